This is an optimization exercise on Yosys and OpenROAD, whose aim is small area, a short achievable clock period and few clock cycles, not a production implementation.
Where RTL was checked, it was by simulation tests only, not by an equivalence proof against the original.
The runs stand in the order in which they began. Some may have run side by side, so a run need not build on the results above it, and the first need not be the original design.
Not every run is shown, and edits may drop behaviour that the tests do not exercise.
Function not checked in run 1: the RTL went through the layout flow alone.

File: run.sh
#!/bin/bash
# synth_recipe.tcl (not shown) runs the flow's synth.tcl, then flattens the netlist and writes it again
# the make line also repeats each setting of config.mk as NAME=value (left out here)
make -C /OpenROAD-flow-scripts/flow DESIGN_CONFIG=/design/flow/config.mk WORK_HOME=/design/flow/orfs CLKGATE_MAP_FILE= SYNTH_SCRIPT=/design/flow/synth_recipe.tcl finish
File: config.mk
export PLATFORM = sky130hd
export DESIGN_NAME = arm
export DESIGN_NICKNAME = arm
export VERILOG_FILES = /design/flow/design.v
export SDC_FILE = /design/flow/constraint.sdc
export NUM_CORES = 4
export LEC_CHECK = 0
export CAP_MARGIN = 20
export CORE_MARGIN = 2
export CORE_UTILIZATION = 40
export SLEW_MARGIN = 20
File: constraint.sdc
create_clock -name core_clock -period 14.0 [get_ports {clk}]
set_input_delay 2.8000 -clock core_clock [delete_from_list [all_inputs] [get_ports {clk}]]
set_output_delay 2.8000 -clock core_clock [all_outputs]
set_load 0.01 [all_outputs]
File: design.v
`timescale 1ns / 1ps
module flopenr (
	clk,
	reset,
	en,
	d,
	q
);
	parameter WIDTH = 8;
	input wire clk;
	input wire reset;
	input wire en;
	input wire [WIDTH - 1:0] d;
	output reg [WIDTH - 1:0] q;
	always @(posedge clk or posedge reset)
		if (reset)
			q <= 0;
		else if (en)
			q <= d;
endmodule
`timescale 1ns / 1ps
module flopr (
	clk,
	reset,
	d,
	q
);
	parameter WIDTH = 8;
	input wire clk;
	input wire reset;
	input wire [WIDTH - 1:0] d;
	output reg [WIDTH - 1:0] q;
	always @(posedge clk or posedge reset)
		if (reset)
			q <= 0;
		else
			q <= d;
endmodule
`timescale 1ns / 1ps
module flopr2 (
	clk,
	reset,
	d1,
    d2,
	q1,
    q2
);
	parameter WIDTH = 8;
	input wire clk;
	input wire reset;
  input wire [WIDTH - 1:0] d1;
  input wire [WIDTH - 1:0] d2;
  output reg [WIDTH - 1:0] q1;
  output reg [WIDTH - 1:0] q2;
	always @(posedge clk or posedge reset)
      if (reset) begin
			q1 <= 0;
  			q2 <=0;
      end
		else begin
			q1 <= d1;
  			q2 <=d2;
        end
endmodule
`timescale 1ns / 1ps
module mux2 (
	d0,
	d1,
	s,
	y
);
	parameter WIDTH = 8;
	input wire [WIDTH - 1:0] d0;
	input wire [WIDTH - 1:0] d1;
	input wire s;
	output wire [WIDTH - 1:0] y;
	assign y = (s ? d1 : d0);
endmodule
`timescale 1ns / 1ps
module mux3 (
	d0,
	d1,
	d2,
	s,
	y
);
	parameter WIDTH = 8;
	input wire [WIDTH - 1:0] d0;
	input wire [WIDTH - 1:0] d1;
	input wire [WIDTH - 1:0] d2;
	input wire [1:0] s;
	output wire [WIDTH - 1:0] y;
	assign y = (s[1] ? d2 : (s[0] ? d1 : d0));
endmodule
`timescale 1ns / 1ps
module extend (
	Instr,
	ImmSrc,
	ExtImm
);
	input wire [23:0] Instr;
	input wire [1:0] ImmSrc;
	output reg [31:0] ExtImm;
	always @(*)
		case (ImmSrc)
			2'b00: ExtImm = {24'b000000000000000000000000, Instr[7:0]};
			2'b01: ExtImm = {20'b00000000000000000000, Instr[11:0]};
			2'b10: ExtImm = {{6 {Instr[23]}}, Instr[23:0], 2'b00};
			default: ExtImm = 32'b00000000000000000000000000000000;
		endcase
endmodule
`timescale 1ns / 1ps
module regfile (
	clk,
	we3,
	ra1,
	ra2,
	wa3,
	wd3,
	r15,
	rd1,
	rd2
);
	input wire clk;
	input wire we3;
	input wire [3:0] ra1;
	input wire [3:0] ra2;
	input wire [3:0] wa3;
	input wire [31:0] wd3;
	input wire [31:0] r15;
	output wire [31:0] rd1;
	output wire [31:0] rd2;
	reg [31:0] rf [14:0];
	always @(posedge clk)
		if (we3)
			rf[wa3] <= wd3;
	assign rd1 = (ra1 == 4'b1111 ? r15 : rf[ra1]);
	assign rd2 = (ra2 == 4'b1111 ? r15 : rf[ra2]);
endmodule
`timescale 1ns / 1ps
module alu(
input [31:0] a, b,
input [2:0] ALUControl,
output reg [31:0] Result,
output wire [3:0] ALUFlags
 );
wire neg, zero, carry, overflow;
wire [31:0] condinvb;
  wire [32:0] sum;
    assign condinvb = ALUControl[0] ? ~b : b;
    assign sum = a + condinvb + ALUControl[0];
    always @(*) begin
        casex (ALUControl)
          3'b00?: Result = sum[31:0];
            3'b010: Result = a & b;
            3'b011: Result = a | b;
            3'b100: Result = a ^ b;
          	3'b101: Result = b;
          	3'b110: Result = a*b;
            default: Result = 32'b0;
        endcase
    end
assign neg = Result[31];
assign zero = (Result == 32'b0);
  assign carry = (ALUControl[1] == 1'b0) & sum[32];
    assign overflow = (ALUControl[1] == 1'b0) &
      ~(a[31] ^ b[31] ^ ALUControl[0]) &
        (a[31] ^ sum[31]);
assign ALUFlags = {neg, zero, carry, overflow};
endmodule
`timescale 1ns / 1ps
module condcheck (
	input wire [3:0] Cond,
	input wire [3:0] Flags,
	output reg CondEx
);
	wire neg, zero, carry, overflow;
	wire ge;
	assign {neg, zero, carry, overflow} = Flags;
	assign ge = (neg == overflow);
	always @(*) begin
		case (Cond)
			4'b0000: CondEx = zero;
			4'b0001: CondEx = ~zero;
			4'b0010: CondEx = carry;
			4'b0011: CondEx = ~carry;
			4'b0100: CondEx = neg;
			4'b0101: CondEx = ~neg;
			4'b0110: CondEx = overflow;
			4'b0111: CondEx = ~overflow;
			4'b1000: CondEx = carry & ~zero;
			4'b1001: CondEx = ~(carry & ~zero);
			4'b1010: CondEx = ge;
			4'b1011: CondEx = ~ge;
			4'b1100: CondEx = ~zero & ge;
			4'b1101: CondEx = ~(~zero & ge);
			4'b1110: CondEx = 1'b1;
			default: CondEx = 1'b0;
		endcase
	end
endmodule
`timescale 1ns / 1ps
module condlogic (
clk,
reset,
Cond,
ALUFlags,
FlagW,
PCS,
NextPC,
RegW,
MemW,
PCWrite,
RegWrite,
MemWrite
);
input wire clk;
input wire reset;
input wire [3:0] Cond;
input wire [3:0] ALUFlags;
input wire [1:0] FlagW;
input wire PCS;
input wire NextPC;
input wire RegW;
input wire MemW;
output wire PCWrite;
output wire RegWrite;
output wire MemWrite;
wire [1:0] FlagWrite;
wire [3:0] Flags;
wire CondEx;
wire CondEx_reg;
flopenr #(2) flagreg1(
.clk(clk),
.reset(reset),
.en(FlagWrite[1]),
.d(ALUFlags[3:2]),
.q(Flags[3:2])
);
flopenr #(2) flagreg0(
.clk(clk),
.reset(reset),
.en(FlagWrite[0]),
.d(ALUFlags[1:0]),
.q(Flags[1:0])
);
condcheck cc(
.Cond(Cond),
.Flags(Flags),
.CondEx(CondEx)
);
flopr #(1) condExReg(
        .clk(clk),
        .reset(reset),
  		.d(CondEx),
  		.q(CondEx_reg)
        );
assign FlagWrite=FlagW &{2{CondEx}};  
assign RegWrite  = RegW  & CondEx_reg;
assign MemWrite  = MemW  & CondEx_reg;
  assign PCWrite   = NextPC | (PCS & CondEx_reg);
endmodule
`timescale 1ns / 1ps
module mainfsm (
	clk,
	reset,
	Op,
	Funct,
	MulFunct,
	IRWrite,
	AdrSrc,
	ALUSrcA,
	ALUSrcB,
	ResultSrc,
	NextPC,
	RegW,
	MemW,
	Branch,
	ALUOp
);
	input wire clk;
	input wire reset;
	input wire [1:0] Op;
	input wire [5:0] Funct;
	input wire [3:0] MulFunct;
	output wire IRWrite;
	output wire AdrSrc;
	output wire [1:0] ALUSrcA;
	output wire [1:0] ALUSrcB;
	output wire [1:0] ResultSrc;
	output wire NextPC;
	output wire RegW;
	output wire MemW;
	output wire Branch;
	output wire ALUOp;
	reg [3:0] state;
	reg [3:0] nextstate;
	reg [12:0] controls;
	localparam [3:0] FETCH = 0;
	localparam [3:0] BRANCH = 9;
	localparam [3:0] DECODE = 1;
	localparam [3:0] EXECUTEI = 7;
	localparam [3:0] EXECUTER = 6;
	localparam [3:0] MEMADR = 2;
	localparam [3:0] UNKNOWN = 10;
	localparam [3:0] ALUWB=8;
	localparam [3:0] MEMWR=5;
	localparam [3:0] MEMWB=4;
	localparam [3:0] MEMRD=3;
	localparam [3:0] EXECUTEMUL = 11;   
	always @(posedge clk or posedge reset)
		if (reset)
			state <= FETCH;
		else
			state <= nextstate;
	always @(*)
		casex (state)
			FETCH: nextstate = DECODE;
			DECODE:
				case (Op)
					2'b00:
						if (Funct[5:4] == 2'b00 && MulFunct == 4'b1001)   
							nextstate = EXECUTEMUL;
						else if (Funct[5] == 1'b1)
							nextstate = EXECUTEI;
						else
							nextstate = EXECUTER;
					2'b01: nextstate = MEMADR;
					2'b10: nextstate = BRANCH;
					default: nextstate = UNKNOWN;
				endcase
			EXECUTER: nextstate = ALUWB;
			EXECUTEI: nextstate = ALUWB;
			EXECUTEMUL: nextstate = ALUWB;   
			MEMADR:
				if (Funct[0])
					nextstate = MEMRD;
				else 
					nextstate = MEMWR;
			MEMRD: nextstate = MEMWB;
			default: nextstate = FETCH;
		endcase
	always @(*)
		case (state)
			FETCH: controls =  13'b1000101001100;
			DECODE: controls = 13'b0000001001100;
			EXECUTER: controls = 13'b0000000000001;
			EXECUTEI: controls = 13'b0000000000011; 
			EXECUTEMUL: controls = 13'b0001000000001;   
			ALUWB: controls = 13'b0001000000000;
			MEMADR: controls = 13'b0000000000010;
			MEMWR: controls = 13'b0010010000000;
			MEMRD: controls = 13'b0000010000000;
			MEMWB: controls = 13'b0001000100000;
			BRANCH: controls = 13'b0100001000010;
			default: controls = 13'b0000000000000;
		endcase
	assign {NextPC, Branch, MemW, RegW, IRWrite, AdrSrc, ResultSrc, ALUSrcA, ALUSrcB, ALUOp} = controls;
endmodule
`timescale 1ns / 1ps
module decode (
    clk,
    reset,
    Op,
    Funct,
    MulFunct,
    Rd,
    FlagW,
    PCS,
    NextPC,
    RegW,
    MemW,
    IRWrite,
    AdrSrc,
    ResultSrc,
    ALUSrcA,
    ALUSrcB,
    ImmSrc,
    RegSrc,
    ALUControl
);
    input wire clk;
    input wire reset;
    input wire [1:0] Op;
    input wire [5:0] Funct;
    input wire [3:0] MulFunct;
    input wire [3:0] Rd;
    output reg [1:0] FlagW;
    output wire PCS;
    output wire NextPC;
    output wire RegW;
    output wire MemW;
    output wire IRWrite;
    output wire AdrSrc;
    output wire [1:0] ResultSrc;
    output wire [1:0] ALUSrcA;
    output wire [1:0] ALUSrcB;
    output wire [1:0] ImmSrc;
    output wire [1:0] RegSrc;
    output reg [2:0] ALUControl;
    wire Branch;
    wire ALUOp;
    mainfsm fsm (
        .clk(clk),
        .reset(reset),
        .Op(Op),
        .Funct(Funct),
        .MulFunct(MulFunct),
        .IRWrite(IRWrite),
        .AdrSrc(AdrSrc),
        .ALUSrcA(ALUSrcA),
        .ALUSrcB(ALUSrcB),
        .ResultSrc(ResultSrc),
        .NextPC(NextPC),
        .RegW(RegW),
        .MemW(MemW),
        .Branch(Branch),
        .ALUOp(ALUOp)
    );
    always @(*) begin
        if (ALUOp) begin
            if (Funct[5:4] == 2'b00 && MulFunct[3:0] == 4'b1001) begin
                ALUControl = 3'b110;
                FlagW[1] = Funct[0];  
                FlagW[0] = 1'b0;      
            end else begin
                case (Funct[4:1])
                    4'b0000: ALUControl = 3'b010;  
                    4'b0001: ALUControl = 3'b100;  
                    4'b0010: ALUControl = 3'b001;  
                    4'b0100: ALUControl = 3'b000;  
                    4'b0101: ALUControl = 3'b000;  
                    4'b1000: ALUControl = 3'b010;  
                    4'b1011: ALUControl = 3'b000;  
                    4'b1100: ALUControl = 3'b011;  
                    default: ALUControl = 3'b000;
                endcase
                FlagW[1] = Funct[0];  
                case (Funct[4:1])
                    4'b0100, 4'b0010, 4'b1010, 4'b1011:
                        FlagW[0] = Funct[0];  
                    default:
                        FlagW[0] = 1'b0;
                endcase
            end
        end else begin
            ALUControl = 3'b000;
            FlagW = 2'b00;
        end
    end
    assign PCS = ((Rd == 4'b1111) & RegW) | Branch;
    assign ImmSrc = Op;
    assign RegSrc[0] = (Op == 2'b10);
    assign RegSrc[1] = (Op == 2'b01); 
endmodule
`timescale 1ns / 1ps
module controller (
	clk,
	reset,
	Instr,
	InstrMul,
	ALUFlags,
	PCWrite,
	MemWrite,
	RegWrite,
	IRWrite,
	AdrSrc,
	RegSrc,
	ALUSrcA,
	ALUSrcB,
	ResultSrc,
	ImmSrc,
	ALUControl
);
	input wire clk;
	input wire reset;
	input wire [31:12] Instr;
	input wire [3:0] InstrMul;
	input wire [3:0] ALUFlags;
	output wire PCWrite;
	output wire MemWrite;
	output wire RegWrite;
	output wire IRWrite;
	output wire AdrSrc;
	output wire [1:0] RegSrc;
	output wire [1:0] ALUSrcA;
	output wire [1:0] ALUSrcB;
	output wire [1:0] ResultSrc;
	output wire [1:0] ImmSrc;
  output wire [2:0] ALUControl;
	wire [1:0] FlagW;
	wire PCS;
	wire NextPC;
	wire RegW;
	wire MemW;
	decode dec(
		.clk(clk),
		.reset(reset),
		.Op(Instr[27:26]),
		.Funct(Instr[25:20]),
		.MulFunct(InstrMul),
		.Rd(Instr[15:12]),
		.FlagW(FlagW),
		.PCS(PCS),
		.NextPC(NextPC),
		.RegW(RegW),
		.MemW(MemW),
		.IRWrite(IRWrite),
		.AdrSrc(AdrSrc),
		.ResultSrc(ResultSrc),
		.ALUSrcA(ALUSrcA),
		.ALUSrcB(ALUSrcB),
		.ImmSrc(ImmSrc),
		.RegSrc(RegSrc),
		.ALUControl(ALUControl)
	);
	condlogic cl(
		.clk(clk),
		.reset(reset),
		.Cond(Instr[31:28]),
		.ALUFlags(ALUFlags),
		.FlagW(FlagW),
		.PCS(PCS),
		.NextPC(NextPC),
		.RegW(RegW),
		.MemW(MemW),
		.PCWrite(PCWrite),
		.RegWrite(RegWrite),
		.MemWrite(MemWrite)
	);
endmodule
`timescale 1ns / 1ps
module datapath (
	clk,
	reset,
	Adr,
	WriteData,
	ReadData,
	Instr,
	ALUFlags,
	PCWrite,
	RegWrite,
	IRWrite,
	AdrSrc,
	RegSrc,
	ALUSrcA,
	ALUSrcB,
	ResultSrc,
	ImmSrc,
	ALUControl
);
	input wire clk;
	input wire reset;
	output wire [31:0] Adr;
	output wire [31:0] WriteData;
	input wire [31:0] ReadData;
	output wire [31:0] Instr;
	output wire [3:0] ALUFlags;
	input wire PCWrite;
	input wire RegWrite;
	input wire IRWrite;
	input wire AdrSrc;
	input wire [1:0] RegSrc;
	input wire [1:0] ALUSrcA;
	input wire [1:0] ALUSrcB;
	input wire [1:0] ResultSrc;
	input wire [1:0] ImmSrc;
	input wire [2:0] ALUControl;
	wire [31:0] PCNext;
	wire [31:0] PC;
	wire [31:0] ExtImm;
	wire [31:0] SrcA;
	wire [31:0] SrcB;
	wire [31:0] Result;
	wire [31:0] Data;
	wire [31:0] RD1;
	wire [31:0] RD2;
	wire [31:0] A;
	wire [31:0] ALUResult;
	wire [31:0] ALUOut;
	wire [3:0] RA1;
	wire [3:0] RA2;
	wire [3:0] WA3;
	wire [3:0] RA1_sel;
	wire [3:0] RA2_sel;
	wire is_mul;
    assign is_mul = (Instr[27:22] == 6'b000000) && (Instr[7:4] == 4'b1001);
	flopenr #(32) pcreg(.clk(clk),.reset(reset),.en(PCWrite),.d(PCNext),.q(PC));
	mux2 #(32) pcmux(.d0(PC), .d1(Result), .s(AdrSrc),.y(Adr));
	flopenr #(32) rdreg(.clk(clk),.reset(reset),.en(IRWrite),.d(ReadData),.q(Instr));
	flopr #(32) datareg(
		.clk(clk),
		.reset(reset),
		.d(ReadData),
		.q(Data)
	);
    mux2 #(4) ra1mux(
        .d0(is_mul ? Instr[3:0] : Instr[19:16]),   
        .d1(4'b1111),
        .s(RegSrc[0]),
        .y(RA1)
    );
    mux2 #(4) ra2mux(
        .d0(is_mul ? Instr[11:8] : Instr[3:0]),    
        .d1(Instr[15:12]),
        .s(RegSrc[1]),
        .y(RA2)
    );
    regfile rf(
        .clk(clk),
        .we3(RegWrite),
        .ra1(RA1),
        .ra2(RA2),
        .wa3(is_mul ? Instr[19:16] : Instr[15:12]),
        .wd3(Result),
        .r15(Result),
        .rd1(RD1),
        .rd2(RD2)
    );
	extend ext(
		.Instr(Instr[23:0]),
		.ImmSrc(ImmSrc),
		.ExtImm(ExtImm)
	);
	flopr2 #(32) datareg2(
		.clk(clk),
		.reset(reset),
		.d1(RD1),
		.d2(RD2),
		.q1(A),
		.q2(WriteData)
	);
	mux2 #(32) Srcmux(
		.d0(A),
		.d1(PC),
		.s(ALUSrcA[0]),
		.y(SrcA)
	);
	mux3 #(32) Srcbmux (
		.d0(WriteData),
		.d1(ExtImm),
		.d2(32'b100),
		.s(ALUSrcB),
		.y(SrcB));
	alu alu(
		SrcA,
		SrcB,
		ALUControl,
		ALUResult,
		ALUFlags
	);
	flopr #(32) aluR(
		.clk(clk),
		.reset(reset),
		.d(ALUResult),
		.q(ALUOut)
	);
	mux3 #(32) AluOutMux (
		.d0(ALUOut),
		.d1(Data),
		.d2(ALUResult),
		.s(ResultSrc),
		.y(Result));
	assign PCNext = Result;
endmodule
`timescale 1ns / 1ps
module arm (
	clk,
	reset,
	MemWrite,
	Adr,
	WriteData,
	ReadData
);
	input wire clk;
	input wire reset;
	output wire MemWrite;
	output wire [31:0] Adr;
	output wire [31:0] WriteData;
	input wire [31:0] ReadData;
	wire [31:0] Instr;
	wire [3:0] ALUFlags;
	wire PCWrite;
	wire RegWrite;
	wire IRWrite;
	wire AdrSrc;
	wire [1:0] RegSrc;
	wire [1:0] ALUSrcA;
	wire [1:0] ALUSrcB;
	wire [1:0] ImmSrc;
  wire [2:0] ALUControl;
	wire [1:0] ResultSrc;
	controller c(
		.clk(clk),
		.reset(reset),
		.Instr(Instr[31:12]),
		.InstrMul(Instr[7:4]),
		.ALUFlags(ALUFlags),
		.PCWrite(PCWrite),
		.MemWrite(MemWrite),
		.RegWrite(RegWrite),
		.IRWrite(IRWrite),
		.AdrSrc(AdrSrc),
		.RegSrc(RegSrc),
		.ALUSrcA(ALUSrcA),
		.ALUSrcB(ALUSrcB),
		.ResultSrc(ResultSrc),
		.ImmSrc(ImmSrc),
		.ALUControl(ALUControl)
	);
	datapath dp(
		.clk(clk),
		.reset(reset),
		.Adr(Adr),
		.WriteData(WriteData),
		.ReadData(ReadData),
		.Instr(Instr),
		.ALUFlags(ALUFlags),
		.PCWrite(PCWrite),
		.RegWrite(RegWrite),
		.IRWrite(IRWrite),
		.AdrSrc(AdrSrc),
		.RegSrc(RegSrc),
		.ALUSrcA(ALUSrcA),
		.ALUSrcB(ALUSrcB),
		.ResultSrc(ResultSrc),
		.ImmSrc(ImmSrc),
		.ALUControl(ALUControl)
	);
endmodule
==> reports/results.tsv, run 1 <==
stage	metric	value	unit
timing	slew_headroom	17.65	%
setup_path	start_kind	register	
setup_path	arrival	10.94	ns
place	port_buffers	98	
setup_path	crit_fanout	12	
final_layout	syn2layout_area_growth	12.67	%
route	avgViaCountPerCell	6.060	
synth	synth-edff-count	480	
route	wl_per_cell	31.00	um
route	drt-total-wl	214300	um
setup_path	reg2reg_to	c.cl.flagreg1.q[0]	
min_path	hold_path_end	dp.rdreg.q[28]	
floorplan	dieHeight	362.8	um
final_layout	layout_common_cells	991 x nand2_1, 480 x edfxtp_1, 457 x inv_1	
setup_path	slowest_stage	clkdlybuf4s50_1	
route	dr_total_vias	41903	
synth	synth-seq-cells	681	
cts	insertion_delay	0.62	ns
setup_path	cpMostUsedCell	fa_1	
timing	fmax	72.79	MHz
cts	cts.htree.levels	3	
timing	setup_viol	0	
timing	setup_tns	0	ns
floorplan	coreArea	0.1277	mm^2
setup_path	reg2reg_from	c.dec.fsm.state[1]	
global_routing	antenna_found_initial	21	
synth	syn_inst	5096	
route	dr.first_iter.drc_count	4928	
global_routing	grt_usage	32.31	%
timing	rsz0062_at_grt	false	
cts	cts_buffer_depth	3	
floorplan	ios	99	
final_layout	final_layout_size_suffix_gt1_share	11.72	%
timing	fin_crit	13.74	ns
cts	clk_transition_reported_paths	0.06	ns
global_routing	grt_pass1_vias	41540	
floorplan	rows	131	
setup_path	cp_slowest_stage_delay	0.58	ns
place	gp_congestion	1.048	
final_layout	mostFrequentLayoutCell	nand2_1	
place	dp.cells	6769	
synth	async_flop_share	29.52	%
floorplan	start_util	40.32	%
route	dr.pass1.iters	8	
global_routing	grt_first_pass_wirelength	302600	um
synth	syn_nets	5761	
synth	synth_ff_type	edfxtp_1	
min_path	min-delay-start	dp.rdreg.q[28]	
synth	synthesis.area	0.05148	mm^2
min_path	holdPathStages	1	
timing	period_share	98.13	%
cts	cts_tree	built	
flow_run	maxCapViolations	0	
timing	hold_viol_final	0	
cts	numCtsBuffers	68	
floorplan	fp.dieW	362.8	um
cts	cts_hold_buf	0	
synth	ys_seq_area_share	37.77	%
timing	tightestPinTransition	1.235	ns
final_layout	stdcell_count	6915	
setup_path	r2r_slack	2.78	ns
setup_path	worst-setup-path-type	reg2out	
final_layout	fill_cells	12077	
cts	clockRootBuffer	clkbuf_16	
timing	slew_viol_final	0	
synth	syn_area_per_cell	10.10	um^2
setup_path	rr_worst_depth	33	
min_path	hold_class	reg2reg	
timing	fin_skew	0.01676	ns
setup_path	end_kind	output pin	
synth	yosysWarnings	11	
run_status	outcome	no timing/DRC/antenna violations	
floorplan	dieArea	0.1316	mm^2
final_layout	fin_nets	5862	
global_routing	grt_max_degree	160	
route	route.detailed.drc	0	
global_routing	grt-ovfl-total	0	
synth	synth_cell_types	82	
route	ant_nets	0	
cts	cts.sinks	681	
setup_path	worst_ep_required_time	11.20	ns
place	dpl.hpwl	156100	um
how the worst max path moves through the flow:
stage,startpoint,endpoint,slack (ns),cells past startpoint
detailed placement,c.dec.fsm.state[1],Adr[31],0.21,31
global route,c.dec.fsm.state[1],Adr[31],0.01,35
global placement,c.dec.fsm.state[1],Adr[31],0.30,34
floorplan,c.dec.fsm.state[1],Adr[31],1.27,33
CTS,c.dec.fsm.state[1],Adr[31],0.0005,32
finish,c.dec.fsm.state[1],Adr[21],0.26,36
cell families after synthesis:
| kind of cell | count (synthesis) | synth area share [%] |
|---|---|---|
| AOI/OAI and AO/OA | 729 | 9.955 |
| xor gates and xnor gates | 126 | 2.304 |
| adders and majority gates | 631 | 21.30 |
| buffers and inverters | 789 | 5.770 |
| DFF | 681 | 37.77 |
| muxes | 254 | 7.318 |
| and+or+nand+nor | 1886 | 15.59 |
flip-flops by register name, indices dropped and copies added, names as in the netlist:
register	count
dp.rf.rf	480
dp.aluR.q	32
dp.datareg.q	32
dp.datareg2.q1	32
dp.datareg2.q2	32
dp.pcreg.q	32
dp.rdreg.q	32
c.dec.fsm.state	4
c.cl.flagreg0.q	2
c.cl.flagreg1.q	2
c.cl.condExReg.q	1
per-layer routing:
metal / wire length [um] / track usage (%)
met5: 85 / 0
met4: 14820 / 18.62
met3: 20830 / 6.220
met2: 97010 / 51.12
met1: 81590 / 41.46
cell usage after synthesis, types with 20 or more instances:
cell type | count | share of area [%]
nand3_1 | 133 | 1.3
edfxtp_1 | 480 | 28
nor2b_1 | 23 | 0.28
xnor2_1 | 90 | 1.5
and3_1 | 82 | 1.0
o21ai_0 | 117 | 1.1
nor2_1 | 472 | 3.4
a221oi_1 | 21 | 0.36
clkbuf_1 | 264 | 1.9
a21oi_1 | 125 | 1.2
mux2_2 | 69 | 1.5
dfrtp_1 | 201 | 9.8
fa_1 | 409 | 16
xor2_1 | 30 | 0.51
mux4_2 | 91 | 4.0
nor3_1 | 33 | 0.32
o31ai_1 | 29 | 0.42
and2_1 | 49 | 0.60
a21o_1 | 40 | 0.58
buf_1 | 44 | 0.32
mux2i_1 | 94 | 1.8
a31oi_1 | 49 | 0.60
nand2b_1 | 20 | 0.24
a311oi_1 | 120 | 2.0
nand2_1 | 996 | 7.3
a211oi_1 | 76 | 1.1
inv_1 | 465 | 3.4
ha_1 | 222 | 5.4
worst max-delay path: cells and delay by family (launching register included):
family	cells	cell delay, ns
AO/OA/AOI/OAI	6	1.57
adder cells (fa/ha/maj)	11	4.64
buffers and inverters	11	1.90
flip-flops	1	0.48
multiplexers	1	0.51
AND/OR/NAND/NOR	7	1.19
metrics by stage:
step	utilization (%)	cell area [um^2]	hold slack [ns]	worst slack, ns
after detailed placement	43.44	55460	0.5252	0.2069
after CTS	45.21	57720	0.5358	0.0004983
final	45.43	58010	0.5377	0.2613
after floorplan	-	51480	0.4710	1.269
after global routing	45.42	58000	0.5548	0.01300
after global placement	43.42	55440	0.4992	0.2979
area by class of cell:
type                            count  area [um^2]  share of cell area (%)
Clock buffer                       88         1871                   3.225
Timing Repair Buffer              343         2930                   5.052
Clock inverter                     33        302.8                  0.5220
Inverter                          476         1821                   3.138
Timing Repair inverter              1        5.005                0.008628
Sequential cell                   681        19440                   33.52
Multi-Input combinational cell   3626        29540                   50.93
Tap cell                         1662         2079                   3.585
Antenna cell                        5        12.51                 0.02157
timing repair:
item | CTS | global route
gates cloned | 0 | 1
setup buffers | 5 | 14
pin swaps | 1 | 1
endpoints found under the setup margin | 8 | 13
gates resized for setup | 10 | 36
Power of run 1 is left out: the tool's default activity adds up to more than one toggle a clock period on the data nets, which glitch-free logic cannot reach.
==> run 2, diff against run 1 <==
==> design.v (replaced) <==
`timescale 1ns / 1ps
module regfile (
	input  wire        clk,
	input  wire        we3,
	input  wire [3:0]  ra1,
	input  wire [3:0]  ra2,
	input  wire [3:0]  wa3,
	input  wire [31:0] wd3,
	input  wire [31:0] r15,
	output wire [31:0] rd1,
	output wire [31:0] rd2
);
	reg [31:0] rf [14:0];
	always @(posedge clk)
		if (we3)
			rf[wa3] <= wd3;
	assign rd1 = (ra1 == 4'b1111) ? r15 : rf[ra1];
	assign rd2 = (ra2 == 4'b1111) ? r15 : rf[ra2];
endmodule
`timescale 1ns / 1ps
module alu (
	input  wire [31:0] a,
	input  wire [31:0] b,
	input  wire [3:0]  cmd,
	input  wire        sub,
	input  wire        lop,
	output reg  [31:0] Result,
	output wire [31:0] Sum,
	output wire [3:0]  ALUFlags
);
	wire [31:0] bb = sub ? ~b : b;
	wire [32:0] sum = {1'b0, a} + {1'b0, bb} + {32'b0, sub};
	assign Sum = sum[31:0];
	always @(*)
		if (~lop)
			Result = sum[31:0];
		else
			case (cmd)
				4'b0000, 4'b1000: Result = a & b;
				4'b0001:          Result = a ^ b;
				4'b1100:          Result = a | b;
				default:          Result = sum[31:0];
			endcase
	wire v = (a[31] ^ sum[31]) & ~(a[31] ^ bb[31]);
	assign ALUFlags = {Result[31], Result == 32'b0, sum[32], v};
endmodule
module mulstep (input wire [31:0] a, input wire [8:0] ch, input wire [23:0] as,
                input wire [23:0] ac, output wire [31:0] s, output wire [31:0] c);
  wire one0, two0, neg0;
  wire pp0_0;
  wire pp0_1;
  wire pp0_2;
  wire pp0_3;
  wire pp0_4;
  wire pp0_5;
  wire pp0_6;
  wire pp0_7;
  wire pp0_8;
  wire pp0_9;
  wire pp0_10;
  wire pp0_11;
  wire pp0_12;
  wire pp0_13;
  wire pp0_14;
  wire pp0_15;
  wire pp0_16;
  wire pp0_17;
  wire pp0_18;
  wire pp0_19;
  wire pp0_20;
  wire pp0_21;
  wire pp0_22;
  wire pp0_23;
  wire pp0_24;
  wire pp0_25;
  wire pp0_26;
  wire pp0_27;
  wire pp0_28;
  wire pp0_29;
  wire pp0_30;
  wire pp0_31;
  wire one1, two1, neg1;
  wire pp1_0;
  wire pp1_1;
  wire pp1_2;
  wire pp1_3;
  wire pp1_4;
  wire pp1_5;
  wire pp1_6;
  wire pp1_7;
  wire pp1_8;
  wire pp1_9;
  wire pp1_10;
  wire pp1_11;
  wire pp1_12;
  wire pp1_13;
  wire pp1_14;
  wire pp1_15;
  wire pp1_16;
  wire pp1_17;
  wire pp1_18;
  wire pp1_19;
  wire pp1_20;
  wire pp1_21;
  wire pp1_22;
  wire pp1_23;
  wire pp1_24;
  wire pp1_25;
  wire pp1_26;
  wire pp1_27;
  wire pp1_28;
  wire pp1_29;
  wire one2, two2, neg2;
  wire pp2_0;
  wire pp2_1;
  wire pp2_2;
  wire pp2_3;
  wire pp2_4;
  wire pp2_5;
  wire pp2_6;
  wire pp2_7;
  wire pp2_8;
  wire pp2_9;
  wire pp2_10;
  wire pp2_11;
  wire pp2_12;
  wire pp2_13;
  wire pp2_14;
  wire pp2_15;
  wire pp2_16;
  wire pp2_17;
  wire pp2_18;
  wire pp2_19;
  wire pp2_20;
  wire pp2_21;
  wire pp2_22;
  wire pp2_23;
  wire pp2_24;
  wire pp2_25;
  wire pp2_26;
  wire pp2_27;
  wire one3, two3, neg3;
  wire pp3_0;
  wire pp3_1;
  wire pp3_2;
  wire pp3_3;
  wire pp3_4;
  wire pp3_5;
  wire pp3_6;
  wire pp3_7;
  wire pp3_8;
  wire pp3_9;
  wire pp3_10;
  wire pp3_11;
  wire pp3_12;
  wire pp3_13;
  wire pp3_14;
  wire pp3_15;
  wire pp3_16;
  wire pp3_17;
  wire pp3_18;
  wire pp3_19;
  wire pp3_20;
  wire pp3_21;
  wire pp3_22;
  wire pp3_23;
  wire pp3_24;
  wire pp3_25;
  wire s1, c2;
  wire s3, c4;
  wire s5, c6;
  wire s7, c8;
  wire s9, c10;
  wire s11, c12;
  wire s13, c14;
  wire s15, c16;
  wire s17, c18;
  wire s19, c20;
  wire s21, c22;
  wire s23, c24;
  wire s25, c26;
  wire s27, c28;
  wire s29, c30;
  wire s31, c32;
  wire s33, c34;
  wire s35, c36;
  wire s37, c38;
  wire s39, c40;
  wire s41, c42;
  wire s43, c44;
  wire s45, c46;
  wire s47, c48;
  wire s49, c50;
  wire s51, c52;
  wire s53, c54;
  wire s55, c56;
  wire s57, c58;
  wire s59, c60;
  wire s61, c62;
  wire s63, c64;
  wire s65, c66;
  wire s67, c68;
  wire s69, c70;
  wire s71, c72;
  wire s73, c74;
  wire s75, c76;
  wire s77, c78;
  wire s79, c80;
  wire s81, c82;
  wire s83, c84;
  wire s85, c86;
  wire s87, c88;
  wire s89, c90;
  wire s91, c92;
  wire s93, c94;
  wire s95, c96;
  wire s97, c98;
  wire s99, c100;
  wire s101, c102;
  wire s103, c104;
  wire s105, c106;
  wire s107, c108;
  wire s109, c110;
  wire s111, c112;
  wire s113, c114;
  wire s115, c116;
  wire s117, c118;
  wire s119, c120;
  wire s121, c122;
  wire s123, c124;
  wire s125, c126;
  wire s127, c128;
  wire s129, c130;
  wire s131, c132;
  wire s133, c134;
  wire s135, c136;
  wire s137, c138;
  wire s139, c140;
  wire s141, c142;
  wire s143, c144;
  wire s145, c146;
  wire s147, c148;
  wire s149, c150;
  wire s151, c152;
  wire s153, c154;
  wire s155, c156;
  wire s157, c158;
  wire s159, c160;
  wire s161, c162;
  wire s163, c164;
  wire s165, c166;
  wire s167, c168;
  wire s169, c170;
  wire s171, c172;
  wire s173, c174;
  wire s175, c176;
  wire s177, c178;
  wire s179, c180;
  wire s181, c182;
  wire s183, c184;
  wire s185, c186;
  wire s187, c188;
  wire s189, c190;
  wire s191, c192;
  wire s193, c194;
  wire s195, c196;
  wire s197, c198;
  wire s199, c200;
  wire s201, c202;
  wire s203, c204;
  wire s205, c206;
  wire s207, c208;
  wire s209, c210;
  wire s211, c212;
  wire s213, c214;
  wire s215, c216;
  assign one0 = ch[1] ^ ch[0];
  assign two0 = (ch[2] & ~ch[1] & ~ch[0]) | (~ch[2] & ch[1] & ch[0]);
  assign neg0 = ch[2];
  assign pp0_0 = ((one0 & a[0]) | (two0 & 1'b0)) ^ neg0;
  assign pp0_1 = ((one0 & a[1]) | (two0 & a[0])) ^ neg0;
  assign pp0_2 = ((one0 & a[2]) | (two0 & a[1])) ^ neg0;
  assign pp0_3 = ((one0 & a[3]) | (two0 & a[2])) ^ neg0;
  assign pp0_4 = ((one0 & a[4]) | (two0 & a[3])) ^ neg0;
  assign pp0_5 = ((one0 & a[5]) | (two0 & a[4])) ^ neg0;
  assign pp0_6 = ((one0 & a[6]) | (two0 & a[5])) ^ neg0;
  assign pp0_7 = ((one0 & a[7]) | (two0 & a[6])) ^ neg0;
  assign pp0_8 = ((one0 & a[8]) | (two0 & a[7])) ^ neg0;
  assign pp0_9 = ((one0 & a[9]) | (two0 & a[8])) ^ neg0;
  assign pp0_10 = ((one0 & a[10]) | (two0 & a[9])) ^ neg0;
  assign pp0_11 = ((one0 & a[11]) | (two0 & a[10])) ^ neg0;
  assign pp0_12 = ((one0 & a[12]) | (two0 & a[11])) ^ neg0;
  assign pp0_13 = ((one0 & a[13]) | (two0 & a[12])) ^ neg0;
  assign pp0_14 = ((one0 & a[14]) | (two0 & a[13])) ^ neg0;
  assign pp0_15 = ((one0 & a[15]) | (two0 & a[14])) ^ neg0;
  assign pp0_16 = ((one0 & a[16]) | (two0 & a[15])) ^ neg0;
  assign pp0_17 = ((one0 & a[17]) | (two0 & a[16])) ^ neg0;
  assign pp0_18 = ((one0 & a[18]) | (two0 & a[17])) ^ neg0;
  assign pp0_19 = ((one0 & a[19]) | (two0 & a[18])) ^ neg0;
  assign pp0_20 = ((one0 & a[20]) | (two0 & a[19])) ^ neg0;
  assign pp0_21 = ((one0 & a[21]) | (two0 & a[20])) ^ neg0;
  assign pp0_22 = ((one0 & a[22]) | (two0 & a[21])) ^ neg0;
  assign pp0_23 = ((one0 & a[23]) | (two0 & a[22])) ^ neg0;
  assign pp0_24 = ((one0 & a[24]) | (two0 & a[23])) ^ neg0;
  assign pp0_25 = ((one0 & a[25]) | (two0 & a[24])) ^ neg0;
  assign pp0_26 = ((one0 & a[26]) | (two0 & a[25])) ^ neg0;
  assign pp0_27 = ((one0 & a[27]) | (two0 & a[26])) ^ neg0;
  assign pp0_28 = ((one0 & a[28]) | (two0 & a[27])) ^ neg0;
  assign pp0_29 = ((one0 & a[29]) | (two0 & a[28])) ^ neg0;
  assign pp0_30 = ((one0 & a[30]) | (two0 & a[29])) ^ neg0;
  assign pp0_31 = ((one0 & a[31]) | (two0 & a[30])) ^ neg0;
  assign one1 = ch[3] ^ ch[2];
  assign two1 = (ch[4] & ~ch[3] & ~ch[2]) | (~ch[4] & ch[3] & ch[2]);
  assign neg1 = ch[4];
  assign pp1_0 = ((one1 & a[0]) | (two1 & 1'b0)) ^ neg1;
  assign pp1_1 = ((one1 & a[1]) | (two1 & a[0])) ^ neg1;
  assign pp1_2 = ((one1 & a[2]) | (two1 & a[1])) ^ neg1;
  assign pp1_3 = ((one1 & a[3]) | (two1 & a[2])) ^ neg1;
  assign pp1_4 = ((one1 & a[4]) | (two1 & a[3])) ^ neg1;
  assign pp1_5 = ((one1 & a[5]) | (two1 & a[4])) ^ neg1;
  assign pp1_6 = ((one1 & a[6]) | (two1 & a[5])) ^ neg1;
  assign pp1_7 = ((one1 & a[7]) | (two1 & a[6])) ^ neg1;
  assign pp1_8 = ((one1 & a[8]) | (two1 & a[7])) ^ neg1;
  assign pp1_9 = ((one1 & a[9]) | (two1 & a[8])) ^ neg1;
  assign pp1_10 = ((one1 & a[10]) | (two1 & a[9])) ^ neg1;
  assign pp1_11 = ((one1 & a[11]) | (two1 & a[10])) ^ neg1;
  assign pp1_12 = ((one1 & a[12]) | (two1 & a[11])) ^ neg1;
  assign pp1_13 = ((one1 & a[13]) | (two1 & a[12])) ^ neg1;
  assign pp1_14 = ((one1 & a[14]) | (two1 & a[13])) ^ neg1;
  assign pp1_15 = ((one1 & a[15]) | (two1 & a[14])) ^ neg1;
  assign pp1_16 = ((one1 & a[16]) | (two1 & a[15])) ^ neg1;
  assign pp1_17 = ((one1 & a[17]) | (two1 & a[16])) ^ neg1;
  assign pp1_18 = ((one1 & a[18]) | (two1 & a[17])) ^ neg1;
  assign pp1_19 = ((one1 & a[19]) | (two1 & a[18])) ^ neg1;
  assign pp1_20 = ((one1 & a[20]) | (two1 & a[19])) ^ neg1;
  assign pp1_21 = ((one1 & a[21]) | (two1 & a[20])) ^ neg1;
  assign pp1_22 = ((one1 & a[22]) | (two1 & a[21])) ^ neg1;
  assign pp1_23 = ((one1 & a[23]) | (two1 & a[22])) ^ neg1;
  assign pp1_24 = ((one1 & a[24]) | (two1 & a[23])) ^ neg1;
  assign pp1_25 = ((one1 & a[25]) | (two1 & a[24])) ^ neg1;
  assign pp1_26 = ((one1 & a[26]) | (two1 & a[25])) ^ neg1;
  assign pp1_27 = ((one1 & a[27]) | (two1 & a[26])) ^ neg1;
  assign pp1_28 = ((one1 & a[28]) | (two1 & a[27])) ^ neg1;
  assign pp1_29 = ((one1 & a[29]) | (two1 & a[28])) ^ neg1;
  assign one2 = ch[5] ^ ch[4];
  assign two2 = (ch[6] & ~ch[5] & ~ch[4]) | (~ch[6] & ch[5] & ch[4]);
  assign neg2 = ch[6];
  assign pp2_0 = ((one2 & a[0]) | (two2 & 1'b0)) ^ neg2;
  assign pp2_1 = ((one2 & a[1]) | (two2 & a[0])) ^ neg2;
  assign pp2_2 = ((one2 & a[2]) | (two2 & a[1])) ^ neg2;
  assign pp2_3 = ((one2 & a[3]) | (two2 & a[2])) ^ neg2;
  assign pp2_4 = ((one2 & a[4]) | (two2 & a[3])) ^ neg2;
  assign pp2_5 = ((one2 & a[5]) | (two2 & a[4])) ^ neg2;
  assign pp2_6 = ((one2 & a[6]) | (two2 & a[5])) ^ neg2;
  assign pp2_7 = ((one2 & a[7]) | (two2 & a[6])) ^ neg2;
  assign pp2_8 = ((one2 & a[8]) | (two2 & a[7])) ^ neg2;
  assign pp2_9 = ((one2 & a[9]) | (two2 & a[8])) ^ neg2;
  assign pp2_10 = ((one2 & a[10]) | (two2 & a[9])) ^ neg2;
  assign pp2_11 = ((one2 & a[11]) | (two2 & a[10])) ^ neg2;
  assign pp2_12 = ((one2 & a[12]) | (two2 & a[11])) ^ neg2;
  assign pp2_13 = ((one2 & a[13]) | (two2 & a[12])) ^ neg2;
  assign pp2_14 = ((one2 & a[14]) | (two2 & a[13])) ^ neg2;
  assign pp2_15 = ((one2 & a[15]) | (two2 & a[14])) ^ neg2;
  assign pp2_16 = ((one2 & a[16]) | (two2 & a[15])) ^ neg2;
  assign pp2_17 = ((one2 & a[17]) | (two2 & a[16])) ^ neg2;
  assign pp2_18 = ((one2 & a[18]) | (two2 & a[17])) ^ neg2;
  assign pp2_19 = ((one2 & a[19]) | (two2 & a[18])) ^ neg2;
  assign pp2_20 = ((one2 & a[20]) | (two2 & a[19])) ^ neg2;
  assign pp2_21 = ((one2 & a[21]) | (two2 & a[20])) ^ neg2;
  assign pp2_22 = ((one2 & a[22]) | (two2 & a[21])) ^ neg2;
  assign pp2_23 = ((one2 & a[23]) | (two2 & a[22])) ^ neg2;
  assign pp2_24 = ((one2 & a[24]) | (two2 & a[23])) ^ neg2;
  assign pp2_25 = ((one2 & a[25]) | (two2 & a[24])) ^ neg2;
  assign pp2_26 = ((one2 & a[26]) | (two2 & a[25])) ^ neg2;
  assign pp2_27 = ((one2 & a[27]) | (two2 & a[26])) ^ neg2;
  assign one3 = ch[7] ^ ch[6];
  assign two3 = (ch[8] & ~ch[7] & ~ch[6]) | (~ch[8] & ch[7] & ch[6]);
  assign neg3 = ch[8];
  assign pp3_0 = ((one3 & a[0]) | (two3 & 1'b0)) ^ neg3;
  assign pp3_1 = ((one3 & a[1]) | (two3 & a[0])) ^ neg3;
  assign pp3_2 = ((one3 & a[2]) | (two3 & a[1])) ^ neg3;
  assign pp3_3 = ((one3 & a[3]) | (two3 & a[2])) ^ neg3;
  assign pp3_4 = ((one3 & a[4]) | (two3 & a[3])) ^ neg3;
  assign pp3_5 = ((one3 & a[5]) | (two3 & a[4])) ^ neg3;
  assign pp3_6 = ((one3 & a[6]) | (two3 & a[5])) ^ neg3;
  assign pp3_7 = ((one3 & a[7]) | (two3 & a[6])) ^ neg3;
  assign pp3_8 = ((one3 & a[8]) | (two3 & a[7])) ^ neg3;
  assign pp3_9 = ((one3 & a[9]) | (two3 & a[8])) ^ neg3;
  assign pp3_10 = ((one3 & a[10]) | (two3 & a[9])) ^ neg3;
  assign pp3_11 = ((one3 & a[11]) | (two3 & a[10])) ^ neg3;
  assign pp3_12 = ((one3 & a[12]) | (two3 & a[11])) ^ neg3;
  assign pp3_13 = ((one3 & a[13]) | (two3 & a[12])) ^ neg3;
  assign pp3_14 = ((one3 & a[14]) | (two3 & a[13])) ^ neg3;
  assign pp3_15 = ((one3 & a[15]) | (two3 & a[14])) ^ neg3;
  assign pp3_16 = ((one3 & a[16]) | (two3 & a[15])) ^ neg3;
  assign pp3_17 = ((one3 & a[17]) | (two3 & a[16])) ^ neg3;
  assign pp3_18 = ((one3 & a[18]) | (two3 & a[17])) ^ neg3;
  assign pp3_19 = ((one3 & a[19]) | (two3 & a[18])) ^ neg3;
  assign pp3_20 = ((one3 & a[20]) | (two3 & a[19])) ^ neg3;
  assign pp3_21 = ((one3 & a[21]) | (two3 & a[20])) ^ neg3;
  assign pp3_22 = ((one3 & a[22]) | (two3 & a[21])) ^ neg3;
  assign pp3_23 = ((one3 & a[23]) | (two3 & a[22])) ^ neg3;
  assign pp3_24 = ((one3 & a[24]) | (two3 & a[23])) ^ neg3;
  assign pp3_25 = ((one3 & a[25]) | (two3 & a[24])) ^ neg3;
  assign s1 = pp0_6 ^ pp1_4;
  assign c2 = pp0_6 & pp1_4;
  assign s3 = pp0_7 ^ pp1_5;
  assign c4 = pp0_7 & pp1_5;
  assign s5 = pp0_8 ^ pp1_6 ^ pp2_4;
  assign c6 = (pp0_8 & pp1_6) | (pp0_8 & pp2_4) | (pp1_6 & pp2_4);
  assign s7 = pp3_2 ^ as[0];
  assign c8 = pp3_2 & as[0];
  assign s9 = pp0_9 ^ pp1_7 ^ pp2_5;
  assign c10 = (pp0_9 & pp1_7) | (pp0_9 & pp2_5) | (pp1_7 & pp2_5);
  assign s11 = pp3_3 ^ as[1] ^ ac[1];
  assign c12 = (pp3_3 & as[1]) | (pp3_3 & ac[1]) | (as[1] & ac[1]);
  assign s13 = pp0_10 ^ pp1_8 ^ pp2_6;
  assign c14 = (pp0_10 & pp1_8) | (pp0_10 & pp2_6) | (pp1_8 & pp2_6);
  assign s15 = pp3_4 ^ as[2] ^ ac[2];
  assign c16 = (pp3_4 & as[2]) | (pp3_4 & ac[2]) | (as[2] & ac[2]);
  assign s17 = pp0_11 ^ pp1_9 ^ pp2_7;
  assign c18 = (pp0_11 & pp1_9) | (pp0_11 & pp2_7) | (pp1_9 & pp2_7);
  assign s19 = pp3_5 ^ as[3] ^ ac[3];
  assign c20 = (pp3_5 & as[3]) | (pp3_5 & ac[3]) | (as[3] & ac[3]);
  assign s21 = pp0_12 ^ pp1_10 ^ pp2_8;
  assign c22 = (pp0_12 & pp1_10) | (pp0_12 & pp2_8) | (pp1_10 & pp2_8);
  assign s23 = pp3_6 ^ as[4] ^ ac[4];
  assign c24 = (pp3_6 & as[4]) | (pp3_6 & ac[4]) | (as[4] & ac[4]);
  assign s25 = pp0_13 ^ pp1_11 ^ pp2_9;
  assign c26 = (pp0_13 & pp1_11) | (pp0_13 & pp2_9) | (pp1_11 & pp2_9);
  assign s27 = pp3_7 ^ as[5] ^ ac[5];
  assign c28 = (pp3_7 & as[5]) | (pp3_7 & ac[5]) | (as[5] & ac[5]);
  assign s29 = pp0_14 ^ pp1_12 ^ pp2_10;
  assign c30 = (pp0_14 & pp1_12) | (pp0_14 & pp2_10) | (pp1_12 & pp2_10);
  assign s31 = pp3_8 ^ as[6] ^ ac[6];
  assign c32 = (pp3_8 & as[6]) | (pp3_8 & ac[6]) | (as[6] & ac[6]);
  assign s33 = pp0_15 ^ pp1_13 ^ pp2_11;
  assign c34 = (pp0_15 & pp1_13) | (pp0_15 & pp2_11) | (pp1_13 & pp2_11);
  assign s35 = pp3_9 ^ as[7] ^ ac[7];
  assign c36 = (pp3_9 & as[7]) | (pp3_9 & ac[7]) | (as[7] & ac[7]);
  assign s37 = pp0_16 ^ pp1_14 ^ pp2_12;
  assign c38 = (pp0_16 & pp1_14) | (pp0_16 & pp2_12) | (pp1_14 & pp2_12);
  assign s39 = pp3_10 ^ as[8] ^ ac[8];
  assign c40 = (pp3_10 & as[8]) | (pp3_10 & ac[8]) | (as[8] & ac[8]);
  assign s41 = pp0_17 ^ pp1_15 ^ pp2_13;
  assign c42 = (pp0_17 & pp1_15) | (pp0_17 & pp2_13) | (pp1_15 & pp2_13);
  assign s43 = pp3_11 ^ as[9] ^ ac[9];
  assign c44 = (pp3_11 & as[9]) | (pp3_11 & ac[9]) | (as[9] & ac[9]);
  assign s45 = pp0_18 ^ pp1_16 ^ pp2_14;
  assign c46 = (pp0_18 & pp1_16) | (pp0_18 & pp2_14) | (pp1_16 & pp2_14);
  assign s47 = pp3_12 ^ as[10] ^ ac[10];
  assign c48 = (pp3_12 & as[10]) | (pp3_12 & ac[10]) | (as[10] & ac[10]);
  assign s49 = pp0_19 ^ pp1_17 ^ pp2_15;
  assign c50 = (pp0_19 & pp1_17) | (pp0_19 & pp2_15) | (pp1_17 & pp2_15);
  assign s51 = pp3_13 ^ as[11] ^ ac[11];
  assign c52 = (pp3_13 & as[11]) | (pp3_13 & ac[11]) | (as[11] & ac[11]);
  assign s53 = pp0_20 ^ pp1_18 ^ pp2_16;
  assign c54 = (pp0_20 & pp1_18) | (pp0_20 & pp2_16) | (pp1_18 & pp2_16);
  assign s55 = pp3_14 ^ as[12] ^ ac[12];
  assign c56 = (pp3_14 & as[12]) | (pp3_14 & ac[12]) | (as[12] & ac[12]);
  assign s57 = pp0_21 ^ pp1_19 ^ pp2_17;
  assign c58 = (pp0_21 & pp1_19) | (pp0_21 & pp2_17) | (pp1_19 & pp2_17);
  assign s59 = pp3_15 ^ as[13] ^ ac[13];
  assign c60 = (pp3_15 & as[13]) | (pp3_15 & ac[13]) | (as[13] & ac[13]);
  assign s61 = pp0_22 ^ pp1_20 ^ pp2_18;
  assign c62 = (pp0_22 & pp1_20) | (pp0_22 & pp2_18) | (pp1_20 & pp2_18);
  assign s63 = pp3_16 ^ as[14] ^ ac[14];
  assign c64 = (pp3_16 & as[14]) | (pp3_16 & ac[14]) | (as[14] & ac[14]);
  assign s65 = pp0_23 ^ pp1_21 ^ pp2_19;
  assign c66 = (pp0_23 & pp1_21) | (pp0_23 & pp2_19) | (pp1_21 & pp2_19);
  assign s67 = pp3_17 ^ as[15] ^ ac[15];
  assign c68 = (pp3_17 & as[15]) | (pp3_17 & ac[15]) | (as[15] & ac[15]);
  assign s69 = pp0_24 ^ pp1_22 ^ pp2_20;
  assign c70 = (pp0_24 & pp1_22) | (pp0_24 & pp2_20) | (pp1_22 & pp2_20);
  assign s71 = pp3_18 ^ as[16] ^ ac[16];
  assign c72 = (pp3_18 & as[16]) | (pp3_18 & ac[16]) | (as[16] & ac[16]);
  assign s73 = pp0_25 ^ pp1_23 ^ pp2_21;
  assign c74 = (pp0_25 & pp1_23) | (pp0_25 & pp2_21) | (pp1_23 & pp2_21);
  assign s75 = pp3_19 ^ as[17] ^ ac[17];
  assign c76 = (pp3_19 & as[17]) | (pp3_19 & ac[17]) | (as[17] & ac[17]);
  assign s77 = pp0_26 ^ pp1_24 ^ pp2_22;
  assign c78 = (pp0_26 & pp1_24) | (pp0_26 & pp2_22) | (pp1_24 & pp2_22);
  assign s79 = pp3_20 ^ as[18] ^ ac[18];
  assign c80 = (pp3_20 & as[18]) | (pp3_20 & ac[18]) | (as[18] & ac[18]);
  assign s81 = pp0_27 ^ pp1_25 ^ pp2_23;
  assign c82 = (pp0_27 & pp1_25) | (pp0_27 & pp2_23) | (pp1_25 & pp2_23);
  assign s83 = pp3_21 ^ as[19] ^ ac[19];
  assign c84 = (pp3_21 & as[19]) | (pp3_21 & ac[19]) | (as[19] & ac[19]);
  assign s85 = pp0_28 ^ pp1_26 ^ pp2_24;
  assign c86 = (pp0_28 & pp1_26) | (pp0_28 & pp2_24) | (pp1_26 & pp2_24);
  assign s87 = pp3_22 ^ as[20] ^ ac[20];
  assign c88 = (pp3_22 & as[20]) | (pp3_22 & ac[20]) | (as[20] & ac[20]);
  assign s89 = pp0_29 ^ pp1_27 ^ pp2_25;
  assign c90 = (pp0_29 & pp1_27) | (pp0_29 & pp2_25) | (pp1_27 & pp2_25);
  assign s91 = pp3_23 ^ as[21] ^ ac[21];
  assign c92 = (pp3_23 & as[21]) | (pp3_23 & ac[21]) | (as[21] & ac[21]);
  assign s93 = pp0_30 ^ pp1_28 ^ pp2_26;
  assign c94 = (pp0_30 & pp1_28) | (pp0_30 & pp2_26) | (pp1_28 & pp2_26);
  assign s95 = pp3_24 ^ as[22] ^ ac[22];
  assign c96 = (pp3_24 & as[22]) | (pp3_24 & ac[22]) | (as[22] & ac[22]);
  assign s97 = pp0_31 ^ pp1_29 ^ pp2_27;
  assign c98 = (pp0_31 & pp1_29) | (pp0_31 & pp2_27) | (pp1_29 & pp2_27);
  assign s99 = pp3_25 ^ as[23] ^ ac[23];
  assign c100 = (pp3_25 & as[23]) | (pp3_25 & ac[23]) | (as[23] & ac[23]);
  assign s101 = pp0_4 ^ pp1_2;
  assign c102 = pp0_4 & pp1_2;
  assign s103 = pp0_5 ^ pp1_3;
  assign c104 = pp0_5 & pp1_3;
  assign s105 = s1 ^ pp2_2 ^ pp3_0;
  assign c106 = (s1 & pp2_2) | (s1 & pp3_0) | (pp2_2 & pp3_0);
  assign s107 = s3 ^ pp2_3 ^ pp3_1;
  assign c108 = (s3 & pp2_3) | (s3 & pp3_1) | (pp2_3 & pp3_1);
  assign s109 = s5 ^ s7 ^ ac[0];
  assign c110 = (s5 & s7) | (s5 & ac[0]) | (s7 & ac[0]);
  assign s111 = s9 ^ s11 ^ c6;
  assign c112 = (s9 & s11) | (s9 & c6) | (s11 & c6);
  assign s113 = s13 ^ s15 ^ c10;
  assign c114 = (s13 & s15) | (s13 & c10) | (s15 & c10);
  assign s115 = s17 ^ s19 ^ c14;
  assign c116 = (s17 & s19) | (s17 & c14) | (s19 & c14);
  assign s117 = s21 ^ s23 ^ c18;
  assign c118 = (s21 & s23) | (s21 & c18) | (s23 & c18);
  assign s119 = s25 ^ s27 ^ c22;
  assign c120 = (s25 & s27) | (s25 & c22) | (s27 & c22);
  assign s121 = s29 ^ s31 ^ c26;
  assign c122 = (s29 & s31) | (s29 & c26) | (s31 & c26);
  assign s123 = s33 ^ s35 ^ c30;
  assign c124 = (s33 & s35) | (s33 & c30) | (s35 & c30);
  assign s125 = s37 ^ s39 ^ c34;
  assign c126 = (s37 & s39) | (s37 & c34) | (s39 & c34);
  assign s127 = s41 ^ s43 ^ c38;
  assign c128 = (s41 & s43) | (s41 & c38) | (s43 & c38);
  assign s129 = s45 ^ s47 ^ c42;
  assign c130 = (s45 & s47) | (s45 & c42) | (s47 & c42);
  assign s131 = s49 ^ s51 ^ c46;
  assign c132 = (s49 & s51) | (s49 & c46) | (s51 & c46);
  assign s133 = s53 ^ s55 ^ c50;
  assign c134 = (s53 & s55) | (s53 & c50) | (s55 & c50);
  assign s135 = s57 ^ s59 ^ c54;
  assign c136 = (s57 & s59) | (s57 & c54) | (s59 & c54);
  assign s137 = s61 ^ s63 ^ c58;
  assign c138 = (s61 & s63) | (s61 & c58) | (s63 & c58);
  assign s139 = s65 ^ s67 ^ c62;
  assign c140 = (s65 & s67) | (s65 & c62) | (s67 & c62);
  assign s141 = s69 ^ s71 ^ c66;
  assign c142 = (s69 & s71) | (s69 & c66) | (s71 & c66);
  assign s143 = s73 ^ s75 ^ c70;
  assign c144 = (s73 & s75) | (s73 & c70) | (s75 & c70);
  assign s145 = s77 ^ s79 ^ c74;
  assign c146 = (s77 & s79) | (s77 & c74) | (s79 & c74);
  assign s147 = s81 ^ s83 ^ c78;
  assign c148 = (s81 & s83) | (s81 & c78) | (s83 & c78);
  assign s149 = s85 ^ s87 ^ c82;
  assign c150 = (s85 & s87) | (s85 & c82) | (s87 & c82);
  assign s151 = s89 ^ s91 ^ c86;
  assign c152 = (s89 & s91) | (s89 & c86) | (s91 & c86);
  assign s153 = s93 ^ s95 ^ c90;
  assign c154 = (s93 & s95) | (s93 & c90) | (s95 & c90);
  assign s155 = s97 ^ s99 ^ c94;
  assign c156 = (s97 & s99) | (s97 & c94) | (s99 & c94);
  assign s157 = pp0_2 ^ pp1_0;
  assign c158 = pp0_2 & pp1_0;
  assign s159 = pp0_3 ^ pp1_1;
  assign c160 = pp0_3 & pp1_1;
  assign s161 = s101 ^ pp2_0 ^ neg2;
  assign c162 = (s101 & pp2_0) | (s101 & neg2) | (pp2_0 & neg2);
  assign s163 = s103 ^ pp2_1 ^ c102;
  assign c164 = (s103 & pp2_1) | (s103 & c102) | (pp2_1 & c102);
  assign s165 = s105 ^ neg3 ^ c104;
  assign c166 = (s105 & neg3) | (s105 & c104) | (neg3 & c104);
  assign s167 = s107 ^ c2 ^ c106;
  assign c168 = (s107 & c2) | (s107 & c106) | (c2 & c106);
  assign s169 = s109 ^ c4 ^ c108;
  assign c170 = (s109 & c4) | (s109 & c108) | (c4 & c108);
  assign s171 = s111 ^ c8 ^ c110;
  assign c172 = (s111 & c8) | (s111 & c110) | (c8 & c110);
  assign s173 = s113 ^ c12 ^ c112;
  assign c174 = (s113 & c12) | (s113 & c112) | (c12 & c112);
  assign s175 = s115 ^ c16 ^ c114;
  assign c176 = (s115 & c16) | (s115 & c114) | (c16 & c114);
  assign s177 = s117 ^ c20 ^ c116;
  assign c178 = (s117 & c20) | (s117 & c116) | (c20 & c116);
  assign s179 = s119 ^ c24 ^ c118;
  assign c180 = (s119 & c24) | (s119 & c118) | (c24 & c118);
  assign s181 = s121 ^ c28 ^ c120;
  assign c182 = (s121 & c28) | (s121 & c120) | (c28 & c120);
  assign s183 = s123 ^ c32 ^ c122;
  assign c184 = (s123 & c32) | (s123 & c122) | (c32 & c122);
  assign s185 = s125 ^ c36 ^ c124;
  assign c186 = (s125 & c36) | (s125 & c124) | (c36 & c124);
  assign s187 = s127 ^ c40 ^ c126;
  assign c188 = (s127 & c40) | (s127 & c126) | (c40 & c126);
  assign s189 = s129 ^ c44 ^ c128;
  assign c190 = (s129 & c44) | (s129 & c128) | (c44 & c128);
  assign s191 = s131 ^ c48 ^ c130;
  assign c192 = (s131 & c48) | (s131 & c130) | (c48 & c130);
  assign s193 = s133 ^ c52 ^ c132;
  assign c194 = (s133 & c52) | (s133 & c132) | (c52 & c132);
  assign s195 = s135 ^ c56 ^ c134;
  assign c196 = (s135 & c56) | (s135 & c134) | (c56 & c134);
  assign s197 = s137 ^ c60 ^ c136;
  assign c198 = (s137 & c60) | (s137 & c136) | (c60 & c136);
  assign s199 = s139 ^ c64 ^ c138;
  assign c200 = (s139 & c64) | (s139 & c138) | (c64 & c138);
  assign s201 = s141 ^ c68 ^ c140;
  assign c202 = (s141 & c68) | (s141 & c140) | (c68 & c140);
  assign s203 = s143 ^ c72 ^ c142;
  assign c204 = (s143 & c72) | (s143 & c142) | (c72 & c142);
  assign s205 = s145 ^ c76 ^ c144;
  assign c206 = (s145 & c76) | (s145 & c144) | (c76 & c144);
  assign s207 = s147 ^ c80 ^ c146;
  assign c208 = (s147 & c80) | (s147 & c146) | (c80 & c146);
  assign s209 = s149 ^ c84 ^ c148;
  assign c210 = (s149 & c84) | (s149 & c148) | (c84 & c148);
  assign s211 = s151 ^ c88 ^ c150;
  assign c212 = (s151 & c88) | (s151 & c150) | (c88 & c150);
  assign s213 = s153 ^ c92 ^ c152;
  assign c214 = (s153 & c92) | (s153 & c152) | (c92 & c152);
  assign s215 = s155 ^ c96 ^ c154;
  assign c216 = (s155 & c96) | (s155 & c154) | (c96 & c154);
  assign s = {s215, s213, s211, s209, s207, s205, s203, s201, s199, s197, s195, s193, s191, s189, s187, s185, s183, s181, s179, s177, s175, s173, s171, s169, s167, s165, s163, s161, s159, s157, pp0_1, pp0_0};
  assign c = {c214, c212, c210, c208, c206, c204, c202, c200, c198, c196, c194, c192, c190, c188, c186, c184, c182, c180, c178, c176, c174, c172, c170, c168, c166, c164, c162, c160, c158, neg1, 1'b0, neg0};
endmodule
`timescale 1ns / 1ps
module condcheck (
	input wire [3:0] Cond,
	input wire [3:0] Flags,
	output reg CondEx
);
	wire neg, zero, carry, overflow;
	wire ge;
	assign {neg, zero, carry, overflow} = Flags;
	assign ge = (neg == overflow);
	always @(*) begin
		case (Cond)
			4'b0000: CondEx = zero;
			4'b0001: CondEx = ~zero;
			4'b0010: CondEx = carry;
			4'b0011: CondEx = ~carry;
			4'b0100: CondEx = neg;
			4'b0101: CondEx = ~neg;
			4'b0110: CondEx = overflow;
			4'b0111: CondEx = ~overflow;
			4'b1000: CondEx = carry & ~zero;
			4'b1001: CondEx = ~(carry & ~zero);
			4'b1010: CondEx = ge;
			4'b1011: CondEx = ~ge;
			4'b1100: CondEx = ~zero & ge;
			4'b1101: CondEx = ~(~zero & ge);
			4'b1110: CondEx = 1'b1;
			default: CondEx = 1'b0;
		endcase
	end
endmodule
`timescale 1ns / 1ps
module arm (
	input  wire        clk,
	input  wire        reset,
	output wire        MemWrite,
	output wire [31:0] Adr,
	output wire [31:0] WriteData,
	input  wire [31:0] ReadData
);
	reg  [31:2] fpc;     
	reg  [31:0] ir;      
	reg  [31:28] tgthi;  
	reg         iv;      
	reg  [3:0]  flags;   
	reg         ml, mw;  
	reg  [3:0]  mrd;     
	reg  [2:0]  mcnt;    
	reg  [31:0] xr, yr;  
	wire [31:2] fpc4 = fpc + 30'd1;
	wire [31:0] r15 = {fpc4, 2'b00};
	wire [31:2] tgt = {tgthi, ir[25:0]};
	wire mcyc = ml | mw;
	wire [3:0] cmd    = ir[24:21];
	wire       sbit   = ir[20];
	wire       is_b   = ir[27];
	wire       is_mem = ~ir[27] & ir[26];
	wire       is_mul = ~ir[27] & ~ir[26] & ~ir[25] & ir[7];
	wire       is_dp  = ~ir[27] & ~ir[26] & ~is_mul;
	wire pass;
	condcheck cc (.Cond(ir[31:28]), .Flags(flags), .CondEx(pass));
	wire ex = iv & pass & ~mcyc;
	wire mulfin = mcnt == 3'd4;
	wire mulbusy = ex & is_mul & ~mulfin;
	wire btaken = ex & is_b;
	wire fetch = ~mcyc & ~mulbusy;
	wire [3:0] ra1 = is_mul ? ir[11:8] : ir[19:16];
	wire [3:0] ra2 = is_mem ? ir[15:12] : ir[3:0];
	wire [3:0] wa  = mcyc ? mrd : (is_mul ? ir[19:16] : ir[15:12]);
	wire [31:0] rd1, rd2, res;
	wire [31:0] mulres = xr + yr;
	wire [31:0] exres = mulfin ? mulres : res;
	wire [31:0] wd = mcyc ? ReadData : exres;
	wire we = ml | (ex & (is_dp | mulfin));
	regfile rf (.clk(clk), .we3(we), .ra1(ra1), .ra2(ra2), .wa3(wa), .wd3(wd),
	            .r15(r15), .rd1(rd1), .rd2(rd2));
	reg [31:0] op2;
	always @(*)
		if (is_mem)
			op2 = {20'b0, ir[11:0]};
		else if (ir[25])
			op2 = {24'b0, ir[7:0]};
		else
			op2 = rd2;
	wire sub = ~is_mem & (cmd == 4'b0010);
	wire [31:0] sum;
	wire [3:0] aflags;
	alu alu (.a(rd1), .b(op2), .cmd(cmd), .sub(sub), .lop(is_dp),
	         .Result(res), .Sum(sum), .ALUFlags(aflags));
	reg [8:0] ch;
	always @(*)
		case (mcnt[1:0])
			2'd0: ch = rd1[31:23];
			2'd1: ch = rd1[23:15];
			2'd2: ch = rd1[15:7];
			default: ch = {rd1[7:0], 1'b0};
		endcase
	wire first = mcnt == 3'd0;
	wire [31:0] ps, pc;
	mulstep ms (.a(rd2), .ch(ch), .as(first ? 24'b0 : xr[23:0]), .ac(first ? 24'b0 : yr[23:0]),
	            .s(ps), .c(pc));
	wire setnz = ex & sbit & (is_dp | mulfin);
	wire setcv = ex & sbit & is_dp &
	             ((cmd == 4'b0100) | (cmd == 4'b0010) | (cmd == 4'b1010) | (cmd == 4'b1011));
	always @(posedge clk or posedge reset)
		if (reset)
			flags <= 4'b0;
		else begin
			if (setnz) flags[3:2] <= {exres[31], exres == 32'b0};
			if (setcv) flags[1:0] <= aflags[1:0];
		end
	assign Adr = mcyc ? xr : {(btaken ? tgt : fpc), 2'b00};
	assign MemWrite = mw;
	assign WriteData = yr;
	wire [31:2] ftgt = Adr[31:2] + 30'd2 + {{6{ReadData[23]}}, ReadData[23:0]};
	always @(posedge clk or posedge reset)
		if (reset) begin
			fpc <= 30'b0;
			iv <= 1'b0;
			ml <= 1'b0;
			mw <= 1'b0;
			mcnt <= 3'd0;
		end else begin
			if (fetch) begin
				iv <= 1'b1;
				fpc <= btaken ? tgt + 30'd1 : fpc4;
			end
			ml <= ex & is_mem & ir[20];
			mw <= ex & is_mem & ~ir[20];
			mcnt <= mulbusy ? mcnt + 3'd1 : 3'd0;
		end
	always @(posedge clk) begin
		if (fetch) begin
			if (ReadData[27])
				{tgthi, ir} <= {ftgt[31:28], ReadData[31:26], ftgt[27:2]};
			else
				{tgthi, ir} <= {4'b0, ReadData};
		end
		mrd <= ir[15:12];
		if (mulbusy) begin
			xr <= ps;
			yr <= pc;
		end else begin
			xr <= sum;
			yr <= rd2;
		end
	end
endmodule
==> reports/results.tsv, run 2 <==
stage	metric	value	unit
run_status	outcome	no timing/DRC/antenna violations	
timing	hold_viol_final	0	
cts	cts_hold_buf	0	
timing	slew_viol_final	0	
synth	synth.area.top_cells	edfxtp_1 35%, mux4_2 8.9%, ha_1 5.6%, nand2_1 5.3%, fa_1 4.5%	
cts	cts.sinks	624	
place	dpl.hpwl	116200	um
synth	syn_area_per_cell	10.28	um^2
place	pre_cts_ws	4.753	ns
synth	synth_cell_types	104	
setup_path	worst-setup-path-type	reg2reg	
final_layout	mostFrequentLayoutCell	nand2_1	
global_routing	grt_pass1_vias	34520	
synth	syn_inst	4258	
synth	syn_nets	4585	
synth	synth_top_cell_area_share	35.41	%
final_layout	stdcell_count	5714	
global_routing	antenna_found_initial	5	
timing	rsz0062_at_grt	false	
setup_path	reg2reg_from	ir[25]	
place	gp_congestion	1.045	
min_path	min-delay-start	iv	
setup_path	critPathLaunch	ir[25]	
global_routing	grt_max_degree	99	
route	ant_nets	0	
final_layout	fin_nets	4566	
final_layout	seq_area	0.01786	mm^2
setup_path	cp_slowest_stage_delay	0.70	ns
cts	cts.htree.levels	3	
setup_path	start_kind	register	
synth	synth-seq-cells	624	
global_routing	grt_first_pass_wirelength	244300	um
synth	synthesis.area	0.04376	mm^2
setup_path	crit_fanout	44	
timing	fin_crit	9.471	ns
floorplan	coreArea	0.1087	mm^2
route	route.detailed.drc	0	
cts	cts_setup_buffers	0	
min_path	hold_class	reg2reg	
final_layout	fill_cells	10084	
synth	ys_seq_area_share	40.81	%
min_path	hold_path_end	iv	
setup_path	cpMostUsedCell	xnor2_1	
place	port_buffers	98	
synth	synth_ff_type	edfxtp_1	
route	dr_total_vias	36739	
final_layout	largest_reg_flops	480	
timing	setup_viol	0	
final_layout	syn2layout_area_growth	11.98	%
final_layout	largest-register	rf.rf	
flow_run	maxCapViolations	0	
route	avgViaCountPerCell	6.430	
setup_path	worst_ep_required_time	14.48	ns
place	dp.cells	5578	
cts	cts_tree	built	
min_path	holdPathStages	1	
cts	cts_buffer_depth	3	
setup_path	end_kind	register	
timing	slew_headroom	18.97	%
cts	insertion_delay	0.68	ns
timing	tightestPinTransition	1.214	ns
floorplan	rows	121	
final_layout	final_layout_size_suffix_gt1_share	12.89	%
setup_path	r2r_slack	4.53	ns
final_layout	layout_common_cells	617 x nand2_1, 516 x edfxtp_1, 345 x nor2_1	
floorplan	ios	99	
timing	fmax	105.6	MHz
final_layout	multi_input_area	0.02442	mm^2
setup_path	reg2reg_to	xr[31]	
timing	fin_ws	4.529	ns
setup_path	arrival	9.95	ns
timing	period_share	67.65	%
synth	synth_common_cells	619 x nand2_1, 516 x edfxtp_1, 364 x nor2_1	
floorplan	start_util	40.26	%
cts	clk_transition_reported_paths	0.06	ns
synth	yosys.area.top_type	edfxtp_1	
floorplan	dieArea	0.1121	mm^2
cts	cts_resized	0	
global_routing	grt-ovfl-total	0	
synth	async_flop_share	6.410	%
setup_path	rr_worst_depth	29	
cts	numCtsBuffers	73	
timing	setup_tns	0	ns
synth	synth-edff-count	516	
synth	yosysMostFrequentCell	nand2_1	
floorplan	fp.dieW	334.8	um
synth	yosysWarnings	4	
global_routing	grt_usage	29.95	%
route	dr.pass1.iters	6	
timing	fin_skew	0.05825	ns
route	wl_per_cell	30.02	um
route	drt-total-wl	171500	um
route	dr.first_iter.drc_count	4859	
cts	clockRootBuffer	clkbuf_16	
setup_path	slowest_stage	buf_4	
floorplan	dieHeight	334.8	um
-- run 2: cell count changes after synthesis, moves of 98 or more --
cell / before / now
o22ai_1: 13 / 157
fa_1: 409 / 98
inv_1: 465 / 137
dfrtp_1: 201 / 40
o21ai_0: 117 / 215
nand2_1: 996 / 619
nor2_1: 472 / 364
-- run 2: cell type report --
type / count / area share [%]
multi-input combinational: 3172 / 49.83
sequential: 624 / 36.44
timing repair buffer: 225 / 3.952
clock buffer: 80 / 3.822
tap: 1414 / 3.610
clock inverter: 54 / 1.233
inverter: 143 / 1.100
antenna: 2 / 0.01021
-- run 2: logic make-up after synthesis --
| family | count (synthesis) | synth area share (%) |
|---|---|---|
| flops | 624 | 40.81 |
| mux | 307 | 12.08 |
| xor+xnor | 215 | 4.303 |
| simple gates | 1310 | 13.02 |
| fa+ha+maj | 293 | 10.06 |
| compound gates | 1047 | 15.46 |
| buf+inv | 462 | 4.274 |
-- run 2: metrics by stage --
step	hold WS, ns	utilization, %	cell area, um^2
after global placement	0.4460	42.78	46500
after floorplan	0.3462	-	43760
after CTS	0.4647	45.07	48990
after detailed placement	0.4476	42.79	46510
final	0.4688	45.08	49010
after global routing	0.4692	45.08	49000
-- run 2: worst max-delay path, delay by kind of cell (launching register included) --
family	cells	cell delay, ns
buf+inv	5	2.37
compound gates	7	1.98
xor+xnor	9	1.51
mux	2	1.15
fa+ha+maj	2	0.90
simple gates	4	0.66
flops	1	0.58
-- run 2: worst max-delay path by stage --
stage	to	cells after the start
after CTS	xr[31]	28
after detailed placement	xr[31]	28
after global placement	xr[31]	28
final	xr[31]	29
after global routing	xr[31]	29
after floorplan	rf.rf[0][27]	27
-- run 2: layer usage --
| metal | global-route usage (%) | up-vias | wire length [um] | part of all wire, % |
|---|---|---|---|---|
| met4 | 18.48 | 6 | 12110 | 7.1 |
| li1 | - | 15766 | - | - |
| met1 | 38.72 | 18224 | 64720 | 38 |
| met3 | 5.563 | 486 | 17680 | 10 |
| met5 | 0 | - | 33 | 0.019 |
| met2 | 46.62 | 2257 | 77000 | 45 |
Testbench counts for the RTL of run 2, summed over its fixed seeds: cycles 35,928.
Power of run 2 is left out for the same reason.
==> run 3, diff against run 2 <==
--- a/design.v
+++ b/design.v
@@ -3,11 +3,13 @@
 	input  wire        clk,
 	input  wire        we3,
-	input  wire [3:0]  ra1,
-	input  wire [3:0]  ra2,
+	input  wire [16:0] s1,
+	input  wire [16:0] s2,
 	input  wire [3:0]  wa3,
 	input  wire [31:0] wd3,
 	input  wire [31:0] r15,
-	output wire [31:0] rd1,
-	output wire [31:0] rd2
+	input  wire [31:0] x1,
+	input  wire [31:0] x2,
+	output reg  [31:0] rd1,
+	output reg  [31:0] rd2
 );
 	reg [31:0] rf [14:0];
@@ -15,6 +17,13 @@
 		if (we3)
 			rf[wa3] <= wd3;
-	assign rd1 = (ra1 == 4'b1111) ? r15 : rf[ra1];
-	assign rd2 = (ra2 == 4'b1111) ? r15 : rf[ra2];
+	integer i;
+	always @(*) begin
+		rd1 = ({32{s1[15]}} & r15) | ({32{s1[16]}} & x1);
+		rd2 = ({32{s2[15]}} & r15) | ({32{s2[16]}} & x2);
+		for (i = 0; i < 15; i = i + 1) begin
+			rd1 = rd1 | ({32{s1[i]}} & rf[i]);
+			rd2 = rd2 | ({32{s2[i]}} & rf[i]);
+		end
+	end
 endmodule
 `timescale 1ns / 1ps
@@ -671,6 +680,4 @@
 	reg  [2:0]  mcnt;    
 	reg  [31:0] xr, yr;  
-	wire [31:2] fpc4 = fpc + 30'd1;
-	wire [31:0] r15 = {fpc4, 2'b00};
 	wire [31:2] tgt = {tgthi, ir[25:0]};
 	wire mcyc = ml | mw;
@@ -687,15 +694,16 @@
 	wire mulbusy = ex & is_mul & ~mulfin;
 	wire btaken = ex & is_b;
+	wire [31:2] fpc4 = fpc + 30'd1;
+	wire [31:0] r15 = {fpc4, 2'b00};
 	wire fetch = ~mcyc & ~mulbusy;
-	wire [3:0] ra1 = is_mul ? ir[11:8] : ir[19:16];
-	wire [3:0] ra2 = is_mem ? ir[15:12] : ir[3:0];
-	wire [3:0] wa  = mcyc ? mrd : (is_mul ? ir[19:16] : ir[15:12]);
+	reg  [16:0] s1, s2;         
+	reg  [3:0]  wax;            
+	wire [3:0] wa = mcyc ? mrd : wax;
 	wire [31:0] rd1, rd2, res;
-	wire [31:0] mulres = xr + yr;
-	wire [31:0] exres = mulfin ? mulres : res;
+	wire [31:0] exres = res;
 	wire [31:0] wd = mcyc ? ReadData : exres;
 	wire we = ml | (ex & (is_dp | mulfin));
-	regfile rf (.clk(clk), .we3(we), .ra1(ra1), .ra2(ra2), .wa3(wa), .wd3(wd),
-	            .r15(r15), .rd1(rd1), .rd2(rd2));
+	regfile rf (.clk(clk), .we3(we), .s1(s1), .s2(s2), .wa3(wa), .wd3(wd),
+	            .r15(r15), .x1(xr), .x2(yr), .rd1(rd1), .rd2(rd2));
 	reg [31:0] op2;
 	always @(*)
@@ -760,5 +768,14 @@
 				{tgthi, ir} <= {4'b0, ReadData};
 		end
-		mrd <= ir[15:12];
+		if (fetch) begin
+			s1 <= 17'b1 << ((ReadData[27:25] == 3'b000 && ReadData[7]) ? ReadData[11:8] : ReadData[19:16]);
+			s2 <= 17'b1 << ((ReadData[27:26] == 2'b01) ? ReadData[15:12] : ReadData[3:0]);
+			wax <= (ReadData[27:25] == 3'b000 && ReadData[7]) ? ReadData[19:16] : ReadData[15:12];
+		end
+		if (mulbusy && mcnt == 3'd3) begin
+			s1 <= 17'h10000;
+			s2 <= 17'h10000;
+		end
+		mrd <= wax;
 		if (mulbusy) begin
 			xr <= ps;
==> flow/run.sh (new file) <==
#!/bin/bash
set -euo pipefail
bash standard.sh SETUP_SLACK_MARGIN=8 finish > standard.log 2>&1
==> standard.sh (new file) <==
#!/bin/bash
# synth_recipe.tcl (not shown) runs the flow's synth.tcl, then flattens the netlist and writes it again
# the make line also repeats each setting of config.mk as NAME=value (left out here)
make -C /OpenROAD-flow-scripts/flow DESIGN_CONFIG=/design/flow/config.mk WORK_HOME=/design/flow/orfs CLKGATE_MAP_FILE= SYNTH_SCRIPT=/design/flow/synth_recipe.tcl "${@:-finish}"
removed: run.sh
==> reports/results.tsv, run 3 <==
stage	metric	value	unit
final_layout	syn2layout_area_growth	21.56	%
floorplan	dieHeight	324.5	um
synth	synth_cell_types	92	
timing	setup_viol	0	
synth	syn_inst	4050	
setup_path	worst-setup-path-type	reg2reg	
synth	synth-seq-cells	661	
floorplan	start_util	40.32	%
min_path	holdPathStages	0	
setup_path	reg2reg_to	rf.rf[2][28]	
cts	clk_transition_reported_paths	0.06	ns
synth	syn_nets	4348	
floorplan	coreArea	0.1019	mm^2
global_routing	grt_max_degree	78	
setup_path	start_kind	register	
cts	numCtsBuffers	75	
floorplan	rows	117	
global_routing	grt_pass1_vias	36319	
synth	yosys.area.top_type	edfxtp_1	
floorplan	fp.dieW	324.5	um
route	wl_per_cell	37.04	um
synth	synth_top_cell_area_share	38.01	%
synth	synth-edff-count	520	
route	route.detailed.drc	0	
timing	period_share	43.40	%
floorplan	ios	99	
timing	slew_viol_final	0	
setup_path	worst_ep_required_time	14.39	ns
final_layout	largest_reg_flops	480	
final_layout	mostFrequentLayoutCell	edfxtp_1	
cts	cts_tree	built	
setup_path	reg2reg_from	s2[10]	
route	ant_nets	0	
timing	hold_viol_final	0	
synth	ys_seq_area_share	45.37	%
cts	insertion_delay	0.68	ns
synth	syn_area_per_cell	10.14	um^2
synth	async_flop_share	6.051	%
synth	synth.area.top_cells	edfxtp_1 38%, a22oi_1 7.2%, ha_1 5.1%, dfxtp_1 4.9%, fa_1 4.8%	
cts	cts.htree.levels	3	
final_layout	largest-register	rf.rf	
route	avgViaCountPerCell	7.020	
place	dpl.hpwl	135300	um
timing	setup_tns	0	ns
floorplan	dieArea	0.1053	mm^2
setup_path	path_cells	buf_8 > nand2_1 > o21ai_0 > a221oi_1 > and3_1 > and3_2 > o21ai_1 > xnor2_1 > ha_1 > a21o_1 > a221o_1 > a211oi_4 > o211ai_1 > a41o_1 > a2111o_1 > a31o_2 > a21o_1 > a21oi_1 > xor2_1 > mux2_2 > o21ai_4 > buf_12	
route	drt-total-wl	210200	um
setup_path	end_kind	register	
global_routing	antenna_found_initial	16	
setup_path	r2r_slack	7.92	ns
place	port_buffers	98	
timing	tightestPinTransition	1.219	ns
synth	synth_common_cells	520 x edfxtp_1, 393 x a22oi_1, 352 x nand2_1	
cts	clockRootBuffer	clkbuf_16	
final_layout	multi_input_area	0.02252	mm^2
place	gp_congestion	1.045	
route	dr_total_vias	39843	
synth	synth_ff_type	edfxtp_1	
setup_path	slowest_stage	and3_2	
timing	rsz0062_at_grt	true	
global_routing	grt_first_pass_wirelength	283800	um
final_layout	fin_nets	4527	
timing	fin_skew	0.04097	ns
global_routing	grt_usage	37.98	%
synth	yosysWarnings	4	
setup_path	rr_worst_depth	22	
cts	cts.sinks	661	
route	dr.pass1.iters	8	
timing	fin_crit	6.076	ns
final_layout	seq_area	0.01872	mm^2
setup_path	crit_fanout	32	
run_status	outcome	no timing/DRC/antenna violations	
synth	yosysMostFrequentCell	edfxtp_1	
min_path	hold_class	reg2reg	
setup_path	cp_slowest_stage_delay	0.45	ns
final_layout	layout_common_cells	520 x edfxtp_1, 389 x a22oi_1, 329 x nand2_1	
route	dr.first_iter.drc_count	7455	
synth	synthesis.area	0.04108	mm^2
global_routing	grt-ovfl-total	0	
final_layout	fill_cells	9349	
flow_run	maxCapViolations	0	
setup_path	cpMostUsedCell	a21o_1	
timing	fmax	164.6	MHz
min_path	min-delay-start	wax[1]	
setup_path	arrival	6.47	ns
cts	cts_buffer_depth	3	
timing	slew_headroom	17.84	%
min_path	hold_path_end	mrd[1]	
final_layout	final_layout_size_suffix_gt1_share	18.46	%
==> run 3: logic make-up (layout without fill, tap and decap cells) <==
logic type | Yosys count | count (layout) | share of synthesized area, %
buffers and inverters | 439 | 672 | 4.130
multiplexers | 40 | 40 | 1.069
other | 0 | 18 | 0
flip-flops | 661 | 661 | 45.37
adder cells (fa/ha/maj) | 264 | 264 | 9.832
XOR/XNOR | 194 | 194 | 4.154
AND/OR/NAND/NOR | 1090 | 1096 | 12.61
AO/OA/AOI/OAI | 1362 | 1363 | 22.83
==> run 3: area by class of cell <==
type	count	share of cell area [%]
multi-input cells	2957	45.10
flip-flops and latches	661	37.49
repair buffers	403	7.927
clock buffers	104	4.202
well taps	1368	3.428
inverters	131	1.037
clock inverters	34	0.7241
diodes	18	0.09020
==> run 3: stage by stage <==
stage / instances / hold WS [ns] / util (%) / area [um^2] / worst slack [ns]
floorplan: 4050 / 0.3695 / - / 41100 / 8.033
global placement: 5347 / 0.3757 / 43.06 / 43870 / 6.754
detailed placement: 5347 / 0.3841 / 43.07 / 43880 / 6.665
CTS: 5569 / 0.4014 / 47.42 / 48310 / 7.919
global route: 5661 / 0.4158 / 48.98 / 49900 / 7.839
finish: 5676 / 0.4023 / 49.01 / 49940 / 7.924
==> run 3: how the worst max path moves through the flow <==
stage,cells past startpoint,endpoint,slack (ns),startpoint
2_1_floorplan,19,tgthi[31],8.03,ReadData[1]
3_3_place_gp,23,xr[31],6.75,fpc[2]
3_5_place_dp,24,xr[31],6.66,fpc[4]
4_1_cts,13,Adr[3],7.92,ir[29]
5_1_grt,26,xr[31],7.84,fpc[19]
6_report,22,rf.rf[2][28],7.92,s2[10]
==> run 3: layer usage <==
metal  global-route usage (%)  vias to the layer above  routed length [um]
met5                   0.6793                        -                 185
met4                    25.94                       16               18900
met3                    16.47                      993               34600
met2                    52.96                     3711               83600
met1                    47.12                    19278               72950
li1                         -                    15845                   -
==> run 3: timing repair <==
item / 4_1_cts / 5_1_grt
hold buffers: 0 / 0
pin swaps: 60 / 92
cloned: 13 / 8
gates resized for setup: 367 / 209
buffers inserted: 71 / 80
endpoints found under the setup margin: 284 / 200
hold endpoints to repair: 0 / 0
==> run 3: worst max-delay path: cells and delay by family (launching register included) <==
family	cells	cell delay (ns)
AO/OA/AOI/OAI	13	3.22
AND/OR/NAND/NOR	3	0.76
XOR/XNOR	2	0.43
buffers and inverters	2	0.42
adder cells (fa/ha/maj)	1	0.36
flip-flops	1	0.33
multiplexers	1	0.25
Testbench counts for the RTL of run 3, summed over its fixed seeds: cycles 35,928.
Power of run 3 is left out for the same reason.
==> run 4, diff against run 3 <==
--- a/design.v
+++ b/design.v
@@ -3,11 +3,9 @@
 	input  wire        clk,
 	input  wire        we3,
-	input  wire [16:0] s1,
-	input  wire [16:0] s2,
+	input  wire [15:0] s1,
+	input  wire [15:0] s2,
 	input  wire [3:0]  wa3,
 	input  wire [31:0] wd3,
 	input  wire [31:0] r15,
-	input  wire [31:0] x1,
-	input  wire [31:0] x2,
 	output reg  [31:0] rd1,
 	output reg  [31:0] rd2
@@ -19,6 +17,6 @@
 	integer i;
 	always @(*) begin
-		rd1 = ({32{s1[15]}} & r15) | ({32{s1[16]}} & x1);
-		rd2 = ({32{s2[15]}} & r15) | ({32{s2[16]}} & x2);
+		rd1 = {32{s1[15]}} & r15;
+		rd2 = {32{s2[15]}} & r15;
 		for (i = 0; i < 15; i = i + 1) begin
 			rd1 = rd1 | ({32{s1[i]}} & rf[i]);
@@ -671,14 +669,19 @@
 	input  wire [31:0] ReadData
 );
-	reg  [31:2] fpc;     
-	reg  [31:0] ir;      
-	reg  [31:28] tgthi;  
-	reg         iv;      
-	reg  [3:0]  flags;   
-	reg         ml, mw;  
-	reg  [3:0]  mrd;     
-	reg  [2:0]  mcnt;    
-	reg  [31:0] xr, yr;  
-	wire [31:2] tgt = {tgthi, ir[25:0]};
+	reg  [31:0] areg;     
+	reg  [31:0] yr;       
+	reg  [31:2] fpc;      
+	reg         ev;       
+	reg  [31:0] ir;       
+	reg  [31:28] althi;   
+	reg         ptk;      
+	reg  [31:0] A, B;     
+	reg  [3:0]  src1, src2;  
+	reg         bimm;     
+	reg  [3:0]  wa;       
+	reg         ml, mw;   
+	reg  [3:0]  mrd;      
+	reg  [2:0]  mcnt;     
+	reg  [3:0]  flags;    
 	wire mcyc = ml | mw;
 	wire [3:0] cmd    = ir[24:21];
@@ -690,45 +693,23 @@
 	wire pass;
 	condcheck cc (.Cond(ir[31:28]), .Flags(flags), .CondEx(pass));
-	wire ex = iv & pass & ~mcyc;
+	wire ev_now = ev & ~mcyc;
+	wire ex = ev_now & pass;
 	wire mulfin = mcnt == 3'd4;
 	wire mulbusy = ex & is_mul & ~mulfin;
-	wire btaken = ex & is_b;
-	wire [31:2] fpc4 = fpc + 30'd1;
-	wire [31:0] r15 = {fpc4, 2'b00};
+	wire ldst = ex & is_mem;
+	wire mispred = ev_now & is_b & (pass ^ ptk);
+	wire [31:2] alt = {althi, ir[25:0]};
 	wire fetch = ~mcyc & ~mulbusy;
-	reg  [16:0] s1, s2;         
-	reg  [3:0]  wax;            
-	wire [3:0] wa = mcyc ? mrd : wax;
-	wire [31:0] rd1, rd2, res;
-	wire [31:0] exres = res;
-	wire [31:0] wd = mcyc ? ReadData : exres;
-	wire we = ml | (ex & (is_dp | mulfin));
-	regfile rf (.clk(clk), .we3(we), .s1(s1), .s2(s2), .wa3(wa), .wd3(wd),
-	            .r15(r15), .x1(xr), .x2(yr), .rd1(rd1), .rd2(rd2));
-	reg [31:0] op2;
-	always @(*)
-		if (is_mem)
-			op2 = {20'b0, ir[11:0]};
-		else if (ir[25])
-			op2 = {24'b0, ir[7:0]};
-		else
-			op2 = rd2;
+	wire [31:0] op2 = is_mem ? {20'b0, ir[11:0]} : B;
 	wire sub = ~is_mem & (cmd == 4'b0010);
-	wire [31:0] sum;
+	wire [31:0] res, sum;
 	wire [3:0] aflags;
-	alu alu (.a(rd1), .b(op2), .cmd(cmd), .sub(sub), .lop(is_dp),
+	alu alu (.a(A), .b(op2), .cmd(cmd), .sub(sub), .lop(is_dp),
 	         .Result(res), .Sum(sum), .ALUFlags(aflags));
-	reg [8:0] ch;
-	always @(*)
-		case (mcnt[1:0])
-			2'd0: ch = rd1[31:23];
-			2'd1: ch = rd1[23:15];
-			2'd2: ch = rd1[15:7];
-			default: ch = {rd1[7:0], 1'b0};
-		endcase
+	wire ewe = ex & (is_dp | mulfin);    
 	wire first = mcnt == 3'd0;
 	wire [31:0] ps, pc;
-	mulstep ms (.a(rd2), .ch(ch), .as(first ? 24'b0 : xr[23:0]), .ac(first ? 24'b0 : yr[23:0]),
-	            .s(ps), .c(pc));
+	mulstep ms (.a(B), .ch(A[31:23]), .as(first ? 24'b0 : areg[23:0]),
+	            .ac(first ? 24'b0 : yr[23:0]), .s(ps), .c(pc));
 	wire setnz = ex & sbit & (is_dp | mulfin);
 	wire setcv = ex & sbit & is_dp &
@@ -738,51 +719,80 @@
 			flags <= 4'b0;
 		else begin
-			if (setnz) flags[3:2] <= {exres[31], exres == 32'b0};
+			if (setnz) flags[3:2] <= {res[31], res == 32'b0};
 			if (setcv) flags[1:0] <= aflags[1:0];
 		end
-	assign Adr = mcyc ? xr : {(btaken ? tgt : fpc), 2'b00};
-	assign MemWrite = mw;
-	assign WriteData = yr;
-	wire [31:2] ftgt = Adr[31:2] + 30'd2 + {{6{ReadData[23]}}, ReadData[23:0]};
+	wire [31:0] RD = ReadData;
+	wire f_mem  = ~RD[27] & RD[26];
+	wire f_mul  = ~RD[27] & ~RD[26] & ~RD[25] & RD[7];
+	wire f_imm8 = ~RD[27] & ~RD[26] & RD[25];
+	wire [3:0] rs1 = f_mul ? RD[11:8] : RD[19:16];
+	wire [3:0] rs2 = f_mem ? RD[15:12] : RD[3:0];
+	wire [3:0] rdst = f_mul ? RD[19:16] : RD[15:12];
+	wire [31:2] fa4 = areg[31:2] + 30'd1;
+	wire [31:0] r15 = {areg[31:2] + 30'd2, 2'b00};
+	wire [31:2] ftgt = areg[31:2] + 30'd2 + {{6{RD[23]}}, RD[23:0]};
+	wire pred = RD[27] & ((RD[31:28] == 4'b1110) | RD[23]);
+	wire [31:2] pnext = pred ? ftgt : fa4;
+	wire [31:2] palt = pred ? fa4 : ftgt;
+	wire [31:0] rd1, rd2;
+	wire we = ml | ewe;
+	regfile rf (.clk(clk), .we3(we), .s1(16'b1 << rs1), .s2(16'b1 << rs2),
+	            .wa3(ml ? mrd : wa), .wd3(ml ? ReadData : res),
+	            .r15(r15), .rd1(rd1), .rd2(rd2));
+	wire byp1 = ewe & (wa == rs1);
+	wire byp2 = ewe & (wa == rs2);
 	always @(posedge clk or posedge reset)
 		if (reset) begin
-			fpc <= 30'b0;
-			iv <= 1'b0;
+			areg <= 32'b0;
+			ev <= 1'b0;
 			ml <= 1'b0;
 			mw <= 1'b0;
 			mcnt <= 3'd0;
 		end else begin
-			if (fetch) begin
-				iv <= 1'b1;
-				fpc <= btaken ? tgt + 30'd1 : fpc4;
-			end
-			ml <= ex & is_mem & ir[20];
-			mw <= ex & is_mem & ~ir[20];
+			if (ldst)
+				areg <= sum;
+			else if (mispred)
+				areg <= {alt, 2'b00};
+			else if (mcyc)
+				areg <= {fpc, 2'b00};
+			else if (mulbusy)
+				areg <= (mcnt == 3'd3) ? {fpc, 2'b00} : ps;
+			else
+				areg <= {pnext, 2'b00};
+			if (fetch)
+				ev <= ~mispred;
+			ml <= ldst & ir[20];
+			mw <= ldst & ~ir[20];
 			mcnt <= mulbusy ? mcnt + 3'd1 : 3'd0;
 		end
 	always @(posedge clk) begin
 		if (fetch) begin
-			if (ReadData[27])
-				{tgthi, ir} <= {ftgt[31:28], ReadData[31:26], ftgt[27:2]};
+			fpc <= pnext;
+			if (RD[27])
+				{althi, ir} <= {palt[31:28], RD[31:26], palt[27:2]};
 			else
-				{tgthi, ir} <= {4'b0, ReadData};
-		end
-		if (fetch) begin
-			s1 <= 17'b1 << ((ReadData[27:25] == 3'b000 && ReadData[7]) ? ReadData[11:8] : ReadData[19:16]);
-			s2 <= 17'b1 << ((ReadData[27:26] == 2'b01) ? ReadData[15:12] : ReadData[3:0]);
-			wax <= (ReadData[27:25] == 3'b000 && ReadData[7]) ? ReadData[19:16] : ReadData[15:12];
-		end
-		if (mulbusy && mcnt == 3'd3) begin
-			s1 <= 17'h10000;
-			s2 <= 17'h10000;
-		end
-		mrd <= wax;
-		if (mulbusy) begin
-			xr <= ps;
-			yr <= pc;
-		end else begin
-			xr <= sum;
-			yr <= rd2;
+				{althi, ir} <= {4'b0, RD};
+			ptk <= pred;
+			A <= byp1 ? res : rd1;
+			B <= f_imm8 ? {24'b0, RD[7:0]} : (byp2 ? res : rd2);
+			src1 <= rs1;
+			src2 <= rs2;
+			bimm <= f_imm8;
+			wa <= rdst;
+		end else if (ml) begin
+			if (src1 == mrd) A <= ReadData;
+			if (src2 == mrd && !bimm) B <= ReadData;
+		end else if (mulbusy) begin
+			if (mcnt == 3'd3) begin
+				A <= ps;
+				B <= pc;
+			end else
+				A <= {A[23:0], 8'b0};
 		end
+		mrd <= wa;
+		yr <= mulbusy ? pc : B;
 	end
+	assign Adr = areg;
+	assign MemWrite = mw;
+	assign WriteData = yr;
 endmodule
==> flow/run.sh (replaced) <==
#!/bin/bash
set -euo pipefail
bash standard.sh SETUP_SLACK_MARGIN=9 TNS_END_PERCENT=10 finish > standard.log 2>&1
==> reports/results.tsv, run 4 <==
stage	metric	value	unit
synth	yosysWarnings	4	
timing	period_share	38.25	%
route	dr_total_vias	45729	
final_layout	largest-register	rf.rf	
final_layout	layout_common_cells	624 x edfxtp_1, 542 x nand2_1, 289 x a21oi_1, 289 x buf_4, 285 x nor2_1	
synth	yosysMostFrequentCell	edfxtp_1	
floorplan	rows	124	
setup_path	worst-setup-path-type	in2reg	
place	port_buffers	98	
floorplan	dieHeight	343.4	um
global_routing	antenna_found_initial	21	
timing	setup_tns	0	ns
timing	hold_viol_final	0	
final_layout	fin_nets	5142	
min_path	hold_class	reg2reg	
global_routing	grt_first_pass_wirelength	326700	um
cts	cts.htree.levels	3	
synth	synthesis.area	0.04607	mm^2
cts	clk_transition_reported_paths	0.07	ns
final_layout	final_layout_size_suffix_gt1_share	17.89	%
synth	synth_top_cell_area_share	40.68	%
final_layout	largest_reg_flops	480	
final_layout	mostFrequentLayoutCell	edfxtp_1	
cts	numCtsBuffers	80	
floorplan	coreArea	0.1143	mm^2
setup_path	crit_fanout	9	
synth	synth_cell_types	81	
setup_path	arrival	5.75	ns
global_routing	grt_usage	39.45	%
timing	tightestPinTransition	1.355	ns
setup_path	worst_ep_required_time	14.40	ns
global_routing	grt-ovfl-total	0	
synth	synth-seq-cells	702	
place	dpl.hpwl	155100	um
synth	synth_common_cells	624 x edfxtp_1, 557 x nand2_1, 336 x nor2_1	
min_path	holdPathStages	1	
cts	insertion_delay	0.71	ns
synth	syn_inst	4704	
setup_path	end_kind	register	
timing	fmax	186.8	MHz
floorplan	dieArea	0.1179	mm^2
floorplan	start_util	40.29	%
setup_path	start_kind	primary input	
cts	cts_buffer_depth	3	
synth	syn_area_per_cell	9.793	um^2
route	avgViaCountPerCell	7.069	
route	dr.pass1.iters	15	
route	ant_nets	0	
synth	yosys.area.top_type	edfxtp_1	
timing	setup_viol	0	
floorplan	ios	99	
route	dr.first_iter.drc_count	8490	
timing	fin_crit	5.355	ns
floorplan	fp.dieW	343.4	um
cts	clockRootBuffer	clkbuf_16	
synth	synth.area.top_cells	edfxtp_1 41%, nand2_1 4.5%, fa_1 4.3%, a22oi_1 3.8%, ha_1 3.7%	
timing	fin_skew	0.06085	ns
global_routing	grt_max_degree	82	
route	route.detailed.drc	0	
global_routing	grt_pass1_vias	41476	
route	drt-total-wl	240600	um
setup_path	rr_worst_depth	18	
synth	async_flop_share	5.983	%
timing	slew_headroom	9.355	%
final_layout	syn2layout_area_growth	21.89	%
route	wl_per_cell	37.19	um
cts	cts.sinks	702	
timing	rsz0062_at_grt	true	
timing	slew_viol_final	0	
timing	fin_ws	8.645	ns
synth	synth_ff_type	edfxtp_1	
synth	syn_nets	4972	
flow_run	maxCapViolations	0	
place	pre_cts_ws	5.838	ns
run_status	outcome	no timing/DRC/antenna violations	
synth	ys_seq_area_share	44.52	%
place	gp_congestion	1.064	
synth	synth-edff-count	624	
cts	cts_tree	built	
[run 4: kinds of logic after synthesis]
| group | share of synthesized area, % |
|---|---|
| AO/OA/AOI/OAI | 22.53 |
| AND/OR/NAND/NOR | 11.99 |
| flip-flops | 44.52 |
| adder cells (fa/ha/maj) | 9.496 |
| buffers and inverters | 5.215 |
| XOR/XNOR | 3.441 |
| multiplexers | 2.806 |
[run 4: repair_timing]
| item | CTS | global route |
|---|---|---|
| setup buffers | 151 | 36 |
| hold buffers | 0 | 0 |
| setup endpoints to repair | 469 | 325 |
| gates resized for setup | 366 | 118 |
| pin swaps | 88 | 46 |
| gates cloned | 15 | 2 |
[run 4: final timing paths]
path | to | slack (ns) | startpoint
worst max-delay path | A[14] | 8.65 | ReadData[7]
worst min-delay path | mcnt[0] | 0.46 | mcnt[0]
worst max register to register | areg[24] | 8.78 | areg[3]
worst min register to register | mcnt[0] | 0.46 | mcnt[0]
max in group asynchronous | areg[1] | 10.84 | reset
min in group asynchronous | areg[14] | 2.62 | reset
[run 4: critical path, cell delays in order]
cell       delay, ns
buf_6           0.09
buf_6           0.12
nor4b_4         0.13
buf_4           0.15
buf_6           0.13
buf_6           0.12
mux2i_4         0.18
buf_12          0.17
buf_12          0.13
nand2_8         0.11
nor2_4          0.06
buf_6           0.15
a22o_1          0.27
a221oi_4        0.23
o2111ai_2       0.25
a211o_1         0.36
o211ai_1        0.14
o211ai_1        0.12
[run 4: through the flow]
stage | cell area, um^2 | std cells | util (%) | hold WS (ns)
final | 56150 | 6469 | 49.11 | 0.4635
after global routing | 56120 | 6455 | 49.08 | 0.4771
after CTS | 55310 | 6415 | 48.37 | 0.4671
after detailed placement | 49370 | 6100 | 43.18 | 0.4575
after global placement | 49330 | 6098 | 43.14 | 0.4497
after floorplan | 46430 | 4704 | - | 0.3462
[run 4: layer usage]
metal | vias up | GRT usage (%) | routed length [um]
met1 | 21914 | 47.15 | 81350
met4 | 12 | 32.98 | 26100
met2 | 4370 | 55.41 | 96080
met3 | 1344 | 15.87 | 36840
met5 | - | 0 | 193
li1 | 18089 | - | -
[run 4: layout make-up]
type | count | area (um^2)
Inverter | 224 | 879.6
Fill cell | 10188 | 58190
Antenna cell | 16 | 40.04
Sequential cell | 702 | 20520
Multi-Input combinational cell | 3380 | 25080
Tap cell | 1512 | 1892
Clock inverter | 54 | 670.6
Timing Repair Buffer | 486 | 4975
Clock buffer | 95 | 2098
Testbench counts for the RTL of run 4, summed over its fixed seeds: cycles 36,909.
Power of run 4 is left out for the same reason.
==> run 5, diff against run 4 <==
==> design.v: back to that of run 3 <==
==> flow/run.sh (replaced) <==
#!/bin/bash
set -euo pipefail
bash standard.sh SETUP_SLACK_MARGIN=8.3 TNS_END_PERCENT=30 finish > standard.log 2>&1
--- a/config.mk
+++ b/config.mk
@@ -8,4 +8,5 @@
 export CAP_MARGIN = 20
 export CORE_MARGIN = 2
-export CORE_UTILIZATION = 40
+export CORE_UTILIZATION = 55
+export PLACE_DENSITY = 0.72
 export SLEW_MARGIN = 20
==> reports/results.tsv, run 5 <==
stage	metric	value	unit
final_layout	fill_cells	5597	
synth	synth_simple_gate_area_share	12.61	%
route	drt-total-wl	204900	um
timing	slew_headroom	13.57	%
setup_path	reg2reg_from	xr[22]	
setup_path	reg2reg_to	xr[25]	
global_routing	grtUsageMet1	60.36	%
route	route.detailed.drc	0	
min_path	min-delay-start	wax[0]	
cts	clockRootBuffer	clkbuf_16	
final_layout	largest-register	rf.rf	
cts	cts_hold_buf	0	
setup_path	arrival	6.50	ns
synth	synth.area.top_cells	edfxtp_1 38%, a22oi_1 7.2%, ha_1 5.1%, dfxtp_1 4.9%, fa_1 4.8%	
synth	synth_common_cells	520 x edfxtp_1, 393 x a22oi_1, 352 x nand2_1	
floorplan	start_util	55.37	%
setup_path	start_kind	register	
synth	yosys.area.top_type	edfxtp_1	
synth	async_flop_share	6.051	%
global_routing	busiest_layer	met2	
synth	synth_fa_ha_area_share	9.832	%
timing	hold_viol_final	0	
synth	synth_top_cell_area_share	38.01	%
min_path	hold_class	reg2reg	
global_routing	grt_usage	50.26	%
route	avgViaCountPerCell	7.769	
cts	cts_buffer_depth	3	
synth	synth-edff-count	520	
floorplan	fp.dieW	277.3	um
global_routing	grt_first_pass_wirelength	272600	um
min_path	holdPathStages	0	
setup_path	end_kind	register	
flow_run	maxCapViolations	0	
timing	tightestPinTransition	1.283	ns
synth	synthesis.area	0.04108	mm^2
synth	syn_inst	4050	
global_routing	grt_use_met2	68.04	%
synth	synthMuxAreaShare	1.069	%
synth	yosysMostFrequentCell	edfxtp_1	
synth	syn_area_per_cell	10.14	um^2
timing	fmax	164.2	MHz
timing	period_share	43.50	%
route	dr.first_iter.drc_count	9113	
final_layout	largest_reg_flops	480	
synth	synth_cell_types	92	
place	pre_cts_ws	6.628	ns
floorplan	dieHeight	277.3	um
synth	ys_seq_area_share	45.37	%
floorplan	coreArea	0.07420	mm^2
synth	synth_compound_area_share	22.83	%
floorplan	rows	100	
place	dpl.hpwl	128100	um
final_layout	fin_nets	4581	
synth	synthXorXnorAreaFrac	4.154	%
cts	cts.htree.levels	3	
cts	insertion_delay	0.68	ns
route	dr.pass1.iters	12	
final_layout	post-route-util	67.68	%
timing	rsz0062_at_grt	true	
synth	yosysWarnings	4	
route	ant_nets	0	
global_routing	grt-ovfl-total	0	
timing	setup_viol	0	
setup_path	worst-setup-path-type	reg2reg	
final_layout	syn2layout_area_growth	22.24	%
final_layout	final_layout_size_suffix_gt1_share	20.72	%
run_status	outcome	no timing/DRC/antenna violations	
timing	slew_viol_final	0	
cts	numCtsBuffers	74	
global_routing	gr-usage-met3	25.41	%
synth	syn_nets	4348	
cts	cts_tree	built	
synth	synth-seq-cells	661	
route	wl_per_cell	38.48	um
min_path	hold_path_end	mrd[0]	
setup_path	rr_worst_depth	16	
final_layout	mostFrequentLayoutCell	edfxtp_1	
cts	clk_transition_reported_paths	0.06	ns
timing	fin_crit	6.090	ns
route	dr_total_vias	41376	
synth	synth_ff_type	edfxtp_1	
setup_path	r2r_slack	7.91	ns
timing	fin_ws	7.910	ns
floorplan	ios	99	
place	gp_congestion	1.090	
place	placed_area	0.04346	mm^2
timing	setup_tns	0	ns
global_routing	grt_pass1_vias	36715	
final_layout	final_area	0.05021	mm^2
place	port_buffers	98	
final_layout	layout_common_cells	520 x edfxtp_1, 384 x a22oi_1, 327 x nand2_1	
global_routing	antenna_found_initial	22	
synth	synth_top_family_by_area	compound AO/OA/AOI/OAI gates	
floorplan	dieArea	0.07689	mm^2
setup_path	worst_ep_required_time	14.41	ns
cts	cts.sinks	661	
setup_path	crit_fanout	9	
global_routing	grt_max_degree	84	
timing	fin_skew	0.04283	ns
[run 5: cell types whose count changed in the layout (fill, tap and decap cells not counted), sizes merged, moves of 67 or more]
cell | before | now
inv | 226 | 132
maj3 | 71 | 0
a22oi | 233 | 396
or3 | 79 | 12
o211ai | 94 | 4
nand2 | 557 | 352
o21ai | 327 | 213
edfxtp | 624 | 520
[run 5: worst max-delay path by stage]
stage | endpoint | startpoint | cells after the start | slack, ns
2_1_floorplan | tgthi[29] | ReadData[1] | 19 | 8.27
3_3_place_gp | xr[31] | fpc[12] | 22 | 6.51
3_5_place_dp | xr[31] | fpc[12] | 22 | 6.63
4_1_cts | xr[31] | s1[5] | 25 | 8.04
5_1_grt | xr[31] | fpc[2] | 26 | 7.82
6_report | xr[25] | xr[22] | 16 | 7.91
[run 5: final cells by class]
class                   instances  area [um^2]  share of cell area [%]
multi-input cells            2956        22780                   45.36
diodes                         18        45.04                 0.08970
flip-flops and latches        661        18760                   37.35
inverters                     131        518.0                   1.032
repair buffers                459         4488                   8.938
clock buffers                  94         1979                   3.942
well taps                     969         1212                   2.414
clock inverters                38        436.7                  0.8696
[run 5: critical path, stage by stage (launching register included)]
cell and delay (ns):
dfxtp_1 0.64, a221oi_2 0.39, nand4_1 0.65, a21o_4 0.45
a222oi_1 0.40, mux2i_4 0.22, and2_4 0.21, buf_12 0.13
buf_4 0.17, o21ai_0 0.21, a21oi_1 0.10, a221oi_1 0.34
fa_1 0.51, fa_1 0.43, fa_1 0.56, nand2_1 0.10
o21ai_0 0.29
[run 5: timing repair]
action	4_1_cts	5_1_grt
pin swaps	65	81
endpoints found under the setup margin	377	328
gates cloned	13	13
buffers inserted	78	121
resized for setup	420	230
[run 5: cells by family after synthesis]
family,count (synthesis)
XOR/XNOR,194
multiplexers,40
adder cells (fa/ha/maj),264
AO/OA/AOI/OAI,1362
flip-flops,661
AND/OR/NAND/NOR,1090
buffers and inverters,439
[run 5: routing by layer]
| metal | vias up | part of all wire, % |
|---|---|---|
| met5 | - | 0.33 |
| met4 | 18 | 10 |
| met3 | 1445 | 19 |
| met2 | 4572 | 39 |
| met1 | 19389 | 32 |
| li1 | 15952 | - |
[run 5: through the flow]
stage	std cells	hold slack (ns)
finish	5326	0.3961
global route	5310	0.4083
CTS	5174	0.3975
detailed placement	4951	0.3839
global placement	4951	0.3749
floorplan	4050	0.3695
Testbench counts for the RTL of run 5, summed over its fixed seeds: cycles 35,928.
Power of run 5 is left out for the same reason.
==> run 6, diff against run 5 <==
--- a/design.v
+++ b/design.v
@@ -3,11 +3,9 @@
 	input  wire        clk,
 	input  wire        we3,
-	input  wire [16:0] s1,
-	input  wire [16:0] s2,
+	input  wire [15:0] s1,
+	input  wire [15:0] s2,
 	input  wire [3:0]  wa3,
 	input  wire [31:0] wd3,
 	input  wire [31:0] r15,
-	input  wire [31:0] x1,
-	input  wire [31:0] x2,
 	output reg  [31:0] rd1,
 	output reg  [31:0] rd2
@@ -19,6 +17,6 @@
 	integer i;
 	always @(*) begin
-		rd1 = ({32{s1[15]}} & r15) | ({32{s1[16]}} & x1);
-		rd2 = ({32{s2[15]}} & r15) | ({32{s2[16]}} & x2);
+		rd1 = {32{s1[15]}} & r15;
+		rd2 = {32{s2[15]}} & r15;
 		for (i = 0; i < 15; i = i + 1) begin
 			rd1 = rd1 | ({32{s1[i]}} & rf[i]);
@@ -671,14 +669,26 @@
 	input  wire [31:0] ReadData
 );
-	reg  [31:2] fpc;     
-	reg  [31:0] ir;      
-	reg  [31:28] tgthi;  
-	reg         iv;      
-	reg  [3:0]  flags;   
-	reg         ml, mw;  
-	reg  [3:0]  mrd;     
-	reg  [2:0]  mcnt;    
-	reg  [31:0] xr, yr;  
-	wire [31:2] tgt = {tgthi, ir[25:0]};
+	reg  [31:0] areg;     
+	reg  [31:0] yr;       
+	reg  [31:2] fpc;      
+	reg         ml, mw;   
+	reg  [3:0]  mrd;      
+	reg  [2:0]  mcnt;     
+	reg  [3:0]  flags;    
+	reg         dv;
+	reg  [31:0] dir;      
+	reg  [31:28] dalthi;  
+	reg         dptk;     
+	reg  [3:0]  drs1, drs2;  
+	reg         dimm8;    
+	reg  [3:0]  dwa;      
+	reg         ev;
+	reg  [31:0] ir;
+	reg  [31:28] althi;
+	reg         ptk;
+	reg  [31:0] A, B;
+	reg  [3:0]  src1, src2;
+	reg         bimm;
+	reg  [3:0]  wa;
 	wire mcyc = ml | mw;
 	wire [3:0] cmd    = ir[24:21];
@@ -690,45 +700,23 @@
 	wire pass;
 	condcheck cc (.Cond(ir[31:28]), .Flags(flags), .CondEx(pass));
-	wire ex = iv & pass & ~mcyc;
+	wire ev_now = ev & ~mcyc;
+	wire ex = ev_now & pass;
 	wire mulfin = mcnt == 3'd4;
 	wire mulbusy = ex & is_mul & ~mulfin;
-	wire btaken = ex & is_b;
-	wire [31:2] fpc4 = fpc + 30'd1;
-	wire [31:0] r15 = {fpc4, 2'b00};
-	wire fetch = ~mcyc & ~mulbusy;
-	reg  [16:0] s1, s2;         
-	reg  [3:0]  wax;            
-	wire [3:0] wa = mcyc ? mrd : wax;
-	wire [31:0] rd1, rd2, res;
-	wire [31:0] exres = res;
-	wire [31:0] wd = mcyc ? ReadData : exres;
-	wire we = ml | (ex & (is_dp | mulfin));
-	regfile rf (.clk(clk), .we3(we), .s1(s1), .s2(s2), .wa3(wa), .wd3(wd),
-	            .r15(r15), .x1(xr), .x2(yr), .rd1(rd1), .rd2(rd2));
-	reg [31:0] op2;
-	always @(*)
-		if (is_mem)
-			op2 = {20'b0, ir[11:0]};
-		else if (ir[25])
-			op2 = {24'b0, ir[7:0]};
-		else
-			op2 = rd2;
+	wire ldst = ex & is_mem;
+	wire mispred = ev_now & is_b & (pass ^ ptk);
+	wire [31:2] alt = {althi, ir[25:0]};
+	wire adv = ~mcyc & ~mulbusy;    
+	wire [31:0] op2 = is_mem ? {20'b0, ir[11:0]} : B;
 	wire sub = ~is_mem & (cmd == 4'b0010);
-	wire [31:0] sum;
+	wire [31:0] res, sum;
 	wire [3:0] aflags;
-	alu alu (.a(rd1), .b(op2), .cmd(cmd), .sub(sub), .lop(is_dp),
+	alu alu (.a(A), .b(op2), .cmd(cmd), .sub(sub), .lop(is_dp),
 	         .Result(res), .Sum(sum), .ALUFlags(aflags));
-	reg [8:0] ch;
-	always @(*)
-		case (mcnt[1:0])
-			2'd0: ch = rd1[31:23];
-			2'd1: ch = rd1[23:15];
-			2'd2: ch = rd1[15:7];
-			default: ch = {rd1[7:0], 1'b0};
-		endcase
+	wire ewe = ex & (is_dp | mulfin);    
 	wire first = mcnt == 3'd0;
 	wire [31:0] ps, pc;
-	mulstep ms (.a(rd2), .ch(ch), .as(first ? 24'b0 : xr[23:0]), .ac(first ? 24'b0 : yr[23:0]),
-	            .s(ps), .c(pc));
+	mulstep ms (.a(B), .ch(A[31:23]), .as(first ? 24'b0 : areg[23:0]),
+	            .ac(first ? 24'b0 : yr[23:0]), .s(ps), .c(pc));
 	wire setnz = ex & sbit & (is_dp | mulfin);
 	wire setcv = ex & sbit & is_dp &
@@ -738,51 +726,87 @@
 			flags <= 4'b0;
 		else begin
-			if (setnz) flags[3:2] <= {exres[31], exres == 32'b0};
+			if (setnz) flags[3:2] <= {res[31], res == 32'b0};
 			if (setcv) flags[1:0] <= aflags[1:0];
 		end
-	assign Adr = mcyc ? xr : {(btaken ? tgt : fpc), 2'b00};
-	assign MemWrite = mw;
-	assign WriteData = yr;
-	wire [31:2] ftgt = Adr[31:2] + 30'd2 + {{6{ReadData[23]}}, ReadData[23:0]};
+	wire [31:2] fa4 = areg[31:2] + 30'd1;
+	wire [31:0] rd1, rd2;
+	wire we = ml | ewe;
+	regfile rf (.clk(clk), .we3(we), .s1(16'b1 << drs1), .s2(16'b1 << drs2),
+	            .wa3(ml ? mrd : wa), .wd3(ml ? ReadData : res),
+	            .r15({fa4, 2'b00}), .rd1(rd1), .rd2(rd2));
+	wire byp1 = ewe & (wa == drs1);
+	wire byp2 = ewe & (wa == drs2);
+	wire [31:0] RD = ReadData;
+	wire f_mem  = ~RD[27] & RD[26];
+	wire f_mul  = ~RD[27] & ~RD[26] & ~RD[25] & RD[7];
+	wire [3:0] rs1 = f_mul ? RD[11:8] : RD[19:16];
+	wire [3:0] rs2 = f_mem ? RD[15:12] : RD[3:0];
+	wire [31:3] f8hi = areg[31:3] + 29'd1;
+	wire [31:2] ftgt = {f8hi, areg[2]} + {{6{RD[23]}}, RD[23:0]};
+	wire pred = RD[27] & ((RD[31:28] == 4'b1110) | RD[23]);
+	wire [31:2] pnext = pred ? ftgt : fa4;
+	wire [31:2] palt = pred ? fa4 : ftgt;
 	always @(posedge clk or posedge reset)
 		if (reset) begin
-			fpc <= 30'b0;
-			iv <= 1'b0;
+			areg <= 32'b0;
+			ev <= 1'b0;
+			dv <= 1'b0;
 			ml <= 1'b0;
 			mw <= 1'b0;
 			mcnt <= 3'd0;
 		end else begin
-			if (fetch) begin
-				iv <= 1'b1;
-				fpc <= btaken ? tgt + 30'd1 : fpc4;
+			if (~ldst & ~mispred & ~mcyc & ~mulbusy)
+				areg <= {pnext, 2'b00};
+			else if (ldst)
+				areg <= sum;
+			else if (mispred)
+				areg <= {alt, 2'b00};
+			else if (mulbusy & (mcnt != 3'd3))
+				areg <= ps;
+			else
+				areg <= {fpc, 2'b00};
+			if (adv) begin
+				ev <= dv & ~mispred;
+				dv <= ~mispred;
 			end
-			ml <= ex & is_mem & ir[20];
-			mw <= ex & is_mem & ~ir[20];
+			ml <= ldst & ir[20];
+			mw <= ldst & ~ir[20];
 			mcnt <= mulbusy ? mcnt + 3'd1 : 3'd0;
 		end
 	always @(posedge clk) begin
-		if (fetch) begin
-			if (ReadData[27])
-				{tgthi, ir} <= {ftgt[31:28], ReadData[31:26], ftgt[27:2]};
+		if (adv) begin
+			fpc <= pnext;
+			if (RD[27])
+				{dalthi, dir} <= {palt[31:28], RD[31:26], palt[27:2]};
 			else
-				{tgthi, ir} <= {4'b0, ReadData};
-		end
-		if (fetch) begin
-			s1 <= 17'b1 << ((ReadData[27:25] == 3'b000 && ReadData[7]) ? ReadData[11:8] : ReadData[19:16]);
-			s2 <= 17'b1 << ((ReadData[27:26] == 2'b01) ? ReadData[15:12] : ReadData[3:0]);
-			wax <= (ReadData[27:25] == 3'b000 && ReadData[7]) ? ReadData[19:16] : ReadData[15:12];
-		end
-		if (mulbusy && mcnt == 3'd3) begin
-			s1 <= 17'h10000;
-			s2 <= 17'h10000;
-		end
-		mrd <= wax;
-		if (mulbusy) begin
-			xr <= ps;
-			yr <= pc;
-		end else begin
-			xr <= sum;
-			yr <= rd2;
+				{dalthi, dir} <= {4'b0, RD};
+			dptk <= pred;
+			drs1 <= rs1;
+			drs2 <= rs2;
+			dimm8 <= ~RD[27] & ~RD[26] & RD[25];
+			dwa <= f_mul ? RD[19:16] : RD[15:12];
+			{althi, ir} <= {dalthi, dir};
+			ptk <= dptk;
+			A <= byp1 ? res : rd1;
+			B <= dimm8 ? {24'b0, dir[7:0]} : (byp2 ? res : rd2);
+			src1 <= drs1;
+			src2 <= drs2;
+			bimm <= dimm8;
+			wa <= dwa;
+		end else if (ml) begin
+			if (src1 == mrd) A <= ReadData;
+			if (src2 == mrd && !bimm) B <= ReadData;
+		end else if (mulbusy) begin
+			if (mcnt == 3'd3) begin
+				A <= ps;
+				B <= pc;
+			end else
+				A <= {A[23:0], 8'b0};
 		end
+		mrd <= wa;
+		yr <= mulbusy ? pc : B;
 	end
+	assign Adr = areg;
+	assign MemWrite = mw;
+	assign WriteData = yr;
 endmodule
==> flow/run.sh (replaced) <==
#!/bin/bash
set -euo pipefail
bash standard.sh SETUP_SLACK_MARGIN=9.7 TNS_END_PERCENT=10 finish > standard.log 2>&1
--- a/config.mk
+++ b/config.mk
@@ -6,7 +6,6 @@
 export NUM_CORES = 4
 export LEC_CHECK = 0
-export CAP_MARGIN = 20
+export CAP_MARGIN = 30
 export CORE_MARGIN = 2
-export CORE_UTILIZATION = 55
-export PLACE_DENSITY = 0.72
-export SLEW_MARGIN = 20
+export CORE_UTILIZATION = 40
+export SLEW_MARGIN = 30
==> reports/results.tsv, run 6 <==
stage	metric	value	unit
synth	yosys.area.top_type	edfxtp_1	
synth	synth-seq-cells	753	
timing	tightestPinTransition	1.191	ns
synth	synthesis.area	0.04715	mm^2
final_layout	final_layout_size_suffix_gt1_share	17.39	%
setup_path	slowest_stage	a211o_1	
global_routing	grt_max_degree	93	
global_routing	antenna_found_initial	14	
route	route.detailed.drc	0	
setup_path	path_cells	buf_2 > ha_4 > a21o_1 > a21oi_1 > a2bb2oi_1 > a21oi_1 > a211o_1 > a31o_4 > a31o_4 > a21oi_4 > xor2_2 > a21oi_2 > a221o_1	
synth	synth_compound_area_share	21.24	%
timing	setup_viol	0	
setup_path	worst_ep_required_time	14.57	ns
route	ant_nets	0	
timing	rsz0062_at_grt	true	
route	wl_per_cell	35.00	um
floorplan	coreArea	0.1165	mm^2
global_routing	grt_pass1_vias	40399	
setup_path	start_kind	primary input	
floorplan	ios	99	
route	dr_total_vias	43776	
cts	clk_transition_reported_paths	0.07	ns
synth	synth_simple_gate_area_share	12.05	%
synth	synth.area.top_cells	edfxtp_1 43%, a22oi_1 5.2%, nand2_1 4.2%, fa_1 4.2%, ha_1 3.6%	
floorplan	dieHeight	347.3	um
final_layout	layout_common_cells	674 x edfxtp_1, 520 x nand2_1, 329 x a22oi_1	
final_layout	fill_cells	10522	
place	dp.cells	6048	
cts	insertion_delay	0.71	ns
synth	synth_cell_types	84	
setup_path	end_kind	register	
synth	ys_seq_area_share	46.74	%
setup_path	crit_fanout	6	
floorplan	fp.dieW	347.3	um
setup_path	critical_path_buf_inv_count	1	
final_layout	largest-register	rf.rf	
floorplan	dieArea	0.1206	mm^2
cts	cts_buffer_depth	3	
route	avgViaCountPerCell	6.899	
final_layout	mostFrequentLayoutCell	edfxtp_1	
timing	setup_tns	0	ns
final_layout	syn2layout_area_growth	19.33	%
synth	synth_common_cells	674 x edfxtp_1, 531 x nand2_1, 342 x clkbuf_1	
synth	async_flop_share	5.710	%
flow_run	maxCapViolations	0	
synth	synthMuxAreaShare	2.800	%
cts	cts.sinks	753	
route	dr.pass1.iters	8	
min_path	hold_class	reg2reg	
final_layout	post-route-util	48.28	%
timing	slew_viol_final	0	
synth	synthXorXnorAreaFrac	2.991	%
final_layout	fin_nets	5012	
synth	yosysMostFrequentCell	edfxtp_1	
synth	synth_ff_type	edfxtp_1	
global_routing	grt-ovfl-total	0	
timing	period_share	36.25	%
timing	hold_viol_final	0	
synth	syn_inst	4675	
setup_path	cp_slowest_stage_delay	0.37	ns
route	drt-total-wl	222100	um
synth	synth_top_cell_area_share	42.93	%
timing	fin_skew	0.02874	ns
synth	syn_area_per_cell	10.08	um^2
place	gp_congestion	1.024	
cts	clockRootBuffer	clkbuf_16	
timing	fin_crit	5.075	ns
cts	cts_tree	built	
synth	syn_nets	4943	
floorplan	start_util	40.46	%
final_layout	largest_reg_flops	480	
synth	yosysWarnings	4	
place	dpl.hpwl	140600	um
synth	synth_top_family_by_area	compound AO/OA/AOI/OAI gates	
run_status	outcome	no timing/DRC/antenna violations	
cts	numCtsBuffers	84	
setup_path	arrival	5.65	ns
place	port_buffers	98	
timing	slew_headroom	20.02	%
global_routing	grt_usage	35.32	%
timing	fmax	197.1	MHz
global_routing	grt_first_pass_wirelength	305500	um
final_layout	stdcell_count	6345	
route	dr.first_iter.drc_count	7492	
synth	synth_fa_ha_area_share	9.278	%
setup_path	worst-setup-path-type	in2reg	
setup_path	crit_family	compound AO/OA/AOI/OAI gates	
cts	cts.htree.levels	3	
floorplan	rows	125	
synth	synth-edff-count	674	
==> run 6: cell types whose count changed after synthesis, moves of 65 or more <==
cell,before,now
nand2_1,352,531
dfxtp_1,101,36
o21ai_0,210,336
inv_1,129,207
o211ai_1,4,90
maj3_1,0,71
clkbuf_1,235,342
edfxtp_1,520,674
==> run 6: through the flow <==
| stage | area [um^2] | hold slack [ns] | worst slack, ns |
|---|---|---|---|
| final | 56260 | 0.4184 | 8.925 |
| after global routing | 56240 | 0.4076 | 8.813 |
| after CTS | 54500 | 0.4106 | 8.985 |
| after detailed placement | 50140 | 0.4068 | 7.587 |
| after global placement | 50070 | 0.4010 | 7.630 |
| after floorplan | 47210 | 0.3462 | 8.564 |
==> run 6: routing by layer <==
metal	track usage [%]	share of wire, %
met1	44.09	35
met2	52.07	42
met3	10.73	14
met4	25.13	8.5
met5	0	0.037
==> run 6: final timing paths <==
path,startpoint,slack [ns],cells past startpoint,endpoint
min reg2reg,dir[13],0.42,0,ir[13]
max in group asynchronous,reset,10.82,3,areg[11]
min,dir[13],0.42,0,ir[13]
min in group asynchronous,reset,2.61,3,mcnt[1]
max reg2reg,areg[4],9.01,18,areg[29]
max,ReadData[16],8.93,13,areg[29]
==> run 6: worst reg2reg max path: cells and delay by family, from the launching register on <==
| kind | cells | cell delay [ns] |
|---|---|---|
| AOI/OAI and AO/OA | 8 | 1.69 |
| DFF | 1 | 0.52 |
| xor gates and xnor gates | 2 | 0.52 |
| and+or+nand+nor | 6 | 1.61 |
| adders and majority gates | 2 | 0.54 |
==> run 6: logic make-up (layout without fill, tap and decap cells) <==
kind of cell               count (synthesis)  in the layout
muxes                                    123            124
DFF                                      753            753
adders and majority gates                305            305
xor gates and xnor gates                 161            161
other                                      0              7
AOI/OAI and AO/OA                       1472           1472
buffers and inverters                    610            746
and+or+nand+nor                         1251           1253
==> run 6: repair_timing <==
action / in CTS / in global routing
buffers inserted: 57 / 60
gates cloned: 8 / 9
hold buffers: 0 / 0
gates resized for setup: 295 / 239
pin swaps: 77 / 93
setup endpoints to repair: 770 / 587
==> run 6: area by class of cell <==
class,instances,area (um^2),share of cell area [%]
antenna,7,17.52,0.03114
clock buffer,101,2197,3.905
clock inverter,55,599.3,1.065
inverter,210,812.0,1.443
multi-input combinational,3315,25090,44.59
sequential,753,22050,39.19
tap,1524,1907,3.389
timing repair buffer,378,3575,6.354
timing repair inverter,2,15.01,0.02669
Testbench counts for the RTL of run 6, summed over its fixed seeds: cycles 37,962.
Power of run 6 is left out for the same reason.
==> run 7, diff against run 6 <==
--- a/design.v
+++ b/design.v
@@ -688,6 +688,5 @@
 	reg         ptk;
 	reg  [31:0] A, B;
-	reg  [3:0]  src1, src2;
-	reg         bimm;
+	reg         patcha, patchb;  
 	reg  [3:0]  wa;
 	wire mcyc = ml | mw;
@@ -732,9 +731,10 @@
 	wire [31:0] rd1, rd2;
 	wire we = ml | ewe;
-	regfile rf (.clk(clk), .we3(we), .s1(16'b1 << drs1), .s2(16'b1 << drs2),
+	regfile rf (.clk(clk), .we3(we), .s1(16'b1 << drs1), .s2(dimm8 ? 16'b0 : 16'b1 << drs2),
 	            .wa3(ml ? mrd : wa), .wd3(ml ? ReadData : res),
 	            .r15({fa4, 2'b00}), .rd1(rd1), .rd2(rd2));
 	wire byp1 = ewe & (wa == drs1);
-	wire byp2 = ewe & (wa == drs2);
+	wire byp2 = ewe & (wa == drs2) & ~dimm8;
+	wire ldnext = ldst & ir[20];    
 	wire [31:0] RD = ReadData;
 	wire f_mem  = ~RD[27] & RD[26];
@@ -744,5 +744,5 @@
 	wire [31:3] f8hi = areg[31:3] + 29'd1;
 	wire [31:2] ftgt = {f8hi, areg[2]} + {{6{RD[23]}}, RD[23:0]};
-	wire pred = RD[27] & ((RD[31:28] == 4'b1110) | RD[23]);
+	wire pred = RD[27];    
 	wire [31:2] pnext = pred ? ftgt : fa4;
 	wire [31:2] palt = pred ? fa4 : ftgt;
@@ -789,12 +789,11 @@
 			ptk <= dptk;
 			A <= byp1 ? res : rd1;
-			B <= dimm8 ? {24'b0, dir[7:0]} : (byp2 ? res : rd2);
-			src1 <= drs1;
-			src2 <= drs2;
-			bimm <= dimm8;
+			B <= byp2 ? res : (rd2 | {24'b0, dimm8 ? dir[7:0] : 8'b0});
+			patcha <= ldnext & (drs1 == wa);
+			patchb <= ldnext & (drs2 == wa) & ~dimm8;
 			wa <= dwa;
 		end else if (ml) begin
-			if (src1 == mrd) A <= ReadData;
-			if (src2 == mrd && !bimm) B <= ReadData;
+			if (patcha) A <= ReadData;
+			if (patchb) B <= ReadData;
 		end else if (mulbusy) begin
 			if (mcnt == 3'd3) begin
==> reports/results.tsv, run 7 <==
stage	metric	value	unit
synth	synth_top_cell_area_share	43.10	%
setup_path	slowest_stage	o41a_1	
global_routing	grt_first_pass_wirelength	275300	um
timing	setup_tns	0	ns
synth	syn_inst	4569	
timing	rsz0062_at_grt	true	
route	dr.pass1.iters	9	
timing	tightestPinTransition	0.9804	ns
global_routing	antenna_found_initial	7	
final_layout	mostFrequentLayoutCell	edfxtp_1	
timing	hold_viol_final	0	
final_layout	largest-register	rf.rf	
synth	async_flop_share	5.780	%
floorplan	dieArea	0.1186	mm^2
route	wl_per_cell	31.69	um
synth	synth_cell_types	84	
cts	cts.htree.levels	3	
setup_path	r2r_slack	9.29	ns
route	ant_nets	0	
cts	cts_buffer_depth	3	
timing	slew_viol_final	0	
final_layout	layout_common_cells	665 x edfxtp_1, 523 x nand2_1, 322 x a22oi_1	
place	placed_area	0.04928	mm^2
timing	setup_viol	0	
floorplan	rows	124	
floorplan	coreArea	0.1147	mm^2
synth	synth_ff_type	edfxtp_1	
final_layout	multi_input_area	0.02397	mm^2
floorplan	ios	99	
synth	synthesis.area	0.04633	mm^2
setup_path	end_kind	register	
route	route.detailed.drc	0	
synth	synth_common_cells	665 x edfxtp_1, 530 x nand2_1, 339 x clkbuf_1	
setup_path	cpMostUsedCell	a21o_1	
final_layout	syn2layout_area_growth	17.48	%
setup_path	crit_fanout	4	
floorplan	start_util	40.41	%
place	gp_congestion	0.9671	
flow_run	maxCapViolations	0	
run_status	outcome	no timing/DRC/antenna violations	
synth	ys_seq_area_share	46.98	%
final_layout	seq_area	0.02179	mm^2
synth	yosys.area.top_type	edfxtp_1	
setup_path	worst-setup-path-type	in2reg	
synth	synth.area.top_cells	edfxtp_1 43%, a22oi_1 5.2%, nand2_1 4.3%, fa_1 4.2%, ha_1 3.7%	
synth	yosysMostFrequentCell	edfxtp_1	
final_layout	fin_nets	4882	
route	dr.first_iter.drc_count	7055	
timing	fmax	203.3	MHz
synth	synth-seq-cells	744	
final_layout	final_area	0.05443	mm^2
route	dr_total_vias	41318	
setup_path	rr_worst_depth	21	
synth	syn_area_per_cell	10.14	um^2
place	dpl.hpwl	125600	um
cts	cts.sinks	744	
floorplan	fp.dieW	344.3	um
synth	syn_nets	4837	
place	port_buffers	98	
floorplan	dieHeight	344.3	um
setup_path	path_cells	buf_8 > ha_4 > fa_2 > a21o_1 > a21oi_2 > o21ba_4 > o21a_4 > o21ai_4 > a22o_1 > o41a_1 > nand4_1 > o21ai_2 > nor2_1 > xnor2_1 > a21o_1	
synth	yosysWarnings	4	
route	drt-total-wl	196400	um
setup_path	worst_ep_required_time	14.42	ns
cts	clk_transition_reported_paths	0.06	ns
global_routing	grt_max_degree	90	
route	avgViaCountPerCell	6.667	
global_routing	grt-ovfl-total	0	
final_layout	final_layout_size_suffix_gt1_share	15.12	%
cts	insertion_delay	0.66	ns
final_layout	fill_cells	10467	
timing	fin_skew	0.03011	ns
timing	slew_headroom	33.95	%
min_path	hold_class	reg2reg	
cts	cts_tree	built	
setup_path	start_kind	primary input	
global_routing	grt_pass1_vias	38649	
cts	cts_hold_buf	0	
setup_path	cp_slowest_stage_delay	0.37	ns
setup_path	arrival	5.34	ns
min_path	holdPathStages	0	
final_layout	largest_reg_flops	480	
cts	numCtsBuffers	83	
synth	synth-edff-count	665	
cts	clockRootBuffer	clkbuf_16	
timing	period_share	35.13	%
global_routing	grt_usage	32.02	%
timing	fin_crit	4.918	ns
## run 7: routing by layer
layer / up-vias / track usage [%] / part of all wire [%]
li1: 17364 / - / -
met1: 20047 / 42.12 / 37
met2: 3210 / 47.80 / 43
met3: 693 / 8.614 / 13
met4: 4 / 17.83 / 6.5
met5: - / 0 / 0.014
## run 7: final timing paths
path,startpoint,to
setup / recovery,ReadData[0],fpc[30]
hold / removal,dir[22],ir[22]
setup reg to reg,areg[6],fpc[31]
hold reg to reg,dir[22],ir[22]
max in group asynchronous,reset,areg[19]
min in group asynchronous,reset,mcnt[0]
## run 7: layout make-up
| class | count | area share [%] |
|---|---|---|
| Antenna cell | 4 | 0.01839 |
| Clock buffer | 106 | 4.127 |
| Clock inverter | 46 | 1.117 |
| Inverter | 191 | 1.329 |
| Multi-Input combinational cell | 3247 | 44.04 |
| Sequential cell | 744 | 40.04 |
| Tap cell | 1512 | 3.476 |
| Timing Repair Buffer | 347 | 5.858 |
## run 7: worst max-delay path: cells and delay by family
kind	cells	cell delay (ns)
compound gates	9	1.61
xor+xnor	1	0.08
simple gates	2	0.25
fa+ha+maj	2	0.48
buf+inv	1	0.10
## run 7: cell families after synthesis
family,synth area share (%)
xor gates and xnor gates,2.911
muxes,2.695
buffers and inverters,4.729
and+or+nand+nor,12.22
AOI/OAI and AO/OA,20.91
adders and majority gates,9.550
DFF,46.98
## run 7: per-stage QoR
stage | utilization [%] | instances | hold slack (ns) | setup WS, ns
6_report | 47.47 | 6197 | 0.4164 | 9.082
2_1_floorplan | - | 4569 | 0.3462 | 8.730
4_1_cts | 46.54 | 6144 | 0.4173 | 9.019
5_1_grt | 47.46 | 6194 | 0.4200 | 8.993
3_5_place_dp | 42.98 | 5938 | 0.4045 | 7.550
3_3_place_gp | 42.96 | 5938 | 0.4008 | 7.627
## run 7: repair_timing
| action | CTS | global route |
|---|---|---|
| buffers inserted | 49 | 44 |
| pin swaps | 58 | 70 |
| gates resized for setup | 234 | 152 |
| endpoints found under the setup margin | 610 | 520 |
| cloned | 5 | 5 |
Testbench counts for the RTL of run 7, summed over its fixed seeds: cycles 37,970.
Power of run 7 is left out for the same reason.
==> run 8, diff against run 7 <==
--- a/design.v
+++ b/design.v
@@ -679,5 +679,4 @@
 	reg  [31:0] dir;      
 	reg  [31:28] dalthi;  
-	reg         dptk;     
 	reg  [3:0]  drs1, drs2;  
 	reg         dimm8;    
@@ -686,5 +685,4 @@
 	reg  [31:0] ir;
 	reg  [31:28] althi;
-	reg         ptk;
 	reg  [31:0] A, B;
 	reg         patcha, patchb;  
@@ -704,5 +702,5 @@
 	wire mulbusy = ex & is_mul & ~mulfin;
 	wire ldst = ex & is_mem;
-	wire mispred = ev_now & is_b & (pass ^ ptk);
+	wire mispred = ev_now & is_b & ~pass;    
 	wire [31:2] alt = {althi, ir[25:0]};
 	wire adv = ~mcyc & ~mulbusy;    
@@ -744,7 +742,5 @@
 	wire [31:3] f8hi = areg[31:3] + 29'd1;
 	wire [31:2] ftgt = {f8hi, areg[2]} + {{6{RD[23]}}, RD[23:0]};
-	wire pred = RD[27];    
-	wire [31:2] pnext = pred ? ftgt : fa4;
-	wire [31:2] palt = pred ? fa4 : ftgt;
+	wire [31:2] pnext = RD[27] ? ftgt : fa4;
 	always @(posedge clk or posedge reset)
 		if (reset) begin
@@ -778,8 +774,7 @@
 			fpc <= pnext;
 			if (RD[27])
-				{dalthi, dir} <= {palt[31:28], RD[31:26], palt[27:2]};
+				{dalthi, dir} <= {fa4[31:28], RD[31:26], fa4[27:2]};
 			else
 				{dalthi, dir} <= {4'b0, RD};
-			dptk <= pred;
 			drs1 <= rs1;
 			drs2 <= rs2;
@@ -787,5 +782,4 @@
 			dwa <= f_mul ? RD[19:16] : RD[15:12];
 			{althi, ir} <= {dalthi, dir};
-			ptk <= dptk;
 			A <= byp1 ? res : rd1;
 			B <= byp2 ? res : (rd2 | {24'b0, dimm8 ? dir[7:0] : 8'b0});
==> reports/results.tsv, run 8 <==
stage	metric	value	unit
cts	cts_hold_buf	0	
timing	fin_crit	5.180	ns
route	drt-total-wl	210100	um
cts	clk_transition_reported_paths	0.06	ns
setup_path	endpoint	fpc[28]	
route	wl_per_cell	32.79	um
setup_path	critPathLaunch	ReadData[4]	
synth	yosys.area.top_type	edfxtp_1	
synth	synth_common_cells	665 x edfxtp_1, 549 x nand2_1, 361 x o21ai_0	
floorplan	dieHeight	347.9	um
timing	period_share	37.00	%
synth	synthesis.area	0.04732	mm^2
timing	slew_headroom	27.56	%
global_routing	grt_pass1_vias	39809	
final_layout	largest-register	rf.rf	
synth	synth_cell_types	105	
final_layout	final_area	0.05587	mm^2
floorplan	fp.dieW	347.9	um
global_routing	antenna_found_initial	18	
run_status	outcome	no timing/DRC/antenna violations	
global_routing	grt_usage	33.22	%
cts	cts_tree	built	
synth	synth.area.top_cells	edfxtp_1 42%, a22oi_1 5.6%, nand2_1 4.4%, fa_1 4.1%, o21ai_0 3.8%	
synth	synth-edff-count	665	
place	dp.cells	6089	
route	route.detailed.drc	0	
setup_path	arrival	5.60	ns
final_layout	mostFrequentLayoutCell	edfxtp_1	
synth	synth-seq-cells	744	
timing	slew_viol_final	0	
synth	yosysMostFrequentCell	edfxtp_1	
cts	cts_buffer_depth	3	
synth	synth_top_cell_area_share	42.20	%
synth	async_flop_share	5.780	%
route	dr.pass1.iters	6	
cts	numCtsBuffers	85	
floorplan	coreArea	0.1178	mm^2
final_layout	post-route-util	47.45	%
setup_path	crit_fanout	5	
place	port_buffers	98	
final_layout	final_layout_size_suffix_gt1_share	16.60	%
cts	clockRootBuffer	clkbuf_16	
place	gp_congestion	1.014	
setup_path	start_kind	primary input	
floorplan	start_util	40.18	%
setup_path	reg2reg_to	fpc[28]	
route	dr.first_iter.drc_count	7339	
setup_path	reg2reg_from	areg[3]	
final_layout	stdcell_count	6407	
synth	syn_area_per_cell	10.03	um^2
global_routing	grt_first_pass_wirelength	291500	um
setup_path	worst_ep_required_time	14.42	ns
synth	syn_nets	4984	
cts	insertion_delay	0.69	ns
timing	tightestPinTransition	1.077	ns
flow_run	maxCapViolations	0	
cts	cts.htree.levels	3	
final_layout	fin_nets	5067	
timing	rsz0062_at_grt	true	
min_path	hold_class	reg2reg	
setup_path	rr_worst_depth	18	
setup_path	r2r_slack	9.01	ns
route	dr_total_vias	43224	
global_routing	grt-ovfl-total	0	
timing	setup_viol	0	
setup_path	worst-setup-path-type	in2reg	
final_layout	largest_reg_flops	480	
setup_path	end_kind	register	
timing	setup_tns	0	ns
floorplan	dieArea	0.1211	mm^2
synth	syn_inst	4716	
synth	ys_seq_area_share	46.00	%
route	avgViaCountPerCell	6.746	
place	placed_area	0.05009	mm^2
timing	hold_viol_final	0	
cts	cts.sinks	744	
final_layout	syn2layout_area_growth	18.09	%
timing	fin_skew	0.02972	ns
synth	yosysWarnings	4	
place	dpl.hpwl	134100	um
floorplan	rows	126	
route	ant_nets	0	
global_routing	grt_max_degree	85	
floorplan	ios	99	
timing	fmax	193.1	MHz
synth	synth_ff_type	edfxtp_1	
final_layout	layout_common_cells	665 x edfxtp_1, 543 x nand2_1, 353 x a22oi_1	
## run 8: cell count changes in the layout (fill, tap and decap cells not counted), moves of 11 or more
cell / previous run / this run
nand2_1: 523 / 543
a22oi_1: 322 / 353
buf_4: 215 / 257
nor2_4: 42 / 31
o21ai_0: 274 / 321
clkinvlp_4: 3 / 17
a221oi_1: 92 / 71
a21oi_1: 233 / 214
nor2_1: 226 / 203
nor3_1: 25 / 65
o211ai_1: 76 / 90
xor2_1: 73 / 59
nand4_1: 54 / 71
## run 8: through the flow
step           hold slack, ns  setup WS [ns]
2_1_floorplan          0.4003          8.395
3_3_place_gp           0.4003          7.407
3_5_place_dp           0.4045          7.393
4_1_cts                0.4167          8.747
5_1_grt                0.4231          8.771
6_report               0.4147          8.820
## run 8: cell families after synthesis
kind of cell             count (synthesis)  synth area share [%]
multiplexers                           110                 2.459
buffers and inverters                  602                 4.884
AND/OR/NAND/NOR                       1319                 13.02
adder cells (fa/ha/maj)                310                 9.351
XOR/XNOR                               143                 2.663
flip-flops                             744                 46.00
AO/OA/AOI/OAI                         1488                 21.62
## run 8: critical path: stages
cell	delay, ns
clkdlybuf4s15_2	0.32
ha_1	0.33
nor3_1	0.31
o21ai_4	0.12
a31oi_4	0.21
nor4_4	0.07
o41a_4	0.38
buf_6	0.14
a41oi_4	0.24
nand2b_1	0.10
a211oi_2	0.22
nor2_2	0.07
mux2_2	0.26
## run 8: repair_timing
| action | 4_1_cts | 5_1_grt |
|---|---|---|
| gates resized for setup | 287 | 166 |
| pin swaps | 102 | 73 |
| gates cloned | 5 | 5 |
| endpoints found under the setup margin | 532 | 460 |
| setup buffers | 79 | 70 |
## run 8: area by class of cell
type,count,area (um^2)
clock buffers,105,2253
well taps,1536,1922
repair buffers,397,3566
diodes,4,10.01
flip-flops and latches,744,21790
multi-input cells,3372,25010
clock inverters,50,548.0
fillers,10734,61890
inverters,198,769.5
repair inverters,1,7.507
## run 8: worst min path at each step
stage               slack, ns        from        end  depth (start not counted)
floorplan                0.40  dalthi[28]  althi[28]                          0
global placement         0.40     dir[20]     ir[20]                          0
detailed placement       0.40  dalthi[28]  althi[28]                          0
CTS                      0.42     dir[25]     ir[25]                          0
global route             0.42     dir[18]     ir[18]                          0
finish                   0.41     dir[25]     ir[25]                          0
## run 8: metal layers
layer / part of all wire (%) / vias up / routed length (um) / track usage [%]
met5: 0.088 / - / 184 / 0.3201
met4: 6.3 / 24 / 13310 / 16.77
met3: 14 / 711 / 29010 / 11.04
met2: 42 / 3385 / 88470 / 48.63
met1: 38 / 21075 / 79120 / 43.78
li1: - / 18029 / - / -
Testbench counts for the RTL of run 8, summed over its fixed seeds: cycles 37,970.
Power of run 8 is left out for the same reason.

==> what the ideal ports hide <==
No port has a modelled driver above. Below, the same layouts with a new extraction and two added sets of constraints. Step 1 sets driving cells, clkbuf_16 on the clock port and buf_2 on the other inputs (assumed; they add their load-dependent delay and slew). Step 2, shift: input delay + t, output delay - t, t = (earliest + latest rising clock arrival at the registers) / 2. This alone moves slack from input paths to output paths. Three values: no drivers, after step 1, after step 2; two values: the first two.
| run | t (ns) | setup slack, ns | latest minus earliest clock arrival (ns) | worst register clock-pin slew, ns | cell pins on the clock port's net |
|---|---|---|---|---|---|
| run 1 | 0.684 | 0.261 / 0.192 / 0.876 | 0.017 / 0.017 | 0.08 / 0.08 | 1 |
| run 2 | 0.711 | 4.529 / 4.529 / 4.529 | 0.058 / 0.058 | 0.07 / 0.07 | 1 |
| run 3 | 0.718 | 7.924 / 7.909 / 7.438 | 0.041 / 0.041 | 0.07 / 0.07 | 1 |
| run 4 | 0.750 | 8.645 / 8.672 / 7.922 | 0.061 / 0.061 | 0.07 / 0.07 | 1 |
| run 5 | 0.732 | 7.910 / 7.890 / 7.312 | 0.043 / 0.043 | 0.07 / 0.07 | 1 |
| run 6 | 0.770 | 8.925 / 8.936 / 8.199 | 0.033 / 0.033 | 0.07 / 0.07 | 1 |
| run 7 | 0.718 | 9.082 / 9.067 / 8.355 | 0.032 / 0.032 | 0.07 / 0.07 | 1 |
| run 8 | 0.744 | 8.820 / 8.767 / 8.022 | 0.030 / 0.029 | 0.07 / 0.07 | 1 |
After both steps setup and hold are still met in every run listed. The setup slack of run 8, which loses most, moves by -0.053 ns with the drivers and by -0.798 ns with both steps.
